Background: an optimization exercise with open tools, aiming at small area. Do not read the settings as production practice. Where RTL was checked, it was by simulation tests only, not by an equivalence proof against the original. The runs stand in the order in which they began. Some may have run side by side, so a run need not build on the results above it, and the first need not be the original design. Some runs may be left out. An edit can pass the tests and still lose a function that they never use. No functional check of the RTL was part of run 2. No activity file was given, so power comes from the tool's default toggle rates.

--- flow/run.sh ---
#!/bin/bash
# synth_recipe.tcl (not shown) runs the flow's synth.tcl, then flattens the netlist and writes it again
# the make line also repeats each setting of config.mk as NAME=value (left out here)
make -C /OpenROAD-flow-scripts/flow DESIGN_CONFIG=/design/flow/config.mk WORK_HOME=/design/flow/orfs CLKGATE_MAP_FILE= SYNTH_SCRIPT=/design/flow/synth_recipe.tcl finish
--- flow/config.mk ---
export PLATFORM = sky130hd
export DESIGN_NAME = shift_concat
export DESIGN_NICKNAME = shift_concat
export VERILOG_FILES = /design/flow/design.v
export SDC_FILE = /design/flow/constraint.sdc
export NUM_CORES = 4
export LEC_CHECK = 0
export ABC_AREA = 1
export CAP_MARGIN = 20
export CORE_MARGIN = 2
export CORE_UTILIZATION = 40
export SLEW_MARGIN = 20
--- flow/design.v ---
`timescale 1 ns/ 1 ps
module shift_concat(clk, rst, stall, data_in,  valid_bits, msg_fin, data_out, done);
  input clk;
  input rst;
  input stall;
  input [63:0] data_in;       	 
  input [6:0] valid_bits;     		 
  input msg_fin;              		 
  output done;                
  output [63:0] data_out;      
  reg [127:0] concatReg;     	 
  reg [5:0] totalValidBits; 			 
	reg msgFinReg;								 
	wire [127:0] shiftedZeroFilledInput;	 
	wire [127:0] ordInputWithPrevious;   
	wire [127:0] previous;										 
	wire [127:0] shiftedConcatReg;				 
	reg overflow;  															 
	wire [6:0] validAddition;									 
	wire [63:0] maskedInput	;								 
	assign shiftedZeroFilledInput = (maskedInput	 << totalValidBits);
	assign ordInputWithPrevious = shiftedZeroFilledInput | previous;
	assign previous = (overflow)? shiftedConcatReg : concatReg;
	assign shiftedConcatReg = (concatReg >> 7'd64);
	assign validAddition = ({1'b0,totalValidBits} + valid_bits);
	assign maskedInput	= data_in & ( 64'hffffffffffffffff >> (7'd64 - valid_bits));
	assign done = overflow;
	assign data_out = concatReg[63:0];
	always@(posedge clk, negedge rst) begin
    if( ~rst ) begin
			concatReg <= 128'd0;
		end else begin
			concatReg <= ordInputWithPrevious;
		end
  end
	always@(posedge clk, negedge rst) begin
    if( ~rst ) begin
			totalValidBits <= 6'd0;
		end else if(msgFinReg) begin
			totalValidBits <= valid_bits[5:0];
		end else begin
			totalValidBits <= validAddition[5:0];
		end
  end
	always@(posedge clk, negedge rst) begin
    if( ~rst ) begin
			overflow <= 1'd0;
		end else if(msgFinReg && totalValidBits != 6'd0) begin
			overflow <= 1'b1;
		end else begin
			overflow <= validAddition[6];
		end
  end
	always@(posedge clk, negedge rst) begin
    if( ~rst ) begin
			msgFinReg <= 1'd0;
		end else if (msg_fin) begin
			msgFinReg <= 1'b1;
		end else if (totalValidBits == 6'd0) begin
			msgFinReg <= 1'd0;
		end else begin
			msgFinReg <= msgFinReg ;
		end
  end
endmodule
--- flow/constraint.sdc ---
create_clock -name core_clock -period 5.0 [get_ports {clk}]
set_input_delay 1.0000 -clock core_clock [delete_from_list [all_inputs] [get_ports {clk}]]
set_output_delay 1.0000 -clock core_clock [all_outputs]
set_load 0.01 [all_outputs]
==> results of run 1 <==
## flip-flops by register name, indices dropped and copies added, names as in the netlist
| signal | cells |
|---|---|
| overflow | 1 |
| totalValidBits | 6 |
| msgFinReg | 1 |
| concatReg | 128 |
## metal layers
| metal | up-vias | global-route usage | routed length [um] |
|---|---|---|---|
| li1 | 6548 | - | - |
| met1 | 6433 | 0.419 | 21000 |
| met2 | 585 | 0.476 | 21100 |
| met3 | 74 | 0.0398 | 3200 |
| met4 | 0 | 0.105 | 1730 |
| met5 | - | 0 | 0 |
## kinds of logic after synthesis
kind of cell / Yosys count / synth area share
muxes: 7 / 0.00579
and+or+nand+nor: 1387 / 0.521
adders and majority gates: 12 / 0.0130
DFF: 136 / 0.281
buffers and inverters: 329 / 0.130
AOI/OAI and AO/OA: 110 / 0.0487
## power breakdown
part,internal (mW),switching [mW]
clock,0.665,0.603
combinational,0.457,0.824
sequential,1.24,0.0890
total,2.36,1.52
## worst reg2reg max path, delay by kind of cell (launching register included)
family | cells | cell delay [ps]
AND/OR/NAND/NOR | 7 | 1010
buffers and inverters | 2 | 1130
flip-flops | 1 | 410
## worst max path at each step
stage | from | end | slack (ps)
final | valid_bits[1] | concatReg[54] | 780
after detailed placement | valid_bits[1] | concatReg[54] | 450
after CTS | valid_bits[1] | concatReg[54] | 880
after floorplan | valid_bits[1] | concatReg[59] | 1880
after global placement | valid_bits[1] | concatReg[54] | 450
after global routing | valid_bits[1] | concatReg[100] | 550
## area by class of cell
class	count	area (sq um)	area share
Inverter	124	467	0.0343
Antenna cell	1	2.50	0.000184
Clock inverter	15	148	0.0109
Timing Repair Buffer	155	1520	0.112
Clock buffer	17	425	0.0313
Multi-Input combinational cell	1516	7130	0.524
Sequential cell	136	3410	0.251
Tap cell	390	488	0.0359
## placed cells by master (no fill, tap or decap), drive strengths merged, types with 17 or more instances in the layout
cell type      netlist  final
buf                136     18
clkbuf              69     17
clkdlybuf4s50        0    137
dfrtp              136    136
inv                123    132
nand2              451    451
nand3              744    744
nand4               29     29
nor2               160    160
o21ai               87     87
## metrics by stage
| stage | area, sq um | std cells |
|---|---|---|
| 6_report | 13600 | 2354 |
| 5_1_grt | 13600 | 2353 |
| 4_1_cts | 13600 | 2353 |
| 3_5_place_dp | 13000 | 2321 |
| 3_3_place_gp | 13000 | 2321 |
| 2_1_floorplan | 12100 | 1981 |
==> run summary, run 1 <==
Place:
- Detailed placement finished with a half-perimeter wire length of 35,000 um.
- During placement, the flow inserted port buffers numbering 138.
- The minimum setup slack after placement is 450 ps.
- The final weighted congestion of routability-driven global placement is 0.962.

STA:
- The max-slew violation count is 0.
- In this run the tightest slew margin relative to its limit is 0.251.
- The final-report setup violation count is 0.
- Setup repair after global routing left no endpoint under its margin.
- The final clock skew is 19.6 ps.
- The number of endpoints with negative hold slack in the final report is 0.
- The smallest clock period supported by the final layout is computed as 4220 ps.
- Static timing analysis puts the maximum clock frequency at 0.237 GHz.
- Setup slack closes at 782 ps.
- The pin slew with the least headroom to its limit is 1120 ps.
- Final hold analysis gives a worst-case slack of 483 ps.
- The final cycle utilization of the critical path is 0.844.
- The total negative setup slack is 0 ps.

CTS:
- The clock sink count is 136.
- The H-tree was split into 4 levels.
- The number of buffers created by CTS is 17.
- The root buffer cell is sky130_fd_sc_hd__clkbuf_16.
- The number of gates resized after CTS is 0.
- The number of setup buffers added after CTS is 0.
- The maximum buffer depth of the clock tree is 2.
- Clock latency on the worst-skew pair, taken at its later pin, is 430 ps.
- For this design, the CTS-stage hold fixing added 0 buffers.
- The clock slew seen by the registers of the worst setup and hold paths is 70 ps.
- TritonCTS built the clock tree.

Yosys:
- The async set-or-reset flop fraction in the synthesized netlist is 1.00.
- The cell with the most instances after synthesis is sky130_fd_sc_hd__nand3_1.
- After synthesis, the netlist uses 33 different library cells.
- After technology mapping, the gate count stands at 1,981.
- After synthesis the netlist holds a flip-flop and latch count of 136.
- The fraction of synthesized cell area taken by the top area cell type is 0.305.
- The number of nets in the synthesized netlist is 2,068.
- The number of flops mapped to enable cells by yosys is 0.
- Among all flip-flop cells after synthesis, the most frequent one is sky130_fd_sc_hd__dfrtp_1.
- The biggest area contributor in the post-synthesis netlist is sky130_fd_sc_hd__nand3_1.
- After synthesis, the mean cell area works out to 6.11 sq um.
- The commonest cells after synthesis are 738 x sky130_fd_sc_hd__nand3_1, 443 x sky130_fd_sc_hd__nand2_1, 152 x sky130_fd_sc_hd__nor2_1, 136 x sky130_fd_sc_hd__dfrtp_1, 121 x sky130_fd_sc_hd__inv_1.
- After synthesis, the cell types taking the most area are sky130_fd_sc_hd__nand3_1 31%, sky130_fd_sc_hd__dfrtp_1 28%, sky130_fd_sc_hd__nand2_1 14%, sky130_fd_sc_hd__nor2_1 4.7%, sky130_fd_sc_hd__buf_4 4.0%.
- The count of synthesis-stage warnings from yosys is 1.
- The portion of the post-synthesis area used by sequential elements is 0.281.
- The mapped netlist covers 12,100 sq um.

Drt:
- The number of DRC markers in iteration 0 is 1,769.
- Before antenna repair, the detailed router went through 6 iterations.
- The final layout contains routed wiring with a total length of 47,100 um.
- Summing over every cut layer, the via total after detailed routing is 13,640.
- The wire length per cell is 20.0 um.
- For this run, design rule violations remaining after detail routing come to 0.
- The routed via count divided by cell count is 5.79.
- The number of nets with antenna violations after routing is 0.

Critical path:
- The most numerous cell type found on the critical path is sky130_fd_sc_hd__nand3_1.
- The start-to-end type of the worst setup path is input pin to flip-flop.
- Walking the worst path, the cells encountered are clkdlybuf4s50_1 -> inv_1 -> ha_1 -> inv_1 -> ha_1 -> inv_1 -> nor2_1 -> inv_1 -> nand3_1 -> nand2_1 -> nor2_1 -> nand3_1 -> nand3_1 -> nand3_1 -> nand2_1 -> nand2_1 -> nand3_2 -> nand3_1 -> nand3_1.
- The logic depth of the worst register-to-register path is 9.
- The critical path crosses 19 cells after its start point.
- The worst-path maximum fanout is 7.
- Together, buffers and inverters on the worst path number 5.
- The arrival time of data at the critical path endpoint is 4580 ps.
- The largest incremental delay on the critical path is 510 ps.
- The required time of the critical path is 5360 ps.
- Across all register-to-register paths, the minimum setup slack is 2330 ps.
- STA classifies the critical path startpoint as an input pin.
- Broken down by cell family, the worst path's largest delay share belongs to simple AND/OR/NAND/NOR gates.
- The endpoint class of the critical path is a flip-flop.
- The endpoint of the worst register-to-register path is concatReg[62].
- The critical path's slowest cell is sky130_fd_sc_hd__clkdlybuf4s50_1.
- The startpoint identified for the worst register-to-register timing path is totalValidBits[1].

Pwr:
- For this design the static power due to leakage is 6.62 nW.
- The completed layout was analyzed and its total power is 3.87 mW.
- The power per cell area is 285 nW/um^2.
- The worst-case vdd ir drop is 0.191 mV.

Floorplanning:
- The floorplan die width is 178 um.
- The floorplan core area is 29,700 sq um.
- The starting density of the core is 0.407.
- The floorplan row count is 63.
- The floorplan die height is 178 um.
- The die footprint is 31,700 sq um.
- The top-level port count is 140.

Min path:
- The path with the worst hold slack has its endpoint at concatReg[109].
- The number of cells traversed by the worst hold path is 2.
- The path type of the worst min-delay path is flip-flop to flip-flop.
- The origin of the worst min-delay path is concatReg[109].

GRT:
- The initial antenna violation count is 1.
- For this run the aggregate overflow at the end of global routing stands at 0.
- The total track usage is 0.301.
- The largest net degree at the start of global routing is 101.
- The first global-routing pass estimated 72,400 um of wire.
- The number of global-route vias before repair is 12,596.

Final layout:
- In the final layout, the share of cells above drive strength 1 is 0.0448.
- Counting the fill cells in the layout gives 3,129.
- The area growth from synthesis to layout is 12.3%.
- The number of nets at the end of the flow is 2,037.
- The final core utilization is 0.457.

Job:
- The tool flagged a number of max-cap violations equal to 0.

Status:
- The run finished with no timing, DRC or antenna violations.
==> run 2, diff against run 1 <==
==> flow/design.v (replaced) <==
`timescale 1 ns/ 1 ps
module sc_stage #(parameter K = 1, parameter W = 64, parameter FILL = 1'b0) (
  input  [W-1:0]   x,
  input            s,
  input            sn,
  output [W+K-1:0] y
);
  genvar i;
  generate
    for (i = 0; i < W + K; i = i + 1) begin : g
      wire a = (i < W) ? x[i] : FILL;
      wire b = (i >= K) ? x[i-K] : FILL;
      assign y[i] = ~((a | s) & (b | sn));
    end
  endgenerate
endmodule
module shift_concat(clk, rst, stall, data_in,  valid_bits, msg_fin, data_out, done);
  input clk;
  input rst;
  input stall;
  input [63:0] data_in;
  input [6:0] valid_bits;
  input msg_fin;
  output done;
  output [63:0] data_out;
  reg [63:0] lo;             
  reg [62:0] hi;             
  reg [5:0] totalValidBits;
  reg msgFinReg;
  reg overflow;
  reg live;                  
  wire [6:0] validAddition = {1'b0, totalValidBits} + valid_bits;
  wire vbok = ~valid_bits[6] | (valid_bits[5:0] == 6'd0);
  reg [63:0] inMask;
  integer j;
  always @* begin
    for (j = 0; j < 64; j = j + 1)
      inMask[j] = vbok & (valid_bits > j);
  end
  wire [63:0] maskedInputN = ~(data_in & inMask);
  wire [5:0] t = totalValidBits;
  wire [5:0] tn = ~totalValidBits;
  wire [64:0]  s0;    
  wire [66:0]  s1;    
  wire [70:0]  s2;    
  wire [78:0]  s3;    
  wire [94:0]  s4;    
  wire [126:0] s5;    
  sc_stage #(.K(1),  .W(64), .FILL(1'b1)) u0 (.x(maskedInputN), .s(t[0]), .sn(tn[0]), .y(s0));
  sc_stage #(.K(2),  .W(65), .FILL(1'b0)) u1 (.x(s0), .s(t[1]), .sn(tn[1]), .y(s1));
  sc_stage #(.K(4),  .W(67), .FILL(1'b1)) u2 (.x(s1), .s(t[2]), .sn(tn[2]), .y(s2));
  sc_stage #(.K(8),  .W(71), .FILL(1'b0)) u3 (.x(s2), .s(t[3]), .sn(tn[3]), .y(s3));
  sc_stage #(.K(16), .W(79), .FILL(1'b1)) u4 (.x(s3), .s(t[4]), .sn(tn[4]), .y(s4));
  sc_stage #(.K(32), .W(95), .FILL(1'b0)) u5 (.x(s4), .s(t[5]), .sn(tn[5]), .y(s5));
  wire [126:0] shifted = ~s5;
  wire [63:0] previous = overflow ? {1'b0, hi} : (live ? lo : 64'd0);
  assign done = overflow;
  assign data_out = lo;
  always @(posedge clk) begin
    lo <= shifted[63:0] | previous;
    hi <= shifted[126:64];
  end
  always @(posedge clk, negedge rst) begin
    if (~rst) begin
      totalValidBits <= 6'd0;
      overflow <= 1'b0;
      msgFinReg <= 1'b0;
      live <= 1'b0;
    end else begin
      live <= 1'b1;
      totalValidBits <= msgFinReg ? valid_bits[5:0] : validAddition[5:0];
      overflow <= (msgFinReg && totalValidBits != 6'd0) ? 1'b1 : validAddition[6];
      if (msg_fin)
        msgFinReg <= 1'b1;
      else if (totalValidBits == 6'd0)
        msgFinReg <= 1'b0;
    end
  end
endmodule
--- a/flow/config.mk
+++ b/flow/config.mk
@@ -5,8 +5,9 @@
 export SDC_FILE = /design/flow/constraint.sdc
 export NUM_CORES = 4
 export LEC_CHECK = 0
-export ABC_AREA = 1
+export ABC_AREA = 0
 export CAP_MARGIN = 20
 export CORE_MARGIN = 2
 export CORE_UTILIZATION = 40
 export SLEW_MARGIN = 20
+export SYNTH_HIERARCHICAL = 1
==> run 2 against run 1 <==
- non-clock buffer count rose by 61
- worst setup slack worse by 170 ps
- clock skew shrank 12 ps
- critical endpoint is now lo[23]
- largest power group is now clock
- global-route usage is 2.3 points lower
- sequential power is essentially flat
- via count is 28% lower
- largest cell class unchanged
==> run summary, run 2 <==
Yosys:
- The synthesized flop and latch total is 136.
- After technology mapping, the gate count stands at 1,210.
- The fraction of the mapped netlist area in compound gates is 0.434.
- The netlist uses 60 different library cells.
- The number of flops mapped to enable cells by yosys is 0.
- The cell with the most instances after synthesis is sky130_fd_sc_hd__o22ai_1.
- By area the synthesized netlist is led by sky130_fd_sc_hd__dfxtp_1 27%, sky130_fd_sc_hd__o22ai_1 24%, sky130_fd_sc_hd__o21ai_0 5.1%, sky130_fd_sc_hd__a22oi_1 4.9%, sky130_fd_sc_hd__buf_6 4.2%.
- Of the total synthesized cell area, the portion taken by full adders, half adders and majority gates is 0.0102.
- The synthesized design spends more area on one cell type than any other, namely sky130_fd_sc_hd__dfxtp_1.
- The synthesized area divided by synthesized cell count is 7.70 sq um.
- The portion of the post-synthesis area used by sequential elements is 0.297.
- The xor and xnor fraction of the mapped netlist area is 0.00188.
- In the synthesized netlist the dominant register cell turns out to be sky130_fd_sc_hd__dfxtp_1.
- Of the post-synthesis cell area, the dominant cell type holds 0.273.
- Synthesis produced a netlist with a net count of 1,292.
- The dominant combinational cell family by area after synthesis is compound AO/OA/AOI/OAI gates.
- The async set-or-reset flop fraction in the synthesized netlist is 0.0662.
- The Yosys step of the flow raised 7 warnings.
- The mapped cell area is 9320 sq um.
- The post-synthesis simple-gate area fraction is 0.111.
- Sorting the synthesized cells by how often they occur yields 351 x sky130_fd_sc_hd__o22ai_1, 127 x sky130_fd_sc_hd__dfxtp_1, 103 x sky130_fd_sc_hd__nand2_1, 95 x sky130_fd_sc_hd__o21ai_0, 74 x sky130_fd_sc_hd__inv_1.
- The portion of synthesized area spent on multiplexers is 0.00349.

STA:
- Setup repair after global routing left no endpoint under its margin.
- The fmax is 0.228 GHz.
- The clock arrives with 7.49 ps of skew.
- In the finished design, the share of the clock period the worst path needs comes to 0.878.
- The time the worst path needs with I/O delays and setup is 4390 ps.
- The max-slew violation count is 0.
- The final-report setup violation count is 0.
- The pin slew with the least headroom to its limit is 1050 ps.
- The total negative setup slack is 0 ps.
- Headroom to the max-slew limit came out at 0.298.
- The number of endpoints with negative hold slack in the final report came to 0.

CTS:
- In this run, post-CTS repair resized a total of 0 instances.
- The maximum buffer depth of the clock tree is 2.
- The H-tree level count is 4.
- The tree is rooted in a sky130_fd_sc_hd__clkbuf_16.
- TritonCTS built the clock tree.
- The number of setup buffers added after CTS is 0.
- The clock sink count is 136.
- The clock slew seen by the registers of the worst setup and hold paths is 60 ps.
- The number of hold buffers added after CTS was 0.
- The clock latency on the worst-skew pair is 430 ps.
- Buffers inserted during clock tree synthesis total 17.

Critical path:
- The critical path is of the input pin to flip-flop type.
- The worst setup path is captured at a flip-flop.
- Traced cell by cell, the critical path runs through clkdlybuf4s50_1 -> buf_4 -> or3_1 -> o311ai_0 -> o22ai_1 -> o22ai_1 -> o22ai_1 -> o21ai_0 -> o22ai_1 -> buf_4 -> o21ai_2 -> o211ai_1.
- For this design, the slowest cell found on the critical path is sky130_fd_sc_hd__clkdlybuf4s50_1.
- The dominant delay contributor by cell family on the critical path is compound AO/OA/AOI/OAI gates.
- In this design, the critical path's most frequently occurring cell is sky130_fd_sc_hd__o22ai_1.
- Data arrives at the worst endpoint at 4690 ps.
- The type of origin of the critical path is an input pin.
- In this design, the stage delay of the slowest critical-path cell is 720 ps.
- The worst-path maximum fanout is 10.
- The buffering stage count on the worst path with inverters included is 3.
- Data on the critical path is required at its endpoint by 5300 ps.

Status:
- The flow ran to the end and the layout has no timing, DRC or antenna violations.

Final layout:
- The final standard cell area without fillers is 11,300 sq um.
- The largest registers in the layout are lo (64), hi (63), totalValidBits (6).
- In the final layout, the share of cells above drive strength 1 is 0.131.
- The register with the most flip-flops is lo.
- The top cell types in the final layout, fill and taps aside, are 351 x sky130_fd_sc_hd__o22ai_1, 138 x sky130_fd_sc_hd__clkdlybuf4s50_1, 127 x sky130_fd_sc_hd__dfxtp_1, 103 x sky130_fd_sc_hd__nand2_1, 95 x sky130_fd_sc_hd__o21ai_0.
- The area growth from synthesis to layout is 21.7%.
- Leaving out fill and tap cells, the most frequent cell in the layout is sky130_fd_sc_hd__o22ai_1.
- The finished layout holds 1,629 standard cells, fillers aside.
- 0 antenna diodes ended up in the layout.
- After the last flow step, the layout net total stands at 1,385.
- The flip-flop count of the largest register, all copies and words added is 64.

Floorplanning:
- The floorplan row count is 55.
- The floorplan die width is 157 um.
- Pin placement for this block handled 140 I/O pins.
- The floorplan die height is 157 um.
- The initial utilization of the core area, before any placement, comes to 0.409.
- The floorplan step defined a core boundary enclosing 22,800 sq um.
- The die covers 24,500 sq um.

Drt:
- Summed over all layers, the routed wires come to 34,200 um.
- The number of iterations in the first detailed-routing pass is 6.
- The number of vias after detailed routing is 9,829.
- The number of DRC markers in iteration 0 is 1,122.
- After detailed routing, the average wire length per cell comes to 21.0 um.
- Once detail routing completed, the nets flagged for antenna violations numbered 0.
- The number of remaining DRC errors is 0.
- The routed via count divided by cell count is 6.03.

Pwr:
- Power comes to 3.80 mW.
- The leakage component of the power is 4.39 nW.
- The power per cell area is 335 nW/um^2.
- The worst-case vdd ir drop is 0.204 mV.

GRT:
- The largest net degree at the start of global routing is 95.
- The first global-routing pass estimated 52,000 um of wire.
- The number of global-route vias before repair came to 9,019.
- The initial antenna violation count is 0.
- In the global route stage, overall resource usage came out at 0.278.
- Summed over all layers, the global routing overflow is 0.

Job:
- Max-cap violations in this run came to 0.

Place:
- The placed instances occupy a cell area of 10,700 sq um.
- Buffers placed on the I/O ports in this run total 138.
- Summed over all nets, the half-perimeter wirelength after detailed placement is 25,500 um.
- At the end of routability-driven placement, the weighted congestion stood at 0.971.
- In this run, placement finished with an instance count of 1,597.

Min path:
- The path type of the worst min-delay path is flip-flop to flip-flop.
run 2: cell count changes after synthesis, moves of 61 or more:
cell,change
sky130_fd_sc_hd__nand3_1,-708
sky130_fd_sc_hd__o22ai_1,+345
sky130_fd_sc_hd__a22oi_1,+61
sky130_fd_sc_hd__nor2_1,-91
sky130_fd_sc_hd__dfxtp_1,+127
sky130_fd_sc_hd__nand2_1,-340
sky130_fd_sc_hd__dfrtp_1,-127
run 2: area by class of cell:
| class | count | area (sq um) |
|---|---|---|
| multi-input combinational | 858 | 5240 |
| sequential | 136 | 2780 |
| clock buffer | 18 | 429 |
| timing repair buffer | 216 | 2030 |
| fill | 2264 | 11400 |
| inverter | 74 | 282 |
| clock inverter | 14 | 198 |
| tap | 313 | 392 |
run 2: final timing paths:
check                                   from           endpoint  slack [ps]  depth (start not counted)
hold / removal                        lo[63]             lo[63]         450                          2
max in group asynchronous                rst  totalValidBits[5]        3780                          1
hold reg to reg                       lo[63]             lo[63]         450                          2
setup reg to reg           totalValidBits[0]             lo[63]        1900                          9
setup / recovery               valid_bits[5]             lo[23]         610                         12
min in group asynchronous                rst           overflow         880                          1
run 2: worst reg2reg max path: stages, from the launching register on:
cell and delay (ps):
sky130_fd_sc_hd__dfrtp_2 400, sky130_fd_sc_hd__inv_1 580, sky130_fd_sc_hd__buf_4 460, sky130_fd_sc_hd__o22ai_1 170, sky130_fd_sc_hd__o22ai_1 280, sky130_fd_sc_hd__o22ai_1 170, sky130_fd_sc_hd__o22ai_1 310, sky130_fd_sc_hd__o22ai_1 200
sky130_fd_sc_hd__o22ai_1 330, sky130_fd_sc_hd__nand2_1 80
run 2: power by group:
| part | internal, mW | switching (mW) | leakage, nW |
|---|---|---|---|
| sequential | 1.23 | 0.0733 | 1.16 |
| clock | 0.838 | 0.505 | 0.301 |
| combinational | 0.507 | 0.646 | 2.93 |
run 2: cell families after synthesis:
| group | Yosys count |
|---|---|
| AOI/OAI and AO/OA | 615 |
| xor gates and xnor gates | 2 |
| adders and majority gates | 7 |
| buffers and inverters | 216 |
| DFF | 136 |
| muxes | 3 |
| other | 1 |
| and+or+nand+nor | 230 |
run 2: per-layer routing:
metal | track usage | part of all wire
met4 | 0.0808 | 0.023
met2 | 0.432 | 0.45
met3 | 0.0598 | 0.069
met1 | 0.385 | 0.46
met5 | 0 | 0
run 2: through the flow:
| step | util | hold WS [ps] | setup WS [ps] |
|---|---|---|---|
| after global placement | 0.471 | 440 | 365 |
| final | 0.498 | 453 | 610 |
| after global routing | 0.498 | 474 | 507 |
| after detailed placement | 0.471 | 443 | 354 |
| after CTS | 0.498 | 452 | 792 |
| after floorplan | - | 429 | 1810 |
==> run 3, diff against run 2 <==
--- a/flow/design.v
+++ b/flow/design.v
@@ -8,9 +8,15 @@
   genvar i;
   generate
     for (i = 0; i < W + K; i = i + 1) begin : g
-      wire a = (i < W) ? x[i] : FILL;
-      wire b = (i >= K) ? x[i-K] : FILL;
-      assign y[i] = ~((a | s) & (b | sn));
+      if (i < K) begin : lo_fill
+        if (FILL) assign y[i] = ~x[i] & sn;
+        else      assign y[i] = ~(x[i] & sn);
+      end else if (i >= W) begin : hi_fill
+        if (FILL) assign y[i] = ~x[i-K] & s;
+        else      assign y[i] = ~(x[i-K] & s);
+      end else begin : mux
+        assign y[i] = ~((x[i] | s) & (x[i-K] | sn));
+      end
     end
   endgenerate
 endmodule
@@ -24,7 +30,7 @@
   output done;
   output [63:0] data_out;
   reg [63:0] lo;             
-  reg [62:0] hi;             
+  reg [62:0] hiN;            
   reg [5:0] totalValidBits;
   reg msgFinReg;
   reg overflow;
@@ -52,13 +58,12 @@
   sc_stage #(.K(8),  .W(71), .FILL(1'b0)) u3 (.x(s2), .s(t[3]), .sn(tn[3]), .y(s3));
   sc_stage #(.K(16), .W(79), .FILL(1'b1)) u4 (.x(s3), .s(t[4]), .sn(tn[4]), .y(s4));
   sc_stage #(.K(32), .W(95), .FILL(1'b0)) u5 (.x(s4), .s(t[5]), .sn(tn[5]), .y(s5));
-  wire [126:0] shifted = ~s5;
-  wire [63:0] previous = overflow ? {1'b0, hi} : (live ? lo : 64'd0);
+  wire [63:0] previous = overflow ? {1'b0, ~hiN} : (live ? lo : 64'd0);
   assign done = overflow;
   assign data_out = lo;
   always @(posedge clk) begin
-    lo <= shifted[63:0] | previous;
-    hi <= shifted[126:64];
+    lo <= ~s5[63:0] | previous;
+    hiN <= s5[126:64];
   end
   always @(posedge clk, negedge rst) begin
     if (~rst) begin
--- a/flow/config.mk
+++ b/flow/config.mk
@@ -9,5 +9,8 @@
 export CAP_MARGIN = 20
 export CORE_MARGIN = 2
 export CORE_UTILIZATION = 40
+export CTS_BUF_LIST = sky130_fd_sc_hd__clkbuf_8
+export CTS_CLUSTER_SIZE = 30
+export GPL_TIMING_DRIVEN = 0
 export SLEW_MARGIN = 20
 export SYNTH_HIERARCHICAL = 1
==> run 3 against run 2 <==
- wire length is 25% higher
- worst setup slack worse by 370 ps
- clock power is 33% lower
- synthesized cell count is 0.41% lower
- flip-flop and latch count stayed put
- fmax is 7.8% lower
- synthesized area is 1.0% higher
- first-iteration DRC count is 7.2% lower
- critical endpoint is now lo[42]
- largest power group is now sequential cells
- highest routed layer unchanged
==> run summary, run 3 <==
Yosys:
- The cell area that synthesis handed to floorplanning was 9420 sq um.
- The number of nets in the synthesized netlist is 1,287.
- For this run, asynchronously set or reset flops after synthesis account for 0.0662.
- The share of synthesized area in the top cell type comes to 0.270.
- The post-synthesis cell count is 1,205.
- The cell with the most instances after synthesis is sky130_fd_sc_hd__o22ai_1.
- Among all flip-flop cells after synthesis, the most frequent one is sky130_fd_sc_hd__dfxtp_1.
- Ranked by instance count, the synthesized netlist is headed by 323 x sky130_fd_sc_hd__o22ai_1, 191 x sky130_fd_sc_hd__nand2_1, 127 x sky130_fd_sc_hd__dfxtp_1, 92 x sky130_fd_sc_hd__nor2b_1, 73 x sky130_fd_sc_hd__a21oi_1.
- The portion of the post-synthesis area used by sequential elements is 0.294.
- Yosys attributes the largest share of cell area to sky130_fd_sc_hd__dfxtp_1 27%, sky130_fd_sc_hd__o22ai_1 21%, sky130_fd_sc_hd__nand2_1 7.6%, sky130_fd_sc_hd__o22ai_2 7.4%, sky130_fd_sc_hd__nor2b_1 6.1%.
- The average instance in the mapped netlist occupies 7.82 sq um.
- The number of flops mapped to enable cells by yosys is 0.
- For this run, the number of Yosys warnings is 7.
- The synthesized design contains 136 register bits.
- The synthesized design spends more area on one cell type than any other, namely sky130_fd_sc_hd__dfxtp_1.
- The number of distinct library cell variants in the gate-level netlist after synthesis is 54.

Final layout:
- The number of antenna diodes in the final layout is 0.
- The largest registers in the layout are lo (64), hiN (63), totalValidBits (6).
- The number of nets at the end of the flow is 1,444.
- In the layout the commonest cells are 323 x sky130_fd_sc_hd__o22ai_1, 191 x sky130_fd_sc_hd__nand2_1, 138 x sky130_fd_sc_hd__clkdlybuf4s50_1, 127 x sky130_fd_sc_hd__dfxtp_1, 92 x sky130_fd_sc_hd__nor2b_1.
- The register with the most flip-flops is lo.
- Of the cells placed in the final design, the portion with a size suffix greater than 1 is 0.152.
- The library cell used most frequently in the layout, excluding fill and tap cells, is sky130_fd_sc_hd__o22ai_1.
- From synthesis to final layout, the design area changed by 22.9%.
- The register with the most flip-flops in the layout has 64 of them.
- After routing the design area is 11,600 sq um.
- Once layout is complete, the utilization of the core stands at 0.498.

CTS:
- The maximum buffer depth of the clock tree is 2.
- The number of gates resized after CTS is 0.
- The count of hold-fix buffers inserted at cts is 0.
- The root buffer cell is sky130_fd_sc_hd__clkbuf_8.
- The number of buffers created by CTS is 17.
- Counting every sink on the clock net gives 136.
- The later pin in the worst-skew pair is clocked with a latency of 460 ps.
- The clock slew seen by the registers of the worst setup and hold paths is 100 ps.
- The number of setup buffers added after CTS is 0.
- CTS built an H-tree with a depth of 4.
- TritonCTS built the clock tree.

Critical path:
- The start-to-end type of the worst setup path is input pin to flip-flop.
- The slack of the worst reg-to-reg path is 2420 ps.
- Tracing the worst setup path back leads to its startpoint at valid_bits[2].
- The type of origin of the critical path is an input pin.
- Data on the critical path is required at its endpoint by 5360 ps.
- The buffering stage count on the worst path with inverters included is 2.
- Among the stages of the critical path, the cell type that occurs most often is sky130_fd_sc_hd__o22ai_1.
- Broken down by cell family, the worst path's largest delay share belongs to compound AO/OA/AOI/OAI gates.
- In this run the worst path has a maximum fanout of 10.
- Traced cell by cell, the critical path runs through clkdlybuf4s50_1 -> buf_2 -> nor3_1 -> a21boi_0 -> o311ai_0 -> o22ai_1 -> o22ai_1 -> o22ai_1 -> o22ai_1 -> o22ai_1 -> o22ai_2 -> nand2_1.
- The worst setup path is captured at a flip-flop.
- The worst register-to-register path begins at totalValidBits[0].
- The critical path runs through a total of 12 cells.
- The critical path endpoint is lo[42].
- The largest incremental delay on the critical path is 820 ps.
- The arrival time of data at the critical path endpoint is 5130 ps.
- The endpoint of the worst register-to-register path is lo[55].
- The critical path's slowest cell is sky130_fd_sc_hd__nor3_1.
- Measured in cells, the most critical reg-to-reg path has a length of 9.

Job:
- Max-cap violations in this run came to 0.

Drt:
- The routed via count divided by cell count is 6.26.
- For this block, the via count after detailed routing is 10,597.
- The number of iterations in the first detailed-routing pass is 6.
- The number of DRC markers in iteration 0 is 1,041.
- The number of remaining DRC errors is 0.
- The final layout contains routed wiring with a total length of 42,600 um.
- The number of nets with antenna violations after routing is 0.
- After detailed routing, the average wire length per cell comes to 25.2 um.

Pwr:
- The analysis attributes to net switching a power of 1.28 mW.
- The internal power summed over all cells is 2.12 mW.
- Power spread over the standard cell area amounts to 294 nW/um^2.
- The leakage component of the power is 4.31 nW.
- The share of total power dissipated in the clock network is 0.265.
- The worst-case IR drop observed on VDD is 0.120 mV.
- The fraction of power spent switching nets is 0.377.
- Overall power consumption after layout is estimated at 3.40 mW.
- Of the total power, registers draw 0.375.
- The share of total power dissipated in combinational logic is 0.359.

STA:
- The final worst slack is 238 ps.
- The max-slew violation count was 0.
- The routed design could run at a clock period as short as 4760 ps.
- Setup violations remaining at the end of the flow were counted as 0.
- Setup repair after global routing left no endpoint under its margin.
- The number of endpoints with negative hold slack in the final report came to 0.
- The fmax is 0.210 GHz.
- Measured against its own limit, the worst slew margin works out to 0.332.
- In the finished design, the share of the clock period the worst path needs comes to 0.952.
- The pin slew with the least headroom to its limit is 995 ps.
- The clock arrives with 16.9 ps of skew.
- Adding up every negative setup slack in the final design gives 0 ps.

Place:
- Input and output buffers added on the ports amount to 138.
- The final weighted congestion of routability-driven global placement is 1.07.
- The total placed instance area is 11,200 sq um.
- The placed wire-length estimate after detailed placement is 34,800 um.
- At the placement stage, the worst setup path has a slack of -47.5 ps.

GRT:
- The largest net degree at the start of global routing is 17.
- The total congestion overflow is 0.
- The number of global-route vias before repair is 10,052.
- The total track usage is 0.339.
- The initial antenna violation count is 0.
- The first global-routing pass estimated 62,200 um of wire.

Floorplanning:
- For this configuration, the core starts out at a cell density of 0.405.
- The floorplan row count is 56.
- In this run the count of I/O pins placed on the die edge is 140.
- Measured along the y axis, the die boundary spans 157 um.
- The die footprint is 24,800 sq um.
- The floorplan die width is 157 um.
- The core region is 23,300 sq um.

Min path:
- In this run the worst hold path is classified as flip-flop to flip-flop.

Status:
- The flow ran to the end and the layout has no timing, DRC or antenna violations.
==> run 3: cell count changes after synthesis, moves of 46 or more <==
cell / previous run / this run
sky130_fd_sc_hd__o21ai_0: 95 / 32
sky130_fd_sc_hd__a22oi_1: 61 / 1
sky130_fd_sc_hd__nor2_1: 61 / 15
sky130_fd_sc_hd__nor2b_1: 3 / 92
sky130_fd_sc_hd__a21oi_1: 15 / 73
sky130_fd_sc_hd__nand2_1: 103 / 191
sky130_fd_sc_hd__inv_1: 74 / 12
==> run 3: power groups by stage <==
| stage | registers [mW] | logic (mW) | clock network, mW |
|---|---|---|---|
| 5_1_grt | 1.29 | 1.29 | 0.960 |
| 3_3_place_gp | 1.30 | 1.19 | 0 |
| 3_5_place_dp | 1.30 | 1.19 | 0 |
| 2_1_floorplan | 1.33 | 0.664 | 0 |
| 6_report | 1.28 | 1.22 | 0.903 |
| 4_1_cts | 1.28 | 1.19 | 0.907 |
==> run 3: worst min-delay path, delay by kind of cell, from the launching register on <==
family	cells	cell delay [ps]
flip-flops	1	320
AND/OR/NAND/NOR	2	90
==> run 3: final cells by class <==
type,count,area [sq um]
Fill cell,2347,11700
Multi-Input combinational cell,923,5620
Sequential cell,136,2770
Timing Repair Buffer,138,1380
Buffer,134,987
Tap cell,319,399
Clock buffer,18,248
Clock inverter,14,128
Inverter,12,45.0
==> run 3: routing by layer <==
layer	vias up	part of all wire	global-route usage
met5	-	0	0
met4	0	0.065	0.201
met3	164	0.068	0.0454
met2	651	0.46	0.577
met1	4901	0.40	0.408
li1	4881	-	-
==> run 3: cell families after synthesis <==
family | share of synthesized area
other cells | 0.000398
compound gates | 0.384
xor+xnor | 0.00186
buf+inv | 0.110
simple gates | 0.197
mux | 0.00345
fa+ha+maj | 0.0101
flops | 0.294
==> run 3: worst min-delay path by stage <==
stage                start  endpoint  depth (start not counted)
floorplan           lo[63]    lo[63]                          2
global placement    lo[63]    lo[63]                          2
detailed placement  lo[63]    lo[63]                          2
CTS                 lo[63]    lo[63]                          2
global route        lo[63]    lo[63]                          2
finish              lo[63]    lo[63]                          2
==> run 3: per-stage QoR <==
stage | hold WS [ps] | instances
2_1_floorplan | 467 | 1205
3_3_place_gp | 433 | 1662
3_5_place_dp | 439 | 1662
4_1_cts | 454 | 1694
5_1_grt | 481 | 1694
6_report | 447 | 1694
==> run 4, diff against run 3 <==
--- a/flow/config.mk
+++ b/flow/config.mk
@@ -9,8 +9,5 @@
 export CAP_MARGIN = 20
 export CORE_MARGIN = 2
 export CORE_UTILIZATION = 40
-export CTS_BUF_LIST = sky130_fd_sc_hd__clkbuf_8
-export CTS_CLUSTER_SIZE = 30
-export GPL_TIMING_DRIVEN = 0
 export SLEW_MARGIN = 20
 export SYNTH_HIERARCHICAL = 1
==> run 4 against run 3 <==
- still clean
- die area unchanged
- sequential share of layout area increased by 1.2 points
- sequential power about the same
- final area decreased by 4.5%
- first-iteration DRC count decreased by 9.1%
- via count decreased by 8.5%
- synthesized area unchanged
- final cell count decreased by 6.3%
- synthesized cell count unchanged
- combinational power decreased by 15%
- critical endpoint is now hiN[18]
- largest cell class unchanged
==> run summary, run 4 <==
Critical path:
- For flop-to-flop paths, the worst setup slack is 1820 ps.
- Data on the critical path arrives at its endpoint at 4470 ps.
- The type of origin of the critical path is an input pin.
- The required time of the critical path is 5330 ps.
- The start-to-end type of the worst setup path is input pin to flip-flop.
- The endpoint class of the critical path is a flip-flop.
- The endpoint identified for the worst register-to-register timing path is hiN[10].
- The worst reg2reg path startpoint is totalValidBits[0].
- Of all nets on the critical path, the largest fanout is 15.
- The logic depth of the worst register-to-register path is 8.

Yosys:
- For this run, the leading register cell type out of synthesis is sky130_fd_sc_hd__dfxtp_1.
- The synthesized area divided by synthesized cell count is 7.82 sq um.
- In the post-synthesis netlist, the biggest area contributors are sky130_fd_sc_hd__dfxtp_1 27%, sky130_fd_sc_hd__o22ai_1 21%, sky130_fd_sc_hd__nand2_1 7.6%, sky130_fd_sc_hd__o22ai_2 7.4%, sky130_fd_sc_hd__nor2b_1 6.1%.
- Of the synthesized area, sequential elements account for 0.294.
- After synthesis, the most frequently instantiated cells are 323 x sky130_fd_sc_hd__o22ai_1, 191 x sky130_fd_sc_hd__nand2_1, 127 x sky130_fd_sc_hd__dfxtp_1, 92 x sky130_fd_sc_hd__nor2b_1, 73 x sky130_fd_sc_hd__a21oi_1.
- The number of nets in the synthesized netlist is 1,287.
- Of all flip-flops after synthesis, the portion carrying an async set or reset was 0.0662.
- The count of synthesis-stage warnings from yosys is 7.
- The fraction of synthesized cell area taken by the top area cell type is 0.270.
- The most common cell in the synthesized netlist is sky130_fd_sc_hd__o22ai_1.
- The mapped cell area is 9420 sq um.
- The synthesized netlist contains 54 unique library cells.
- The post-synthesis cell count is 1,205.
- The number of flops mapped to enable cells by yosys is 0.
- Of all cell types, the one taking the most synthesized area is sky130_fd_sc_hd__dfxtp_1.
- Counting flops and latches in the post-synthesis netlist gives 136.

Final layout:
- Leaving out fill and tap cells, the most frequent cell in the layout is sky130_fd_sc_hd__o22ai_1.
- The layout overhead on the synthesized area is 17.3%.
- The register with the most flip-flops in the layout has 64 of them.
- The fill cell total of the finished layout is 2,350.
- The largest registers in the layout are lo (64), hiN (63), totalValidBits (6).
- The number of antenna diodes in the final layout is 0.
- The finished cells cover 11,000 sq um.
- The final core utilization is 0.475.
- Summing all flip-flop and latch instances after layout gives 2780 sq um.
- Leaving out fill and tap cells, the most frequent cells in the layout are 323 x sky130_fd_sc_hd__o22ai_1, 191 x sky130_fd_sc_hd__nand2_1, 138 x sky130_fd_sc_hd__clkdlybuf4s50_1, 127 x sky130_fd_sc_hd__dfxtp_1, 91 x sky130_fd_sc_hd__nor2b_1.
- Summing all multi-input logic gate instances after layout gives 5630 sq um.
- The register with the most flip-flops is lo.
- The number of nets at the end of the flow is 1,338.
- Of the cells placed in the final design, the portion with a size suffix greater than 1 is 0.103.

GRT:
- Entering global routing, the biggest net connects 82 pins.
- The number of global-route vias before repair was 8,513.
- Summed over all layers, the global routing overflow is 0.
- The total track usage is 0.248.
- The first global-routing pass estimated 47,700 um of wire.
- The initial antenna violation count is 0.

CTS:
- The root buffer cell is sky130_fd_sc_hd__clkbuf_16.
- In this run, post-CTS hold repair placed 0 buffers.
- The number of setup buffers added after CTS is 0.
- The later pin in the worst-skew pair is clocked with a latency of 420 ps.
- Once the clock tree was built, the resizer swapped 0 gates to a different size.
- The number of buffers created by CTS is 17.
- The H-tree level count is 4.
- No sink is reached through more buffers than the 2 on the longest clock path.
- The TritonCTS clock tree is done.
- The clock sink count is 136.
- The clock slew seen by the registers of the worst setup and hold paths is 60 ps.

Pwr:
- The power after layout is 3.65 mW.
- VDD sags by at most 0.232 mV.
- The leakage component of the power is 3.95 nW.
- The power per cell area is 330 nW/um^2.

Floorplanning:
- The floorplan row count is 56.
- The floorplan die height is 157 um.
- After floorplanning, the core was sized to cover 23,300 sq um.
- The top-level port count is 140.
- The initial utilization of the core area, before any placement, comes to 0.405.
- From left edge to right edge, the die measures 157 um.
- The die footprint is 24,800 sq um.

Min path:
- In this run the worst hold path is classified as flip-flop to flip-flop.
- Counting instances, the worst hold path has a depth of 2.
- In this run the most critical hold path is launched from lo[63].
- The path with the worst hold slack has its endpoint at lo[63].

Drt:
- The final route contains 9,699 vias.
- The number of remaining DRC errors is 0.
- The routed via count divided by cell count is 6.11.
- The wire length per cell is 19.8 um.
- The number of DRC markers in iteration 0 is 946.
- The number of iterations in the first detailed-routing pass is 5.
- The number of nets with antenna violations after routing is 0.
- The aggregate routed wire length is 31,400 um.

Place:
- Routability-driven placement finished with a final weighted congestion of 0.962.
- The port buffer count is 138.
- Detailed placement finished with a half-perimeter wire length of 23,200 um.
- In this run the cell area measured after placement is 10,400 sq um.

STA:
- At the pin with the least slew margin, the transition time is 1030 ps.
- Timing would allow up to 0.242 GHz.
- The max-slew violation count was 0.
- The time the worst path needs with I/O delays and setup is 4140 ps.
- The normalized max-slew margin is 0.312.
- The final hold slack is 443 ps.
- Setup repair after global routing left no endpoint under its margin.
- The number of endpoints with negative hold slack in the final report is 0.
- Between clock sinks in the finished design, the worst skew comes to 14.0 ps.
- Summed over all failing endpoints, the final setup total negative slack is 0 ps.
- The final-report setup violation count is 0.
- In the finished design, the share of the clock period the worst path needs comes to 0.828.

Job:
- Across the run, the number of max-cap violations was 0.

Status:
- The flow ran to the end and the layout has no timing, DRC or antenna violations.
[run 4: area by class of cell]
class / count / share of cell area
timing repair buffer: 166 / 0.144
clock inverter: 11 / 0.0132
multi-input combinational: 923 / 0.509
inverter: 12 / 0.00419
sequential: 136 / 0.252
tap: 319 / 0.0361
clock buffer: 21 / 0.0417
[run 4: stage by stage]
| step | setup slack (ps) | cells |
|---|---|---|
| floorplan | 1930 | 1205 |
| global placement | 627 | 1556 |
| detailed placement | 582 | 1556 |
| CTS | 1020 | 1588 |
| global route | 759 | 1588 |
| finish | 860 | 1588 |
[run 4: where the power goes]
| group | total (mW) | switching (mW) | internal (mW) | leakage, nW |
|---|---|---|---|---|
| Combinational | 1.04 | 0.573 | 0.465 | 2.50 |
| Sequential | 1.31 | 0.0939 | 1.22 | 1.16 |
| Clock | 1.29 | 0.483 | 0.811 | 0.293 |
| Total | 3.65 | 1.15 | 2.50 | 3.95 |
[run 4: worst max path at each step]
stage	startpoint	end	slack [ps]	depth (start not counted)
floorplan	valid_bits[5]	lo[33]	1930	12
global placement	valid_bits[6]	hiN[18]	630	11
finish	valid_bits[6]	hiN[18]	860	11
CTS	valid_bits[6]	lo[62]	1020	12
detailed placement	valid_bits[6]	lo[62]	580	12
global route	valid_bits[1]	lo[48]	760	12
[run 4: layer usage]
metal | GRT usage | vias up | part of all wire
met5 | 0 | - | 0
met4 | 0.0827 | 0 | 0.029
met3 | 0.0383 | 48 | 0.077
met2 | 0.377 | 511 | 0.42
met1 | 0.357 | 4483 | 0.47
li1 | - | 4657 | -
[run 4: critical path, cell delays in order]
cell and delay (ps):
sky130_fd_sc_hd__clkdlybuf4s50_1 710, sky130_fd_sc_hd__and2b_1 440, sky130_fd_sc_hd__nand2_1 210, sky130_fd_sc_hd__or3_1 390, sky130_fd_sc_hd__o2111ai_1 140, sky130_fd_sc_hd__o22ai_1 170
sky130_fd_sc_hd__o22ai_1 410, sky130_fd_sc_hd__o22ai_1 220, sky130_fd_sc_hd__o22ai_1 380, sky130_fd_sc_hd__and2b_1 240, sky130_fd_sc_hd__o22ai_1 140
[run 4: logic make-up after synthesis]
group | after synthesis | synth area share
flip-flops | 136 | 0.294
AND/OR/NAND/NOR | 381 | 0.197
buffers and inverters | 146 | 0.110
other | 1 | 0.000398
XOR/XNOR | 2 | 0.00186
AO/OA/AOI/OAI | 529 | 0.384
adder cells (fa/ha/maj) | 7 | 0.0101
multiplexers | 3 | 0.00345
==> run 5, diff against run 4 <==
--- a/flow/design.v
+++ b/flow/design.v
@@ -9,13 +9,46 @@
   generate
     for (i = 0; i < W + K; i = i + 1) begin : g
       if (i < K) begin : lo_fill
-        if (FILL) assign y[i] = ~x[i] & sn;
+        if (FILL) assign y[i] = ~(x[i] | s);
         else      assign y[i] = ~(x[i] & sn);
       end else if (i >= W) begin : hi_fill
-        if (FILL) assign y[i] = ~x[i-K] & s;
+        if (FILL) assign y[i] = ~(x[i-K] | sn);
         else      assign y[i] = ~(x[i-K] & s);
       end else begin : mux
         assign y[i] = ~((x[i] | s) & (x[i-K] | sn));
+      end
+    end
+  endgenerate
+endmodule
+module sc_mask (
+  input  [63:0] d,
+  input  [7:0]  gtH,
+  input  [7:0]  eqH,
+  input  [7:0]  gtL,
+  output [63:0] yn
+);
+  genvar j;
+  generate
+    for (j = 0; j < 64; j = j + 1) begin : g
+      assign yn[j] = ~((d[j] & gtH[j/8]) | (d[j] & eqH[j/8] & gtL[j%8]));
+    end
+  endgenerate
+endmodule
+module sc_merge (
+  input  [63:0] sn,
+  input  [62:0] hiN,
+  input  [63:0] lo,
+  input         ovN,
+  input         selLo,
+  output [63:0] y
+);
+  genvar i;
+  generate
+    for (i = 0; i < 64; i = i + 1) begin : g
+      if (i < 63) begin : with_hi
+        assign y[i] = ~((ovN | hiN[i]) & sn[i] & ~(selLo & lo[i]));
+      end else begin : no_hi
+        assign y[i] = ~(sn[i] & ~(selLo & lo[i]));
       end
     end
   endgenerate
@@ -36,14 +69,20 @@
   reg overflow;
   reg live;                  
   wire [6:0] validAddition = {1'b0, totalValidBits} + valid_bits;
-  wire vbok = ~valid_bits[6] | (valid_bits[5:0] == 6'd0);
-  reg [63:0] inMask;
+  wire [2:0] uh = valid_bits[5:3];
+  wire [2:0] ul = valid_bits[2:0];
+  wire vbZero = (valid_bits[5:0] == 6'd0);
+  reg [7:0] gtH, eqH, gtL;
   integer j;
   always @* begin
-    for (j = 0; j < 64; j = j + 1)
-      inMask[j] = vbok & (valid_bits > j);
+    for (j = 0; j < 8; j = j + 1) begin
+      gtH[j] = valid_bits[6] ? vbZero : (uh > j);
+      eqH[j] = ~valid_bits[6] & (uh == j);
+      gtL[j] = (ul > j);
+    end
   end
-  wire [63:0] maskedInputN = ~(data_in & inMask);
+  wire [63:0] maskedInputN;
+  sc_mask um (.d(data_in), .gtH(gtH), .eqH(eqH), .gtL(gtL), .yn(maskedInputN));
   wire [5:0] t = totalValidBits;
   wire [5:0] tn = ~totalValidBits;
   wire [64:0]  s0;    
@@ -58,11 +97,12 @@
   sc_stage #(.K(8),  .W(71), .FILL(1'b0)) u3 (.x(s2), .s(t[3]), .sn(tn[3]), .y(s3));
   sc_stage #(.K(16), .W(79), .FILL(1'b1)) u4 (.x(s3), .s(t[4]), .sn(tn[4]), .y(s4));
   sc_stage #(.K(32), .W(95), .FILL(1'b0)) u5 (.x(s4), .s(t[5]), .sn(tn[5]), .y(s5));
-  wire [63:0] previous = overflow ? {1'b0, ~hiN} : (live ? lo : 64'd0);
+  wire [63:0] loNext;
+  sc_merge umg (.sn(s5[63:0]), .hiN(hiN), .lo(lo), .ovN(~overflow), .selLo(~overflow & live), .y(loNext));
   assign done = overflow;
   assign data_out = lo;
   always @(posedge clk) begin
-    lo <= ~s5[63:0] | previous;
+    lo <= loNext;
     hiN <= s5[126:64];
   end
   always @(posedge clk, negedge rst) begin
==> flow/flow/run.sh (new file) <==
#!/bin/bash
# Layout flow: the standard layout (standard.sh) with these changes:
#  - synthesis is the standard flow's own script (synth_recipe.tcl) with ABC's mapping step
#    run as an area-oriented script (flow/abc_area_map.script); the registers
#    and their names are those of the standard synthesis;
#  - the input and output ports are buffered with buf_1 cells;
#  - clock tree synthesis uses clkbuf_8 buffers and no dummy loads.
# Each ORFS step writes its full log under orfs/logs/; make's own output goes
# to layout.log in the work folder.
set -euo pipefail
W=$(pwd)
F=$W/flow
{ sed "s#@ABC_SCRIPT@#$F/abc_area_map.script#" "$F/abc_override.tcl"; cat "$W/synth_recipe.tcl"; } > "$W/synth_area.tcl"
sed "s#SYNTH_SCRIPT=[^ ]*#SYNTH_SCRIPT=$W/synth_area.tcl#" "$W/standard.sh" > "$W/layout.sh"
grep -q "SYNTH_SCRIPT=$W/synth_area.tcl" "$W/layout.sh"
export BUFFER_PORTS_ARGS="-buffer_cell sky130_fd_sc_hd__buf_1"
export CTS_ARGS="-sink_clustering_enable -repair_clock_nets -dont_use_dummy_load -buf_list sky130_fd_sc_hd__clkbuf_8"
bash "$W/layout.sh" finish > "$W/layout.log" 2>&1
==> flow/flow/abc_area_map.script (new file) <==
strash
dch
map -a
==> flow/flow/abc_override.tcl (new file) <==
proc abc {args} {
  set i [lsearch -exact $args -script]
  if {$i >= 0} { lset args [expr {$i + 1}] @ABC_SCRIPT@ }
  yosys abc {*}$args
}
==> flow/standard.sh (new file) <==
#!/bin/bash
# synth_recipe.tcl (not shown) runs the flow's synth.tcl, then flattens the netlist and writes it again
# the make line also repeats each setting of config.mk as NAME=value (left out here)
make -C /OpenROAD-flow-scripts/flow DESIGN_CONFIG=/design/flow/config.mk WORK_HOME=/design/flow/orfs CLKGATE_MAP_FILE= SYNTH_SCRIPT=/design/flow/synth_recipe.tcl "${@:-finish}"
removed: flow/run.sh
==> run 5 against run 4 <==
- die area fell by 20%
- critical path depth up 3
- clock skew up 4.9 ps
- fmax up 10%
- synthesized cell count decreased by 16%
- combinational power fell by 26%
- largest cell class unchanged
- still clean
- critical path type unchanged
- wire length down 15%
==> run summary, run 5 <==
Final layout:
- The largest registers in the layout are lo (64), hiN (63), totalValidBits (6).
- The repair_antennas step left the layout with diodes totalling 0.
- The layout overhead on the synthesized area is 15.5%.
- The count of cells in the finished layout, fillers not included, comes to 1,405.
- The flip-flop count of the largest register, all copies and words added is 64.
- The library cell used most frequently in the layout, excluding fill and tap cells, is sky130_fd_sc_hd__o22ai_1.
- After the last flow step, the layout net total stands at 1,260.
- The fraction of layout instances using a drive strength above 1 is 0.0349.
- Leaving out fill and tap cells, the most frequent cells in the layout are 378 x sky130_fd_sc_hd__o22ai_1, 165 x sky130_fd_sc_hd__nand2_1, 138 x sky130_fd_sc_hd__buf_1, 127 x sky130_fd_sc_hd__dfxtp_1, 118 x sky130_fd_sc_hd__nor2_1.
- Counting flops per register, the top entry is lo.
- Once layout is done, the placed cells without fillers occupy 8600 sq um.

CTS:
- The tree is rooted in a sky130_fd_sc_hd__clkbuf_8.
- The tree built by TritonCTS fans out to 136 sinks.
- After clock tree synthesis, the clock-pin slew on the worst setup and hold paths is 80 ps.
- The H-tree level count is 4.
- The clock latency on the worst-skew pair is 450 ps.
- The TritonCTS clock tree is done.
- No sink is reached through more buffers than the 2 on the longest clock path.
- The number of buffers created by CTS is 17.
- The count of hold-fix buffers inserted at cts is 0.
- The number of setup buffers added after CTS is 0.
- The number of gates resized after CTS is 0.

Place:
- The cell count after placement is 1,388.
- Detailed placement ended at an HPWL of 19,400 um.
- The total placed instance area is 8360 sq um.
- At the end of routability-driven placement, the weighted congestion stood at 0.987.
- In this run the tool buffered the top-level ports with 138 buffer cells.

Critical path:
- The critical path goes through buf_1 -> nor2_1 -> clkinv_1 -> nor2_1 -> clkinv_1 -> nor3_1 -> o21ai_0 -> o22ai_1 -> o22ai_1 -> o22ai_1 -> o22ai_1 -> o22ai_1 -> o22ai_1 -> o211ai_1.
- The slowest stage of the critical path belongs to the cell sky130_fd_sc_hd__nor3_1.
- The worst setup path is captured at a flip-flop.
- The critical path in this run is classified as input pin to flip-flop.
- For this run, the slowest stage of the critical path takes 680 ps.
- The required time of the critical path is 5380 ps.
- The worst-path maximum fanout is 8.
- STA classifies the critical path startpoint as an input pin.
- Across all register-to-register paths, the minimum setup slack is 2030 ps.
- By instance count, the cell type seen most on the critical path is sky130_fd_sc_hd__o22ai_1.
- Data arrives at the worst endpoint at 4130 ps.

STA:
- The time the worst path needs with I/O delays and setup is 3750 ps.
- The normalized max-slew margin is 0.282.
- The total negative setup slack is 0 ps.
- Setup repair after global routing left no endpoint under its margin.
- For this run, the top clock speed supported by timing is 0.267 GHz.
- The final clock skew is 18.9 ps.
- The final-report setup violation count is 0.
- The max-slew violation count is 0.
- Dividing the final minimum period by the clock period gives 0.750.
- The number of endpoints with negative hold slack in the final report is 0.
- The final hold slack is 400 ps.
- The pin slew with the least headroom to its limit is 1080 ps.

Min path:
- The path type of the worst min-delay path is flip-flop to flip-flop.

Yosys:
- The number of nets in the synthesized netlist is 1,090.
- The top cell type by total area after synthesis is sky130_fd_sc_hd__dfxtp_1.
- Sorting the synthesized cells by area gives the leading types as sky130_fd_sc_hd__dfxtp_1 34%, sky130_fd_sc_hd__o22ai_1 32%, sky130_fd_sc_hd__nand2_1 8.3%, sky130_fd_sc_hd__o211ai_1 6.5%, sky130_fd_sc_hd__nor2_1 6.0%.
- The mapped netlist covers 7440 sq um.
- The synthesized design contains 136 register bits.
- A synthesized cell averages 7.38 sq um.
- The count of synthesis-stage warnings from yosys is 7.
- The commonest cells after synthesis are 378 x sky130_fd_sc_hd__o22ai_1, 165 x sky130_fd_sc_hd__nand2_1, 127 x sky130_fd_sc_hd__dfxtp_1, 119 x sky130_fd_sc_hd__nor2_1, 72 x sky130_fd_sc_hd__o21ai_0.
- The fraction of synthesized cell area taken by the top area cell type is 0.342.
- The share of the Yosys chip area taken by registers is 0.372.
- The async set-or-reset flop fraction in the synthesized netlist is 0.0662.
- For this run, the leading register cell type out of synthesis is sky130_fd_sc_hd__dfxtp_1.
- The cell count after synthesis came out at 1,008.
- The number of flops mapped to enable cells by yosys is 0.
- By instance count, the leading cell after synthesis is sky130_fd_sc_hd__o22ai_1.
- Synthesis instantiated 21 different standard cells from the library.

GRT:
- For this run, the total global-route usage over all layers was measured as 0.265.
- Entering global routing, the biggest net connects 80 pins.
- The initial antenna violation count is 0.
- The first-pass GRT wire length is 41,100 um.
- The number of global-route vias before repair is 7,585.
- The total congestion overflow is 0.

Drt:
- The number of DRC markers in iteration 0 is 873.
- The aggregate routed wire length is 26,700 um.
- In this run the remaining antenna-violating nets after routing total 0.
- Dividing the detail-routed wire length by the instance count gives 19.0 um.
- The number of vias after detailed routing is 8,761.
- The number of iterations in the first detailed-routing pass is 6.
- After detailed routing, the number of remaining DRC violations is 0.
- After detailed routing, the number of vias per cell comes to 6.24.

Floorplanning:
- The floorplan row count is 49.
- The top-level port count is 140.
- The die footprint is 19,700 sq um.
- The floorplan die height is 140 um.
- The floorplan core area is 18,100 sq um.
- The starting density of the core is 0.412.
- The die is 140 um wide.

Pwr:
- The power per cell area is 315 nW/um^2.
- IR analysis of the VDD net gives a maximum drop of 0.152 mV.
- The power after layout is 2.71 mW.
- For this design the static power due to leakage is 2.71 nW.

Status:
- The run finished with no timing, DRC or antenna violations.

Job:
- The max-cap check violation count is 0.
-- run 5: cell count changes in the layout (fill, tap and decap cells not counted), sizes merged, moves of 26 or more --
cell           change
clkdlybuf4s50    -138
buf              +124
nor2             +104
nor2b             -92
a21oi             -66
o211ai            +49
o21ai             +40
clkinv            +30
nand3             -27
nand2             -26
-- run 5: layout make-up --
type,instances,area (sq um)
Tap cell,229,287
Timing Repair Buffer,152,623
Clock buffer,17,234
Multi-Input combinational cell,832,4530
Sequential cell,136,2780
Fill cell,1923,9490
Inverter,39,148
-- run 5: logic make-up after synthesis --
family,after synthesis,synth area share
and+or+nand+nor,294,0.150
buffers and inverters,40,0.0202
adders and majority gates,7,0.0128
other,2,0.00101
DFF,136,0.372
AOI/OAI and AO/OA,525,0.439
xor gates and xnor gates,4,0.00471
-- run 5: worst paths after layout --
kind,endpoint,cells after the start,start
min in group asynchronous,live,1,rst
setup reg to reg,lo[58],8,totalValidBits[0]
hold reg to reg,lo[8],1,hiN[8]
max in group asynchronous,totalValidBits[3],1,rst
hold / removal,lo[8],1,hiN[8]
setup / recovery,lo[57],14,valid_bits[5]
-- run 5: critical path, delay by kind of cell --
kind	cells	cell delay [ps]
compound gates	8	1750
buf+inv	3	390
simple gates	3	970
-- run 5: modules after synthesis (local to each module, per instance), a selection --
module,flip-flops and latches,copies in the design,cells inside
sc_merge,0,1,128
sc_mask,0,1,144
shift_concat,136,1,232
-- run 5: metrics by stage --
| stage | utilization | setup WS, ps |
|---|---|---|
| after global routing | 0.475 | 1020 |
| after floorplan | - | 380 |
| after detailed placement | 0.462 | 947 |
| final | 0.475 | 1250 |
| after CTS | 0.475 | 1430 |
| after global placement | 0.462 | 968 |
-- run 5: where the power goes --
part | switching, mW | internal, mW
clock | 0.363 | 0.299
sequential | 0.0590 | 1.22
combinational | 0.504 | 0.266
-- run 5: layer usage --
layer | up-vias | global-route usage | routed length [um]
met5 | - | 0 | 0
li1 | 4371 | - | -
met4 | 0 | 0.0835 | 609
met2 | 361 | 0.406 | 11700
met3 | 43 | 0.0520 | 2060
met1 | 3986 | 0.376 | 12300
==> run 6, diff against run 5 <==
--- a/flow/design.v
+++ b/flow/design.v
@@ -23,14 +23,18 @@
 module sc_mask (
   input  [63:0] d,
   input  [7:0]  gtH,
-  input  [7:0]  eqH,
-  input  [7:0]  gtL,
+  input  [7:0]  geH,
+  input  [6:0]  gtL,
   output [63:0] yn
 );
   genvar j;
   generate
     for (j = 0; j < 64; j = j + 1) begin : g
-      assign yn[j] = ~((d[j] & gtH[j/8]) | (d[j] & eqH[j/8] & gtL[j%8]));
+      if (j % 8 == 7) begin : top
+        assign yn[j] = ~(d[j] & gtH[j/8]);
+      end else begin : mid
+        assign yn[j] = ~(d[j] & geH[j/8] & (gtH[j/8] | gtL[j%8]));
+      end
     end
   endgenerate
 endmodule
@@ -72,17 +76,19 @@
   wire [2:0] uh = valid_bits[5:3];
   wire [2:0] ul = valid_bits[2:0];
   wire vbZero = (valid_bits[5:0] == 6'd0);
-  reg [7:0] gtH, eqH, gtL;
+  reg [7:0] gtH, geH;
+  reg [6:0] gtL;
   integer j;
   always @* begin
     for (j = 0; j < 8; j = j + 1) begin
       gtH[j] = valid_bits[6] ? vbZero : (uh > j);
-      eqH[j] = ~valid_bits[6] & (uh == j);
+      geH[j] = valid_bits[6] ? vbZero : (uh >= j);
+    end
+    for (j = 0; j < 7; j = j + 1)
       gtL[j] = (ul > j);
-    end
   end
   wire [63:0] maskedInputN;
-  sc_mask um (.d(data_in), .gtH(gtH), .eqH(eqH), .gtL(gtL), .yn(maskedInputN));
+  sc_mask um (.d(data_in), .gtH(gtH), .geH(geH), .gtL(gtL), .yn(maskedInputN));
   wire [5:0] t = totalValidBits;
   wire [5:0] tn = ~totalValidBits;
   wire [64:0]  s0;    
--- a/flow/flow/run.sh
+++ b/flow/flow/run.sh
@@ -4,7 +4,7 @@
 #    run as an area-oriented script (flow/abc_area_map.script); the registers
 #    and their names are those of the standard synthesis;
 #  - the input and output ports are buffered with buf_1 cells;
-#  - clock tree synthesis uses clkbuf_8 buffers and no dummy loads.
+#  - clock tree synthesis uses clkbuf_8 buffers, clusters of up to 40 sinks and no dummy loads.
 # Each ORFS step writes its full log under orfs/logs/; make's own output goes
 # to layout.log in the work folder.
 set -euo pipefail
@@ -14,5 +14,5 @@
 sed "s#SYNTH_SCRIPT=[^ ]*#SYNTH_SCRIPT=$W/synth_area.tcl#" "$W/standard.sh" > "$W/layout.sh"
 grep -q "SYNTH_SCRIPT=$W/synth_area.tcl" "$W/layout.sh"
 export BUFFER_PORTS_ARGS="-buffer_cell sky130_fd_sc_hd__buf_1"
-export CTS_ARGS="-sink_clustering_enable -repair_clock_nets -dont_use_dummy_load -buf_list sky130_fd_sc_hd__clkbuf_8"
+export CTS_ARGS="-sink_clustering_enable -repair_clock_nets -dont_use_dummy_load -buf_list sky130_fd_sc_hd__clkbuf_8 -sink_clustering_size 40 -sink_clustering_max_diameter 200"
 bash "$W/layout.sh" finish > "$W/layout.log" 2>&1
==> run 6 against run 5 <==
- global-route usage is 1.5 points lower
- power is 1.7% lower
- register-to-register slack worse by 150 ps
- critical endpoint is now lo[33]
- synthesized cell count is 8.2% lower
- clock power is 2% lower
- final cell count is 5.8% lower
- flip-flop and latch count stayed put
- still clean on timing, DRC and antenna
- core utilization is 0.32 points lower
- critical path depth is 3 higher
- largest power group unchanged
- non-clock buffer count is 9 higher
==> run summary, run 6 <==
Pwr:
- The relative contribution of sequential cells to total power is 0.484.
- Of the total power, combinational logic draws 0.271.
- The fraction of power consumed by the clock network is 0.245.
- The analysis attributes to net switching a power of 888 uW.
- The worst-case vdd ir drop is 0.151 mV.
- Power spread over the standard cell area amounts to 315 nW/um^2.
- Of the total power, the share spent switching nets is 0.333.
- The internal power summed over all cells is 1.78 mW.
- For this design the static power due to leakage is 2.57 nW.

Yosys:
- The dominant combinational cell family by area after synthesis is compound AO/OA/AOI/OAI gates.
- The fraction of the mapped netlist area in compound gates is 0.466.
- The fraction of synthesized area in multiplexers is 0.
- The synthesized area divided by synthesized cell count is 7.84 sq um.
- Of all cell types, the one taking the most synthesized area is sky130_fd_sc_hd__dfxtp_1.
- The number of nets handed over by synthesis was 1,007.
- The mapped netlist covers 7250 sq um.
- Sorting the synthesized cells by area gives the leading types as sky130_fd_sc_hd__dfxtp_1 35%, sky130_fd_sc_hd__o22ai_1 33%, sky130_fd_sc_hd__o211ai_1 12%, sky130_fd_sc_hd__nand2_1 9.0%, sky130_fd_sc_hd__dfrtp_1 3.1%.
- sky130_fd_sc_hd__o22ai_1 is the most common cell in the netlist.
- The primary flip-flop cell chosen by synthesis mapping is sky130_fd_sc_hd__dfxtp_1.
- The synthesized flop and latch total is 136.
- Yosys mapped the design onto 20 distinct sky130hd cell types.
- Counting instances in the post-synthesis netlist gives the leading cell types as 378 x sky130_fd_sc_hd__o22ai_1, 173 x sky130_fd_sc_hd__nand2_1, 127 x sky130_fd_sc_hd__dfxtp_1, 120 x sky130_fd_sc_hd__o211ai_1, 50 x sky130_fd_sc_hd__nor2_1.
- The share of the Yosys chip area taken by registers is 0.382.
- After synthesis, the share of flip-flops with an asynchronous set or reset is 0.0662.
- The share of synthesized area in the top cell type comes to 0.350.
- The cell count after synthesis came out at 925.
- The xor and xnor fraction of the mapped netlist area is 0.00483.
- The post-synthesis simple-gate area fraction is 0.118.
- The number of flops mapped to enable cells by yosys is 0.
- The count of synthesis-stage warnings from yosys is 7.
- The adder and majority cell fraction of the synthesized area is 0.0131.

STA:
- For the pin with the worst max-slew slack, the measured transition is 1070 ps.
- The fmax is 0.257 GHz.
- The max-slew violation count came to 0.
- The final clock skew is 21.1 ps.
- The worst path needs 3890 ps of the cycle, external delays included.
- Measured against its own limit, the worst slew margin works out to 0.286.
- The total negative setup slack is 0 ps.
- The final-report setup violation count is 0.
- The number of endpoints with negative hold slack in the final report is 0.
- Setup repair after global routing left no endpoint under its margin.
- In the finished design, the share of the clock period the worst path needs comes to 0.778.

Drt:
- Summed over all layers, the routed wires come to 25,000 um.
- The number of remaining DRC errors is 0.
- The number of iterations in the first detailed-routing pass is 5.
- The number of vias after detailed routing is 8,435.
- For this block, the initial DRC count from the detailed router was 762.
- In this run the remaining antenna-violating nets after routing total 0.
- The wire length per cell is 18.9 um.
- The routed via count divided by cell count is 6.37.

GRT:
- Entering global routing, the biggest net connects 80 pins.
- The total congestion overflow is 0.
- The number of global-route vias before repair is 7,454.
- The first-pass GRT wire length is 38,800 um.
- The total track usage is 0.250.
- The initial antenna violation count is 0.

Final layout:
- The most common cell after layout, fill and taps aside is sky130_fd_sc_hd__o22ai_1.
- In the layout the commonest cells are 378 x sky130_fd_sc_hd__o22ai_1, 173 x sky130_fd_sc_hd__nand2_1, 138 x sky130_fd_sc_hd__buf_1, 127 x sky130_fd_sc_hd__dfxtp_1, 120 x sky130_fd_sc_hd__o211ai_1.
- lo holds more flip-flops than any other register.
- Summing all flip-flop and latch instances after layout gives 2780 sq um.
- The repair_antennas step left the layout with diodes totalling 0.
- Summing all multi-input logic gate instances after layout gives 4380 sq um.
- The number of nets at the end of the flow is 1,179.
- The flip-flop count of the largest register, all copies and words added is 64.
- Compared with the post-synthesis result, the final layout area differs by 16.6%.
- In the final layout, the share of cells above drive strength 1 is 0.0457.
- The final standard cell area without fillers is 8460 sq um.
- The layout has 1,879 filler cells.
- The largest registers in the layout are lo (64), hiN (63), totalValidBits (6).

CTS:
- Clock tree synthesis selected as its root buffer the cell sky130_fd_sc_hd__clkbuf_8.
- The number of hold buffers added after CTS was 0.
- The clock slew seen by the registers of the worst setup and hold paths is 70 ps.
- The H-tree level count is 4.
- The clock sink count is 136.
- Buffers inserted during clock tree synthesis total 17.
- The TritonCTS clock tree is done.
- The maximum buffer depth of the clock tree is 2.
- Post-CTS repair changed the size of 0 cells.
- The clock latency on the worst-skew pair is 440 ps.
- Once the clock tree was built, the setup fixing pass inserted 0 buffers.

Critical path:
- The worst register-to-register path begins at totalValidBits[0].
- At the worst endpoint, the required time is 5360 ps.
- The dominant delay contributor by cell family on the critical path is compound AO/OA/AOI/OAI gates.
- The largest single stage delay on the critical path is 460 ps.
- The buffering stage count on the worst path with inverters included is 4.
- The critical path in this run is classified as input pin to flip-flop.
- Among the stages of the critical path, the cell type that occurs most often is sky130_fd_sc_hd__o22ai_1.
- STA puts the critical path data arrival time at 4250 ps.
- Walking the worst path, the cells encountered are buf_1 -> nor2_1 -> nand2_1 -> nor2_1 -> clkinv_1 -> nor2_1 -> buf_4 -> clkinv_1 -> nand2_1 -> o211ai_1 -> o22ai_1 -> o22ai_1 -> o22ai_1 -> o22ai_1 -> o22ai_1 -> o22ai_1 -> o211ai_1.
- The critical path's slowest cell is sky130_fd_sc_hd__nand2_1.
- Along the worst path, the maximum fanout reaches 15.
- Tracing the worst setup path back leads to its startpoint at valid_bits[4].
- The worst register-to-register path has a setup slack of 1880 ps.
- The endpoint class of the critical path is a flip-flop.
- The type of origin of the critical path is an input pin.

Floorplanning:
- The floorplan core area is 17,900 sq um.
- In this run the vertical extent of the chip is 139 um.
- For this configuration, the core starts out at a cell density of 0.405.
- The die covers 19,200 sq um.
- The floorplan row count is 49.
- The top-level port count is 140.
- The floorplan die width is 139 um.

Place:
- At the end of routability-driven placement, the weighted congestion stood at 1.04.
- In this run the cell area measured after placement is 8210 sq um.
- The port buffer count is 138.
- Once detailed placement completed, the half-perimeter wirelength came to 18,300 um.

Status:
- The flow ran to the end and the layout has no timing, DRC or antenna violations.

Min path:
- The origin of the worst min-delay path is hiN[30].
- The min-delay analysis places its worst path in the category flip-flop to flip-flop.

Job:
- The tool flagged a number of max-cap violations equal to 0.
==> run 6: changes by cell type in the layout (fill, tap and decap cells not counted), moves of 3 or more <==
| cell | before | now |
|---|---|---|
| sky130_fd_sc_hd__o21ai_0 | 72 | 8 |
| sky130_fd_sc_hd__nor3_1 | 4 | 1 |
| sky130_fd_sc_hd__buf_4 | 14 | 23 |
| sky130_fd_sc_hd__nor2_1 | 118 | 49 |
| sky130_fd_sc_hd__nand2_1 | 165 | 173 |
| sky130_fd_sc_hd__clkinv_1 | 36 | 21 |
| sky130_fd_sc_hd__o211ai_1 | 64 | 120 |
==> run 6: layer usage <==
metal	global-route usage	up-vias	wire [um]
li1	-	4185	-
met1	0.370	3860	11900
met2	0.368	353	10400
met3	0.0449	37	2080
met4	0.0803	0	554
met5	0	-	0
==> run 6: power groups by stage <==
stage	Clock [mW]	Sequential [mW]	Combinational (mW)
6_report	0.652	1.29	0.723
5_1_grt	0.725	1.31	0.791
4_1_cts	0.680	1.29	0.710
3_5_place_dp	0	1.31	0.707
3_3_place_gp	0	1.31	0.703
2_1_floorplan	0	1.37	0.418
==> run 6: cell type report <==
type / instances / share of cell area
multi-input combinational: 758 / 0.518
sequential: 136 / 0.328
timing repair buffer: 161 / 0.0817
tap: 229 / 0.0339
clock buffer: 17 / 0.0277
inverter: 23 / 0.0104
==> run 6: cell families after synthesis <==
family / count (synthesis)
flops: 136
xor+xnor: 4
other cells: 1
compound gates: 519
simple gates: 227
fa+ha+maj: 7
buf+inv: 31
==> run 6: metrics by stage <==
stage	util	hold slack [ps]	total power [mW]	instances	worst slack (ps)
global route	0.472	434	2.82	1324	798
finish	0.472	412	2.66	1324	1110
detailed placement	0.459	416	2.02	1306	639
floorplan	-	410	1.79	925	380
global placement	0.459	411	2.01	1306	681
CTS	0.472	411	2.68	1323	1100
==> run 6: path summary, 6_finish.rpt <==
path / end / depth (start not counted)
setup / recovery: lo[33] / 17
hold / removal: lo[30] / 1
setup reg to reg: lo[33] / 9
hold reg to reg: lo[30] / 1
max in group asynchronous: totalValidBits[1] / 1
min in group asynchronous: totalValidBits[5] / 1
==> run 6: per-module statistics from Yosys (local to each module, per instance), a selection <==
module        cells  flip-flops and latches
sc_merge        128                       0
sc_mask          64                       0
shift_concat    229                     136
==> run 7, diff against run 6 <==
--- a/flow/flow/run.sh
+++ b/flow/flow/run.sh
@@ -14,5 +14,5 @@
 sed "s#SYNTH_SCRIPT=[^ ]*#SYNTH_SCRIPT=$W/synth_area.tcl#" "$W/standard.sh" > "$W/layout.sh"
 grep -q "SYNTH_SCRIPT=$W/synth_area.tcl" "$W/layout.sh"
 export BUFFER_PORTS_ARGS="-buffer_cell sky130_fd_sc_hd__buf_1"
-export CTS_ARGS="-sink_clustering_enable -repair_clock_nets -dont_use_dummy_load -buf_list sky130_fd_sc_hd__clkbuf_8 -sink_clustering_size 40 -sink_clustering_max_diameter 200"
+export CTS_ARGS="-sink_clustering_enable -repair_clock_nets -dont_use_dummy_load -buf_list sky130_fd_sc_hd__clkbuf_4"
 bash "$W/layout.sh" finish > "$W/layout.log" 2>&1
==> run 7 against run 6 <==
- critical path type unchanged
- still clean on timing, DRC and antenna
- die area stayed put
- via count grew 0.36%
- final area is 1.2% lower
- largest cell class unchanged
- final cell count hardly changed
- combinational power is essentially flat
- largest power group unchanged
- highest routed layer unchanged
==> run summary, run 7 <==
Status:
- The flow ran to the end and the layout has no timing, DRC or antenna violations.

Drt:
- The number of iterations in the first detailed-routing pass is 6.
- The wire length per cell is 18.8 um.
- Across all layers, the routed design uses 8,465 vias.
- The routed design has 24,900 um of wire.
- The number of nets with antenna violations after routing is 0.
- The number of DRC markers in iteration 0 is 808.
- Using the TritonRoute via totals, the vias-per-cell ratio works out to 6.39.
- For this run, design rule violations remaining after detail routing come to 0.

Critical path:
- The required time of the critical path is 5450 ps.
- The worst-path maximum fanout is 15.
- The type of origin of the critical path is an input pin.
- The critical path's slowest cell is sky130_fd_sc_hd__nand2_1.
- The cell repeated most along the worst path is sky130_fd_sc_hd__o22ai_1.
- The signal on the critical path passes through buf_1 -> nor2_1 -> nand2_1 -> nor2_1 -> clkinv_1 -> nor2_1 -> buf_4 -> clkinv_1 -> nand2_1 -> o211ai_1 -> o22ai_1 -> o22ai_1 -> o22ai_1 -> o22ai_1 -> o22ai_1 -> o22ai_1 -> o211ai_1.
- The worst setup path is captured at a flip-flop.
- On the worst path, the slowest cell contributes a delay of 480 ps.
- The arrival time of data at the critical path endpoint is 4260 ps.
- The start-to-end type of the worst setup path is input pin to flip-flop.

CTS:
- The clock sink count is 136.
- The later pin in the worst-skew pair is clocked with a latency of 540 ps.
- The cell sitting at the root of the clock tree is a sky130_fd_sc_hd__clkbuf_4.
- The number of buffers created by CTS is 17.
- The H-tree level count is 4.
- The maximum buffer depth of the clock tree is 2.
- After clock tree synthesis, the repair step resized 0 gates.
- The count of hold-fix buffers inserted at cts is 0.
- The number of setup buffers added after CTS is 0.
- The TritonCTS clock tree is done.
- Clock-pin slew was measured on the worst setup and hold paths at 90 ps.

Final layout:
- Of the cells placed in the final design, the portion with a size suffix greater than 1 is 0.0457.
- The register with the most flip-flops in the layout has 64 of them.
- Leaving out fill and tap cells, the most frequent cell in the layout is sky130_fd_sc_hd__o22ai_1.
- In the layout the commonest cells are 378 x sky130_fd_sc_hd__o22ai_1, 173 x sky130_fd_sc_hd__nand2_1, 138 x sky130_fd_sc_hd__buf_1, 127 x sky130_fd_sc_hd__dfxtp_1, 120 x sky130_fd_sc_hd__o211ai_1.
- In the final design database the tool counted 1,179 nets.
- The largest registers in the layout are lo (64), hiN (63), totalValidBits (6).
- The layout overhead on the synthesized area is 15.1%.
- Summing all non-filler instances in the final layout gives an area of 8350 sq um.
- Counting flops per register, the top entry is lo.

Pwr:
- The power after layout is 2.50 mW.
- The worst-case vdd ir drop is 0.140 mV.
- The analysis attributes to cell leakage a power of 2.52 nW.
- Dividing total power by cell area gives a power density of 299 nW/um^2.

GRT:
- The initial antenna violation count is 1.
- The total track usage is 0.250.
- Entering global routing, the biggest net connects 80 pins.
- The first global-routing pass estimated 38,800 um of wire.
- Summed over all layers, the global routing overflow is 0.
- The number of global-route vias before repair came to 7,438.

STA:
- In this run the tightest slew margin relative to its limit is 0.288.
- The final clock skew is 39.2 ps.
- The final cycle utilization of the critical path is 0.762.
- The final-report setup violation count is 0.
- Derived from the worst setup path, the maximum achievable clock frequency is 0.262 GHz.
- The number of endpoints with negative hold slack in the final report is 0.
- Across all hold checks on the routed design, the worst slack comes to 403 ps.
- Setup repair after global routing left no endpoint under its margin.
- Setup total negative slack on the finished layout was measured at 0 ps.
- The max-slew violation count came to 0.
- At the pin with the least slew margin, the transition time is 1070 ps.
- The smallest clock period supported by the final layout is computed as 3810 ps.

Floorplanning:
- The floorplan row count is 49.
- The top-level port count is 140.
- The die is 139 um wide.
- The floorplan step defined a die boundary enclosing 19,200 sq um.
- The floorplan die height is 139 um.
- The floorplan core area is 17,900 sq um.
- The starting density of the core is 0.405.

Place:
- The final weighted congestion of routability-driven global placement is 1.04.
- The placed wire-length estimate after detailed placement is 18,300 um.
- The port buffer count is 138.
- The total placed instance area is 8210 sq um.

Yosys:
- Synthesis produced a netlist whose cell count is 925.
- The primary flip-flop cell chosen by synthesis mapping is sky130_fd_sc_hd__dfxtp_1.
- Ranked by total cell area, the synthesized netlist is headed by sky130_fd_sc_hd__dfxtp_1 35%, sky130_fd_sc_hd__o22ai_1 33%, sky130_fd_sc_hd__o211ai_1 12%, sky130_fd_sc_hd__nand2_1 9.0%, sky130_fd_sc_hd__dfrtp_1 3.1%.
- The cell area that synthesis handed to floorplanning was 7250 sq um.
- Averaged over all synthesized cells, the footprint is 7.84 sq um.
- After synthesis, the netlist uses 20 different library cells.
- The biggest area contributor in the post-synthesis netlist is sky130_fd_sc_hd__dfxtp_1.
- The async set-or-reset flop fraction in the synthesized netlist is 0.0662.
- Synthesis produced a netlist with a net count of 1,007.
- Yosys printed 7 warnings.
- The cell with the most instances after synthesis is sky130_fd_sc_hd__o22ai_1.
- The number of flops mapped to enable cells by yosys is 0.
- Of the synthesized area, sequential elements account for 0.382.
- The synthesized flop and latch total is 136.
- Of the post-synthesis cell area, the dominant cell type holds 0.350.
- Sorting the synthesized cells by how often they occur yields 378 x sky130_fd_sc_hd__o22ai_1, 173 x sky130_fd_sc_hd__nand2_1, 127 x sky130_fd_sc_hd__dfxtp_1, 120 x sky130_fd_sc_hd__o211ai_1, 50 x sky130_fd_sc_hd__nor2_1.

Min path:
- The worst hold path belongs to the class input pin to async pin.

Job:
- The max-cap check violation count is 0.
[run 7: worst paths after layout]
| kind | startpoint | end | slack (ps) | depth (start not counted) |
|---|---|---|---|---|
| worst max-delay path | valid_bits[4] | lo[59] | 1190 | 17 |
| max in group asynchronous | rst | totalValidBits[1] | 4210 | 1 |
| worst min-delay path | rst | live | 400 | 1 |
| worst min register to register | hiN[30] | lo[30] | 400 | 1 |
| worst max register to register | totalValidBits[0] | lo[49] | 1920 | 9 |
| min in group core_clock | hiN[30] | lo[30] | 400 | 1 |
[run 7: stage by stage]
| stage | cells | setup slack [ps] | util |
|---|---|---|---|
| after floorplan | 925 | 380 | - |
| after global placement | 1306 | 681 | 0.459 |
| after global routing | 1325 | 913 | 0.467 |
| final | 1325 | 1190 | 0.467 |
| after detailed placement | 1306 | 639 | 0.459 |
| after CTS | 1323 | 1210 | 0.466 |
[run 7: area by class of cell]
class / count / area (sq um)
Tap cell: 229 / 287
Fill cell: 1902 / 9550
Multi-Input combinational cell: 758 / 4380
Inverter: 23 / 87.6
Antenna cell: 1 / 2.50
Timing Repair Buffer: 161 / 691
Clock buffer: 17 / 128
Sequential cell: 136 / 2780
[run 7: report_power, final]
group | total (mW) | internal, mW | switching, mW
registers | 1.29 | 1.21 | 0.0722
logic | 0.723 | 0.260 | 0.463
clock network | 0.489 | 0.155 | 0.334
total | 2.50 | 1.63 | 0.869
[run 7: kinds of logic (layout without fill, tap and decap cells)]
| group | count (synthesis) | in the layout | share of synthesized area |
|---|---|---|---|
| other | 1 | 2 | 0.000517 |
| adder cells (fa/ha/maj) | 7 | 7 | 0.0131 |
| XOR/XNOR | 4 | 4 | 0.00483 |
| AO/OA/AOI/OAI | 519 | 519 | 0.466 |
| flip-flops | 136 | 136 | 0.382 |
| buffers and inverters | 31 | 201 | 0.0160 |
| AND/OR/NAND/NOR | 227 | 227 | 0.118 |
[run 7: critical path: cells and delay by family]
kind	cells	cell delay, ps
AO/OA/AOI/OAI	8	1680
buffers and inverters	4	600
AND/OR/NAND/NOR	5	970
[run 7: modules after synthesis, one instance, submodules excluded, excerpt]
module,copies in the design,cells,cell area (sq um)
sc_merge,1,128,717
sc_mask,1,64,450
shift_concat,1,229,3250
[run 7: metal layers]
layer  up-vias  wire length, um  track usage
li1       4199                -            -
met1      3881            12000        0.372
met2       345            10500        0.366
met3        40             1840       0.0449
met4         0              564       0.0808
met5         -                0            0
==> run 8, diff against run 7 <==
--- a/flow/flow/run.sh
+++ b/flow/flow/run.sh
@@ -14,5 +14,5 @@
 sed "s#SYNTH_SCRIPT=[^ ]*#SYNTH_SCRIPT=$W/synth_area.tcl#" "$W/standard.sh" > "$W/layout.sh"
 grep -q "SYNTH_SCRIPT=$W/synth_area.tcl" "$W/layout.sh"
 export BUFFER_PORTS_ARGS="-buffer_cell sky130_fd_sc_hd__buf_1"
-export CTS_ARGS="-sink_clustering_enable -repair_clock_nets -dont_use_dummy_load -buf_list sky130_fd_sc_hd__clkbuf_4"
+export CTS_ARGS="-sink_clustering_enable -repair_clock_nets -dont_use_dummy_load -root_buf sky130_fd_sc_hd__clkbuf_8 -buf_list sky130_fd_sc_hd__clkbuf_4"
 bash "$W/layout.sh" finish > "$W/layout.log" 2>&1
==> run 8 against run 7 <==
- count of clock-buffer cells in the layout stayed put
- synthesized cell count unchanged
- highest routed layer unchanged
- worst setup slack lost 120 ps
- critical path type unchanged
- non-clock buffer count is the same
- hold slack gained 6.0 ps
- final area barely moved
- combinational power about the same
- still clean on timing, DRC and antenna
==> run summary, run 8 <==
Critical path:
- The worst setup path is launched from an input pin.
- The required time of the critical path is 5340 ps.
- The signal on the critical path passes through buf_1 -> nor2_1 -> nand2_1 -> nor2_1 -> clkinv_1 -> nor2_1 -> buf_4 -> clkinv_1 -> nand2_1 -> o211ai_1 -> o22ai_1 -> o22ai_1 -> o22ai_1 -> o22ai_1 -> o22ai_1 -> o22ai_1 -> o211ai_1.
- The worst setup path is of the input pin to flip-flop kind.
- The worst reg2reg path startpoint is totalValidBits[0].
- The worst register-to-register path has a depth of 9.
- The endpoint class of the critical path is a flip-flop.
- The largest single stage delay on the critical path is 480 ps.
- The critical path's slowest cell is sky130_fd_sc_hd__nand2_1.
- Together, buffers and inverters on the worst path number 4.
- Among cell families on the critical path, the largest total delay comes from compound AO/OA/AOI/OAI gates.
- Of all nets on the critical path, the largest fanout is 15.
- For the worst setup path, the data arrival time is 4270 ps.
- The cell repeated most along the worst path is sky130_fd_sc_hd__o22ai_1.
- In this run the register-to-register setup slack is 1910 ps.
- The endpoint of the worst register-to-register path is lo[49].

Yosys:
- The cell area that synthesis handed to floorplanning was 7250 sq um.
- The synthesized area divided by synthesized cell count is 7.84 sq um.
- Ranked by total cell area, the synthesized netlist is headed by sky130_fd_sc_hd__dfxtp_1 35%, sky130_fd_sc_hd__o22ai_1 33%, sky130_fd_sc_hd__o211ai_1 12%, sky130_fd_sc_hd__nand2_1 9.0%, sky130_fd_sc_hd__dfrtp_1 3.1%.
- The synthesized flop and latch total is 136.
- The number of distinct library cell variants in the gate-level netlist after synthesis is 20.
- The number of nets in the synthesized netlist is 1,007.
- For this run, the number of Yosys warnings is 7.
- The primary flip-flop cell chosen by synthesis mapping is sky130_fd_sc_hd__dfxtp_1.
- Yosys mapped a number of flops with a built-in enable equal to 0.
- After synthesis, the most frequently instantiated cells are 378 x sky130_fd_sc_hd__o22ai_1, 173 x sky130_fd_sc_hd__nand2_1, 127 x sky130_fd_sc_hd__dfxtp_1, 120 x sky130_fd_sc_hd__o211ai_1, 50 x sky130_fd_sc_hd__nor2_1.
- The post-synthesis cell count is 925.
- The fraction of synthesized cell area taken by the top area cell type is 0.350.
- In the post-synthesis netlist, the cell with the most instances is sky130_fd_sc_hd__o22ai_1.
- The async set-or-reset flop fraction in the synthesized netlist is 0.0662.
- The top cell type by total area after synthesis is sky130_fd_sc_hd__dfxtp_1.
- Of the synthesized area, sequential elements account for 0.382.

Floorplanning:
- In this run the standard cell core region covers 17,900 sq um.
- The die covers 19,200 sq um.
- The floorplan row count is 49.
- The die is 139 um wide.
- Pin placement for this block handled 140 I/O pins.
- The starting density of the core is 0.405.
- The floorplan die height is 139 um.

Min path:
- The path type of the worst min-delay path is flip-flop to flip-flop.
- The number of cells traversed by the worst hold path is 1.
- In this run the most critical hold path is launched from hiN[30].
- The end of the worst hold path is lo[30].

CTS:
- The clock sink count is 136.
- Gates resized during post-CTS repair numbered 0.
- The maximum buffer depth of the clock tree is 2.
- The later pin in the worst-skew pair is clocked with a latency of 430 ps.
- The TritonCTS clock tree is done.
- Clock tree synthesis selected as its root buffer the cell sky130_fd_sc_hd__clkbuf_8.
- The count of hold-fix buffers inserted at cts is 0.
- The H-tree generated during clock tree synthesis spans 4 levels.
- Post-CTS timing repair inserted 0 buffers for setup.
- The number of clock buffers added by TritonCTS is 17.
- After clock tree synthesis, the clock-pin slew on the worst setup and hold paths is 100 ps.

Pwr:
- IR analysis of the VDD net gives a maximum drop of 0.140 mV.
- Dividing total power by cell area gives a power density of 301 nW/um^2.
- The leakage component of the power is 2.53 nW.

Drt:
- The final route contains 8,391 vias.
- The routed via count divided by cell count is 6.34.
- In the routed design, unresolved DRC markers number 0.
- The pre-antenna-repair detailed-routing pass consisted of 5 iterations.
- The number of nets with antenna violations after routing is 0.
- Summed over all layers, the routed wires come to 24,900 um.
- Dividing the detail-routed wire length by the instance count gives 18.8 um.
- The number of DRC markers in iteration 0 is 769.

STA:
- The fmax is 0.254 GHz.
- The max-slew violation count was 0.
- The time the worst path needs with I/O delays and setup is 3930 ps.
- The number of endpoints with negative hold slack in the final report is 0.
- Setup repair after global routing left no endpoint under its margin.
- Setup total negative slack on the finished layout was measured at 0 ps.
- The final-report setup violation count is 0.
- For the pin with the worst max-slew slack, the measured transition is 1070 ps.
- The final worst slack is 1070 ps.
- The final cycle utilization of the critical path is 0.786.
- The clock arrives with 39.3 ps of skew.
- The normalized max-slew margin is 0.284.
- Hold timing on the final database bottoms out at a slack of 409 ps.

Final layout:
- Of the cells placed in the final design, the portion with a size suffix greater than 1 is 0.0457.
- The top cell types in the final layout, fill and taps aside, are 378 x sky130_fd_sc_hd__o22ai_1, 173 x sky130_fd_sc_hd__nand2_1, 138 x sky130_fd_sc_hd__buf_1, 127 x sky130_fd_sc_hd__dfxtp_1, 120 x sky130_fd_sc_hd__o211ai_1.
- The final core utilization is 0.467.
- The register with the most flip-flops is lo.
- The repair_antennas step left the layout with diodes totalling 0.
- In the final layout, the registers with the most flip-flops are lo (64), hiN (63), totalValidBits (6).
- The register with the most flip-flops in the layout has 64 of them.
- The most common cell after layout, fill and taps aside is sky130_fd_sc_hd__o22ai_1.
- The layout overhead on the synthesized area is 15.2%.
- The number of nets at the end of the flow is 1,179.

Place:
- At the placement stage, the worst setup path has a slack of 639 ps.
- Summed over all nets, the half-perimeter wirelength after detailed placement is 18,300 um.
- Routability-driven placement finished with a final weighted congestion of 1.04.
- The port buffer count is 138.

GRT:
- The largest net degree at the start of global routing is 80.
- Global routing finished with a remaining overflow of 0.
- The total track usage is 0.250.
- The initial antenna violation count is 0.
- The number of global-route vias before repair is 7,433.
- The first global-routing pass estimated 38,800 um of wire.

Job:
- Across the run, the number of max-cap violations was 0.

Status:
- The run finished with no timing, DRC or antenna violations.
-- run 8: cell counts after synthesis --
Identical to the previous run, type by type.
-- run 8: cell families (layout without fill, tap and decap cells) --
| logic type | Yosys count | in the layout | share of synthesized area |
|---|---|---|---|
| XOR/XNOR | 4 | 4 | 0.00483 |
| flip-flops | 136 | 136 | 0.382 |
| AND/OR/NAND/NOR | 227 | 227 | 0.118 |
| other | 1 | 1 | 0.000517 |
| buffers and inverters | 31 | 201 | 0.0160 |
| AO/OA/AOI/OAI | 519 | 519 | 0.466 |
| adder cells (fa/ha/maj) | 7 | 7 | 0.0131 |
-- run 8: power by group --
| group | switching (mW) | internal (mW) | total [mW] |
|---|---|---|---|
| logic | 0.462 | 0.260 | 0.722 |
| registers | 0.0719 | 1.21 | 1.29 |
| clock network | 0.336 | 0.167 | 0.502 |
| total | 0.870 | 1.64 | 2.51 |
-- run 8: area by class of cell --
class / count / area [sq um]
multi-input combinational: 758 / 4380
tap: 229 / 287
sequential: 136 / 2780
clock buffer: 17 / 134
timing repair buffer: 161 / 691
inverter: 23 / 87.6
fill: 1901 / 9550
-- run 8: worst reg2reg max path: stages (launching register included) --
cell and delay, ps:
sky130_fd_sc_hd__dfrtp_2 370, sky130_fd_sc_hd__clkinv_1 680, sky130_fd_sc_hd__buf_4 540, sky130_fd_sc_hd__o22ai_1 320
sky130_fd_sc_hd__o22ai_1 180, sky130_fd_sc_hd__o22ai_1 300, sky130_fd_sc_hd__o22ai_1 140, sky130_fd_sc_hd__o22ai_1 250
sky130_fd_sc_hd__o22ai_1 130, sky130_fd_sc_hd__o211ai_1 130
-- run 8: how the worst max path moves through the flow --
stage | slack (ps) | from | cells past startpoint | end
floorplan | 380 | totalValidBits[5] | 3 | lo[32]
global placement | 680 | valid_bits[1] | 17 | lo[48]
detailed placement | 640 | valid_bits[1] | 17 | lo[59]
CTS | 1080 | valid_bits[1] | 17 | lo[59]
global route | 790 | valid_bits[1] | 17 | lo[48]
finish | 1070 | valid_bits[4] | 17 | lo[51]
-- run 8: per-layer routing --
layer,global-route usage,share of wire,up-vias
li1,-,-,4200
met2,0.367,0.42,327
met1,0.372,0.48,3823
met4,0.0787,0.023,0
met5,0,0,-
met3,0.0449,0.080,41
-- run 8: through the flow --
step / instance area, sq um / std cells / power, mW
6_report: 8360 / 1324 / 2.51
5_1_grt: 8360 / 1324 / 2.67
4_1_cts: 8340 / 1323 / 2.52
3_5_place_dp: 8210 / 1306 / 2.02
3_3_place_gp: 8210 / 1306 / 2.01
2_1_floorplan: 7250 / 925 / 1.79
-- run 8: Yosys stat by module (local to each module, per instance), a selection --
| module | area, sq um | flip-flops and latches | times used |
|---|---|---|---|
| shift_concat | 3250 | 136 | 1 |
| sc_merge | 717 | 0 | 1 |
| sc_mask | 450 | 0 | 1 |
==> run 9, diff against run 8 <==
--- a/flow/config.mk
+++ b/flow/config.mk
@@ -8,6 +8,6 @@
 export ABC_AREA = 0
 export CAP_MARGIN = 20
 export CORE_MARGIN = 2
-export CORE_UTILIZATION = 40
+export CORE_UTILIZATION = 60
 export SLEW_MARGIN = 20
 export SYNTH_HIERARCHICAL = 1
==> run 9 against run 8 <==
- final area shrank 1.4%
- sequential power is essentially flat
- final cell count shrank 6.3%
- fmax shrank 7.3%
- synthesized cell count is the same
- die area shrank 32%
- worst setup slack lost 310 ps
- largest cell class unchanged
- largest power group unchanged
==> run summary, run 9 <==
Final layout:
- After filler insertion, the fill cell instance count of the layout stands at 1,071.
- The register with the most flip-flops in the layout has 64 of them.
- The library cells used most frequently in the layout, excluding fill and tap cells, are 378 x sky130_fd_sc_hd__o22ai_1, 173 x sky130_fd_sc_hd__nand2_1, 138 x sky130_fd_sc_hd__buf_1, 127 x sky130_fd_sc_hd__dfxtp_1, 120 x sky130_fd_sc_hd__o211ai_1.
- Across the whole layout, storage elements account for 2780 sq um.
- The fraction of layout instances using a drive strength above 1 is 0.0439.
- The layout overhead on the synthesized area is 13.6%.
- The number of antenna diodes in the final layout is 0.
- The largest registers in the layout are lo (64), hiN (63), totalValidBits (6).
- The final core utilization is 0.692.
- Leaving out filler cells and counting taps, the final layout contains 1,241.
- The multi-input logic area is 4380 sq um.
- More flip-flops sit in one register than any other, and that register is lo.
- The library cell used most frequently in the layout, excluding fill and tap cells, is sky130_fd_sc_hd__o22ai_1.
- The final layout contains 1,178 nets.

GRT:
- The number of global-route vias before repair is 7,393.
- The initial antenna violation count came to 0.
- Entering global routing, the biggest net connects 89 pins.
- The first-pass GRT wire length is 36,600 um.
- In the global route stage, overall resource usage came out at 0.359.
- The total congestion overflow is 0.

Place:
- Once detailed placement completed, the half-perimeter wirelength came to 16,700 um.
- Routability-driven placement finished with a final weighted congestion of 0.994.
- Input and output buffers added on the ports amount to 138.
- Counting tap cells, the placed design contains a total of 1,224 instances.

STA:
- On the final layout, the worst hold slack is 404 ps.
- The pin slew with the least headroom to its limit is 1060 ps.
- The final cycle utilization of the critical path is 0.848.
- The fmax is 0.236 GHz.
- Setup repair after global routing left no endpoint under its margin.
- The normalized max-slew margin is 0.286.
- The max-slew violation count is 0.
- In the final timing run, aggregate negative setup slack is 0 ps.
- The final-report setup violation count is 0.
- The number of endpoints with negative hold slack in the final report came to 0.
- Across the routed clock network, the largest skew measured is 25.8 ps.
- The time the worst path needs with I/O delays and setup is 4240 ps.

Floorplanning:
- The floorplan core area is 11,900 sq um.
- 140 I/O pins were placed.
- The die footprint is 13,000 sq um.
- The floorplan die height is 114 um.
- After floorplanning, the core was divided into 40 placement rows.
- The floorplan die width is 114 um.
- For this configuration, the core starts out at a cell density of 0.609.

Critical path:
- The critical path in this run is classified as input pin to flip-flop.
- The logic depth of the worst register-to-register path is 10.
- In this run the worst path has a maximum fanout of 15.
- The endpoint identified for the worst register-to-register timing path is lo[54].
- The worst reg2reg path startpoint is totalValidBits[0].
- The type of origin of the critical path is an input pin.
- The slack of the worst reg-to-reg path is 1310 ps.
- The required time of the critical path is 5360 ps.
- The endpoint class of the critical path is a flip-flop.
- The arrival time of data at the critical path endpoint is 4600 ps.

Min path:
- The path with the worst hold slack has its endpoint at lo[1].
- The number of cells traversed by the worst hold path is 1.
- The path type of the worst min-delay path is flip-flop to flip-flop.
- The origin of the worst min-delay path is hiN[1].

Drt:
- The number of vias after detailed routing is 8,669.
- The number of remaining DRC errors is 0.
- In this run the remaining antenna-violating nets after routing total 0.
- The number of DRC markers in iteration 0 is 934.
- Wires add up to 23,800 um.
- Dividing the detail-routed via count by the number of cells gives 6.99.
- The number of iterations in the first detailed-routing pass is 6.
- In the final routed layout, each cell accounts on average for 19.2 um.

CTS:
- Post-CTS timing repair inserted 0 buffers for setup.
- TritonCTS built the clock tree.
- Clock-pin slew was measured on the worst setup and hold paths at 110 ps.
- For the worst-skew pair, the clock arrives at the later sink with an insertion delay of 440 ps.
- After clock tree synthesis, the flow added hold-fix buffers numbering 0.
- The number of buffers created by CTS is 17.
- The H-tree generated during clock tree synthesis spans 4 levels.
- The maximum buffer depth of the clock tree is 2.
- The number of gates resized after CTS is 0.
- The clock sink count is 136.
- The root buffer cell is sky130_fd_sc_hd__clkbuf_8.

Pwr:
- The power per cell area is 305 nW/um^2.
- The fraction of power consumed by the clock network is 0.199.
- Cell internal power was estimated by the tool at 1.64 mW.
- Of the total power, the share spent switching nets is 0.347.
- In this run the static leakage power is 2.52 nW.
- The switching power of the nets is 873 uW.
- The power after layout is 2.51 mW.
- The worst-case vdd ir drop is 0.245 mV.
- The relative contribution of sequential cells to total power is 0.507.
- The fraction of power consumed by combinational cells is 0.294.

Yosys:
- Synthesis produced a netlist with a net count of 1,007.
- The cell with the most instances after synthesis is sky130_fd_sc_hd__o22ai_1.
- The top cell type by total area after synthesis is sky130_fd_sc_hd__dfxtp_1.
- For this run, the number of Yosys warnings is 7.
- The cell count after synthesis came out at 925.
- Among all flip-flop cells after synthesis, the most frequent one is sky130_fd_sc_hd__dfxtp_1.
- The fraction of synthesized cell area taken by the top area cell type is 0.350.
- The synthesized flop and latch total is 136.
- The async set-or-reset flop fraction in the synthesized netlist is 0.0662.
- A synthesized cell averages 7.84 sq um.
- The cell area that synthesis handed to floorplanning was 7250 sq um.
- The number of flops mapped to enable cells by yosys is 0.
- The portion of the post-synthesis area used by sequential elements is 0.382.
- By area the synthesized netlist is led by sky130_fd_sc_hd__dfxtp_1 35%, sky130_fd_sc_hd__o22ai_1 33%, sky130_fd_sc_hd__o211ai_1 12%, sky130_fd_sc_hd__nand2_1 9.0%, sky130_fd_sc_hd__dfrtp_1 3.1%.
- The number of distinct library cell variants in the gate-level netlist after synthesis is 20.
- After synthesis, the most frequently instantiated cells are 378 x sky130_fd_sc_hd__o22ai_1, 173 x sky130_fd_sc_hd__nand2_1, 127 x sky130_fd_sc_hd__dfxtp_1, 120 x sky130_fd_sc_hd__o211ai_1, 50 x sky130_fd_sc_hd__nor2_1.

Job:
- Max-cap violations in this run came to 0.

Status:
- The run finished with no timing, DRC or antenna violations.
run 9: how the worst max path moves through the flow:
| stage | start | cells after the start | to | slack (ps) |
|---|---|---|---|---|
| final | valid_bits[1] | 18 | lo[60] | 760 |
| after global routing | valid_bits[1] | 18 | lo[52] | 500 |
| after CTS | valid_bits[1] | 18 | lo[60] | 950 |
| after detailed placement | valid_bits[1] | 18 | lo[60] | 510 |
| after global placement | valid_bits[1] | 18 | lo[62] | 560 |
| after floorplan | totalValidBits[5] | 3 | lo[32] | 380 |
run 9: worst max-delay path, stage by stage:
cell and delay, ps:
sky130_fd_sc_hd__buf_1 130, sky130_fd_sc_hd__nor2_1 210, sky130_fd_sc_hd__nand2_1 70, sky130_fd_sc_hd__buf_4 180, sky130_fd_sc_hd__nor2_1 120, sky130_fd_sc_hd__clkinv_1 80
sky130_fd_sc_hd__nor2_1 90, sky130_fd_sc_hd__buf_4 170, sky130_fd_sc_hd__clkinv_1 170, sky130_fd_sc_hd__o21ai_1 610, sky130_fd_sc_hd__o211ai_1 250, sky130_fd_sc_hd__o22ai_1 280
sky130_fd_sc_hd__o22ai_1 180, sky130_fd_sc_hd__o22ai_1 340, sky130_fd_sc_hd__o22ai_1 160, sky130_fd_sc_hd__o22ai_1 250, sky130_fd_sc_hd__o22ai_1 140, sky130_fd_sc_hd__o211ai_1 130
run 9: per-layer routing:
layer / GRT usage / up-vias / routed length [um]
li1: - / 4188 / -
met3: 0.0781 / 79 / 2360
met1: 0.484 / 3909 / 10200
met5: 0 / - / 0
met4: 0.169 / 0 / 937
met2: 0.548 / 493 / 10300
run 9: power groups by stage:
stage / Combinational (mW) / Sequential (mW) / Clock (mW)
2_1_floorplan: 0.418 / 1.37 / 0
3_3_place_gp: 0.705 / 1.29 / 0
3_5_place_dp: 0.714 / 1.30 / 0
4_1_cts: 0.717 / 1.27 / 0.507
5_1_grt: 0.802 / 1.29 / 0.549
6_report: 0.740 / 1.27 / 0.501
run 9: cells by family (layout without fill, tap and decap cells):
logic type               Yosys count  count (layout)  share of synthesized area
AO/OA/AOI/OAI                    519             519                      0.466
XOR/XNOR                           4               4                    0.00483
adder cells (fa/ha/maj)            7               7                     0.0131
buffers and inverters             31             200                     0.0160
flip-flops                       136             136                      0.382
other                              1               1                   0.000517
AND/OR/NAND/NOR                  227             227                      0.118
run 9: final cells by class:
cell class | count | area share
clock buffer | 17 | 0.0162
inverter | 23 | 0.0106
multi-input combinational | 758 | 0.531
sequential | 136 | 0.337
tap | 147 | 0.0223
timing repair buffer | 160 | 0.0829
run 9: through the flow:
step           worst slack [ps]  instance area [sq um]
6_report                    761                   8240
5_1_grt                     496                   8240
4_1_cts                     951                   8240
3_5_place_dp                508                   8110
3_3_place_gp                561                   8110
2_1_floorplan               380                   7250
run 9: Yosys stat by module (local to each module, per instance), a selection:
| module | cells | times used | flip-flops and latches | cell area [sq um] |
|---|---|---|---|---|
| shift_concat | 229 | 1 | 136 | 3250 |
| sc_merge | 128 | 1 | 0 | 717 |
| sc_mask | 64 | 1 | 0 | 450 |
==> run 10, diff against run 9 <==
--- a/flow/flow/run.sh
+++ b/flow/flow/run.sh
@@ -4,7 +4,7 @@
 #    run as an area-oriented script (flow/abc_area_map.script); the registers
 #    and their names are those of the standard synthesis;
 #  - the input and output ports are buffered with buf_1 cells;
-#  - clock tree synthesis uses clkbuf_8 buffers, clusters of up to 40 sinks and no dummy loads.
+#  - clock tree synthesis uses a clkbuf_8 root, clkbuf_4 buffers below it and no dummy loads.
 # Each ORFS step writes its full log under orfs/logs/; make's own output goes
 # to layout.log in the work folder.
 set -euo pipefail
==> run 10 against run 9 <==
- still clean on timing, DRC and antenna
- sequential power about the same
- final cell count unchanged
- die area did not move
- worst setup slack did not move
- wire length unchanged
- hold slack is the same
- synthesized area did not move
- synthesized cell count unchanged
- register-to-register slack about the same
- via count is the same
- clock skew stayed put
- global-route usage did not move
- largest cell class unchanged
- highest routed layer unchanged
==> run summary, run 10 <==
CTS:
- Post-CTS repair changed the size of 0 cells.
- The number of buffers created by CTS is 17.
- The maximum buffer depth of the clock tree is 2.
- The count of hold-fix buffers inserted at cts is 0.
- The H-tree level count is 4.
- The TritonCTS clock tree is done.
- The root buffer cell chosen for the clock tree is sky130_fd_sc_hd__clkbuf_8.
- The clock reaches the later pin of the worst-skew pair after 440 ps.
- After clock tree synthesis, the clock-pin slew on the worst setup and hold paths is 110 ps.
- For this design, the sink count on the clock tree is 136.
- The number of setup buffers added after CTS is 0.

Drt:
- The number of vias after detailed routing is 8,669.
- In this run the remaining antenna-violating nets after routing total 0.
- The routed via count divided by cell count is 6.99.
- For this block, the routed nets add up to 23,800 um of wire.
- The first detailed-routing pass took 6 iterations.
- After detailed routing, the average wire length per cell comes to 19.2 um.
- After the first detailed-routing iteration, the DRC count stood at 934.
- After detailed routing, the number of remaining DRC violations is 0.

Place:
- The placed wire-length estimate after detailed placement is 16,700 um.
- The port buffer count is 138.
- The minimum setup slack after placement is 508 ps.
- Routability-driven placement finished with a final weighted congestion of 0.994.

STA:
- The time the worst path needs with I/O delays and setup is 4240 ps.
- In this run the tightest slew margin relative to its limit is 0.286.
- The max-slew violation count was 0.
- Setup slack closes at 761 ps.
- The number of endpoints with negative hold slack in the final report came to 0.
- Dividing the final minimum period by the clock period gives 0.848.
- Setup repair after global routing left no endpoint under its margin.
- For the pin with the worst max-slew slack, the measured transition is 1060 ps.
- Summed over all failing endpoints, the final setup total negative slack is 0 ps.
- Setup violations remaining at the end of the flow were counted as 0.
- The final clock skew is 25.8 ps.
- The fmax is 0.236 GHz.

Yosys:
- By area the synthesized netlist is led by sky130_fd_sc_hd__dfxtp_1 35%, sky130_fd_sc_hd__o22ai_1 33%, sky130_fd_sc_hd__o211ai_1 12%, sky130_fd_sc_hd__nand2_1 9.0%, sky130_fd_sc_hd__dfrtp_1 3.1%.
- The post-synthesis cell count is 925.
- For this run, the register share of the synthesized area comes to 0.382.
- Counting flops and latches in the post-synthesis netlist gives 136.
- The number of distinct library cell variants in the gate-level netlist after synthesis is 20.
- The top cell type by total area after synthesis is sky130_fd_sc_hd__dfxtp_1.
- The primary flip-flop cell chosen by synthesis mapping is sky130_fd_sc_hd__dfxtp_1.
- The number of nets in the synthesized netlist is 1,007.
- In the synthesized netlist the async set-or-reset flop fraction comes to 0.0662.
- A synthesized cell averages 7.84 sq um.
- After synthesis, the most frequently instantiated cells are 378 x sky130_fd_sc_hd__o22ai_1, 173 x sky130_fd_sc_hd__nand2_1, 127 x sky130_fd_sc_hd__dfxtp_1, 120 x sky130_fd_sc_hd__o211ai_1, 50 x sky130_fd_sc_hd__nor2_1.
- The cell with the most instances after synthesis is sky130_fd_sc_hd__o22ai_1.
- The mapped cell area is 7250 sq um.
- The Yosys step of the flow raised 7 warnings.
- The fraction of synthesized cell area taken by the top area cell type is 0.350.
- The synthesized design contains 0 enable-type register cells.

Job:
- The tool flagged a number of max-cap violations equal to 0.

Critical path:
- In this run the critical register-to-register path is captured at lo[54].
- The arrival time of data at the critical path endpoint is 4600 ps.
- The start-to-end type of the worst setup path is input pin to flip-flop.
- The required time of the critical path is 5360 ps.
- The critical path endpoint is lo[60].
- The endpoint class of the critical path is a flip-flop.
- The worst setup path is launched from an input pin.
- Setup slack on the worst reg-to-reg path comes out at 1310 ps.
- The logic depth of the worst register-to-register path is 10.
- The worst-path maximum fanout is 15.
- In this run the worst setup path begins at valid_bits[1].
- The worst reg2reg path startpoint is totalValidBits[0].

GRT:
- The first global-routing pass estimated 36,600 um of wire.
- The number of global-route vias before repair is 7,393.
- After global routing the overflow that remains totals 0.
- Entering global routing, the biggest net connects 89 pins.
- The initial antenna violation count is 0.
- In the global route stage, overall resource usage came out at 0.359.

Final layout:
- The fill cell total of the finished layout is 1,071.
- Leaving out fill and tap cells, the most frequent cell in the layout is sky130_fd_sc_hd__o22ai_1.
- The register with the most flip-flops is lo.
- The library cells used most frequently in the layout, excluding fill and tap cells, are 378 x sky130_fd_sc_hd__o22ai_1, 173 x sky130_fd_sc_hd__nand2_1, 138 x sky130_fd_sc_hd__buf_1, 127 x sky130_fd_sc_hd__dfxtp_1, 120 x sky130_fd_sc_hd__o211ai_1.
- The number of antenna diodes in the final layout is 0.
- The fraction of layout instances using a drive strength above 1 is 0.0439.
- The register with the most flip-flops in the layout has 64 of them.
- The number of nets at the end of the flow is 1,178.
- From synthesis to final layout, the design area changed by 13.6%.
- The largest registers in the layout are lo (64), hiN (63), totalValidBits (6).

Pwr:
- The worst-case vdd ir drop is 0.245 mV.
- Summed over all cells, the static leakage comes to 2.52 nW.
- The power per cell area is 305 nW/um^2.

Floorplanning:
- The floorplan die width is 114 um.
- The starting density of the core is 0.609.
- The floorplan has 40 rows.
- The floorplan die height is 114 um.
- The floorplan core area is 11,900 sq um.
- The die covers 13,000 sq um.
- For this design the top-level I/O count stands at 140.

Min path:
- The worst hold path belongs to the class flip-flop to flip-flop.

Status:
- The flow ran to the end and the layout has no timing, DRC or antenna violations.
## run 10: layer usage
metal | wire length [um] | vias up | GRT usage
met2 | 10300 | 493 | 0.548
li1 | - | 4188 | -
met5 | 0 | - | 0
met4 | 937 | 0 | 0.169
met3 | 2360 | 79 | 0.0781
met1 | 10200 | 3909 | 0.484
## run 10: layout make-up
type,instances,area [sq um],area share
inverter,23,87.6,0.0106
clock buffer,17,134,0.0162
tap,147,184,0.0223
timing repair buffer,160,683,0.0829
sequential,136,2780,0.337
multi-input combinational,758,4380,0.531
## run 10: per-module statistics from Yosys (local to each module, per instance), excerpt
module,flops+latches,times used,cells,cell area [sq um]
sc_mask,0,1,64,450
sc_merge,0,1,128,717
shift_concat,136,1,229,3250
## run 10: worst min-delay path by stage
stage	endpoint	cells past startpoint	slack, ps	startpoint
6_report	lo[1]	1	400	hiN[1]
2_1_floorplan	lo[10]	1	410	hiN[10]
4_1_cts	lo[1]	1	400	hiN[1]
3_3_place_gp	lo[49]	1	410	hiN[49]
3_5_place_dp	lo[36]	1	420	hiN[36]
5_1_grt	lo[1]	1	410	hiN[1]
## run 10: through the flow
stage | instance area (sq um) | cells | util | hold WS (ps) | power [mW]
floorplan | 7250 | 925 | - | 410 | 1.79
global placement | 8110 | 1224 | 0.681 | 410 | 2.00
detailed placement | 8110 | 1224 | 0.681 | 416 | 2.01
CTS | 8240 | 1241 | 0.692 | 401 | 2.50
global route | 8240 | 1241 | 0.692 | 414 | 2.64
finish | 8240 | 1241 | 0.692 | 404 | 2.51
## run 10: worst max-delay path, stage by stage
cell and delay (ps):
sky130_fd_sc_hd__buf_1 130, sky130_fd_sc_hd__nor2_1 210, sky130_fd_sc_hd__nand2_1 70, sky130_fd_sc_hd__buf_4 180, sky130_fd_sc_hd__nor2_1 120, sky130_fd_sc_hd__clkinv_1 80
sky130_fd_sc_hd__nor2_1 90, sky130_fd_sc_hd__buf_4 170, sky130_fd_sc_hd__clkinv_1 170, sky130_fd_sc_hd__o21ai_1 610, sky130_fd_sc_hd__o211ai_1 250, sky130_fd_sc_hd__o22ai_1 280
sky130_fd_sc_hd__o22ai_1 180, sky130_fd_sc_hd__o22ai_1 340, sky130_fd_sc_hd__o22ai_1 160, sky130_fd_sc_hd__o22ai_1 250, sky130_fd_sc_hd__o22ai_1 140, sky130_fd_sc_hd__o211ai_1 130
## run 10: power by group
| group | switching [mW] | internal (mW) |
|---|---|---|
| clock network | 0.334 | 0.166 |
| registers | 0.0586 | 1.21 |
| logic | 0.480 | 0.259 |
## run 10: kinds of logic after synthesis
| group | Yosys count | share of synthesized area |
|---|---|---|
| compound gates | 519 | 0.466 |
| xor+xnor | 4 | 0.00483 |
| fa+ha+maj | 7 | 0.0131 |
| buf+inv | 31 | 0.0160 |
| flops | 136 | 0.382 |
| other cells | 1 | 0.000517 |
| simple gates | 227 | 0.118 |
==> run 11, diff against run 10 <==
--- a/flow/config.mk
+++ b/flow/config.mk
@@ -6,8 +6,8 @@
 export NUM_CORES = 4
 export LEC_CHECK = 0
 export ABC_AREA = 0
-export CAP_MARGIN = 20
+export CAP_MARGIN = 0
 export CORE_MARGIN = 2
 export CORE_UTILIZATION = 60
-export SLEW_MARGIN = 20
+export SLEW_MARGIN = 0
 export SYNTH_HIERARCHICAL = 1
==> run 11 against run 10 <==
- still clean
- non-clock buffer count is the same
- hold slack worse by 5.1 ps
- worst setup slack improved by 25 ps
- critical path depth is the same
- power barely moved
- critical endpoint unchanged
==> run summary, run 11 <==
Drt:
- The routed via count divided by cell count is 6.96.
- In this run, the number of DRC markers left after iteration 0 of detailed routing was 941.
- After detailed routing, the total wire length is 23,700 um.
- The number of nets with antenna violations after routing is 0.
- The number of vias after detailed routing is 8,643.
- The number of remaining DRC errors is 0.
- The number of iterations in the first detailed-routing pass is 6.
- Dividing the detail-routed wire length by the instance count gives 19.1 um.

Yosys:
- The fraction of the mapped netlist area in compound gates is 0.466.
- The fraction of synthesized cell area taken by the top area cell type is 0.350.
- The cell with the most instances after synthesis is sky130_fd_sc_hd__o22ai_1.
- Synthesis produced 925 cells.
- The post-synthesis simple-gate area fraction is 0.118.
- Yosys printed 7 warnings.
- In the synthesized netlist the dominant register cell turns out to be sky130_fd_sc_hd__dfxtp_1.
- When the netlist entered floorplanning its net count stood at 1,007.
- The fraction of synthesized area in multiplexers is 0.
- Yosys mapped a number of flops with a built-in enable equal to 0.
- Of the total synthesized cell area, the portion taken by full adders, half adders and majority gates is 0.0131.
- Ranked by instance count, the synthesized netlist is headed by 378 x sky130_fd_sc_hd__o22ai_1, 173 x sky130_fd_sc_hd__nand2_1, 127 x sky130_fd_sc_hd__dfxtp_1, 120 x sky130_fd_sc_hd__o211ai_1, 50 x sky130_fd_sc_hd__nor2_1.
- Summing every instance area after synthesis gives 7250 sq um.
- Of the total synthesized cell area, the portion taken by XOR and XNOR cells is 0.00483.
- By area, the combinational part of the netlist is dominated by compound AO/OA/AOI/OAI gates.
- The synthesized area divided by synthesized cell count is 7.84 sq um.
- The share of the Yosys chip area taken by registers is 0.382.
- Summed over all instances, the cell type with the most area after synthesis is sky130_fd_sc_hd__dfxtp_1.
- For this run, asynchronously set or reset flops after synthesis account for 0.0662.
- Counting flops and latches in the post-synthesis netlist gives 136.
- Sorting the synthesized cells by area gives the leading types as sky130_fd_sc_hd__dfxtp_1 35%, sky130_fd_sc_hd__o22ai_1 33%, sky130_fd_sc_hd__o211ai_1 12%, sky130_fd_sc_hd__nand2_1 9.0%, sky130_fd_sc_hd__dfrtp_1 3.1%.
- The number of distinct library cell variants in the gate-level netlist after synthesis is 20.

Pwr:
- The worst-case IR drop observed on VDD is 0.245 mV.
- The power after layout is 2.52 mW.
- The leakage component of the power is 2.52 nW.
- In this run the power density over the cells is 305 nW/um^2.

GRT:
- The number of global-route vias before repair is 7,393.
- The total congestion overflow is 0.
- The initial antenna violation count was 0.
- Entering global routing, the biggest net connects 89 pins.
- The first-pass GRT wire length is 36,600 um.
- The total track usage is 0.359.

STA:
- The worst path needs 4210 ps of the cycle, external delays included.
- Dividing the final minimum period by the clock period gives 0.843.
- After routing, the total negative slack on setup checks comes to 0 ps.
- On the final layout, the worst clock skew is 26.4 ps.
- The normalized max-slew margin is 0.156.
- Setup violations remaining at the end of the flow were counted as 0.
- For this run, the top clock speed supported by timing is 0.237 GHz.
- Setup repair after global routing left no endpoint under its margin.
- The max-slew violation count came to 0.
- The pin slew with the least headroom to its limit is 1270 ps.
- After layout, the worst setup slack is 787 ps.
- The number of endpoints with negative hold slack in the final report came to 0.

Final layout:
- The most common cell after layout, fill and taps aside is sky130_fd_sc_hd__o22ai_1.
- lo holds more flip-flops than any other register.
- The number of non-filler instances in the completed layout is 1,241.
- Of the cells placed in the final design, the portion with a size suffix greater than 1 is 0.0439.
- The number of antenna diodes in the final layout is 0.
- The number of nets at the end of the flow is 1,178.
- The top cell types in the final layout, fill and taps aside, are 378 x sky130_fd_sc_hd__o22ai_1, 173 x sky130_fd_sc_hd__nand2_1, 138 x sky130_fd_sc_hd__buf_1, 127 x sky130_fd_sc_hd__dfxtp_1, 120 x sky130_fd_sc_hd__o211ai_1.
- The largest registers in the layout are lo (64), hiN (63), totalValidBits (6).
- Compared with the post-synthesis result, the final layout area differs by 13.6%.
- The register with the most flip-flops in the layout has 64 of them.

CTS:
- The number of buffers created by CTS is 17.
- Clock-pin slew was measured on the worst setup and hold paths at 110 ps.
- The maximum buffer depth of the clock tree is 2.
- The count of hold-fix buffers inserted at cts is 0.
- The H-tree was split into 4 levels.
- The root buffer cell is sky130_fd_sc_hd__clkbuf_8.
- Once the clock tree was built, the resizer swapped 0 gates to a different size.
- For this design, the sink count on the clock tree is 136.
- The clock latency on the worst-skew pair is 450 ps.
- TritonCTS built the clock tree.
- Once the clock tree was built, the setup fixing pass inserted 0 buffers.

Critical path:
- The slack of the worst reg-to-reg path is 1370 ps.
- In this design, the critical path's most frequently occurring cell is sky130_fd_sc_hd__o22ai_1.
- In this run the number of cells on the critical path is 18.
- Traced cell by cell, the critical path runs through buf_1 -> nor2_1 -> nand2_1 -> buf_4 -> nor2_1 -> clkinv_1 -> nor2_1 -> buf_4 -> clkinv_1 -> o21ai_1 -> o211ai_1 -> o22ai_1 -> o22ai_1 -> o22ai_1 -> o22ai_1 -> o22ai_1 -> o22ai_1 -> o211ai_1.
- The arrival time of data at the critical path endpoint is 4580 ps.
- The required time of the critical path is 5370 ps.
- The worst register-to-register path begins at totalValidBits[0].
- The buffering stage count on the worst path with inverters included is 5.
- The endpoint of the worst register-to-register path is lo[54].
- The dominant delay contributor by cell family on the critical path is compound AO/OA/AOI/OAI gates.
- The endpoint class of the critical path is a flip-flop.
- The largest incremental delay on the critical path is 610 ps.
- The start-to-end type of the worst setup path is input pin to flip-flop.
- The type of origin of the critical path is an input pin.
- Counting cells, the worst reg-to-reg path comes to 10.
- Tracing the worst setup path back leads to its startpoint at valid_bits[1].
- The critical path's slowest cell is sky130_fd_sc_hd__o21ai_1.
- The worst-path maximum fanout is 15.
- The critical path endpoint is lo[60].

Job:
- Max-cap violations in this run came to 0.

Place:
- The minimum setup slack after placement is 508 ps.
- During placement, the flow inserted port buffers numbering 138.
- The final weighted congestion of routability-driven global placement is 0.994.
- The cell count after placement is 1,224.
- Detailed placement finished with a half-perimeter wire length of 16,700 um.

Min path:
- The path type of the worst min-delay path is flip-flop to flip-flop.

Floorplanning:
- For this design the top-level I/O count stands at 140.
- The die footprint is 13,000 sq um.
- The starting density of the core is 0.609.
- Row generation in the floorplan step produced 40 rows.
- The floorplan step defined a core boundary enclosing 11,900 sq um.
- The floorplan die width is 114 um.
- Measured along the y axis, the die boundary spans 114 um.

Status:
- The flow ran to the end and the layout has no timing, DRC or antenna violations.
-- run 11: metrics by stage --
step / instance area [sq um] / utilization / hold slack, ps
floorplan: 7250 / - / 410
global placement: 8110 / 0.681 / 410
detailed placement: 8110 / 0.681 / 416
CTS: 8240 / 0.692 / 401
global route: 8240 / 0.692 / 414
finish: 8240 / 0.692 / 399
-- run 11: worst min path at each step --
| stage | slack [ps] | depth (start not counted) | endpoint | start |
|---|---|---|---|---|
| 2_1_floorplan | 410 | 1 | lo[10] | hiN[10] |
| 3_3_place_gp | 410 | 1 | lo[49] | hiN[49] |
| 3_5_place_dp | 420 | 1 | lo[36] | hiN[36] |
| 4_1_cts | 400 | 1 | lo[1] | hiN[1] |
| 5_1_grt | 410 | 1 | lo[1] | hiN[1] |
| 6_report | 400 | 1 | lo[1] | hiN[1] |
-- run 11: report_power, final --
group | leakage [nW] | switching (mW) | internal (mW)
combinational | 1.28 | 0.479 | 0.260
sequential | 1.16 | 0.0586 | 1.21
clock | 0.0808 | 0.337 | 0.166
-- run 11: layout make-up --
class | count | area [sq um]
repair buffers | 160 | 683
well taps | 147 | 184
fillers | 1070 | 3670
multi-input cells | 758 | 4380
clock buffers | 17 | 134
flip-flops and latches | 136 | 2780
inverters | 23 | 86.3
-- run 11: logic make-up (layout without fill, tap and decap cells) --
kind of cell / Yosys count / count (layout)
adders and majority gates: 7 / 7
and+or+nand+nor: 227 / 227
AOI/OAI and AO/OA: 519 / 519
xor gates and xnor gates: 4 / 4
buffers and inverters: 31 / 200
DFF: 136 / 136
other: 1 / 1
-- run 11: per-layer routing --
| metal | part of all wire | up-vias | track usage |
|---|---|---|---|
| met2 | 0.43 | 490 | 0.548 |
| met1 | 0.43 | 3884 | 0.484 |
| li1 | - | 4189 | - |
| met4 | 0.041 | 0 | 0.169 |
| met3 | 0.098 | 80 | 0.0781 |
| met5 | 0 | - | 0 |
-- run 11: worst reg2reg max path, cell delays in order, from the launching register on --
cell                       delay [ps]
sky130_fd_sc_hd__dfrtp_2          340
sky130_fd_sc_hd__buf_4            520
sky130_fd_sc_hd__clkinv_1         650
sky130_fd_sc_hd__buf_4            480
sky130_fd_sc_hd__o22ai_1          310
sky130_fd_sc_hd__o22ai_1          160
sky130_fd_sc_hd__o22ai_1          400
sky130_fd_sc_hd__o22ai_1          170
sky130_fd_sc_hd__o22ai_1          280
sky130_fd_sc_hd__o22ai_1          130
sky130_fd_sc_hd__o211ai_1         130
-- run 11: modules after synthesis (local to each module, per instance), excerpt --
module / copies in the design / cell area (sq um) / cells
sc_mask: 1 / 450 / 64
sc_merge: 1 / 717 / 128
shift_concat: 1 / 3250 / 229
==> run 12, diff against run 11 <==
--- a/flow/design.v
+++ b/flow/design.v
@@ -72,7 +72,8 @@
   reg msgFinReg;
   reg overflow;
   reg live;                  
-  wire [6:0] validAddition = {1'b0, totalValidBits} + valid_bits;
+  wire flushMore = msgFinReg & (totalValidBits != 6'd0);
+  wire [6:0] validAddition = {1'b0, totalValidBits & {6{~msgFinReg}}} + valid_bits;
   wire [2:0] uh = valid_bits[5:3];
   wire [2:0] ul = valid_bits[2:0];
   wire vbZero = (valid_bits[5:0] == 6'd0);
@@ -119,12 +120,9 @@
       live <= 1'b0;
     end else begin
       live <= 1'b1;
-      totalValidBits <= msgFinReg ? valid_bits[5:0] : validAddition[5:0];
-      overflow <= (msgFinReg && totalValidBits != 6'd0) ? 1'b1 : validAddition[6];
-      if (msg_fin)
-        msgFinReg <= 1'b1;
-      else if (totalValidBits == 6'd0)
-        msgFinReg <= 1'b0;
+      totalValidBits <= validAddition[5:0];
+      overflow <= flushMore | validAddition[6];
+      msgFinReg <= msg_fin | flushMore;
     end
   end
 endmodule
--- a/flow/config.mk
+++ b/flow/config.mk
@@ -6,8 +6,8 @@
 export NUM_CORES = 4
 export LEC_CHECK = 0
 export ABC_AREA = 0
-export CAP_MARGIN = 0
+export CAP_MARGIN = 20
 export CORE_MARGIN = 2
-export CORE_UTILIZATION = 60
-export SLEW_MARGIN = 0
+export CORE_UTILIZATION = 75
+export SLEW_MARGIN = 20
 export SYNTH_HIERARCHICAL = 1
==> run 12 against run 11 <==
- largest power group unchanged
- clock power hardly changed
- non-clock buffer count is 2 higher
- critical endpoint is now lo[55]
- combinational power is 6.5% higher
- sequential share of layout area is 0.22 points higher
- first-iteration DRC count is 91% higher
- power is 2.4% higher
==> run summary, run 12 <==
CTS:
- The number of buffers created by CTS is 17.
- The root buffer cell is sky130_fd_sc_hd__clkbuf_8.
- The clock latency on the worst-skew pair is 420 ps.
- The TritonCTS clock tree is done.
- The H-tree level count is 4.
- For this design, the CTS-stage hold fixing added 0 buffers.
- In this run the deepest clock path goes through 2 buffers.
- The clock slew seen by the registers of the worst setup and hold paths is 120 ps.
- The number of setup buffers added after CTS is 0.
- The clock sink count is 136.
- Once the clock tree was built, the resizer swapped 0 gates to a different size.

Floorplanning:
- Pin placement for this block handled 140 I/O pins.
- The floorplan die height is 102 um.
- The region available for standard cell placement spans 9280 sq um.
- The floorplan die width is 102 um.
- The initial utilization of the core area, before any placement, comes to 0.776.
- The die footprint is 10,400 sq um.
- In this run the core area contains 35 standard-cell rows.

Final layout:
- The most common cell after layout, fill and taps aside is sky130_fd_sc_hd__o22ai_1.
- 0 antenna diodes ended up in the layout.
- Compared with the post-synthesis result, the final layout area differs by 13.7%.
- The final core utilization is 0.882.
- The top cell types in the final layout, fill and taps aside, are 378 x sky130_fd_sc_hd__o22ai_1, 169 x sky130_fd_sc_hd__nand2_1, 138 x sky130_fd_sc_hd__buf_1, 127 x sky130_fd_sc_hd__dfxtp_1, 119 x sky130_fd_sc_hd__o211ai_1.
- In the final layout, the registers with the most flip-flops are lo (64), hiN (63), totalValidBits (6).
- The register with the most flip-flops in the layout has 64 of them.
- The register with the most flip-flops is lo.
- The number of nets at the end of the flow is 1,170.
- Once layout is complete, the cells apart from fillers number 1,215.
- The final standard cell area without fillers is 8190 sq um.
- Of the cells placed in the final design, the portion with a size suffix greater than 1 is 0.0470.

Yosys:
- The number of flops mapped to enable cells by yosys is 0.
- The commonest cells after synthesis are 378 x sky130_fd_sc_hd__o22ai_1, 169 x sky130_fd_sc_hd__nand2_1, 127 x sky130_fd_sc_hd__dfxtp_1, 119 x sky130_fd_sc_hd__o211ai_1, 55 x sky130_fd_sc_hd__nor2_1.
- In the synthesized netlist the dominant register cell turns out to be sky130_fd_sc_hd__dfxtp_1.
- The count of synthesis-stage warnings from yosys is 7.
- After synthesis, the cell types taking the most area are sky130_fd_sc_hd__dfxtp_1 35%, sky130_fd_sc_hd__o22ai_1 33%, sky130_fd_sc_hd__o211ai_1 12%, sky130_fd_sc_hd__nand2_1 8.8%, sky130_fd_sc_hd__dfrtp_1 3.1%.
- When the netlist entered floorplanning its net count stood at 995.
- Among all cell types in the netlist, the one instantiated most often is sky130_fd_sc_hd__o22ai_1.
- The synthesized flop and latch total is 136.
- After synthesis, the share of flip-flops with an asynchronous set or reset is 0.0662.
- A synthesized cell averages 7.89 sq um.
- Of the post-synthesis cell area, the dominant cell type holds 0.353.
- The portion of the post-synthesis area used by sequential elements is 0.384.
- The biggest area contributor in the post-synthesis netlist is sky130_fd_sc_hd__dfxtp_1.
- The number of distinct library cell variants in the gate-level netlist after synthesis is 22.
- After synthesis the cells add up to 7200 sq um.
- In the synthesized netlist, the number of instances is 913.

Status:
- The run finished with no timing, DRC or antenna violations.

GRT:
- For this run, the total global-route usage over all layers was measured as 0.464.
- The initial antenna violation count was 0.
- The number of global-route vias before repair came to 7,941.
- The total congestion overflow is 0.
- Entering global routing, the biggest net connects 97 pins.
- The first-pass GRT wire length is 38,000 um.

Pwr:
- The analysis attributes to cell leakage a power of 2.53 nW.
- The power per cell area is 314 nW/um^2.
- Across the VDD grid, the largest voltage drop is 0.237 mV.

Critical path:
- The setup path with the least slack is of type input pin to flip-flop.
- The worst-path maximum fanout is 16.
- On the critical path the largest part of the delay comes from compound AO/OA/AOI/OAI gates.
- The required time of the critical path is 5250 ps.
- The type of origin of the critical path is an input pin.
- For this design, the slowest cell found on the critical path is sky130_fd_sc_hd__buf_1.
- Traced cell by cell, the critical path runs through buf_1 -> clkinv_1 -> nand2_1 -> nor2_1 -> clkinv_1 -> nor2_1 -> buf_4 -> clkinv_1 -> nand2_1 -> clkinv_1 -> o21ai_0 -> buf_4 -> o211ai_1 -> o22ai_1 -> o22ai_1 -> o22ai_1 -> o22ai_1 -> o22ai_1 -> o22ai_1 -> o211ai_1.
- The endpoint class of the critical path is a flip-flop.
- The largest incremental delay on the critical path is 570 ps.
- The arrival time of data at the critical path endpoint is 5050 ps.
- Together, buffers and inverters on the worst path number 7.
- Counting stages on the worst path, the most repeated cell is sky130_fd_sc_hd__o22ai_1.

Job:
- The max-cap check violation count is 0.

STA:
- The smallest clock period supported by the final layout is computed as 4810 ps.
- The pin slew with the least headroom to its limit is 1060 ps.
- The final-report setup violation count is 0.
- The total negative setup slack is 0 ps.
- Setup repair after global routing left no endpoint under its margin.
- Measured against its own limit, the worst slew margin works out to 0.288.
- Across all hold checks on the routed design, the worst slack comes to 385 ps.
- In the finished design, the share of the clock period the worst path needs comes to 0.961.
- The max-slew violation count is 0.
- The final clock skew is 39.7 ps.
- Based on the critical path, the design can be clocked at up to 0.208 GHz.
- The number of endpoints with negative hold slack in the final report was 0.

Place:
- Once placement completed, the tool counted placed cells totaling 1,198.
- The port buffer count is 138.
- The HPWL after detailed placement is 16,800 um.
- The final weighted congestion of routability-driven global placement is 1.10.
- After detailed placement, the total cell area comes to 8050 sq um.

Drt:
- The detailed router finished its first iteration with 1,801 violations.
- The routed layout has 9,327 vias.
- In the routed design, unresolved DRC markers number 0.
- Dividing the detail-routed wire length by the instance count gives 20.4 um.
- Dividing the detail-routed via count by the number of cells gives 7.68.
- The first TritonRoute pass finished after 8 iterations.
- The number of nets with antenna violations after routing is 0.
- Summed over all layers, the routed wires come to 24,800 um.

Min path:
- The tightest min-delay check is of the flip-flop to flip-flop type.
run 12: cell count changes after synthesis, sizes merged, moves of 2 or more:
cell	before	now
a21oi	8	4
nor2	50	55
buf	8	6
clkinv	23	19
nand2	173	169
run 12: cell type report:
cell class                      count  area [sq um]
Fill cell                         549          1100
Clock buffer                       17           134
Timing Repair Buffer              162           698
Multi-Input combinational cell    752          4350
Inverter                           19          71.3
Sequential cell                   136          2780
Tap cell                          129           161
run 12: final timing paths:
kind,startpoint,to,slack (ps),cells past startpoint
setup / recovery,valid_bits[2],lo[55],190,20
hold / removal,hiN[18],lo[18],390,1
setup reg to reg,totalValidBits[1],lo[55],1980,8
hold reg to reg,hiN[18],lo[18],390,1
max in group asynchronous,rst,totalValidBits[0],4090,1
min in group asynchronous,rst,totalValidBits[1],510,1
run 12: report_power, final:
group          total [mW]  switching (mW)  internal [mW]
sequential           1.29          0.0608           1.22
clock               0.502           0.335          0.167
combinational       0.787           0.520          0.267
total                2.57           0.916           1.66
run 12: per-stage QoR:
stage | worst slack [ps] | power, mW
finish | 193 | 2.57
CTS | 585 | 2.53
global placement | 387 | 2.01
global route | 149 | 2.69
floorplan | 598 | 1.81
detailed placement | 209 | 2.05
run 12: modules after synthesis, one instance, submodules excluded, a selection:
module | area (sq um) | cells inside | flops+latches | times used
sc_merge | 717 | 128 | 0 | 1
shift_concat | 3200 | 217 | 136 | 1
sc_mask | 450 | 64 | 0 | 1
run 12: metal layers:
metal / share of wire / up-vias / GRT usage
li1: - / 4155 / -
met1: 0.35 / 4076 / 0.578
met2: 0.43 / 853 / 0.743
met3: 0.15 / 243 / 0.128
met4: 0.076 / 0 / 0.228
met5: 0 / - / 0
run 12: kinds of logic (layout without fill, tap and decap cells):
logic type               after synthesis  in the layout  share of synthesized area
AO/OA/AOI/OAI                        513            513                      0.465
AND/OR/NAND/NOR                      227            227                      0.119
flip-flops                           136            136                      0.384
buffers and inverters                 25            198                     0.0130
adder cells (fa/ha/maj)                7              7                     0.0132
XOR/XNOR                               4              4                    0.00487
other                                  1              1                   0.000521
==> run 13, diff against run 12 <==
--- a/flow/config.mk
+++ b/flow/config.mk
@@ -8,6 +8,6 @@
 export ABC_AREA = 0
 export CAP_MARGIN = 20
 export CORE_MARGIN = 2
-export CORE_UTILIZATION = 75
+export CORE_UTILIZATION = 60
 export SLEW_MARGIN = 20
 export SYNTH_HIERARCHICAL = 1
==> run 13 against run 12 <==
- still clean
- core utilization shrank 19 points
- register-to-register slack lost 210 ps
- first-iteration DRC count decreased by 41%
- final cell count up 1.6%
- combinational power is 2.9% lower
- largest power group unchanged
==> run summary, run 13 <==
Floorplanning:
- The initial utilization of the core area, before any placement, comes to 0.607.
- The floorplan die height is 114 um.
- Row generation in the floorplan step produced 40 rows.
- The die is 114 um wide.
- The die footprint is 12,900 sq um.
- The core region is 11,900 sq um.
- The top-level port count is 140.

STA:
- The final worst slack is 768 ps.
- The pin slew with the least headroom to its limit is 928 ps.
- Clock skew on the completed layout was measured at 31.6 ps.
- The final-report setup violation count is 0.
- Hold timing on the final database bottoms out at a slack of 393 ps.
- Summed over all failing endpoints, the final setup total negative slack is 0 ps.
- Timing would allow up to 0.236 GHz.
- In the finished design, the share of the clock period the worst path needs comes to 0.846.
- The time the worst path needs with I/O delays and setup is 4230 ps.
- Setup repair after global routing left no endpoint under its margin.
- The normalized max-slew margin is 0.381.
- The number of endpoints with negative hold slack in the final report was 0.
- The max-slew violation count was 0.

Yosys:
- The commonest cells after synthesis are 378 x sky130_fd_sc_hd__o22ai_1, 169 x sky130_fd_sc_hd__nand2_1, 127 x sky130_fd_sc_hd__dfxtp_1, 119 x sky130_fd_sc_hd__o211ai_1, 55 x sky130_fd_sc_hd__nor2_1.
- For this run, the number of Yosys warnings is 7.
- The synthesized area divided by synthesized cell count is 7.89 sq um.
- The post-synthesis cell count is 913.
- The number of flops mapped to enable cells by yosys is 0.
- The share of synthesized area in the top cell type comes to 0.353.
- Counting every net in the synthesized netlist gives 995.
- The portion of the post-synthesis area used by sequential elements is 0.384.
- The async set-or-reset flop fraction in the synthesized netlist is 0.0662.
- The top cell type by total area after synthesis is sky130_fd_sc_hd__dfxtp_1.
- After synthesis, the cell types taking the most area are sky130_fd_sc_hd__dfxtp_1 35%, sky130_fd_sc_hd__o22ai_1 33%, sky130_fd_sc_hd__o211ai_1 12%, sky130_fd_sc_hd__nand2_1 8.8%, sky130_fd_sc_hd__dfrtp_1 3.1%.
- After synthesis the cells add up to 7200 sq um.
- The synthesized design contains 136 register bits.
- The primary flip-flop cell chosen by synthesis mapping is sky130_fd_sc_hd__dfxtp_1.
- Counting distinct cell types in the post-synthesis netlist gives 22.
- The cell with the most instances after synthesis is sky130_fd_sc_hd__o22ai_1.

CTS:
- The H-tree level count is 4.
- The number of setup buffers added after CTS is 0.
- The number of gates resized after CTS is 0.
- The clock passes through at most 2 buffers.
- After clock tree synthesis, the flow added hold-fix buffers numbering 0.
- The clock latency on the worst-skew pair is 430 ps.
- The cell sitting at the root of the clock tree is a sky130_fd_sc_hd__clkbuf_8.
- The clock sink count is 136.
- The number of buffers created by CTS is 17.
- After clock tree synthesis, the clock-pin slew on the worst setup and hold paths is 110 ps.
- The TritonCTS clock tree is done.

Place:
- Summed over all nets, the half-perimeter wirelength after detailed placement is 16,700 um.
- At the end of routability-driven placement, the weighted congestion stood at 0.962.
- At the placement stage, the worst setup path has a slack of 513 ps.
- The cell count after placement is 1,217.
- Input and output buffers added on the ports amount to 138.

Critical path:
- At the worst endpoint, the required time is 5320 ps.
- The number of buffers and inverters on the critical path is 6.
- The largest incremental delay on the critical path is 410 ps.
- The arrival time of data at the critical path endpoint is 4550 ps.
- The critical path goes through buf_1 -> nor2_1 -> nand2_1 -> nor2_1 -> clkinv_1 -> nor2_1 -> buf_4 -> clkinv_1 -> nand2_1 -> clkinv_1 -> o21ai_0 -> buf_4 -> o211ai_1 -> o22ai_1 -> o22ai_1 -> o22ai_1 -> o22ai_1 -> o22ai_1 -> o22ai_1 -> o211ai_1.
- The endpoint class of the critical path is a flip-flop.
- The dominant delay contributor by cell family on the critical path is compound AO/OA/AOI/OAI gates.
- The critical path is of the input pin to flip-flop type.
- Among the stages of the critical path, the cell type that occurs most often is sky130_fd_sc_hd__o22ai_1.
- The worst setup path is launched from an input pin.
- The critical path's slowest cell is sky130_fd_sc_hd__nand2_1.
- The worst-path maximum fanout is 16.

Pwr:
- The power per cell area is 310 nW/um^2.
- In this run the static leakage power is 2.53 nW.
- IR analysis of the VDD net gives a maximum drop of 0.265 mV.
- The completed layout was analyzed and its total power is 2.55 mW.

Drt:
- Summed over all layers, the routed wires come to 23,700 um.
- The wire length per cell is 19.2 um.
- Before antenna repair, the detailed router went through 6 iterations.
- In the routed layout, each cell is associated on average with a via count of 6.94.
- For this block, the via count after detailed routing is 8,563.
- The number of DRC markers in iteration 0 is 1,059.
- The count of nets left with antenna violations once routing finished came out at 0.
- The number of remaining DRC errors is 0.

GRT:
- The initial antenna violation count came to 0.
- The met1 track demand over resource is 0.502.
- The met2 global-route usage is 0.549.
- The number of global-route vias before repair is 7,178.
- After global routing, the most crowded layer is met2.
- Summed over all layers, the global routing overflow is 0.
- The met3 global-route usage is 0.0829.
- The first global-routing pass estimated 36,800 um of wire.
- Entering global routing, the biggest net connects 97 pins.
- Across every metal layer, demand over resource in global routing totals 0.363.

Final layout:
- In the final layout, the share of cells above drive strength 1 is 0.0478.
- Summing all flip-flop and latch instances after layout gives 2780 sq um.
- The library cells used most frequently in the layout, excluding fill and tap cells, are 378 x sky130_fd_sc_hd__o22ai_1, 169 x sky130_fd_sc_hd__nand2_1, 138 x sky130_fd_sc_hd__buf_1, 127 x sky130_fd_sc_hd__dfxtp_1, 119 x sky130_fd_sc_hd__o211ai_1.
- Counting flops per register, the top entry is lo.
- The multi-input combinational cells in the finished layout cover a total of 4350 sq um.
- The finished layout holds 1,234 standard cells, fillers aside.
- The net count of the finished layout is 1,171.
- The number of antenna diodes in the final layout is 0.
- The most common cell after layout, fill and taps aside is sky130_fd_sc_hd__o22ai_1.
- The fill cell total of the finished layout is 1,035.
- The largest registers in the layout are lo (64), hiN (63), totalValidBits (6).
- The flip-flop count of the largest register, all copies and words added is 64.
- The layout overhead on the synthesized area is 14.1%.

Min path:
- The path type of the worst min-delay path is flip-flop to flip-flop.

Status:
- The run finished with no timing, DRC or antenna violations.

Job:
- The max-cap check violation count is 0.
## run 13: cell counts after synthesis
Identical to the previous run, type by type.
## run 13: layout make-up
| type | instances | share of cell area |
|---|---|---|
| multi-input combinational | 752 | 0.529 |
| timing repair buffer | 163 | 0.0859 |
| inverter | 19 | 0.00868 |
| sequential | 136 | 0.338 |
| tap | 147 | 0.0224 |
| clock buffer | 17 | 0.0163 |
## run 13: per-module statistics from Yosys, one instance, submodules excluded, excerpt
module	cells	cell area (sq um)	flops+latches
sc_mask	64	450	0
sc_merge	128	717	0
shift_concat	217	3200	136
## run 13: worst paths after layout
| kind | start | end | slack, ps | cells after the start |
|---|---|---|---|---|
| hold / removal | hiN[7] | lo[7] | 390 | 1 |
| setup reg to reg | totalValidBits[3] | lo[38] | 1770 | 7 |
| setup / recovery | valid_bits[1] | lo[35] | 770 | 20 |
| max in group asynchronous | rst | totalValidBits[2] | 4130 | 1 |
| hold reg to reg | hiN[7] | lo[7] | 390 | 1 |
| min in group asynchronous | rst | totalValidBits[4] | 490 | 1 |
## run 13: cells by family (layout without fill, tap and decap cells)
logic type / after synthesis / after routing / synth area share
AO/OA/AOI/OAI: 513 / 513 / 0.465
XOR/XNOR: 4 / 4 / 0.00487
adder cells (fa/ha/maj): 7 / 7 / 0.0132
buffers and inverters: 25 / 199 / 0.0130
flip-flops: 136 / 136 / 0.384
other: 1 / 1 / 0.000521
AND/OR/NAND/NOR: 227 / 227 / 0.119
## run 13: worst reg2reg max path, cell delays in order (launching register included)
cell,delay (ps)
sky130_fd_sc_hd__dfrtp_2,340
sky130_fd_sc_hd__buf_4,530
sky130_fd_sc_hd__clkinv_1,840
sky130_fd_sc_hd__buf_4,530
sky130_fd_sc_hd__o22ai_1,400
sky130_fd_sc_hd__o22ai_1,160
sky130_fd_sc_hd__o22ai_1,170
sky130_fd_sc_hd__o211ai_1,120
## run 13: layer usage
| metal | up-vias | routed length, um |
|---|---|---|
| met5 | - | 0 |
| met4 | 0 | 779 |
| met3 | 56 | 2410 |
| met2 | 491 | 10200 |
| met1 | 3864 | 10300 |
| li1 | 4152 | - |
## run 13: report_power, final
part | internal (mW) | total, mW | leakage [nW] | switching [mW]
Sequential | 1.22 | 1.28 | 1.16 | 0.0587
Clock | 0.167 | 0.497 | 0.0808 | 0.331
Combinational | 0.267 | 0.764 | 1.29 | 0.497
Total | 1.66 | 2.55 | 2.53 | 0.887
## run 13: per-stage QoR
stage           util  instance area [sq um]
4_1_cts        0.693                   8220
3_3_place_gp   0.681                   8080
2_1_floorplan      -                   7200
6_report       0.693                   8220
5_1_grt        0.693                   8220
3_5_place_dp   0.681                   8080

==> static timing again, ports no longer ideal <==
The flow's constraints put no driver on any port. The routed layouts listed below were extracted and timed again, unchanged, in two steps. Step 1 (the two cells are an assumption about what drives the block):
set clk [get_ports {clk}]
set_driving_cell -lib_cell sky130_fd_sc_hd__clkbuf_16 $clk
set_driving_cell -lib_cell sky130_fd_sc_hd__buf_2 [delete_from_list [all_inputs] $clk]
Step 2 moves the port delays by t, midway between the first and last clock arrival at a register: inputs arrive t later, outputs are due t later. That takes back most of the time a late clock gives input paths. Slacks: ideal ports / drivers / drivers and shift; pairs: ideal ports / drivers.
run	shift t [ns]	setup slack, ns	clock arrival spread, ns	pins driven straight from the clock port
run 1	0.478	0.782 / 0.810 / 0.332	0.020 / 0.020	1
run 2	0.467	0.610 / 0.631 / 0.165	0.008 / 0.009	1
run 3	0.502	0.238 / 0.259 / -0.242	0.019 / 0.019	1
run 4	0.466	0.860 / 0.889 / 0.423	0.015 / 0.014	1
run 5	0.481	1.252 / 1.273 / 0.792	0.024 / 0.024	1
run 6	0.473	1.110 / 1.124 / 0.651	0.022 / 0.021	1
run 7	0.561	1.190 / 1.202 / 0.641	0.039 / 0.039	1
run 8	0.454	1.070 / 1.084 / 0.630	0.039 / 0.039	1
run 9	0.463	0.761 / 0.781 / 0.319	0.029 / 0.029	1
run 10	0.463	0.761 / 0.781 / 0.319	0.029 / 0.029	1
run 11	0.469	0.787 / 0.805 / 0.336	0.030 / 0.030	1
run 12	0.436	0.193 / 0.192 / -0.245	0.042 / 0.041	1
run 13	0.451	0.768 / 0.785 / 0.335	0.032 / 0.031	1
With both steps, setup timing fails in run 3 and run 12, where it was met with ideal ports. The setup slack of run 7, which loses most, moves by +0.012 ns with the drivers and by -0.549 ns with both steps.
